Context: an optimization exercise on an open-source flow, tuned for small area and a short achievable clock period. The choices shown serve that exercise and are no tape-out recipe. Where RTL was checked, it was by simulation tests only, not by an equivalence proof against the original. The runs stand in the order in which they began. Some may have run side by side, so a run need not build on the results above it, and the first need not be the original design. Not every run is shown, and edits may drop behaviour that the tests do not exercise. Function not checked in runs 2, 5 and 7 to 10: the RTL went through the layout flow alone.

File: flow/design.v
`timescale 1ns / 1ps
module Full_Adder(   
	input signed p,
    input signed q,
    input signed cin,
    output signed cout,
    output signed sum
    );
    wire signed w1, w2, w3, w4;
    xor(w1, p, q);
    xor(sum, w1, cin);
    and(w2, p, q);
    and(w3, p, cin);
    and(w4, q, cin);
    or(cout, w2, w3, w4);
endmodule
`timescale 1ns / 1ps
module Adder(
    input signed [15:0] p,
    input signed [15:0] q,
    input signed cin,
    output signed [15:0] sum,
    output signed cout
);
    wire [15:0] t;
    assign t={16{cin}} ^q ;
    wire signed [15:0] carry;
    Full_Adder FA0 (
        .p(p[0]),
        .q(t[0]),
        .cin(cin),
        .sum(sum[0]),
        .cout(carry[0])
    );
    genvar i;
    generate
        for (i = 1; i < 16; i = i + 1) begin : full_adder_chain
            Full_Adder FA (
                .p(p[i]),
                .q(t[i]),
                .cin(carry[i-1]),
                .sum(sum[i]),
                .cout(carry[i])
            );
        end
    endgenerate
    assign cout = carry[15];
endmodule
`timescale 1ns / 1ps
module Hadamard(
    input signed [15:0] a0, a1, a2, a3,
    output signed [15:0] g0, g1, g2, g3
    );
    wire signed [15:0] i0, i1, i2, i3, i4, i5, i6, i7;
    Adder A1 ( .p(a0), .q(a1), .cin(1'd0), .cout(), .sum(i0));
    Adder A2 ( .p(i0), .q(a2), .cin(1'd0), .cout(), .sum(i1));
    Adder A3 ( .p(i1), .q(a3), .cin(1'd0), .cout(), .sum(g0));
   Adder S1 ( .p(a0), .q(a1), .cin(1'd1), .cout(), .sum(i2));
    Adder A4 ( .p(i2), .q(a2), .cin(1'd0), .cout(), .sum(i3));
    Adder S2 ( .p(i3), .q(a3), .cin(1'd1), .cout(), .sum(g1));
    Adder A5 ( .p(a0), .q(a1), .cin(1'd0), .cout(), .sum(i4));
    Adder S3 ( .p(i4), .q(a2), .cin(1'd1), .cout(), .sum(i5));
    Adder S4 ( .p(i5), .q(a3), .cin(1'd1), .cout(), .sum(g2));
    Adder S5 ( .p(a0), .q(a1), .cin(1'd1), .cout(), .sum(i6));
    Adder S6 ( .p(i6), .q(a2), .cin(1'd1), .cout(), .sum(i7));
    Adder A6 ( .p(i7), .q(a3), .cin(1'd0), .cout(), .sum(g3));
endmodule 
`timescale 1ns / 1ps
module Multiplication(
    input signed [15:0] a,
    input signed [15:0] b,
    output reg signed [15:0] out    
);
    reg signed [15:0] accm;
    reg signed [15:0] tempb;
    reg signed [16:0] sum;
    reg signed carry;
    integer i;
    reg [31:0] temmmp;
    always @(*) begin
        accm = 0;
        tempb = b;
        carry = 0;
        for (i = 0; i < 16; i = i + 1) begin
            if (tempb[0] == 0) begin
                tempb = {accm[0], tempb[15:1]};
                accm = {carry, accm[15:1]};
            end
            else begin
                sum = accm + a;
                carry = sum[16];
                accm = sum[15:0];
                tempb = {accm[0], tempb[15:1]};
                accm = {carry, accm[15:1]};
            end
        end
         temmmp= {accm, tempb};
         out=temmmp[15:0];
    end
endmodule
module Algorithmic_Multiplier(
    input signed [15:0] b0, b1, b2, b3,
    input signed [15:0] x0, x1, x2, x3,
    input clk,
    output signed [15:0] y0, y1, y2, y3
);
    wire signed [15:0] s0, s1, s2, s3;
    wire signed [15:0] s4, s5, s6, s7;
    wire signed [15:0] w0, w1, w2, w3;
    wire signed [15:0] z0, z1, z2, z3;
    wire signed [15:0] m0, m1, m2, m3, m4, m5, m6, m7;
    wire signed [15:0] n0, n1, n2, n3;
    assign s4 = b1 <<< 1;
    assign s5 = b3 <<< 1;
    assign s6 = b2 <<< 1;
    assign s7 = b0 <<< 1;
    reg signed [15:0] s4_latch, s5_latch, s6_latch, s7_latch;
    reg signed [15:0] b0_latch, b1_latch, b2_latch, b3_latch;
    reg signed [15:0] x0_latch, x1_latch, x2_latch, x3_latch;
    always @(posedge clk) begin
        s4_latch <= s4;
        s5_latch <= s5;
        s6_latch <= s6;
        s7_latch <= s7;
        b0_latch <= b0;
        b1_latch <= b1;
        b2_latch <= b2;
        b3_latch <= b3;
        x0_latch <= x0;
        x1_latch <= x1;
        x2_latch <= x2;
        x3_latch <= x3;
    end
    Hadamard H1(
        .a0(x0_latch), .a1(x1_latch), .a2(x2_latch), .a3(x3_latch),
        .g0(w0), .g1(w1), .g2(w2), .g3(w3)
    );
    Hadamard H2(
        .a0(b0_latch), .a1(b1_latch), .a2(b2_latch), .a3(b3_latch),
        .g0(s0), .g1(s1), .g2(s2), .g3(s3)
    );
    reg signed [15:0] w0_latch, w1_latch, w2_latch, w3_latch;
    reg signed [15:0] s0_latch, s1_latch, s2_latch, s3_latch;
    reg signed [15:0] s4_latch1, s5_latch1, s6_latch1, s7_latch1;
    reg signed [15:0] x0_latch1, x1_latch1, x2_latch1, x3_latch1;
    always @(posedge clk) begin
        w0_latch <= w0;
        w1_latch <= w1;
        w2_latch <= w2;
        w3_latch <= w3;
        s0_latch <= s0;
        s1_latch <= s1;
        s2_latch <= s2;
        s3_latch <= s3;
        s4_latch1 <= s4_latch;
        s5_latch1 <= s5_latch;
        s6_latch1 <= s6_latch;
        s7_latch1 <= s7_latch;
        x0_latch1 <= x0_latch;
        x1_latch1 <= x1_latch;
        x2_latch1 <= x2_latch;
        x3_latch1 <= x3_latch;
    end
    Multiplication M0 (.a(s0_latch), .b(w0_latch), .out(m0));
    Multiplication M1 (.a(s1_latch), .b(w1_latch), .out(m1));
    Multiplication M2 (.a(s2_latch), .b(w2_latch), .out(m2));
    Multiplication M3 (.a(s3_latch), .b(w3_latch), .out(m3));
    Multiplication M4 (.a(s6_latch1), .b(x1_latch1), .out(m4));
    Multiplication M5 (.a(s4_latch1), .b(x3_latch1), .out(m5));
    Multiplication M6 (.a(s5_latch1), .b(x2_latch1), .out(m6));
    Multiplication M7 (.a(s7_latch1), .b(x0_latch1), .out(m7));
    reg signed [15:0] m0_latch,m1_latch,m2_latch,m3_latch;
    reg signed [15:0] m4_latch,m5_latch,m6_latch,m7_latch;                    
    always @(posedge clk) begin
        m0_latch <= m0;
        m1_latch <= m1;
        m2_latch <= m2;
        m3_latch <= m3;
        m4_latch <= m4;
        m5_latch <= m5;
        m6_latch <= m6;
        m7_latch <= m7;
    end
    Hadamard H3(
        .a0(m0_latch), .a1(m1_latch), .a2(m2_latch), .a3(m3_latch),
        .g0(z0), .g1(z1), .g2(z2), .g3(z3)
    );
    assign n0 = z0 >>> 2;
    assign n1 = z1 >>> 2;
    assign n2 = z2 >>> 2;
    assign n3 = z3 >>> 2;
    reg signed [15:0] n0_latch,n1_latch,n2_latch,n3_latch;
    reg signed [15:0] m4_latch1,m5_latch1,m6_latch1,m7_latch1; 
    always @(posedge clk) begin
        n0_latch<=n0;
        n1_latch<=n1;
        n2_latch<=n2;
        n3_latch<=n3;
        m4_latch1 <= m4_latch;
        m5_latch1 <= m5_latch;
        m6_latch1 <= m6_latch;
        m7_latch1 <= m7_latch;
    end
    Adder S0 (.p(m7_latch1), .q(n0_latch), .cin(1'd1), .sum(y0), .cout());
    Adder S1 (.p(n3_latch), .q(m4_latch1), .cin(1'd1), .sum(y3), .cout());
    Adder S2 (.p(n2_latch), .q(m5_latch1), .cin(1'd1), .sum(y2), .cout());
    Adder S3 (.p(n1_latch), .q(m6_latch1), .cin(1'd1), .sum(y1), .cout());
endmodule
File: flow/run.sh
#!/bin/bash
# synth_recipe.tcl (not shown) runs the flow's synth.tcl, then flattens the netlist and writes it again
# the make line also repeats each setting of config.mk as NAME=value (left out here)
make -C /OpenROAD-flow-scripts/flow DESIGN_CONFIG=/design/flow/config.mk WORK_HOME=/design/flow/orfs CLKGATE_MAP_FILE= SYNTH_SCRIPT=/design/flow/synth_recipe.tcl finish
File: flow/config.mk
export PLATFORM = sky130hd
export DESIGN_NAME = Algorithmic_Multiplier
export DESIGN_NICKNAME = Algorithmic_Multiplier
export VERILOG_FILES = /design/flow/design.v
export SDC_FILE = /design/flow/constraint.sdc
export NUM_CORES = 4
export LEC_CHECK = 0
export CAP_MARGIN = 20
export CORE_MARGIN = 2
export CORE_UTILIZATION = 40
export SLEW_MARGIN = 20
File: flow/constraint.sdc
create_clock -name core_clock -period 21.0 [get_ports {clk}]
set_input_delay 4.2000 -clock core_clock [delete_from_list [all_inputs] [get_ports {clk}]]
set_output_delay 4.2000 -clock core_clock [all_outputs]
set_load 0.01 [all_outputs]
==> results.py, run 1 <==
metrics = {
    "sta": {
        "drv_slew": 0,
        "worst_pin_slew_ps": 1042,
        "slew_headroom_pct": 30.46,
        "fin_crit_sh_pct": 88.84,
        "clock_skew_ps": 37.66,
        "finalSetupViolCount": 0,
        "tns_ps": 0,
        "whs_ps": 312.9,
        "finalHoldViolCount": 0,
        "min_period_ps": 18660,
        "rsz0062_at_grt": "no",
        "fmax_mhz": 53.60,
    },
    "drt": {
        "detail_route.vias_per_cell": 5.423,
        "drt-wirelength-per-cell_um": 20.79,
        "drt_first_pass_iters": 5,
        "route.antenna.remaining_nets": 0,
        "first_iter_violations": 3968,
        "drc": 0,
        "routed-via-count": 56890,
        "routed_wl_mm": 218.1,
    },
    "die": {
        "coreArea_mm2": 0.1736,
        "die_y_um": 421.6,
        "die_width_um": 421.6,
        "pin_count": 193,
        "initial_core_util_pct": 40.18,
        "dieArea_mm2": 0.1778,
        "rows": 153,
    },
    "clock_tree": {
        "cts_setup_buffers": 0,
        "cts_repair_resize_count": 0,
        "numCtsBuffers": 75,
        "h-tree-depth": 3,
        "clkSinkCount": 616,
        "cts_tree": "done",
        "clk_pin_slew_ps": 70,
        "hold_buffers": 0,
        "cts_root_buffer": "clkbuf_16",
        "cts.path.max_buffers": 3,
        "clk_latency_ps": 700,
    },
    "worst_setup_path": {
        "critical_path.startpoint": "s1_latch[1]$_DFF_P_",
        "critPathMaxFanout": 16,
        "critical-path-slowest-cell": "dfxtp_1",
        "path_class": "register to register",
        "rr_worst_depth": 76,
        "crit_required_ps": 21570,
        "end_kind": "register",
        "critPathTopFamily": "compound AO/OA/AOI/OAI gates",
        "crit_end": "m1_latch[15]$_DFF_P_",
        "r2r_setup_slack_ps": 2340,
        "reg2reg_from": "s1_latch[1]$_DFF_P_",
        "arrival_ps": 19220,
        "path_buf_inv": 4,
        "r2r-end": "m1_latch[15]$_DFF_P_",
        "cp.depth": 76,
        "critical-path-max-stage-delay_ps": 850,
        "cp-start-kind": "register",
        "worst_path_most_repeated_cell": "ha_1",
    },
    "yosys": {
        "synth-seq-area-share_pct": 17.68,
        "async_flop_share_pct": 0,
        "synth_cells": 8026,
        "ys_warn_count": 2,
        "yosys_most_used_dff": "dfxtp_1",
        "yosys_register_bits": 616,
        "netlist_area_mm2": 0.06977,
        "avgSynthCellArea_um2": 8.692,
        "synth-edff-count": 0,
        "ys_types": 105,
    },
    "placed_design": {
        "port_buffers": 192,
        "place_inst": 10350,
        "place.gp.congestion": 0.9479,
        "dp_hpwl_mm": 180.8,
    },
    "global_routing": {
        "grt_max_degree": 33,
        "grt_pass1_wl_mm": 335.2,
        "grt-ovfl-total": 0,
        "antenna_found_initial": 16,
        "grt_pass1_vias": 57240,
        "grt_use_total_pct": 24.24,
    },
    "layout": {
        "final_common_cell": "inv_1",
        "fin_cells": 10490,
        "fin_nets": 9617,
        "drive_above_1_share_pct": 5.329,
        "mostFrequentLayoutCells": "1020 x inv_1, 813 x ha_1, 616 x dfxtp_1",
        "area_delta_synth_final_pct": 9.548,
    },
    "min_path": {
        "holdCritPathClass": "register to register",
    },
    "status": {
        "status": "no timing/DRC/antenna violations",
    },
    "flow_run": {
        "cap_viol_max_count": 0,
    },
}
[cell usage after synthesis (all sizes together), types with 105 or more instances]
cell type / instances / area share, %
a21o: 249 / 2.7
a21oi: 550 / 4.0
and2: 105 / 0.94
clkbuf: 158 / 0.85
dfxtp: 616 / 18
fa: 569 / 16
ha: 813 / 15
inv: 1022 / 5.5
mux2: 182 / 2.9
nand2: 610 / 3.3
nor2: 433 / 2.3
nor2b: 119 / 1.1
o21a: 129 / 1.4
o21ai: 461 / 3.3
xnor2: 464 / 5.8
xor2: 204 / 2.6
[logic make-up (layout without fill, tap and decap cells)]
kind of cell | count (synthesis) | after routing | share of synthesized area [%]
multiplexers | 286 | 286 | 4.441
buffers and inverters | 1273 | 1410 | 7.211
other | 0 | 3 | 0
adder cells (fa/ha/maj) | 1385 | 1385 | 30.95
AND/OR/NAND/NOR | 1751 | 1751 | 11.86
flip-flops | 616 | 616 | 17.68
XOR/XNOR | 684 | 684 | 8.904
AO/OA/AOI/OAI | 2031 | 2031 | 18.95
[registers in the layout (all words and copies together), names as in the netlist, 16 cells and up]
name      flops
x2_latch     16
s0_latch     16
w3_latch     16
b2_latch     16
s3_latch     16
m0_latch     16
m2_latch     16
s2_latch     16
b0_latch     16
w0_latch     16
w1_latch     16
w2_latch     16
x3_latch     16
s1_latch     16
m1_latch     16
x1_latch     16
x0_latch     16
m3_latch     16
b1_latch     16
b3_latch     16
[through the flow]
step           utilization, %  worst slack, ps  instance area (µm²)
5_1_grt                 44.01            990.9                76420
2_1_floorplan               -             5310                69770
3_3_place_gp            42.51             2887                73820
4_1_cts                 44.01             2573                76420
6_report                44.02             2344                76430
3_5_place_dp            42.51             2711                73820
[how the worst min path moves through the flow]
stage	startpoint	end	slack [ps]	depth (start not counted)
global placement	m7_latch[11]$_DFF_P_	m7_latch1[11]$_DFF_P_	310	0
finish	m6_latch[3]$_DFF_P_	m6_latch1[3]$_DFF_P_	310	0
floorplan	m4_latch[10]$_DFF_P_	m4_latch1[10]$_DFF_P_	310	0
global route	m5_latch[3]$_DFF_P_	m5_latch1[3]$_DFF_P_	330	0
CTS	m6_latch[3]$_DFF_P_	m6_latch1[3]$_DFF_P_	310	0
detailed placement	m5_latch[4]$_DFF_P_	m5_latch1[4]$_DFF_P_	310	0
[final cells by class]
type                       instances  area [µm²]
fill                           16970       97200
multi-input combinational       6137       52400
sequential                       616       12330
inverter                        1035        3885
tap                             2325        2909
timing repair buffer             241        2290
clock buffer                      89        2051
clock inverter                    45       550.5
antenna                            3       7.507
[layer usage]
layer | wire (µm) | global-route usage (%)
met4 | 11130 | 11.43
met1 | 94690 | 31.05
met2 | 100500 | 40.06
met3 | 11660 | 3.571
met5 | 48 | 0
Power of run 1 is not shown: default switching activity piles up to over one toggle a cycle in this logic, so the estimate is an artifact.
==> inputs of run 2 (changes only) <==
==> flow/design.v (replaced) <==
module Algorithmic_Multiplier(
    input signed [15:0] b0, b1, b2, b3,
    input signed [15:0] x0, x1, x2, x3,
    input clk,
    output signed [15:0] y0, y1, y2, y3
);
    reg [15:0] xr0, xr1, xr2, xr3, br0, br1, br2, br3;
    always @(posedge clk) begin
        xr0 <= x0; xr1 <= x1; xr2 <= x2; xr3 <= x3;
        br0 <= b0; br1 <= b1; br2 <= b2; br3 <= b3;
    end
    wire [15:0] xp01 = xr0 + xr1, xm01 = xr0 - xr1, xp23 = xr2 + xr3, xm23 = xr2 - xr3;
    wire [15:0] bp01 = br0 + br1, bm01 = br0 - br1, bp23 = br2 + br3, bm23 = br2 - br3;
    reg [15:0] w0, w1, w2, w3, s0, s1, s2, s3;
    reg [14:0] p4, p5, p6, p7;
    always @(posedge clk) begin
        w0 <= xp01 + xp23; w1 <= xm01 + xm23; w2 <= xp01 - xp23; w3 <= xm01 - xm23;
        s0 <= bp01 + bp23; s1 <= bm01 + bm23; s2 <= bp01 - bp23; s3 <= bm01 - bm23;
        p4 <= br2[14:0] * xr1[14:0];
        p5 <= br1[14:0] * xr3[14:0];
        p6 <= br3[14:0] * xr2[14:0];
        p7 <= br0[14:0] * xr0[14:0];
    end
    reg [15:0] m0, m1, m2, m3;
    reg [14:0] q4, q5, q6, q7;
    always @(posedge clk) begin
        m0 <= s0 * w0; m1 <= s1 * w1; m2 <= s2 * w2; m3 <= s3 * w3;
        q4 <= p4; q5 <= p5; q6 <= p6; q7 <= p7;
    end
    wire [15:0] zp01 = m0 + m1, zm01 = m0 - m1, zp23 = m2 + m3, zm23 = m2 - m3;
    wire [15:0] z0 = zp01 + zp23, z1 = zm01 + zm23, z2 = zp01 - zp23, z3 = zm01 - zm23;
    wire [15:0] n0 = {{2{z0[15]}}, z0[15:2]};
    wire [15:0] n1 = {{2{z1[15]}}, z1[15:2]};
    wire [15:0] n2 = {{2{z2[15]}}, z2[15:2]};
    wire [15:0] n3 = {{2{z3[15]}}, z3[15:2]};
    reg [15:0] r0, r1, r2, r3;
    always @(posedge clk) begin
        r0 <= {q7, 1'b0} - n0;
        r1 <= n1 - {q6, 1'b0};
        r2 <= n2 - {q5, 1'b0};
        r3 <= n3 - {q4, 1'b0};
    end
    assign y0 = r0; assign y1 = r1; assign y2 = r2; assign y3 = r3;
endmodule
==> run 2 against run 1 <==
Against the previous run:
- routed wire length down 25%
- sequential share of layout area down 0.14 points
- final area down 18%
- fmax rose to 3.1 times the previous value
- global-route usage down 1.4 points
- die area down 19%
- critical path type is now register to primary output
==> results.py, run 2 <==
metrics = {
    "worst_setup_path": {
        "critPathTopFamily": "buffers and inverters",
        "cp.depth": 1,
        "path_buf_inv": 1,
        "rr_worst_depth": 25,
        "end_kind": "primary output",
        "crit_required_ps": 16800,
        "critical-path-slowest-cell": "clkdlybuf4s50_1",
        "critical-path-max-stage-delay_ps": 630,
        "critPathMaxFanout": 1,
        "cp-start-kind": "register",
        "cp_cell_sequence": "clkdlybuf4s50_1",
        "arrival_ps": 1870,
        "path_class": "register to primary output",
    },
    "yosys": {
        "yosys_register_bits": 498,
        "yosys_most_used_dff": "dfxtp_1",
        "synth_common_cells": "1225 x inv_1, 773 x ha_1, 616 x fa_1",
        "avgSynthCellArea_um2": 8.767,
        "async_flop_share_pct": 0,
        "synth-compound-area-share_pct": 8.934,
        "synth-edff-count": 0,
        "netlist_area_mm2": 0.05651,
        "synth_xor_area_share_pct": 10.47,
        "ys_types": 83,
        "synth_cells": 6446,
        "synth_area_leaders": "fa_1 22%, dfxtp_1 18%, ha_1 17%, inv_1 8.1%, xnor2_1 8.1%",
        "synth_top_family_by_area": "adder cells",
        "synthSimpleGateAreaFrac_pct": 14.52,
        "synth-seq-area-share_pct": 17.64,
        "yosysMostFrequentCell": "inv_1",
        "synthDominantCellAreaShare_pct": 21.82,
        "synth-adder-area-share_pct": 38.94,
        "yosysTopAreaCell": "fa_1",
        "muxShareOfSynthArea_pct": 0.1240,
        "ys_warn_count": 1,
    },
    "sta": {
        "worst_pin_slew_ps": 1057,
        "finalSetupViolCount": 0,
        "whs_ps": 324.1,
        "fin_crit_sh_pct": 28.88,
        "slew_headroom_pct": 29.43,
        "clock_skew_ps": 30.47,
        "rsz0062_at_grt": "no",
        "min_period_ps": 6065,
        "tns_ps": 0,
        "fmax_mhz": 164.9,
        "drv_slew": 0,
        "finalHoldViolCount": 0,
    },
    "drt": {
        "detail_route.vias_per_cell": 4.949,
        "drc": 0,
        "routed_wl_mm": 163.1,
        "route.antenna.remaining_nets": 0,
        "routed-via-count": 41930,
        "drt-wirelength-per-cell_um": 19.25,
        "first_iter_violations": 2702,
        "drt_first_pass_iters": 5,
    },
    "layout": {
        "fin_nets": 8063,
        "final-seq-area_mm2": 0.009971,
        "mostFrequentLayoutCells": "1225 x inv_1, 773 x ha_1, 616 x fa_1",
        "multi_input_area_mm2": 0.04124,
        "fill_cells": 13810,
        "drive_above_1_share_pct": 2.865,
        "area_delta_synth_final_pct": 10.34,
        "final_common_cell": "inv_1",
    },
    "global_routing": {
        "gr-usage-met1_pct": 30.76,
        "grt_pass1_wl_mm": 254.1,
        "grt-ovfl-total": 0,
        "busiest_layer": "met2",
        "grt_use_total_pct": 22.83,
        "grt_pass1_vias": 42980,
        "antenna_found_initial": 16,
        "grt_max_degree": 32,
        "met2_usage_pct": 37.32,
        "met3_usage_pct": 2.690,
    },
    "die": {
        "initial_core_util_pct": 40.40,
        "coreArea_mm2": 0.1399,
        "die_y_um": 379.9,
        "rows": 137,
        "dieArea_mm2": 0.1443,
        "die_width_um": 379.9,
        "pin_count": 193,
    },
    "clock_tree": {
        "numCtsBuffers": 60,
        "clk_latency_ps": 700,
        "cts.path.max_buffers": 3,
        "h-tree-depth": 2,
        "cts_root_buffer": "clkbuf_16",
        "cts_repair_resize_count": 0,
        "cts_setup_buffers": 0,
        "cts_tree": "done",
        "hold_buffers": 0,
        "clkSinkCount": 498,
        "clk_pin_slew_ps": 60,
    },
    "placed_design": {
        "port_buffers": 192,
        "dp_hpwl_mm": 136.4,
        "place.gp.congestion": 0.9467,
    },
    "min_path": {
        "min_path_cells": 0,
        "holdCritPathClass": "register to register",
    },
    "status": {
        "status": "no timing/DRC/antenna violations",
    },
    "flow_run": {
        "cap_viol_max_count": 0,
    },
}
run 2: final timing paths:
check / start / slack (ps) / endpoint
hold reg to reg: p7[11]$_DFF_P_ / 320 / q7[11]$_DFF_P_
setup reg to reg: m3[0]$_DFF_P_ / 14960 / r0[15]$_DFF_P_
hold / removal: p7[11]$_DFF_P_ / 320 / q7[11]$_DFF_P_
setup / recovery: r3[15]$_DFF_P_ / 14930 / y3[15]
run 2: cells by family (layout without fill, tap and decap cells):
logic type	Yosys count	count (layout)
AND/OR/NAND/NOR	1703	1703
AO/OA/AOI/OAI	768	768
adder cells (fa/ha/maj)	1389	1389
buffers and inverters	1408	1558
multiplexers	7	7
flip-flops	498	498
other	0	1
XOR/XNOR	673	673
run 2: area by class of cell:
cell class / count / share of cell area, %
clock buffer: 71 / 2.554
clock inverter: 42 / 0.7685
tap: 1876 / 3.764
multi-input combinational: 4540 / 66.14
inverter: 1228 / 7.392
timing repair buffer: 217 / 3.383
antenna: 1 / 0.004013
sequential: 498 / 15.99
run 2: worst register-to-register path, cell delays in order, from the launching register on:
cell and delay (ps):
dfxtp_1 360, ha_1 250, inv_1 70, fa_1 410, o21ba_2 210, o21bai_1 220
a21oi_1 120, o21bai_1 220, a21oi_1 130, o21ai_0 220, a2111oi_0 180, or3_1 410
xnor2_1 150, ha_1 370, nand3_1 110, o21ai_2 230, nor2_1 110, nor2b_1 120
nor2_1 60, xnor2_1 170, ha_1 220, or3_1 370, o21ai_0 700, nor3b_1 260
mux2i_1 110, xnor2_1 150
run 2: routing by layer:
metal / up-vias / share of wire, %
met5: - / 0
met4: 0 / 4.3
met3: 238 / 5.5
met2: 1124 / 45
met1: 20390 / 45
li1: 20180 / -
run 2: per-stage QoR:
step           worst slack [ps]  util, %  instances  area [µm²]
4_1_cts                   14890    44.58       8472       62350
6_report                  14930    44.58       8473       62350
5_1_grt                   14500    44.58       8472       62350
3_5_place_dp              14940    43.10       8359       60280
2_1_floorplan             15770        -       6446       56510
3_3_place_gp              14940    43.10       8359       60280
Power of run 2 is left out for the same reason.
==> run 3: too many edits to list; what changed since run 2 <==
flow/design.v: 44 -> 6021 lines; modules unchanged: 0
  Algorithmic_Multiplier: edited, 44 -> 6013 lines, shown in part
  Full_Adder: new, 4 lines
  Half_Adder: new, 4 lines
==> module Algorithmic_Multiplier, changes in run 3, first 79 of 6036 lines <==
@@ -9,36 +9,6005 @@
         xr0 <= x0; xr1 <= x1; xr2 <= x2; xr3 <= x3;
         br0 <= b0; br1 <= b1; br2 <= b2; br3 <= b3;
     end
-    wire [15:0] xp01 = xr0 + xr1, xm01 = xr0 - xr1, xp23 = xr2 + xr3, xm23 = xr2 - xr3;
-    wire [15:0] bp01 = br0 + br1, bm01 = br0 - br1, bp23 = br2 + br3, bm23 = br2 - br3;
-    reg [15:0] w0, w1, w2, w3, s0, s1, s2, s3;
-    reg [14:0] p4, p5, p6, p7;
+    reg xr0_12_r1;
+    reg xr0_13_r1;
+    reg xr0_14_r1;
+    reg xr1_12_r1;
+    reg xr1_13_r1;
+    reg xr1_14_r1;
+    reg xr2_12_r1;
+    reg xr2_13_r1;
+    reg xr2_14_r1;
+    reg xr3_12_r1;
+    reg xr3_13_r1;
+    reg xr3_14_r1;
+    reg br0_12_r1;
+    reg br0_13_r1;
+    reg br0_14_r1;
+    reg br1_12_r1;
+    reg br1_13_r1;
+    reg br1_14_r1;
+    reg br2_12_r1;
+    reg br2_13_r1;
+    reg br2_14_r1;
+    reg br3_12_r1;
+    reg br3_13_r1;
+    reg br3_14_r1;
+    reg hc317_r1;
+    reg fc347_r1;
+    reg fs349_r1;
+    reg fc350_r1;
+    reg fs385_r1;
+    reg x418_r1;
+    reg hc737_r1;
+    reg fc767_r1;
+    reg fs769_r1;
+    reg fc770_r1;
+    reg fs805_r1;
+    reg x838_r1;
+    reg hc1157_r1;
+    reg fc1187_r1;
+    reg fs1189_r1;
+    reg fc1190_r1;
+    reg fs1225_r1;
+    reg x1258_r1;
+    reg p1261_r1;
+    reg hs1381_r1;
+    reg hs1387_r1;
+    reg hs1396_r1;
+    reg hs1408_r1;
+    reg hs1423_r1;
+    reg hs1423_r2;
+    reg hs1441_r1;
+    reg hs1441_r2;
+    reg hs1462_r1;
+    reg hs1462_r2;
+    reg hs1486_r1;
+    reg hs1486_r2;
+    reg hs1513_r1;
+    reg hs1513_r2;
+    reg hs1543_r1;
+    reg hs1543_r2;
+    reg hs1576_r1;
+    reg hs1576_r2;
+    reg hc1577_r1;
+    reg fc1607_r1;
+    reg fs1609_r1;
+    reg fc1610_r1;
+    reg hs1612_r2;
+    reg fs1645_r1;
+    reg hs1651_r2;
+    reg x1678_r1;
+    reg x1680_r2;
+    reg fs1714_r1;
==> module Full_Adder as of run 3 <==
module Full_Adder(input p, q, cin, output sum, cout);
    assign sum = p ^ q ^ cin;
    assign cout = (p & q) | (p & cin) | (q & cin);
endmodule
==> module Half_Adder as of run 3 <==
module Half_Adder(input p, q, output sum, cout);
    assign sum = p ^ q;
    assign cout = p & q;
endmodule
--- a/flow/config.mk
+++ b/flow/config.mk
@@ -9,3 +9,5 @@
 export CORE_MARGIN = 2
 export CORE_UTILIZATION = 40
 export SLEW_MARGIN = 20
+export SYNTH_HIERARCHICAL = 1
+export SYNTH_MINIMUM_KEEP_SIZE = 0
==> run 3 against run 2 <==
Against the previous run:
- still clean
- non-clock buffer count shrank 12
- critical path depth grew 12
- fmax grew 0.71%
- cell count shrank 40%
- critical path type is now register to register
- critical endpoint is now fs2412_r1$_DFF_P_
- largest cell class unchanged
==> results.py, run 3 <==
metrics = {
    "yosys": {
        "synth_xor_area_share_pct": 5.463,
        "synth-edff-count": 0,
        "yosys_most_used_dff": "dfxtp_1",
        "ys_types": 20,
        "synth_top_family_by_area": "adder cells",
        "async_flop_share_pct": 0,
        "yosysTopAreaCell": "fa_1",
        "synthSimpleGateAreaFrac_pct": 13.29,
        "synth_common_cells": "1065 x fa_1, 790 x and2_1, 554 x dfxtp_1",
        "synth_area_leaders": "fa_1 48%, dfxtp_1 25%, and2_1 11%, ha_1 3.8%, xnor2_1 3.6%",
        "avgSynthCellArea_um2": 12.81,
        "synth-adder-area-share_pct": 51.95,
        "synth_cells": 3454,
        "ys_warn_count": 7,
        "netlist_area_mm2": 0.04425,
        "synthDominantCellAreaShare_pct": 48.18,
        "synth-seq-area-share_pct": 25.07,
        "yosysMostFrequentCell": "fa_1",
        "yosys_register_bits": 554,
        "muxShareOfSynthArea_pct": 0.1810,
        "synth-compound-area-share_pct": 0,
    },
    "clock_tree": {
        "cts_setup_buffers": 0,
        "clk_latency_ps": 670,
        "cts_root_buffer": "clkbuf_16",
        "cts_tree": "done",
        "numCtsBuffers": 69,
        "clk_pin_slew_ps": 60,
        "h-tree-depth": 3,
        "cts_repair_resize_count": 0,
        "hold_buffers": 0,
        "clkSinkCount": 554,
        "cts.path.max_buffers": 3,
    },
    "worst_setup_path": {
        "reg2reg_from": "br1[0]$_DFF_P_",
        "critical-path-max-stage-delay_ps": 790,
        "cp-start-kind": "register",
        "critical_path.startpoint": "br1[0]$_DFF_P_",
        "cp.depth": 13,
        "path_class": "register to register",
        "rr_worst_depth": 13,
        "crit_end": "fs2412_r1$_DFF_P_",
        "critPathTopFamily": "adder cells",
        "worst_path_most_repeated_cell": "fa_1",
        "r2r_setup_slack_ps": 14980,
        "crit_required_ps": 21510,
        "cp_cell_sequence": "ha_1 > inv_1 > fa_1 > fa_1 > fa_1 > fa_1 > fa_1 > fa_1 > fa_1 > fa_1 > fa_1 > fa_1 > fa_1",
        "critical-path-slowest-cell": "dfxtp_1",
        "path_buf_inv": 1,
        "critPathMaxFanout": 17,
        "end_kind": "register",
        "arrival_ps": 6540,
        "r2r-end": "fs2412_r1$_DFF_P_",
    },
    "sta": {
        "tns_ps": 0,
        "slew_headroom_pct": 24.52,
        "min_period_ps": 6023,
        "worst_pin_slew_ps": 1124,
        "finalHoldViolCount": 0,
        "fmax_mhz": 166.0,
        "finalSetupViolCount": 0,
        "drv_slew": 0,
        "fin_crit_sh_pct": 28.68,
        "rsz0062_at_grt": "no",
        "clock_skew_ps": 46.35,
    },
    "drt": {
        "routed-via-count": 24820,
        "drt_first_pass_iters": 5,
        "first_iter_violations": 1737,
        "routed_wl_mm": 124.3,
        "detail_route.vias_per_cell": 4.847,
        "drc": 0,
        "drt-wirelength-per-cell_um": 24.28,
        "route.antenna.remaining_nets": 0,
    },
    "layout": {
        "drive_above_1_share_pct": 3.582,
        "area_delta_synth_final_pct": 12.35,
        "fin_cells": 5121,
        "final_common_cell": "fa_1",
        "fin_area_mm2": 0.04971,
        "fin_nets": 4907,
        "mostFrequentLayoutCells": "1065 x fa_1, 790 x and2_1, 554 x dfxtp_1",
    },
    "global_routing": {
        "grt_pass1_vias": 28930,
        "antenna_found_initial": 5,
        "grt-ovfl-total": 0,
        "grt_use_total_pct": 23.02,
        "grt_max_degree": 18,
        "grt_pass1_wl_mm": 187.4,
    },
    "placed_design": {
        "dp_hpwl_mm": 103.8,
        "place_inst": 4997,
        "port_buffers": 192,
        "place_area_mm2": 0.04733,
        "place.gp.congestion": 0.9407,
    },
    "die": {
        "die_y_um": 336.6,
        "die_width_um": 336.6,
        "dieArea_mm2": 0.1133,
        "rows": 122,
        "initial_core_util_pct": 40.15,
        "pin_count": 193,
        "coreArea_mm2": 0.1102,
    },
    "min_path": {
        "min_path_cells": 0,
        "holdCritPathClass": "register to register",
    },
    "flow_run": {
        "cap_viol_max_count": 0,
    },
    "status": {
        "status": "no timing/DRC/antenna violations",
    },
}
run 3: cell types whose count changed after synthesis, sizes merged, moves of 90 or more:
cell,change
o21ai,-123
o21bai,-90
inv,-967
xor2,-102
ha,-640
nor2,-258
and2,+331
nand2,-448
a21oi,-276
fa,+449
xnor2,-342
run 3: cells by family (layout without fill, tap and decap cells):
family,count (synthesis),count (layout)
adder cells (fa/ha/maj),1198,1198
AND/OR/NAND/NOR,1034,1034
flip-flops,554,554
buffers and inverters,414,589
XOR/XNOR,246,246
multiplexers,8,8
other,0,4
run 3: metal layers:
| metal | track usage, % | wire length (µm) | vias up |
|---|---|---|---|
| met1 | 29.82 | 50360 | 13220 |
| met2 | 36.92 | 58490 | 907 |
| met5 | 0 | 0 | - |
| li1 | - | - | 10450 |
| met3 | 4.170 | 8270 | 245 |
| met4 | 12.17 | 7206 | 0 |
run 3: worst min-delay path by stage:
stage,slack (ps),endpoint,startpoint
floorplan,310,fs4744_r3$_DFF_P_,fs4744_r2$_DFF_P_
global placement,310,n5093_r2$_DFF_P_,n5093_r1$_DFF_P_
detailed placement,310,fs5106_r3$_DFF_P_,fs5106_r2$_DFF_P_
CTS,320,n5036_r2$_DFF_P_,n5036_r1$_DFF_P_
global route,330,fs4996_r3$_DFF_P_,fs4996_r2$_DFF_P_
finish,320,n5037_r2$_DFF_P_,n5037_r1$_DFF_P_
run 3: Yosys stat by module, one instance, submodules excluded:
module,flip-flops and latches,cells,copies in the design
Full_Adder,0,1,1065
Algorithmic_Multiplier,554,2269,1
Half_Adder,0,1,120
run 3: worst register-to-register path, stage by stage (launching register included):
cell and delay (ps):
dfxtp_1 790, ha_1 310, inv_1 60, fa_1 390
fa_1 470, fa_1 410, fa_1 390, fa_1 380
fa_1 380, fa_1 390, fa_1 390, fa_1 440
fa_1 650, fa_1 430
run 3: layout make-up:
class                           count  area, µm²
Clock inverter                     34      493.0
Timing Repair Buffer              205       2019
Fill cell                       10140      60500
Clock buffer                       86       1882
Antenna cell                        4      10.01
Tap cell                         1488       1862
Inverter                          264      991.0
Sequential cell                   554      11090
Multi-Input combinational cell   2486      31360
run 3: metrics by stage:
step	setup WS (ps)	hold slack, ps	utilization, %
floorplan	15500	309.6	-
global placement	15080	310.0	42.94
detailed placement	15040	312.1	42.94
CTS	15010	324.5	45.10
global route	14790	330.3	45.10
finish	14980	324.6	45.10
Power of run 3 is left out for the same reason.
==> inputs of run 4 (changes only) <==
==> flow/flow/run.sh (new file) <==
#!/bin/bash
# Standard ORFS layout, with the port buffers chosen here instead of by buffer_ports' default.
set -euo pipefail
W=$PWD
export DONT_BUFFER_PORTS=1
export PRE_GLOBAL_PLACE_TCL=$W/flow/ports.tcl
bash standard.sh > $W/standard_make.log 2>&1
==> flow/flow/ports.tcl (new file) <==
# Buffer every input and output port: small buffers on the inputs, a stronger one on the outputs.
buffer_ports -inputs -buffer_cell sky130_fd_sc_hd__buf_1
buffer_ports -outputs -buffer_cell sky130_fd_sc_hd__buf_4
==> flow/standard.sh (new file) <==
#!/bin/bash
# synth_recipe.tcl (not shown) runs the flow's synth.tcl, then flattens the netlist and writes it again
# the make line also repeats each setting of config.mk as NAME=value (left out here)
make -C /OpenROAD-flow-scripts/flow DESIGN_CONFIG=/design/flow/config.mk WORK_HOME=/design/flow/orfs CLKGATE_MAP_FILE= SYNTH_SCRIPT=/design/flow/synth_recipe.tcl "${@:-finish}"
removed: flow/run.sh
==> run 4 against run 3 <==
Against the previous run:
- sequential share of layout area grew 0.79 points
- synthesized cell count did not move
- critical path type unchanged
- register-to-register slack is essentially flat
- die area stayed put
- first-iteration DRC count down 4.5%
- core utilization shrank 1.5 points
- highest routed layer is now met5
- fmax shrank 0.11%
==> results.py, run 4 <==
metrics = {
    "die": {
        "coreArea_mm2": 0.1102,
        "rows": 122,
        "initial_core_util_pct": 40.15,
        "dieArea_mm2": 0.1133,
        "die_width_um": 336.6,
        "pin_count": 193,
        "die_y_um": 336.6,
    },
    "sta": {
        "finalSetupViolCount": 0,
        "fmax_mhz": 165.9,
        "drv_slew": 0,
        "worst_pin_slew_ps": 978.1,
        "fin_crit_sh_pct": 28.71,
        "slew_headroom_pct": 34.71,
        "rsz0062_at_grt": "no",
        "finalHoldViolCount": 0,
        "min_period_ps": 6029,
        "tns_ps": 0,
        "clock_skew_ps": 54.59,
    },
    "min_path": {
        "holdCritPathClass": "register to register",
    },
    "worst_setup_path": {
        "path_class": "register to register",
        "cp-start-kind": "register",
        "end_kind": "register",
        "crit_required_ps": 21550,
        "critPathMaxFanout": 14,
        "arrival_ps": 6580,
    },
    "global_routing": {
        "grt_pass1_wl_mm": 182.7,
        "antenna_found_initial": 6,
        "grt-ovfl-total": 0,
        "grt_use_total_pct": 22.47,
        "grt_pass1_vias": 27610,
        "grt_max_degree": 18,
    },
    "placed_design": {
        "place_inst": 4812,
        "dp_hpwl_mm": 100.8,
        "port_buffers": 192,
        "place.gp.congestion": 0.9292,
    },
    "drt": {
        "routed-via-count": 24080,
        "routed_wl_mm": 121.3,
        "drt-wirelength-per-cell_um": 24.57,
        "first_iter_violations": 1659,
        "met2_length_mm": 56.67,
        "top_layer": "met5",
        "wl_met1_mm": 50.25,
        "route.met3.wl_mm": 7.852,
        "drc": 0,
        "detail_route.vias_per_cell": 4.875,
        "drt_first_pass_iters": 5,
        "route.antenna.remaining_nets": 0,
    },
    "yosys": {
        "synth_area_leaders": "fa_1 48%, dfxtp_1 25%, and2_1 11%, ha_1 3.8%, xnor2_1 3.6%",
        "yosys_register_bits": 554,
        "async_flop_share_pct": 0,
        "yosysTopAreaCell": "fa_1",
        "netlist_area_mm2": 0.04425,
        "synth-seq-area-share_pct": 25.07,
        "ys_warn_count": 7,
        "avgSynthCellArea_um2": 12.81,
        "ys_types": 20,
        "synthDominantCellAreaShare_pct": 48.18,
        "synth_common_cells": "1065 x fa_1, 790 x and2_1, 554 x dfxtp_1",
        "yosys_most_used_dff": "dfxtp_1",
        "synth-edff-count": 0,
        "yosysMostFrequentCell": "fa_1",
        "synth_cells": 3454,
    },
    "clock_tree": {
        "cts_setup_buffers": 0,
        "cts_tree": "done",
        "cts.path.max_buffers": 3,
        "h-tree-depth": 3,
        "clkSinkCount": 554,
        "clk_latency_ps": 670,
        "cts_repair_resize_count": 0,
        "clk_pin_slew_ps": 70,
        "numCtsBuffers": 67,
        "cts_root_buffer": "clkbuf_16",
        "hold_buffers": 0,
    },
    "layout": {
        "drive_above_1_share_pct": 4.180,
        "fill_cells": 10180,
        "area_delta_synth_final_pct": 8.511,
        "fin_nets": 4720,
        "fin_cells": 4938,
        "mostFrequentLayoutCells": "1065 x fa_1, 790 x and2_1, 554 x dfxtp_1",
        "final_common_cell": "fa_1",
        "final-seq-area_mm2": 0.01109,
        "multi_input_area_mm2": 0.03136,
    },
    "flow_run": {
        "cap_viol_max_count": 0,
    },
    "status": {
        "status": "no timing/DRC/antenna violations",
    },
}
[run 4: cell count changes in the layout (fill, tap and decap cells not counted), sizes merged]
cell	before	now
buf	13	20
bufinv	8	14
diode	4	5
clkbuf	86	80
clkdlybuf4s50	192	0
inv	266	267
[run 4: metal layers]
layer | global-route usage, % | vias up
li1 | - | 10090
met1 | 29.65 | 12850
met2 | 35.85 | 883
met3 | 4.360 | 254
met4 | 10.49 | 2
met5 | 0 | -
[run 4: modules after synthesis, one instance, submodules excluded]
module | cell area (µm²) | copies in the design | flip-flops and latches
Algorithmic_Multiplier | 21430 | 1 | 554
Full_Adder | 20.02 | 1065 | 0
Half_Adder | 12.51 | 120 | 0
[run 4: critical path, stage by stage, from the launching register on]
cell	delay, ps
dfxtp_1	620
inv_1	410
ha_1	330
inv_1	70
fa_1	480
fa_1	410
fa_1	380
fa_1	410
fa_1	400
fa_1	390
fa_1	390
fa_1	400
fa_1	390
fa_1	400
fa_1	430
[run 4: path summary, 6_finish.rpt]
kind	start	endpoint	slack, ps	cells after the start
worst max-delay path	xr2[0]$_DFF_P_	fs1976_r1$_DFF_P_	14970	14
worst min-delay path	n4977_r1$_DFF_P_	n4977_r2$_DFF_P_	320	0
worst max register to register	xr2[0]$_DFF_P_	fs1976_r1$_DFF_P_	14970	14
worst min register to register	n4977_r1$_DFF_P_	n4977_r2$_DFF_P_	320	0
[run 4: cells by family (layout without fill, tap and decap cells)]
kind of cell | count (synthesis) | count (layout) | synth area share, %
buffers and inverters | 414 | 405 | 4.055
multiplexers | 8 | 8 | 0.1810
flip-flops | 554 | 554 | 25.07
AND/OR/NAND/NOR | 1034 | 1034 | 13.29
adder cells (fa/ha/maj) | 1198 | 1198 | 51.95
XOR/XNOR | 246 | 246 | 5.463
other | 0 | 5 | 0
[run 4: metrics by stage]
stage	util, %	area, µm²	setup slack [ps]	hold WS (ps)
global route	43.56	48010	14800	327.6
CTS	43.55	48000	14940	323.5
floorplan	-	44250	15500	309.6
detailed placement	41.24	45460	14960	312.1
finish	43.57	48010	14970	323.4
global placement	41.24	45460	15040	310.3
[run 4: final cells by class]
type,count,share of cell area (%)
Multi-Input combinational cell,2486,65.32
Tap cell,1488,3.878
Inverter,264,2.064
Clock inverter,41,1.475
Antenna cell,5,0.02606
Sequential cell,554,23.10
Clock buffer,80,3.826
Timing Repair Buffer,20,0.3127
Power of run 4 is left out for the same reason.
--- run 5: outline of the changes from run 4 ---
flow/design.v: 6021 -> 4807 lines; modules unchanged: 2
  Algorithmic_Multiplier: edited, 6013 -> 4799 lines, shown in part
==> module Algorithmic_Multiplier, changes in run 5, first 87 of 10727 lines <==
@@ -9,6005 +9,4791 @@
         xr0 <= x0; xr1 <= x1; xr2 <= x2; xr3 <= x3;
         br0 <= b0; br1 <= b1; br2 <= b2; br3 <= b3;
     end
+    reg xr0_10_r1;
+    reg xr0_11_r1;
     reg xr0_12_r1;
     reg xr0_13_r1;
     reg xr0_14_r1;
+    reg xr1_10_r1;
+    reg xr1_11_r1;
     reg xr1_12_r1;
     reg xr1_13_r1;
     reg xr1_14_r1;
+    reg xr2_10_r1;
+    reg xr2_11_r1;
     reg xr2_12_r1;
     reg xr2_13_r1;
     reg xr2_14_r1;
+    reg xr3_10_r1;
+    reg xr3_11_r1;
     reg xr3_12_r1;
     reg xr3_13_r1;
     reg xr3_14_r1;
+    reg br0_10_r1;
+    reg br0_11_r1;
     reg br0_12_r1;
     reg br0_13_r1;
     reg br0_14_r1;
+    reg br1_10_r1;
+    reg br1_11_r1;
     reg br1_12_r1;
     reg br1_13_r1;
     reg br1_14_r1;
+    reg br2_10_r1;
+    reg br2_11_r1;
     reg br2_12_r1;
     reg br2_13_r1;
     reg br2_14_r1;
+    reg br3_10_r1;
+    reg br3_11_r1;
     reg br3_12_r1;
     reg br3_13_r1;
     reg br3_14_r1;
-    reg hc317_r1;
-    reg fc347_r1;
-    reg fs349_r1;
-    reg fc350_r1;
-    reg fs385_r1;
-    reg x418_r1;
-    reg hc737_r1;
-    reg fc767_r1;
-    reg fs769_r1;
-    reg fc770_r1;
-    reg fs805_r1;
-    reg x838_r1;
-    reg hc1157_r1;
-    reg fc1187_r1;
-    reg fs1189_r1;
-    reg fc1190_r1;
-    reg fs1225_r1;
-    reg x1258_r1;
-    reg p1261_r1;
-    reg hs1381_r1;
-    reg hs1387_r1;
-    reg hs1396_r1;
-    reg hs1408_r1;
-    reg hs1423_r1;
-    reg hs1423_r2;
-    reg hs1441_r1;
-    reg hs1441_r2;
-    reg hs1462_r1;
-    reg hs1462_r2;
-    reg hs1486_r1;
-    reg hs1486_r2;
-    reg hs1513_r1;
-    reg hs1513_r2;
-    reg hs1543_r1;
-    reg hs1543_r2;
-    reg hs1576_r1;
-    reg hs1576_r2;
-    reg hc1577_r1;
-    reg fc1607_r1;
-    reg fs1609_r1;
-    reg fc1610_r1;
-    reg hs1612_r2;
-    reg fs1645_r1;
--- a/flow/flow/run.sh
+++ b/flow/flow/run.sh
@@ -4,4 +4,5 @@
 W=$PWD
 export DONT_BUFFER_PORTS=1
 export PRE_GLOBAL_PLACE_TCL=$W/flow/ports.tcl
+export SETUP_SLACK_MARGIN=15.7
 bash standard.sh > $W/standard_make.log 2>&1
==> run 5 against run 4 <==
Against the previous run:
- global-route usage decreased by 0.80 points
- critical path depth is 1 higher
- sequential share of layout area up 1.1 points
- critical endpoint is now x4338_r2$_DFF_P_
- count of clock-buffer cells in the layout grew 13
- routed wire length fell by 3.6%
==> results.py, run 5 <==
metrics = {
    "layout": {
        "fin_cells": 5082,
        "fin_nets": 4937,
        "mostFrequentLayoutCells": "1004 x nand2_1, 963 x fa_1, 543 x dfxtp_1",
        "multi_input_area_mm2": 0.02985,
        "final-seq-area_mm2": 0.01164,
        "drive_above_1_share_pct": 10.41,
        "fill_cells": 9722,
        "area_delta_synth_final_pct": 10.54,
        "final_common_cell": "nand2_1",
    },
    "clock_tree": {
        "numCtsBuffers": 73,
        "cts_root_buffer": "clkbuf_16",
        "h-tree-depth": 3,
        "clk_pin_slew_ps": 60,
        "clkSinkCount": 578,
        "clk_latency_ps": 650,
        "cts_tree": "done",
        "hold_buffers": 0,
        "cts.path.max_buffers": 3,
    },
    "yosys": {
        "yosysTopAreaCell": "fa_1",
        "synth-seq-area-share_pct": 26.62,
        "avgSynthCellArea_um2": 11.86,
        "synth-edff-count": 0,
        "synthDominantCellAreaShare_pct": 49.06,
        "yosys_most_used_dff": "dfxtp_1",
        "ys_warn_count": 7,
        "netlist_area_mm2": 0.04346,
        "synth_common_cells": "1065 x fa_1, 1007 x nand2_1, 578 x dfxtp_1",
        "synth_cells": 3665,
        "async_flop_share_pct": 0,
        "synth_area_leaders": "fa_1 49%, dfxtp_1 27%, nand2_1 8.7%, ha_1 3.8%, xnor2_1 3.5%",
        "ys_types": 16,
        "yosysMostFrequentCell": "fa_1",
        "yosys_register_bits": 578,
    },
    "sta": {
        "rsz0062_at_grt": "yes",
        "worst_pin_slew_ps": 982.4,
        "clock_skew_ps": 35.17,
        "fin_crit_sh_pct": 25.80,
        "min_period_ps": 5417,
        "tns_ps": 0,
        "finalHoldViolCount": 0,
        "drv_slew": 0,
        "fmax_mhz": 184.6,
        "slew_headroom_pct": 34.41,
        "finalSetupViolCount": 0,
    },
    "drt": {
        "routed_wl_mm": 116.9,
        "detail_route.vias_per_cell": 4.934,
        "drt-wirelength-per-cell_um": 23.01,
        "routed-via-count": 25080,
        "drt_first_pass_iters": 6,
        "first_iter_violations": 1807,
        "route.antenna.remaining_nets": 0,
        "drc": 0,
    },
    "worst_setup_path": {
        "end_kind": "register",
        "path_class": "register to register",
        "arrival_ps": 5950,
        "critPathMaxFanout": 3,
        "cp-start-kind": "register",
        "crit_required_ps": 21530,
        "rr_worst_depth": 15,
    },
    "global_routing": {
        "grt_use_total_pct": 21.67,
        "grt-ovfl-total": 0,
        "antenna_found_initial": 10,
        "grt_max_degree": 18,
        "grt_pass1_vias": 28600,
        "grt_pass1_wl_mm": 177.4,
    },
    "die": {
        "rows": 120,
        "coreArea_mm2": 0.1074,
        "die_y_um": 333.6,
        "initial_core_util_pct": 40.48,
        "dieArea_mm2": 0.1113,
        "pin_count": 193,
        "die_width_um": 333.6,
    },
    "status": {
        "status": "no timing/DRC/antenna violations",
    },
    "flow_run": {
        "cap_viol_max_count": 0,
    },
    "placed_design": {
        "place.gp.congestion": 0.9513,
        "dp_hpwl_mm": 94.91,
        "place_inst": 4903,
        "port_buffers": 192,
    },
    "min_path": {
        "min_path_cells": 0,
        "holdCritPathClass": "register to register",
    },
}
==> run 5: modules after synthesis (local to each module, per instance) <==
module,flip-flops and latches,times used,cell area [µm²]
Algorithmic_Multiplier,578,1,22030
Full_Adder,0,1065,20.02
Half_Adder,0,9,12.51
==> run 5: timing repair <==
item / in CTS / in global routing
resized for setup: 108 / 94
hold endpoints to repair: 0 / 0
buffers inserted: 28 / 8
setup endpoints to repair: 32 / 21
pin swaps: 77 / 49
==> run 5: worst max-delay path: stages, from the launching register on <==
cell and delay [ps]:
dfxtp_1 320, fa_2 610, inv_2 50, fa_2 640, nand2_2 80, fa_1 540
fa_1 450, fa_1 540, fa_1 450, fa_2 380, fa_2 350, xor2_1 160
xnor2_1 170, xnor2_1 160, xnor2_1 160, xnor3_1 230
==> run 5: logic make-up after synthesis <==
family / after synthesis / share of synthesized area [%]
flip-flops: 578 / 26.62
buffers and inverters: 604 / 5.769
AND/OR/NAND/NOR: 1034 / 9.068
multiplexers: 8 / 0.1843
XOR/XNOR: 244 / 5.499
adder cells (fa/ha/maj): 1197 / 52.86
==> run 5: per-layer routing <==
layer,vias up,global-route usage (%),share of wire (%)
li1,10530,-,-
met1,13230,27.69,40
met2,1070,34.29,47
met3,248,5.186,8.0
met4,4,11.38,5.5
met5,-,0,0.018
==> run 5: worst paths after layout <==
check / start / endpoint / slack [ps]
setup / recovery: n2244_r1$_DFF_P_ / x4338_r2$_DFF_P_ / 15580
hold / removal: x196_r1$_DFF_P_ / x196_r2$_DFF_P_ / 320
setup reg to reg: n2244_r1$_DFF_P_ / x4338_r2$_DFF_P_ / 15580
hold reg to reg: x196_r1$_DFF_P_ / x196_r2$_DFF_P_ / 320
==> run 5: layout make-up <==
| cell class | instances | share of cell area [%] |
|---|---|---|
| multi-input cells | 2483 | 62.13 |
| flip-flops and latches | 578 | 24.22 |
| clock buffers | 93 | 4.321 |
| well taps | 1403 | 3.654 |
| inverters | 396 | 3.094 |
| repair buffers | 79 | 1.419 |
| clock inverters | 41 | 1.115 |
| diodes | 9 | 0.04688 |
==> run 5: stage by stage <==
stage          util [%]  instance area [µm²]  setup WS (ps)  hold WS (ps)
4_1_cts           44.37                47630          15500         320.4
3_3_place_gp      41.47                44520          15030         311.2
3_5_place_dp      41.47                44520          14980         312.1
5_1_grt           44.75                48040          15380         327.9
2_1_floorplan         -                43470          15680         309.6
6_report          44.75                48040          15580         316.3
Power of run 5 is left out for the same reason.
==> inputs of run 6 (changes only) <==
==> flow/design.v: back to that of run 3 <==
--- a/flow/flow/run.sh
+++ b/flow/flow/run.sh
@@ -4,5 +4,5 @@
 W=$PWD
 export DONT_BUFFER_PORTS=1
 export PRE_GLOBAL_PLACE_TCL=$W/flow/ports.tcl
-export SETUP_SLACK_MARGIN=15.7
+export SETUP_SLACK_MARGIN=15.5
 bash standard.sh > $W/standard_make.log 2>&1
==> run 6 against run 5 <==
Against the previous run:
- worst hold slack improved by 7.6 ps
- fmax fell by 0.64%
- synthesized cell count fell by 5.8%
- critical path depth fell by 1
- non-clock buffer count fell by 7
- cell count fell by 1.8%
- die area rose by 1.8%
- core utilization fell by 0.071 points
- routed wire length rose by 6.1%
- clock skew rose by 20 ps
- register-to-register slack got worse by 30 ps
- area after synthesis rose by 1.8%
==> results.py, run 6 <==
metrics = {
    "status": {
        "status": "no timing/DRC/antenna violations",
    },
    "yosys": {
        "ys_types": 20,
        "synth-seq-area-share_pct": 25.07,
        "async_flop_share_pct": 0,
        "synth_area_leaders": "fa_1 48%, dfxtp_1 25%, and2_1 11%, ha_1 3.8%, xnor2_1 3.6%",
        "synthDominantCellAreaShare_pct": 48.18,
        "avgSynthCellArea_um2": 12.81,
        "synth-edff-count": 0,
        "yosysMostFrequentCell": "fa_1",
        "synth_common_cells": "1065 x fa_1, 790 x and2_1, 554 x dfxtp_1",
        "ys_warn_count": 7,
        "yosys_most_used_dff": "dfxtp_1",
        "yosys_register_bits": 554,
        "netlist_area_mm2": 0.04425,
        "synth_cells": 3454,
        "yosysTopAreaCell": "fa_1",
    },
    "drt": {
        "first_iter_violations": 1639,
        "drt-wirelength-per-cell_um": 24.88,
        "drc": 0,
        "route.antenna.remaining_nets": 0,
        "routed-via-count": 24450,
        "routed_wl_mm": 124.1,
        "detail_route.vias_per_cell": 4.900,
        "drt_first_pass_iters": 5,
    },
    "flow_run": {
        "cap_viol_max_count": 0,
    },
    "sta": {
        "finalSetupViolCount": 0,
        "slew_headroom_pct": 36.11,
        "fmax_mhz": 183.4,
        "setup_slack_ps": 15550,
        "min_period_ps": 5452,
        "worst_pin_slew_ps": 951.4,
        "clock_skew_ps": 55.46,
        "drv_slew": 0,
        "finalHoldViolCount": 0,
        "fin_crit_sh_pct": 25.96,
        "tns_ps": 0,
        "rsz0062_at_grt": "yes",
    },
    "worst_setup_path": {
        "worst_path_most_repeated_cell": "fa_1",
        "path_class": "register to register",
        "cp-start-kind": "register",
        "critical-path-max-stage-delay_ps": 480,
        "path_buf_inv": 2,
        "end_kind": "register",
        "arrival_ps": 6010,
        "crit_required_ps": 21550,
        "critical-path-slowest-cell": "fa_2",
        "cp_cell_sequence": "clkinvlp_4 > ha_1 > inv_1 > fa_2 > fa_1 > fa_1 > fa_1 > fa_1 > fa_1 > fa_1 > fa_1 > fa_1 > fa_1 > fa_1",
        "critPathMaxFanout": 4,
        "critPathTopFamily": "adder cells",
    },
    "layout": {
        "mostFrequentLayoutCells": "977 x fa_1, 789 x and2_1, 492 x dfxtp_1",
        "fin_area_mm2": 0.04924,
        "final_common_cell": "fa_1",
        "fin_nets": 4772,
        "area_delta_synth_final_pct": 11.29,
        "fill_cells": 10050,
        "drive_above_1_share_pct": 11.21,
    },
    "clock_tree": {
        "numCtsBuffers": 67,
        "h-tree-depth": 3,
        "cts.path.max_buffers": 3,
        "cts_tree": "done",
        "clk_pin_slew_ps": 70,
        "clk_latency_ps": 670,
        "cts_root_buffer": "clkbuf_16",
        "clkSinkCount": 554,
        "hold_buffers": 0,
    },
    "placed_design": {
        "place.gp.congestion": 0.9292,
        "place_area_mm2": 0.04546,
        "pre_cts_slack_ps": 14960,
        "port_buffers": 192,
        "dp_hpwl_mm": 100.8,
    },
    "die": {
        "coreArea_mm2": 0.1102,
        "rows": 122,
        "initial_core_util_pct": 40.15,
        "die_width_um": 336.6,
        "pin_count": 193,
        "die_y_um": 336.6,
        "dieArea_mm2": 0.1133,
    },
    "global_routing": {
        "grt-ovfl-total": 0,
        "grt_pass1_wl_mm": 184.6,
        "grt_max_degree": 18,
        "grt_pass1_vias": 27810,
        "grt_use_total_pct": 22.81,
        "antenna_found_initial": 10,
    },
    "min_path": {
        "holdCritPathClass": "register to register",
    },
}
[run 6: changes by cell type after synthesis, moves of 2 or more]
cell	delta
clkbuf_1	-60
and2_1	+774
clkinv_1	+4
inv_2	+2
inv_1	-138
dfxtp_1	-24
nor2_1	+102
xnor2_1	+9
nand2_1	-877
buf_1	+2
xor2_1	-7
[run 6: worst paths after layout]
| path | start | endpoint | slack (ps) | cells past startpoint |
|---|---|---|---|---|
| setup / recovery | xr2[0]$_DFF_P_ | fs1976_r1$_DFF_P_ | 15550 | 14 |
| hold / removal | x5043_r2$_DFF_P_ | x5043_r3$_DFF_P_ | 320 | 0 |
| setup reg to reg | xr2[0]$_DFF_P_ | fs1976_r1$_DFF_P_ | 15550 | 14 |
| hold reg to reg | x5043_r2$_DFF_P_ | x5043_r3$_DFF_P_ | 320 | 0 |
[run 6: cells by family (layout without fill, tap and decap cells)]
kind of cell	Yosys count	after routing	synth area share, %
fa+ha+maj	1198	1198	51.95
simple gates	1034	1034	13.29
flops	554	554	25.07
buf+inv	414	457	4.055
xor+xnor	246	246	5.463
mux	8	8	0.1810
other cells	0	4	0
[run 6: what timing repair did]
item                       CTS  global route
pin swaps                   14            29
gates resized for setup    137           115
gates cloned                 0             0
setup buffers               22            30
setup endpoints to repair   78            40
[run 6: modules after synthesis, one instance, submodules excluded]
module	area, µm²	flip-flops and latches
Algorithmic_Multiplier	21430	554
Full_Adder	20.02	0
Half_Adder	12.51	0
[run 6: routing by layer]
metal,part of all wire (%),wire length (µm),global-route usage (%)
met1,41,51420,30.20
met2,46,57290,35.98
met3,6.8,8460,4.653
met4,5.6,6914,10.86
met5,0.021,26,0
[run 6: cell type report]
cell class	count	area (µm²)	area share [%]
multi-input cells	2486	31960	64.90
flip-flops and latches	554	11250	22.85
well taps	1488	1862	3.781
clock buffers	80	1837	3.730
inverters	264	1028	2.089
clock inverters	41	708.2	1.438
repair buffers	72	586.8	1.192
diodes	4	10.01	0.02033
[run 6: worst register-to-register path, delay by kind of cell (launching register included)]
kind | cells | cell delay (ps)
adders and majority gates | 12 | 4680
DFF | 1 | 420
buffers and inverters | 2 | 230
[run 6: per-stage QoR]
stage	cells	hold slack, ps	utilization, %
final	4989	323.9	44.68
after global routing	4986	327.6	44.67
after CTS	4955	323.5	44.18
after detailed placement	4812	312.1	41.24
after global placement	4812	310.3	41.24
after floorplan	3454	309.6	-
Power of run 6 is left out for the same reason.
==> inputs of run 7 (changes only) <==
==> flow/design.v: back to that of run 5 <==
--- a/flow/flow/run.sh
+++ b/flow/flow/run.sh
@@ -4,5 +4,5 @@
 W=$PWD
 export DONT_BUFFER_PORTS=1
 export PRE_GLOBAL_PLACE_TCL=$W/flow/ports.tcl
-export SETUP_SLACK_MARGIN=15.5
+export SETUP_SLACK_MARGIN=15.7
 bash standard.sh > $W/standard_make.log 2>&1
--- a/flow/config.mk
+++ b/flow/config.mk
@@ -8,6 +8,8 @@
 export CAP_MARGIN = 20
 export CORE_MARGIN = 2
 export CORE_UTILIZATION = 40
+export CTS_CLUSTER_DIAMETER = 100
+export CTS_CLUSTER_SIZE = 30
 export SLEW_MARGIN = 20
 export SYNTH_HIERARCHICAL = 1
 export SYNTH_MINIMUM_KEEP_SIZE = 0
==> run 7 against run 6 <==
Against the previous run:
- sequential share of layout area rose by 2.1 points
- global-route usage fell by 1.4 points
- fmax rose by 0.27%
- register-to-register slack barely moved
- die area fell by 1.8%
- critical path type unchanged
==> results.py, run 7 <==
metrics = {
    "global_routing": {
        "grt_max_degree": 31,
        "grt_use_total_pct": 21.37,
        "antenna_found_initial": 10,
        "met2_usage_pct": 33.72,
        "grt_pass1_wl_mm": 174.5,
        "grt-ovfl-total": 0,
        "grt_pass1_vias": 28000,
        "met3_usage_pct": 5.256,
        "gr-usage-met1_pct": 27.39,
        "busiest_layer": "met2",
    },
    "worst_setup_path": {
        "crit_required_ps": 21510,
        "arrival_ps": 5950,
        "end_kind": "register",
        "r2r_setup_slack_ps": 15560,
        "cp-start-kind": "register",
        "reg2reg_from": "br2_10_r1$_DFF_P_",
        "critPathMaxFanout": 4,
        "path_class": "register to register",
        "r2r-end": "x2940_r2$_DFF_P_",
        "rr_worst_depth": 15,
    },
    "die": {
        "rows": 120,
        "die_y_um": 333.6,
        "initial_core_util_pct": 40.48,
        "dieArea_mm2": 0.1113,
        "coreArea_mm2": 0.1074,
        "die_width_um": 333.6,
        "pin_count": 193,
    },
    "sta": {
        "rsz0062_at_grt": "yes",
        "worst_pin_slew_ps": 920.2,
        "slew_headroom_pct": 38.57,
        "tns_ps": 0,
        "fin_crit_sh_pct": 25.89,
        "finalSetupViolCount": 0,
        "fmax_mhz": 183.9,
        "min_period_ps": 5438,
        "clock_skew_ps": 40.44,
        "drv_slew": 0,
        "finalHoldViolCount": 0,
    },
    "clock_tree": {
        "clkSinkCount": 578,
        "cts.path.max_buffers": 3,
        "clk_latency_ps": 640,
        "hold_buffers": 0,
        "cts_root_buffer": "clkbuf_16",
        "numCtsBuffers": 34,
        "clk_pin_slew_ps": 110,
        "cts_tree": "done",
        "h-tree-depth": 2,
    },
    "drt": {
        "routed_wl_mm": 115.8,
        "drt_first_pass_iters": 6,
        "route.antenna.remaining_nets": 0,
        "routed-via-count": 24710,
        "detail_route.vias_per_cell": 4.930,
        "first_iter_violations": 1869,
        "drt-wirelength-per-cell_um": 23.11,
        "drc": 0,
    },
    "layout": {
        "mostFrequentLayoutCells": "1003 x nand2_1, 965 x fa_1, 539 x dfxtp_1",
        "fin_nets": 4901,
        "fill_cells": 9832,
        "fin_area_mm2": 0.04673,
        "drive_above_1_share_pct": 8.725,
        "final_common_cell": "nand2_1",
        "area_delta_synth_final_pct": 7.531,
    },
    "yosys": {
        "netlist_area_mm2": 0.04346,
        "yosysTopAreaCell": "fa_1",
        "ys_types": 16,
        "avgSynthCellArea_um2": 11.86,
        "ys_warn_count": 7,
        "yosys_most_used_dff": "dfxtp_1",
        "synth-edff-count": 0,
        "synth_common_cells": "1065 x fa_1, 1007 x nand2_1, 578 x dfxtp_1",
        "synth_area_leaders": "fa_1 49%, dfxtp_1 27%, nand2_1 8.7%, ha_1 3.8%, xnor2_1 3.5%",
        "synth_cells": 3665,
        "synth-seq-area-share_pct": 26.62,
        "async_flop_share_pct": 0,
        "yosys_register_bits": 578,
        "synthDominantCellAreaShare_pct": 49.06,
        "yosysMostFrequentCell": "fa_1",
    },
    "flow_run": {
        "cap_viol_max_count": 0,
    },
    "placed_design": {
        "dp_hpwl_mm": 94.91,
        "place_area_mm2": 0.04452,
        "port_buffers": 192,
        "place.gp.congestion": 0.9513,
    },
    "status": {
        "status": "no timing/DRC/antenna violations",
    },
    "min_path": {
        "hold_end": "x196_r2$_DFF_P_",
        "min_path_cells": 0,
        "holdCritPathClass": "register to register",
        "hold_start": "x196_r1$_DFF_P_",
    },
}
[run 7: logic make-up after synthesis]
family	Yosys count	synth area share, %
DFF	578	26.62
muxes	8	0.1843
buffers and inverters	604	5.769
and+or+nand+nor	1034	9.068
xor gates and xnor gates	244	5.499
adders and majority gates	1197	52.86
[run 7: area by class of cell]
class                      count  area, µm²  share of cell area, %
multi-input combinational   2483      29800                  63.77
clock inverter                21      324.1                 0.6934
clock buffer                  39      953.4                  2.040
sequential                   578      11650                  24.92
tap                         1403       1755                  3.756
timing repair buffer          82      743.2                  1.590
inverter                     396       1486                  3.181
antenna                        9      22.52                0.04819
[run 7: per-module statistics from Yosys, one instance, submodules excluded]
module	times used	cell area (µm²)	cells inside
Full_Adder	1065	20.02	1
Half_Adder	9	12.51	1
Algorithmic_Multiplier	1	22030	2591
[run 7: layer usage]
metal | up-vias | routed length, µm
met3 | 229 | 9872
met4 | 6 | 6631
met1 | 12990 | 45660
li1 | 10420 | -
met2 | 1060 | 53590
met5 | - | 34
[run 7: critical path, stage by stage, from the launching register on]
cell	delay, ps
dfxtp_4	380
fa_1	490
buf_4	170
fa_2	620
nand2_2	80
fa_1	530
fa_1	440
fa_1	530
fa_1	440
fa_2	360
fa_2	360
xor2_2	190
xnor2_1	170
xnor2_1	150
xnor2_1	150
xnor3_1	230
[run 7: what timing repair did]
action | in CTS | in global routing
buffers inserted | 27 | 11
cloned | 0 | 1
pin swaps | 69 | 52
endpoints found under the setup margin | 32 | 23
gates resized for setup | 108 | 98
[run 7: how the worst max path moves through the flow]
stage                                 start               end  slack [ps]  cells after the start
after global routing       n1820_r1$_DFF_P_  x4338_r2$_DFF_P_       15400                     15
after detailed placement  fc2761_r2$_DFF_P_  x4909_r3$_DFF_P_       14980                     15
after global placement    fc2761_r2$_DFF_P_  x4909_r3$_DFF_P_       15030                     15
final                     br2_10_r1$_DFF_P_  x2940_r2$_DFF_P_       15560                     15
after floorplan           xr0_10_r1$_DFF_P_  x2940_r2$_DFF_P_       15680                     14
after CTS                 fc3230_r2$_DFF_P_  x4909_r3$_DFF_P_       15500                     15
[run 7: through the flow]
step | utilization (%) | worst slack, ps | hold WS [ps] | cells
2_1_floorplan | - | 15680 | 309.6 | 3665
3_3_place_gp | 41.47 | 15030 | 311.2 | 4903
3_5_place_dp | 41.47 | 14980 | 312.1 | 4903
4_1_cts | 43.11 | 15500 | 330.7 | 4990
5_1_grt | 43.53 | 15400 | 332.5 | 5009
6_report | 43.53 | 15560 | 330.5 | 5011
Power of run 7 is left out for the same reason.
==> inputs of run 8 (changes only) <==
--- a/flow/config.mk
+++ b/flow/config.mk
@@ -7,9 +7,7 @@
 export LEC_CHECK = 0
 export CAP_MARGIN = 20
 export CORE_MARGIN = 2
-export CORE_UTILIZATION = 40
-export CTS_CLUSTER_DIAMETER = 100
-export CTS_CLUSTER_SIZE = 30
+export CORE_UTILIZATION = 60
 export SLEW_MARGIN = 20
 export SYNTH_HIERARCHICAL = 1
 export SYNTH_MINIMUM_KEEP_SIZE = 0
==> run 8 against run 7 <==
Against the previous run:
- still clean on timing, DRC and antenna
- fmax grew 0.96%
- worst hold slack worse by 26 ps
- first-iteration DRC count is 9.1% higher
- clock skew down 11 ps
- routed wire length up 4.5%
- flip-flop and latch count stayed put
- setup slack better by 52 ps
- count of clock-buffer cells in the layout is 49 higher
- die area down 33%
- core utilization is 22 points higher
- critical path type unchanged
- critical endpoint is now x3872_r2$_DFF_P_
==> results.py, run 8 <==
metrics = {
    "global_routing": {
        "grt-ovfl-total": 0,
        "gr-usage-met1_pct": 44.70,
        "grt_max_degree": 18,
        "met3_usage_pct": 7.565,
        "antenna_found_initial": 3,
        "met2_usage_pct": 53.30,
        "busiest_layer": "met2",
        "grt_pass1_vias": 29130,
        "grt_use_total_pct": 33.89,
        "grt_pass1_wl_mm": 181.2,
    },
    "placed_design": {
        "dp_hpwl_mm": 99.18,
        "place.gp.congestion": 0.9736,
        "port_buffers": 192,
    },
    "layout": {
        "final_common_cell": "nand2_1",
        "antennaDiodeCount": 0,
        "drive_above_1_share_pct": 9.700,
        "fin_util_pct": 65.60,
        "mostFrequentLayoutCells": "1001 x nand2_1, 977 x fa_1, 524 x dfxtp_1",
        "fin_nets": 4916,
        "fill_cells": 5451,
        "area_delta_synth_final_pct": 8.081,
    },
    "yosys": {
        "synth-compound-area-share_pct": 0,
        "synth-seq-area-share_pct": 26.62,
        "synth_cells": 3665,
        "synth-adder-area-share_pct": 52.86,
        "synth_area_leaders": "fa_1 49%, dfxtp_1 27%, nand2_1 8.7%, ha_1 3.8%, xnor2_1 3.5%",
        "yosysMostFrequentCell": "fa_1",
        "async_flop_share_pct": 0,
        "yosysTopAreaCell": "fa_1",
        "synth_xor_area_share_pct": 5.499,
        "synthSimpleGateAreaFrac_pct": 9.068,
        "synthDominantCellAreaShare_pct": 49.06,
        "ys_types": 16,
        "avgSynthCellArea_um2": 11.86,
        "yosys_most_used_dff": "dfxtp_1",
        "synth-edff-count": 0,
        "muxShareOfSynthArea_pct": 0.1842,
        "synth_common_cells": "1065 x fa_1, 1007 x nand2_1, 578 x dfxtp_1",
        "yosys_register_bits": 578,
        "ys_warn_count": 7,
        "synth_top_family_by_area": "adder cells",
        "netlist_area_mm2": 0.04346,
    },
    "clock_tree": {
        "clk_latency_ps": 620,
        "cts_tree": "done",
        "numCtsBuffers": 66,
        "cts.path.max_buffers": 3,
        "clkSinkCount": 578,
        "cts_root_buffer": "clkbuf_16",
        "h-tree-depth": 3,
        "clk_pin_slew_ps": 60,
    },
    "sta": {
        "slew_headroom_pct": 30.01,
        "finalHoldViolCount": 0,
        "worst_pin_slew_ps": 1048,
        "rsz0062_at_grt": "yes",
        "fin_crit_sh_pct": 25.65,
        "clock_skew_ps": 29.07,
        "finalSetupViolCount": 0,
        "drv_slew": 0,
        "tns_ps": 0,
        "min_period_ps": 5386,
        "fmax_mhz": 185.7,
    },
    "die": {
        "coreArea_mm2": 0.07161,
        "pin_count": 193,
        "die_y_um": 273.1,
        "die_width_um": 273.1,
        "initial_core_util_pct": 60.69,
        "rows": 98,
        "dieArea_mm2": 0.07461,
    },
    "worst_setup_path": {
        "end_kind": "register",
        "critical-path-max-stage-delay_ps": 750,
        "crit_required_ps": 21480,
        "worst_path_most_repeated_cell": "fa_1",
        "critPathMaxFanout": 7,
        "path_class": "register to register",
        "arrival_ps": 5860,
        "critical-path-slowest-cell": "fa_1",
        "cp_cell_sequence": "fa_1 > nand2_1 > fa_1 > fa_1 > fa_1 > fa_1 > fa_1 > fa_2 > fa_2 > xor2_2 > xnor2_2 > xnor2_1 > xnor2_1 > xnor3_1",
        "cp-start-kind": "register",
    },
    "flow_run": {
        "cap_viol_max_count": 0,
    },
    "drt": {
        "first_iter_violations": 2040,
        "drt-wirelength-per-cell_um": 26.37,
        "routed_wl_mm": 121.0,
        "detail_route.vias_per_cell": 5.577,
        "drt_first_pass_iters": 5,
        "routed-via-count": 25600,
        "route.antenna.remaining_nets": 0,
        "drc": 0,
    },
    "status": {
        "status": "no timing/DRC/antenna violations",
    },
    "min_path": {
        "holdCritPathClass": "register to register",
    },
}
==> run 8: cell counts after synthesis <==
Identical to the previous run, type by type.
==> run 8: per-module statistics from Yosys (local to each module, per instance) <==
| module | copies in the design | flops+latches |
|---|---|---|
| Algorithmic_Multiplier | 1 | 578 |
| Full_Adder | 1065 | 0 |
| Half_Adder | 9 | 0 |
==> run 8: repair_timing <==
item	CTS	global route
gates resized for setup	110	103
hold buffers	0	0
cloned	0	1
setup buffers	22	8
setup endpoints to repair	33	29
pin swaps	62	62
==> run 8: cells by family (layout without fill, tap and decap cells) <==
kind of cell | count (synthesis) | in the layout
flops | 578 | 578
fa+ha+maj | 1197 | 1197
mux | 8 | 8
buf+inv | 604 | 578
xor+xnor | 244 | 244
simple gates | 1034 | 1034
==> run 8: worst max-delay path: cells and delay by family, from the launching register on <==
kind / cells / cell delay [ps]
fa+ha+maj: 8 / 3920
xor+xnor: 5 / 870
flops: 1 / 340
simple gates: 1 / 130
==> run 8: path summary, 6_finish.rpt <==
check	startpoint	endpoint	slack, ps	cells past startpoint
worst max-delay path	fs2080_r1$_DFF_P_	x3872_r2$_DFF_P_	15610	14
worst min-delay path	x990_r1$_DFF_P_	x990_r2$_DFF_P_	300	0
worst min register to register	x990_r1$_DFF_P_	x990_r2$_DFF_P_	300	0
worst max register to register	fs2080_r1$_DFF_P_	x3872_r2$_DFF_P_	15610	14
==> run 8: final cells by class <==
class | count | area [µm²] | area share (%)
clock buffer | 88 | 1837 | 3.910
clock inverter | 29 | 394.1 | 0.8390
inverter | 396 | 1486 | 3.164
multi-input combinational | 2483 | 29860 | 63.56
sequential | 578 | 11670 | 24.85
tap | 950 | 1189 | 2.530
timing repair buffer | 65 | 539.3 | 1.148
==> run 8: per-stage QoR <==
stage | instances | setup slack, ps | hold WS (ps) | area (µm²)
after detailed placement | 4441 | 14950 | 312.1 | 43890
after global routing | 4589 | 15470 | 316.8 | 46970
after global placement | 4441 | 15010 | 310.9 | 43890
after floorplan | 3665 | 15680 | 309.6 | 43470
after CTS | 4580 | 15450 | 315.7 | 46590
final | 4589 | 15610 | 304.0 | 46970
==> run 8: layer usage <==
| layer | wire (µm) | vias to the layer above |
|---|---|---|
| met1 | 46500 | 13470 |
| met3 | 10650 | 265 |
| met5 | 0 | - |
| met2 | 56840 | 1376 |
| li1 | - | 10480 |
| met4 | 7025 | 0 |
Power of run 8 is left out for the same reason.
==> run 9: too many edits to list; what changed since run 8 <==
flow/design.v: 4807 -> 4834 lines; modules unchanged: 2
  Algorithmic_Multiplier: edited, 4799 -> 4826 lines, shown in part
==> module Algorithmic_Multiplier, changes in run 9, first 95 of 2886 lines <==
@@ -53,6 +53,7 @@
     reg x121_r1;
     reg x126_r1;
     reg x134_r1;
+    reg x134_r2;
     reg x145_r1;
     reg x145_r2;
     reg x159_r1;
@@ -65,11 +66,11 @@
     reg x219_r2;
     reg x245_r1;
     reg x245_r2;
+    reg o246_r1;
     reg fc269_r1;
+    reg fs271_r1;
     reg fc272_r1;
-    reg x274_r1;
     reg x274_r2;
-    reg o275_r1;
     reg fs300_r1;
     reg fc301_r1;
     reg x306_r2;
@@ -84,6 +85,7 @@
     reg x528_r1;
     reg x533_r1;
     reg x541_r1;
+    reg x541_r2;
     reg x552_r1;
     reg x552_r2;
     reg x566_r1;
@@ -96,11 +98,11 @@
     reg x626_r2;
     reg x652_r1;
     reg x652_r2;
+    reg o653_r1;
     reg fc676_r1;
+    reg fs678_r1;
     reg fc679_r1;
-    reg x681_r1;
     reg x681_r2;
-    reg o682_r1;
     reg fs707_r1;
     reg fc708_r1;
     reg x713_r2;
@@ -115,6 +117,7 @@
     reg x935_r1;
     reg x940_r1;
     reg x948_r1;
+    reg x948_r2;
     reg x959_r1;
     reg x959_r2;
     reg x973_r1;
@@ -127,11 +130,11 @@
     reg x1033_r2;
     reg x1059_r1;
     reg x1059_r2;
+    reg o1060_r1;
     reg fc1083_r1;
+    reg fs1085_r1;
     reg fc1086_r1;
-    reg x1088_r1;
     reg x1088_r2;
-    reg o1089_r1;
     reg fs1114_r1;
     reg fc1115_r1;
     reg x1120_r2;
@@ -142,20 +145,24 @@
     reg x1193_r2;
     reg x1219_r1;
     reg x1221_r2;
+    reg o1467_r1;
     reg fc1490_r1;
+    reg fs1492_r1;
     reg fc1493_r1;
-    reg x1495_r1;
-    reg o1496_r1;
     reg fs1521_r1;
     reg fc1522_r1;
     reg fs1556_r1;
     reg fc1557_r1;
+    reg x1562_r2;
     reg fs1594_r1;
+    reg x1600_r2;
     reg x1626_r1;
     reg x1628_r2;
+    reg fs1653_r1;
     reg fs1656_r1;
     reg fc1657_r1;
     reg x1674_r1;
+    reg fs1707_r1;
     reg fs1711_r1;
     reg fc1712_r1;
     reg n1714_r1;
@@ -163,9 +170,11 @@
     reg n1722_r1;
==> flow/flow/run.sh (replaced) <==
#!/bin/bash
# Standard ORFS layout, with the port buffers chosen here (flow/ports.tcl) and timing repair
# aimed at a period well below the design's, so that it sizes the critical paths.
set -euo pipefail
W=$PWD
export DONT_BUFFER_PORTS=1
export PRE_GLOBAL_PLACE_TCL=$W/flow/ports.tcl
export SKIP_BUFFER_REMOVAL=1
export SETUP_SLACK_MARGIN=15.8
bash standard.sh > $W/standard_make.log 2>&1
==> flow/flow/ports.tcl (replaced) <==
# Buffer every input and output port (as the standard flow does), with small buffers on the
# inputs and a stronger one on the outputs, and keep those buffers through timing repair.
buffer_ports -inputs -buffer_cell sky130_fd_sc_hd__buf_1
buffer_ports -outputs -buffer_cell sky130_fd_sc_hd__buf_4
foreach port [get_ports -quiet *] {
  if {[get_name $port] eq "clk"} { continue }
  foreach pin [get_pins -quiet -of_objects [get_nets -quiet -of_objects $port]] {
    set_dont_touch [get_cells -of_objects $pin]
  }
}
--- a/flow/config.mk
+++ b/flow/config.mk
@@ -7,7 +7,9 @@
 export LEC_CHECK = 0
 export CAP_MARGIN = 20
 export CORE_MARGIN = 2
-export CORE_UTILIZATION = 60
+export CORE_UTILIZATION = 70
+export CTS_CLUSTER_DIAMETER = 80
+export CTS_CLUSTER_SIZE = 25
 export SLEW_MARGIN = 20
 export SYNTH_HIERARCHICAL = 1
 export SYNTH_MINIMUM_KEEP_SIZE = 0
==> run 9 against run 8 <==
Against the previous run:
- the run now fails in global placement
- area after synthesis rose by 0.52%
- synthesized cell count rose by 0.98%
==> results.py, run 9 <==
metrics = {
    "yosys": {
        "synth_area_leaders": "fa_1 48%, dfxtp_1 27%, nand2_1 8.6%, ha_1 4.0%, xnor2_1 3.8%",
        "synth-edff-count": 0,
        "synthDominantCellAreaShare_pct": 48.44,
        "synth_common_cells": "1057 x fa_1, 1005 x nand2_1, 588 x dfxtp_1",
        "yosys_register_bits": 588,
        "yosys_most_used_dff": "dfxtp_1",
        "yosysMostFrequentCell": "fa_1",
        "async_flop_share_pct": 0,
        "ys_warn_count": 7,
        "ys_types": 21,
        "synth_cells": 3701,
        "netlist_area_mm2": 0.04369,
        "yosysTopAreaCell": "fa_1",
        "synth-seq-area-share_pct": 26.94,
        "avgSynthCellArea_um2": 11.80,
    },
    "die": {
        "initial_core_util_pct": 70.79,
        "rows": 91,
        "die_width_um": 253.8,
        "pin_count": 193,
        "die_y_um": 253.8,
    },
    "status": {
        "status": "aborted with a tool error",
        "haltStage": "global placement",
        "error": "[ERROR STA-0100] unsupported object type Port.",
    },
    "placed_design": {
        "port_buffers": 192,
    },
}
==> run 9: cell count changes after synthesis, moves of 5 or more <==
cell and delta:
xnor3_1 -10, clkbuf_1 -5, nand2b_1 -8, ha_1 +8, dfxtp_1 +10, fa_1 -8, xnor2_1 +20, inv_1 +8
xor2_1 +11
==> run 9: logic make-up after synthesis <==
logic type,share of synthesized area [%]
flip-flops,26.94
multiplexers,0.1833
XOR/XNOR,5.631
adder cells (fa/ha/maj),52.45
buffers and inverters,5.774
AND/OR/NAND/NOR,9.022
==> run 9: modules after synthesis (local to each module, per instance) <==
module / cell area [µm²] / cells inside / flip-flops and latches
Full_Adder: 20.02 / 1 / 0
Algorithmic_Multiplier: 22410 / 2635 / 588
Half_Adder: 12.51 / 1 / 0
--- run 10: outline of the changes from run 9 ---
flow/design.v: 4834 -> 4800 lines; modules unchanged: 2
  Algorithmic_Multiplier: edited, 4826 -> 4792 lines, shown in part
==> module Algorithmic_Multiplier, changes in run 10, first 93 of 6714 lines <==
@@ -52,6 +52,7 @@
     reg p1_r1;
     reg x121_r1;
     reg x126_r1;
+    reg x126_r2;
     reg x134_r1;
     reg x134_r2;
     reg x145_r1;
@@ -84,6 +85,7 @@
     reg p408_r1;
     reg x528_r1;
     reg x533_r1;
+    reg x533_r2;
     reg x541_r1;
     reg x541_r2;
     reg x552_r1;
@@ -116,6 +118,7 @@
     reg p815_r1;
     reg x935_r1;
     reg x940_r1;
+    reg x940_r2;
     reg x948_r1;
     reg x948_r2;
     reg x959_r1;
@@ -162,313 +165,312 @@
     reg fs1656_r1;
     reg fc1657_r1;
     reg x1674_r1;
-    reg fs1707_r1;
-    reg fs1711_r1;
-    reg fc1712_r1;
-    reg n1714_r1;
-    reg n1718_r1;
-    reg n1722_r1;
-    reg n1726_r1;
-    reg n1730_r1;
-    reg fs1759_r1;
-    reg fs1762_r1;
-    reg fc1763_r1;
-    reg x1780_r1;
-    reg fs1813_r1;
-    reg fs1817_r1;
-    reg fc1818_r1;
-    reg n1820_r1;
-    reg n1824_r1;
-    reg n1828_r1;
-    reg n1832_r1;
-    reg n1836_r1;
-    reg hs1841_r1;
-    reg fs1844_r1;
-    reg fs1847_r1;
-    reg fs1850_r1;
-    reg fs1853_r1;
-    reg fs1856_r1;
-    reg fs1859_r1;
-    reg fs1862_r1;
-    reg fc1863_r1;
-    reg hs1888_r1;
-    reg fs1891_r1;
-    reg fs1894_r1;
-    reg fs1897_r1;
-    reg fs1900_r1;
-    reg fs1903_r1;
-    reg fs1906_r1;
-    reg fs1909_r1;
-    reg fc1910_r1;
-    reg x1935_r1;
-    reg fs1938_r1;
-    reg fs1942_r1;
-    reg fs1946_r1;
-    reg fs1950_r1;
-    reg fs1954_r1;
-    reg fs1958_r1;
-    reg fs1962_r1;
-    reg fc1963_r1;
-    reg n1965_r1;
-    reg n1969_r1;
-    reg x1994_r1;
+    reg fs1706_r1;
+    reg fs1710_r1;
+    reg fc1711_r1;
+    reg n1713_r1;
+    reg n1717_r1;
+    reg n1721_r1;
+    reg n1725_r1;
+    reg n1729_r1;
+    reg fs1758_r1;
+    reg fs1761_r1;
+    reg fc1762_r1;
+    reg x1779_r1;
+    reg fs1811_r1;
+    reg fs1815_r1;
+    reg fc1816_r1;
--- a/flow/flow/run.sh
+++ b/flow/flow/run.sh
@@ -7,4 +7,5 @@
 export PRE_GLOBAL_PLACE_TCL=$W/flow/ports.tcl
 export SKIP_BUFFER_REMOVAL=1
 export SETUP_SLACK_MARGIN=15.8
+export CTS_ARGS="-sink_clustering_enable -repair_clock_nets -sink_clustering_size 25 -sink_clustering_max_diameter 80 -dont_use_dummy_load"
 bash standard.sh > $W/standard_make.log 2>&1
==> flow/flow/ports.tcl (replaced) <==
# Buffer every input and output port (as the standard flow does), with small buffers on the
# inputs and a stronger one on the outputs, and keep those buffers through timing repair.
# Synthesis' pass-through buffers (flip-flop to output port) go first.
remove_buffers
buffer_ports -inputs -buffer_cell sky130_fd_sc_hd__buf_1
buffer_ports -outputs -buffer_cell sky130_fd_sc_hd__buf_4
set kept 0
foreach bt [[ord::get_db_block] getBTerms] {
  set net [$bt getNet]
  if {[$net getSigType] eq "CLOCK" || [$bt getName] eq "clk"} { continue }
  foreach it [$net getITerms] {
    set inst [$it getInst]
    if {[string match "sky130_fd_sc_hd__buf_*" [[$inst getMaster] getName]]} {
      $inst setDoNotTouch 1
      incr kept
    }
  }
}
puts "port buffers kept: $kept"
==> run 10 against run 9 <==
Against the previous run:
- the run now finishes clean
- area after synthesis fell by 0.68%
- synthesized cell count fell by 0.95%
==> results.py, run 10 <==
metrics = {
    "status": {
        "status": "no timing/DRC/antenna violations",
    },
    "worst_setup_path": {
        "crit_required_ps": 16800,
        "path_buf_inv": 1,
        "arrival_ps": 1050,
        "critPathTopFamily": "flip-flops",
        "critPathMaxFanout": 1,
        "critical-path-max-stage-delay_ps": 360,
        "path_class": "register to primary output",
        "cp-start-kind": "register",
        "critical-path-slowest-cell": "dfxtp_2",
        "cp_cell_sequence": "buf_4",
        "end_kind": "primary output",
    },
    "die": {
        "initial_core_util_pct": 70.57,
        "coreArea_mm2": 0.06148,
        "rows": 91,
        "die_width_um": 253.0,
        "pin_count": 193,
        "dieArea_mm2": 0.06399,
        "die_y_um": 253.0,
    },
    "clock_tree": {
        "cts_tree": "done",
        "cts_root_buffer": "clkbuf_16",
        "cts.path.max_buffers": 3,
        "hold_buffers": 0,
        "clk_latency_ps": 600,
        "numCtsBuffers": 39,
        "clk_pin_slew_ps": 90,
        "clkSinkCount": 590,
        "h-tree-depth": 2,
    },
    "yosys": {
        "avgSynthCellArea_um2": 11.84,
        "synth_common_cells": "1051 x fa_1, 1002 x nand2_1, 590 x dfxtp_1",
        "async_flop_share_pct": 0,
        "netlist_area_mm2": 0.04339,
        "ys_types": 22,
        "yosysMostFrequentCell": "fa_1",
        "synth_cells": 3666,
        "yosys_register_bits": 590,
        "synth_area_leaders": "fa_1 48%, dfxtp_1 27%, nand2_1 8.7%, xnor2_1 3.9%, ha_1 3.7%",
        "ys_warn_count": 7,
        "yosysTopAreaCell": "fa_1",
        "synth-seq-area-share_pct": 27.22,
        "synthDominantCellAreaShare_pct": 48.49,
        "synth-edff-count": 0,
        "yosys_most_used_dff": "dfxtp_1",
    },
    "global_routing": {
        "grt-ovfl-total": 0,
        "grt_use_total_pct": 37.37,
        "grt_pass1_vias": 29860,
        "antenna_found_initial": 2,
        "grt_pass1_wl_mm": 173.3,
        "grt_max_degree": 39,
    },
    "layout": {
        "fill_cells": 4114,
        "fin_nets": 5032,
        "area_delta_synth_final_pct": 6.673,
        "multi_input_area_mm2": 0.02966,
        "drive_above_1_share_pct": 10.29,
        "final-seq-area_mm2": 0.01199,
        "final_common_cell": "nand2_1",
        "mostFrequentLayoutCells": "998 x nand2_1, 928 x fa_1, 508 x dfxtp_1",
    },
    "drt": {
        "routed_wl_mm": 113.6,
        "detail_route.vias_per_cell": 5.811,
        "drc": 0,
        "drt_first_pass_iters": 6,
        "drt-wirelength-per-cell_um": 25.17,
        "route.antenna.remaining_nets": 0,
        "route.met3.wl_mm": 11.44,
        "routed-via-count": 26240,
        "first_iter_violations": 2363,
        "met2_length_mm": 52.78,
        "wl_met1_mm": 40.70,
        "top_layer": "met5",
    },
    "sta": {
        "min_period_ps": 5255,
        "drv_slew": 0,
        "finalSetupViolCount": 0,
        "fmax_mhz": 190.3,
        "slew_headroom_pct": 34.44,
        "fin_crit_sh_pct": 25.02,
        "worst_pin_slew_ps": 982.0,
        "rsz0062_at_grt": "yes",
        "tns_ps": 0,
        "finalHoldViolCount": 0,
        "clock_skew_ps": 59.75,
    },
    "min_path": {
        "holdCritPathClass": "register to register",
    },
    "placed_design": {
        "place.gp.congestion": 1.027,
        "dp_hpwl_mm": 91.58,
        "port_buffers": 192,
    },
    "flow_run": {
        "cap_viol_max_count": 0,
    },
}
-- run 10: changes by cell type after synthesis, sizes merged, moves of 2 or more --
cell and change:
inv -26, ha -13, clkbuf +7, fa -6
nand2b +6, nand2 -3, nor2 -3, dfxtp +2
-- run 10: cell type report --
type	instances	share of cell area (%)
Tap cell	790	2.136
Clock buffer	39	2.109
Sequential cell	590	25.90
Timing Repair Buffer	227	2.684
Inverter	378	3.076
Antenna cell	2	0.01081
Multi-Input combinational cell	2489	64.08
-- run 10: metrics by stage --
step | cell area, µm² | setup WS (ps) | hold slack, ps | instances | util, %
final | 46290 | 15750 | 317.2 | 4515 | 75.28
after global routing | 46280 | 15670 | 329.3 | 4513 | 75.27
after CTS | 45740 | 15710 | 318.5 | 4500 | 74.40
after detailed placement | 44450 | 15300 | 312.1 | 4457 | 72.30
after global placement | 44450 | 15380 | 310.2 | 4457 | 72.30
after floorplan | 43390 | 15960 | 309.6 | 3667 | -
-- run 10: path summary, 6_finish.rpt --
kind | start | end | slack [ps] | cells after the start
max reg2reg | fc4114_r2$_DFF_P_ | k4906_r3$_DFF_P_ | 15790 | 15
max | k4904_r3$_DFF_P_ | y3[13] | 15750 | 1
min reg2reg | x948_r1$_DFF_P_ | x948_r2$_DFF_P_ | 320 | 0
min | x948_r1$_DFF_P_ | x948_r2$_DFF_P_ | 320 | 0
-- run 10: logic make-up after synthesis --
kind of cell,count (synthesis),share of synthesized area [%]
adders and majority gates,1178,52.15
and+or+nand+nor,1035,9.132
DFF,590,27.22
buffers and inverters,588,5.640
xor gates and xnor gates,266,5.661
muxes,8,0.1846
other,1,0.008642
-- run 10: what timing repair did --
action,CTS,global route
buffers inserted,4,13
resized for setup,125,150
setup endpoints to repair,93,88
pin swaps,29,66
-- run 10: modules after synthesis, one instance, submodules excluded --
module                  copies in the design  cells  area, µm²  flops+latches
Full_Adder                              1051      1      20.02              0
Algorithmic_Multiplier                     1   2609      22280            590
Half_Adder                                 6      1      12.51              0
-- run 10: layer usage --
metal  track usage [%]  vias up
li1                  -    10700
met1             48.43    13480
met2             58.33     1652
met3             8.378      395
met4             22.76        2
met5                 0        -
Power of run 10 is left out for the same reason.
## Run 11: large edit since run 10, in outline
flow/design.v: 4800 -> 4936 lines; modules unchanged: 2
  Algorithmic_Multiplier: edited, 4792 -> 4922 lines, shown in part
  Or_Gate: new, 3 lines
  And_Gate: new, 3 lines
==> module Algorithmic_Multiplier, changes in run 11, first 98 of 9020 lines <==
@@ -51,426 +51,426 @@
     reg br3_14_r1;
     reg p1_r1;
     reg x121_r1;
-    reg x126_r1;
-    reg x126_r2;
-    reg x134_r1;
-    reg x134_r2;
-    reg x145_r1;
-    reg x145_r2;
-    reg x159_r1;
-    reg x159_r2;
-    reg x176_r1;
-    reg x176_r2;
-    reg x196_r1;
-    reg x196_r2;
-    reg x219_r1;
-    reg x219_r2;
-    reg x245_r1;
-    reg x245_r2;
-    reg o246_r1;
-    reg fc269_r1;
-    reg fs271_r1;
-    reg fc272_r1;
-    reg x274_r2;
-    reg fs300_r1;
-    reg fc301_r1;
-    reg x306_r2;
-    reg fs335_r1;
-    reg fc336_r1;
-    reg x341_r2;
-    reg fs373_r1;
-    reg x379_r2;
-    reg x405_r1;
-    reg x407_r2;
-    reg p408_r1;
-    reg x528_r1;
-    reg x533_r1;
-    reg x533_r2;
+    reg x127_r1;
+    reg x127_r2;
+    reg x136_r1;
+    reg x136_r2;
+    reg x148_r1;
+    reg x148_r2;
+    reg x163_r1;
+    reg x163_r2;
+    reg x181_r1;
+    reg x181_r2;
+    reg x202_r1;
+    reg x202_r2;
+    reg x226_r1;
+    reg x226_r2;
+    reg x253_r1;
+    reg x253_r2;
+    reg oc254_r1;
+    reg fc278_r1;
+    reg fs280_r1;
+    reg fc281_r1;
+    reg x283_r2;
+    reg fs310_r1;
+    reg fc311_r1;
+    reg x316_r2;
+    reg fs346_r1;
+    reg fc347_r1;
+    reg x352_r2;
+    reg fs385_r1;
+    reg x391_r2;
+    reg x418_r1;
+    reg x420_r2;
+    reg p421_r1;
     reg x541_r1;
-    reg x541_r2;
-    reg x552_r1;
-    reg x552_r2;
-    reg x566_r1;
-    reg x566_r2;
+    reg x547_r1;
+    reg x547_r2;
+    reg x556_r1;
+    reg x556_r2;
+    reg x568_r1;
+    reg x568_r2;
     reg x583_r1;
     reg x583_r2;
-    reg x603_r1;
-    reg x603_r2;
-    reg x626_r1;
-    reg x626_r2;
-    reg x652_r1;
-    reg x652_r2;
-    reg o653_r1;
-    reg fc676_r1;
-    reg fs678_r1;
-    reg fc679_r1;
-    reg x681_r2;
-    reg fs707_r1;
-    reg fc708_r1;
==> module Or_Gate as of run 11 <==
module Or_Gate(input p, q, output y);
    assign y = p | q;
endmodule
==> module And_Gate as of run 11 <==
module And_Gate(input p, q, output y);
    assign y = p & q;
endmodule
--- a/flow/flow/ports.tcl
+++ b/flow/flow/ports.tcl
@@ -4,6 +4,8 @@
 remove_buffers
 buffer_ports -inputs -buffer_cell sky130_fd_sc_hd__buf_1
 buffer_ports -outputs -buffer_cell sky130_fd_sc_hd__buf_4
+# connect the new buffers to the power grid before they are marked don't-touch
+global_connect
 set kept 0
 foreach bt [[ord::get_db_block] getBTerms] {
   set net [$bt getNet]
==> run 11 against run 10 <==
Against the previous run:
- still clean
- area after synthesis down 1.1%
- global-route usage is essentially flat
- flip-flop and latch count unchanged
- setup slack lost 29 ps
- register-to-register slack better by 70 ps
- routed wire length is 0.69% lower
- count of clock-buffer cells in the layout shrank 1
- via count is 0.82% lower
- core utilization is 0.67 points higher
- clock skew up 21 ps
==> results.py, run 11 <==
metrics = {
    "status": {
        "status": "no timing/DRC/antenna violations",
    },
    "global_routing": {
        "grt_use_total_pct": 37.37,
        "grt_pass1_vias": 29610,
        "grt-ovfl-total": 0,
        "grt_pass1_wl_mm": 171.4,
        "antenna_found_initial": 6,
        "grt_max_degree": 62,
    },
    "drt": {
        "drt-wirelength-per-cell_um": 25.43,
        "drc": 0,
        "detail_route.vias_per_cell": 5.864,
        "route.antenna.remaining_nets": 0,
        "drt_first_pass_iters": 8,
        "routed_wl_mm": 112.8,
        "routed-via-count": 26020,
        "first_iter_violations": 2536,
    },
    "yosys": {
        "yosysTopAreaCell": "fa_1",
        "muxShareOfSynthArea_pct": 0.1866,
        "synth_cells": 3586,
        "synthSimpleGateAreaFrac_pct": 10.82,
        "yosys_most_used_dff": "dfxtp_1",
        "synth_area_leaders": "fa_1 49%, dfxtp_1 28%, nand2_1 8.9%, xnor2_1 5.5%, xor2_1 2.0%",
        "synth-seq-area-share_pct": 27.52,
        "ys_types": 21,
        "netlist_area_mm2": 0.04292,
        "avgSynthCellArea_um2": 11.97,
        "synth-edff-count": 0,
        "yosysMostFrequentCell": "fa_1",
        "synth_top_family_by_area": "adder cells",
        "yosys_register_bits": 590,
        "ys_warn_count": 7,
        "synth_xor_area_share_pct": 8.038,
        "synth_common_cells": "1051 x fa_1, 1018 x nand2_1, 590 x dfxtp_1",
        "synth-adder-area-share_pct": 49.43,
        "synthDominantCellAreaShare_pct": 49.02,
        "synth-compound-area-share_pct": 0,
        "async_flop_share_pct": 0,
    },
    "layout": {
        "final_common_cell": "nand2_1",
        "fin_cells": 4437,
        "mostFrequentLayoutCells": "1018 x nand2_1, 934 x fa_1, 504 x dfxtp_1",
        "fin_area_mm2": 0.04593,
        "fin_nets": 4850,
        "area_delta_synth_final_pct": 7.014,
        "drive_above_1_share_pct": 10.73,
        "fin_util_pct": 75.95,
    },
    "die": {
        "pin_count": 193,
        "dieArea_mm2": 0.06331,
        "initial_core_util_pct": 70.97,
        "rows": 90,
        "coreArea_mm2": 0.06047,
        "die_width_um": 251.6,
        "die_y_um": 251.6,
    },
    "clock_tree": {
        "clk_latency_ps": 600,
        "cts_tree": "done",
        "cts_root_buffer": "clkbuf_16",
        "hold_buffers": 0,
        "clk_pin_slew_ps": 100,
        "cts.path.max_buffers": 3,
        "numCtsBuffers": 38,
        "h-tree-depth": 2,
        "clkSinkCount": 590,
    },
    "sta": {
        "tns_ps": 0,
        "clock_skew_ps": 80.76,
        "fin_crit_sh_pct": 25.16,
        "drv_slew": 0,
        "slew_headroom_pct": 35.25,
        "finalHoldViolCount": 0,
        "finalSetupViolCount": 0,
        "fmax_mhz": 189.3,
        "rsz0062_at_grt": "yes",
        "min_period_ps": 5283,
        "worst_pin_slew_ps": 970.0,
    },
    "min_path": {
        "hold_end": "x163_r2$_DFF_P_",
        "holdCritPathClass": "register to register",
        "min_path_cells": 0,
        "hold_start": "x163_r1$_DFF_P_",
    },
    "worst_setup_path": {
        "reg2reg_from": "fc2791_r2$_DFF_P_",
        "arrival_ps": 1080,
        "rr_worst_depth": 13,
        "r2r_setup_slack_ps": 15860,
        "path_class": "register to primary output",
        "cp-start-kind": "register",
        "r2r-end": "k4944_r3$_DFF_P_",
        "critical-path-slowest-cell": "dfxtp_4",
        "path_buf_inv": 1,
        "critical-path-max-stage-delay_ps": 390,
        "end_kind": "primary output",
        "critPathMaxFanout": 1,
        "crit_required_ps": 16800,
        "critPathTopFamily": "flip-flops",
        "cp_cell_sequence": "buf_4",
    },
    "placed_design": {
        "place_area_mm2": 0.04390,
        "dp_hpwl_mm": 92.36,
        "port_buffers": 192,
        "place.gp.congestion": 0.9593,
        "place_inst": 4358,
    },
    "flow_run": {
        "cap_viol_max_count": 0,
    },
}
==> run 11: worst max-delay path by stage <==
stage	start	endpoint	slack, ps	cells after the start
finish	fs5025_r3$_DFF_P_	y3[12]	15720	1
CTS	k5036_r3$_DFF_P_	y3[15]	15690	1
global placement	fs4514_r2$_DFF_P_	k4944_r3$_DFF_P_	15460	13
floorplan	fs4514_r2$_DFF_P_	k5036_r3$_DFF_P_	15960	13
detailed placement	fs4251_r2$_DFF_P_	k4944_r3$_DFF_P_	15430	12
global route	k5036_r3$_DFF_P_	y3[15]	15690	1
==> run 11: kinds of logic after synthesis <==
kind of cell / after synthesis
DFF: 590
and+or+nand+nor: 1150
xor gates and xnor gates: 379
buffers and inverters: 394
muxes: 8
adders and majority gates: 1065
==> run 11: Yosys stat by module (local to each module, per instance) <==
module | flip-flops and latches | cell area [µm²] | copies in the design
Algorithmic_Multiplier | 590 | 21050 | 1
Half_Adder | 0 | 12.51 | 6
Full_Adder | 0 | 20.02 | 1051
Or_Gate | 0 | 6.256 | 121
==> run 11: repair_timing <==
action / 4_1_cts / 5_1_grt
pin swaps: 26 / 66
resized for setup: 134 / 153
hold endpoints to repair: 0 / 0
buffers inserted: 6 / 34
setup endpoints to repair: 80 / 88
==> run 11: layer usage <==
metal  track usage [%]  vias up  wire length [µm]  part of all wire, %
li1                  -    10560                 -                    -
met1             46.44    13530             38630                   34
met2             60.47     1583             54760                   49
met3             9.048      350             11760                   10
met4             21.92        4              7672                  6.8
met5                 0        -                21                0.019
==> run 11: stage by stage <==
step / hold WS (ps) / worst slack [ps]
detailed placement: 312.1 / 15430
CTS: 289.3 / 15690
global route: 280.7 / 15690
finish: 290.0 / 15720
floorplan: 309.6 / 15960
global placement: 310.7 / 15460
==> run 11: area by class of cell <==
cell class,count,area (µm²)
antenna,1,2.502
clock buffer,38,950.9
fill,3887,14540
inverter,182,683.2
multi-input combinational,2602,29930
sequential,590,12040
tap,782,978.4
timing repair buffer,242,1348
Power of run 11 is left out for the same reason.
==> inputs of run 12 (changes only) <==
--- a/flow/config.mk
+++ b/flow/config.mk
@@ -7,7 +7,7 @@
 export LEC_CHECK = 0
 export CAP_MARGIN = 20
 export CORE_MARGIN = 2
-export CORE_UTILIZATION = 70
+export CORE_UTILIZATION = 80
 export CTS_CLUSTER_DIAMETER = 80
 export CTS_CLUSTER_SIZE = 25
 export SLEW_MARGIN = 20
==> run 12 against run 11 <==
Against the previous run:
- still clean on timing, DRC and antenna
- sequential share of layout area up 0.075 points
- via count up 9.0%
- synthesized cell count unchanged
==> results.py, run 12 <==
metrics = {
    "status": {
        "status": "no timing/DRC/antenna violations",
    },
    "layout": {
        "drive_above_1_share_pct": 10.84,
        "mostFrequentLayoutCells": "1017 x nand2_1, 937 x fa_1, 498 x dfxtp_1",
        "fin_nets": 4848,
        "final_common_cell": "nand2_1",
        "fin_area_mm2": 0.04581,
        "fin_cells": 4342,
        "area_delta_synth_final_pct": 6.732,
    },
    "yosys": {
        "async_flop_share_pct": 0,
        "synthDominantCellAreaShare_pct": 49.02,
        "yosysMostFrequentCell": "fa_1",
        "yosys_register_bits": 590,
        "synth-seq-area-share_pct": 27.52,
        "netlist_area_mm2": 0.04292,
        "ys_types": 21,
        "yosysTopAreaCell": "fa_1",
        "avgSynthCellArea_um2": 11.97,
        "yosys_most_used_dff": "dfxtp_1",
        "synth_common_cells": "1051 x fa_1, 1018 x nand2_1, 590 x dfxtp_1",
        "synth_area_leaders": "fa_1 49%, dfxtp_1 28%, nand2_1 8.9%, xnor2_1 5.5%, xor2_1 2.0%",
        "synth_cells": 3586,
        "synth-edff-count": 0,
        "ys_warn_count": 7,
    },
    "die": {
        "coreArea_mm2": 0.05276,
        "pin_count": 193,
        "initial_core_util_pct": 81.34,
        "die_width_um": 235.6,
        "dieArea_mm2": 0.05551,
        "rows": 84,
        "die_y_um": 235.6,
    },
    "flow_run": {
        "cap_viol_max_count": 0,
    },
    "sta": {
        "rsz0062_at_grt": "yes",
        "slew_headroom_pct": 3.727,
        "finalHoldViolCount": 0,
        "finalSetupViolCount": 0,
        "drv_slew": 0,
        "worst_pin_slew_ps": 1434,
        "clock_skew_ps": 58.74,
        "min_period_ps": 5825,
        "whs_ps": 321.9,
        "tns_ps": 0,
        "fmax_mhz": 171.7,
        "fin_crit_sh_pct": 27.74,
    },
    "worst_setup_path": {
        "cp.depth": 10,
        "worst_path_most_repeated_cell": "fa_1",
        "arrival_ps": 6320,
        "crit_required_ps": 21490,
        "path_class": "register to register",
        "critical-path-slowest-cell": "xnor2_1",
        "path_buf_inv": 1,
        "critical-path-max-stage-delay_ps": 1130,
        "critPathTopFamily": "adder cells",
        "rr_worst_depth": 10,
        "end_kind": "register",
        "critPathMaxFanout": 35,
        "cp-start-kind": "register",
        "cp_cell_sequence": "buf_6 > nand2_1 > fa_1 > fa_1 > fa_1 > fa_1 > xnor2_1 > fa_1 > fa_1 > fa_1",
    },
    "drt": {
        "drc": 0,
        "drt_first_pass_iters": 7,
        "detail_route.vias_per_cell": 6.532,
        "first_iter_violations": 3635,
        "routed-via-count": 28360,
        "route.antenna.remaining_nets": 0,
        "drt-wirelength-per-cell_um": 29.66,
        "routed_wl_mm": 128.8,
    },
    "global_routing": {
        "met2_usage_pct": 71.32,
        "grt_use_total_pct": 46.01,
        "antenna_found_initial": 15,
        "met3_usage_pct": 13.45,
        "grt_max_degree": 60,
        "grt_pass1_vias": 31520,
        "grt_pass1_wl_mm": 183.9,
        "grt-ovfl-total": 0,
        "busiest_layer": "met2",
        "gr-usage-met1_pct": 54.47,
    },
    "clock_tree": {
        "h-tree-depth": 2,
        "cts.path.max_buffers": 3,
        "cts_tree": "done",
        "cts_root_buffer": "clkbuf_16",
        "clk_latency_ps": 630,
        "numCtsBuffers": 37,
        "clkSinkCount": 590,
        "hold_buffers": 0,
        "clk_pin_slew_ps": 90,
    },
    "placed_design": {
        "dp_hpwl_mm": 94.15,
        "place.gp.congestion": 1.021,
        "place_area_mm2": 0.04378,
        "port_buffers": 192,
        "place_inst": 4264,
    },
    "min_path": {
        "min_path_cells": 0,
        "holdCritPathClass": "register to register",
    },
}
run 12: final cells by class:
type / instances / area, µm²
Antenna cell: 2 / 5.005
Clock buffer: 37 / 925.9
Fill cell: 2425 / 6954
Inverter: 182 / 683.2
Multi-Input combinational cell: 2602 / 29940
Sequential cell: 590 / 12040
Tap cell: 688 / 860.8
Timing Repair Buffer: 241 / 1355
run 12: final timing paths:
kind | startpoint | end | slack (ps)
max reg2reg | hs2317_r1$_DFF_P_ | fs4665_r2$_DFF_P_ | 15170
min | n4870_r1$_DFF_P_ | n4870_r2$_DFF_P_ | 320
max | hs2317_r1$_DFF_P_ | fs4665_r2$_DFF_P_ | 15170
min reg2reg | n4870_r1$_DFF_P_ | n4870_r2$_DFF_P_ | 320
run 12: metal layers:
layer  share of wire (%)  wire [µm]
met4                  11      13820
met2                  45      58430
met1                  30      38220
met5                0.10        129
met3                  14      18190
run 12: per-stage QoR:
stage          setup WS, ps  util, %
2_1_floorplan         15960        -
3_3_place_gp          15680    82.98
3_5_place_dp          15480    82.98
4_1_cts               15670    85.40
5_1_grt               15150    86.81
6_report              15170    86.82
run 12: cells by family (layout without fill, tap and decap cells):
group         Yosys count  in the layout  synth area share [%]
mux                     8              8                0.1866
flops                 590            590                 27.52
simple gates         1150           1150                 10.82
buf+inv               394            460                 4.006
other cells             0              2                     0
xor+xnor              379            379                 8.038
fa+ha+maj            1065           1065                 49.43
run 12: repair_timing:
item	4_1_cts	5_1_grt
pin swaps	12	70
gates resized for setup	121	171
hold endpoints to repair	0	0
endpoints found under the setup margin	83	89
buffers inserted	5	34
run 12: worst register-to-register path, cell delays in order (launching register included):
cell and delay [ps]:
dfxtp_4 610, buf_6 400, nand2_1 180, fa_1 480, fa_1 420, fa_1 400
fa_1 480, xnor2_1 1130, fa_1 660, fa_1 460, fa_1 510
run 12: modules after synthesis, one instance, submodules excluded:
module | flip-flops and latches | copies in the design | cells
Algorithmic_Multiplier | 590 | 1 | 2408
Or_Gate | 0 | 121 | 1
Half_Adder | 0 | 6 | 1
Full_Adder | 0 | 1051 | 1
Power of run 12 is left out for the same reason.
==> inputs of run 13 (changes only) <==
--- a/flow/flow/run.sh
+++ b/flow/flow/run.sh
@@ -6,6 +6,6 @@
 export DONT_BUFFER_PORTS=1
 export PRE_GLOBAL_PLACE_TCL=$W/flow/ports.tcl
 export SKIP_BUFFER_REMOVAL=1
-export SETUP_SLACK_MARGIN=15.8
+export SETUP_SLACK_MARGIN=15.75
 export CTS_ARGS="-sink_clustering_enable -repair_clock_nets -sink_clustering_size 25 -sink_clustering_max_diameter 80 -dont_use_dummy_load"
 bash standard.sh > $W/standard_make.log 2>&1
--- a/flow/config.mk
+++ b/flow/config.mk
@@ -7,7 +7,7 @@
 export LEC_CHECK = 0
 export CAP_MARGIN = 20
 export CORE_MARGIN = 2
-export CORE_UTILIZATION = 80
+export CORE_UTILIZATION = 70
 export CTS_CLUSTER_DIAMETER = 80
 export CTS_CLUSTER_SIZE = 25
 export SLEW_MARGIN = 20
==> run 13 against run 12 <==
Against the previous run:
- still clean
- area after synthesis stayed put
- worst hold slack worse by 31 ps
- setup slack improved by 540 ps
- clock skew grew 18 ps
- fmax rose by 10%
- final area fell by 0.15%
- cell count grew 1.9%
- routed wire length fell by 12%
- sequential share of layout area hardly changed
- global-route usage shrank 8.7 points
- die area increased by 14%
- critical path depth down 9
- critical endpoint is now y3[15]
==> results.py, run 13 <==
metrics = {
    "worst_setup_path": {
        "rr_worst_depth": 14,
        "path_buf_inv": 1,
        "critPathMaxFanout": 1,
        "critical-path-max-stage-delay_ps": 360,
        "arrival_ps": 1080,
        "cp-start-kind": "register",
        "path_class": "register to primary output",
        "r2r_setup_slack_ps": 15820,
        "end_kind": "primary output",
        "crit_required_ps": 16800,
        "cp_cell_sequence": "buf_4",
        "critical-path-slowest-cell": "dfxtp_4",
        "reg2reg_from": "fs2817_r2$_DFF_P_",
        "critPathTopFamily": "flip-flops",
        "r2r-end": "k4943_r3$_DFF_P_",
    },
    "min_path": {
        "min_path_cells": 0,
        "hold_end": "x163_r2$_DFF_P_",
        "holdCritPathClass": "register to register",
        "hold_start": "x163_r1$_DFF_P_",
    },
    "placed_design": {
        "port_buffers": 192,
        "place.gp.congestion": 0.9593,
        "dp_hpwl_mm": 92.36,
    },
    "global_routing": {
        "antenna_found_initial": 8,
        "grt-ovfl-total": 0,
        "grt_pass1_wl_mm": 171.3,
        "grt_pass1_vias": 29580,
        "grt_use_total_pct": 37.36,
        "grt_max_degree": 62,
    },
    "layout": {
        "final_common_cell": "nand2_1",
        "fill_cells": 3883,
        "fin_nets": 4838,
        "multi_input_area_mm2": 0.02985,
        "mostFrequentLayoutCells": "1018 x nand2_1, 952 x fa_1, 510 x dfxtp_1",
        "area_delta_synth_final_pct": 6.571,
        "final-seq-area_mm2": 0.01201,
        "drive_above_1_share_pct": 9.692,
    },
    "sta": {
        "finalSetupViolCount": 0,
        "slew_headroom_pct": 31.49,
        "fmax_mhz": 189.3,
        "worst_pin_slew_ps": 1026,
        "rsz0062_at_grt": "yes",
        "drv_slew": 0,
        "finalHoldViolCount": 0,
        "min_period_ps": 5283,
        "tns_ps": 0,
        "clock_skew_ps": 76.40,
        "fin_crit_sh_pct": 25.16,
    },
    "status": {
        "status": "no timing/DRC/antenna violations",
    },
    "die": {
        "die_y_um": 251.6,
        "dieArea_mm2": 0.06331,
        "coreArea_mm2": 0.06047,
        "die_width_um": 251.6,
        "pin_count": 193,
        "rows": 90,
        "initial_core_util_pct": 70.97,
    },
    "yosys": {
        "yosysMostFrequentCell": "fa_1",
        "netlist_area_mm2": 0.04292,
        "synthDominantCellAreaShare_pct": 49.02,
        "synth_area_leaders": "fa_1 49%, dfxtp_1 28%, nand2_1 8.9%, xnor2_1 5.5%, xor2_1 2.0%",
        "ys_types": 21,
        "yosysTopAreaCell": "fa_1",
        "synth-edff-count": 0,
        "synth_common_cells": "1051 x fa_1, 1018 x nand2_1, 590 x dfxtp_1",
        "yosys_most_used_dff": "dfxtp_1",
        "yosys_register_bits": 590,
        "synth_cells": 3586,
        "avgSynthCellArea_um2": 11.97,
        "synth-seq-area-share_pct": 27.52,
        "async_flop_share_pct": 0,
        "ys_warn_count": 7,
    },
    "clock_tree": {
        "clk_latency_ps": 590,
        "cts.path.max_buffers": 3,
        "numCtsBuffers": 38,
        "hold_buffers": 0,
        "clkSinkCount": 590,
        "cts_tree": "done",
        "clk_pin_slew_ps": 100,
        "cts_root_buffer": "clkbuf_16",
        "h-tree-depth": 2,
    },
    "drt": {
        "route.antenna.remaining_nets": 0,
        "route.met3.wl_mm": 12.19,
        "drt_first_pass_iters": 6,
        "drc": 0,
        "met2_length_mm": 54.26,
        "detail_route.vias_per_cell": 5.880,
        "routed-via-count": 26020,
        "first_iter_violations": 2200,
        "routed_wl_mm": 112.8,
        "wl_met1_mm": 38.21,
        "top_layer": "met5",
        "drt-wirelength-per-cell_um": 25.49,
    },
    "flow_run": {
        "cap_viol_max_count": 0,
    },
}
-- run 13: cell types whose count changed in the layout (fill, tap and decap cells not counted), moves of 2 or more --
cell / delta
fa_1: +15
fa_2: -15
dfxtp_1: +12
buf_4: -9
dfxtp_2: -8
dfxtp_4: -4
xnor2_2: +3
xnor2_4: -2
xor2_1: +2
xor2_2: -2
-- run 13: kinds of logic after synthesis --
family / Yosys count / synth area share (%)
buffers and inverters: 394 / 4.006
XOR/XNOR: 379 / 8.038
multiplexers: 8 / 0.1866
adder cells (fa/ha/maj): 1065 / 49.43
flip-flops: 590 / 27.52
AND/OR/NAND/NOR: 1150 / 10.82
-- run 13: layout make-up --
class                      instances  share of cell area (%)
timing repair buffer             230                   2.741
inverter                         182                   1.494
sequential                       590                   26.27
multi-input combinational       2602                   65.27
clock buffer                      38                   2.079
antenna                            1                0.005471
tap                              782                   2.139
-- run 13: per-stage QoR --
step / utilization [%] / cells / hold slack [ps] / setup slack (ps) / cell area [µm²]
finish: 75.64 / 4425 / 290.6 / 15720 / 45740
global route: 75.63 / 4424 / 281.8 / 15660 / 45740
CTS: 74.65 / 4401 / 289.3 / 15690 / 45140
detailed placement: 72.59 / 4358 / 312.1 / 15430 / 43900
global placement: 72.59 / 4358 / 310.7 / 15460 / 43900
floorplan: - / 3586 / 309.6 / 15960 / 42920
-- run 13: what timing repair did --
action | in CTS | in global routing
endpoints found under the hold margin | 0 | 0
gates cloned | 0 | 0
pin swaps | 19 | 54
setup buffers | 5 | 23
resized for setup | 107 | 144
endpoints found under the setup margin | 56 | 56
-- run 13: Yosys stat by module, one instance, submodules excluded --
module / times used / flip-flops and latches / area (µm²) / cells inside
Algorithmic_Multiplier: 1 / 590 / 21050 / 2408
Full_Adder: 1051 / 0 / 20.02 / 1
Half_Adder: 6 / 0 / 12.51 / 1
Or_Gate: 121 / 0 / 6.256 / 1
-- run 13: worst max path at each step --
stage	start	end	slack, ps	depth (start not counted)
floorplan	fs4514_r2$_DFF_P_	k5036_r3$_DFF_P_	15960	13
global placement	fs4514_r2$_DFF_P_	k4944_r3$_DFF_P_	15460	13
detailed placement	fs4251_r2$_DFF_P_	k4944_r3$_DFF_P_	15430	12
CTS	k5036_r3$_DFF_P_	y3[15]	15690	1
global route	fs2335_r1$_DFF_P_	x3001_r2$_DFF_P_	15660	15
finish	k5036_r3$_DFF_P_	y3[15]	15720	1
-- run 13: metal layers --
| metal | global-route usage [%] | up-vias |
|---|---|---|
| li1 | - | 10540 |
| met3 | 8.986 | 374 |
| met1 | 46.45 | 13450 |
| met2 | 60.36 | 1651 |
| met5 | 0 | - |
| met4 | 22.11 | 6 |
Power of run 13 is left out for the same reason.
==> inputs of run 14 (changes only) <==
--- a/flow/flow/run.sh
+++ b/flow/flow/run.sh
@@ -7,5 +7,5 @@
 export PRE_GLOBAL_PLACE_TCL=$W/flow/ports.tcl
 export SKIP_BUFFER_REMOVAL=1
 export SETUP_SLACK_MARGIN=15.75
-export CTS_ARGS="-sink_clustering_enable -repair_clock_nets -sink_clustering_size 25 -sink_clustering_max_diameter 80 -dont_use_dummy_load"
+export CTS_ARGS="-sink_clustering_enable -repair_clock_nets -sink_clustering_size 30 -sink_clustering_max_diameter 100 -dont_use_dummy_load"
 bash standard.sh > $W/standard_make.log 2>&1
==> run 14 against run 13 <==
Against the previous run:
- worst hold slack improved by 0.94 ps
- cell count fell by 0.14%
- die area did not move
- critical path depth did not move
- sequential share of layout area rose by 0.060 points
- routed wire length fell by 0.53%
- final area fell by 0.43%
- setup slack got worse by 110 ps
- count of clock-buffer cells in the layout fell by 8
- register-to-register slack got worse by 60 ps
- first-iteration DRC count rose by 12%
==> results.py, run 14 <==
metrics = {
    "drt": {
        "detail_route.vias_per_cell": 5.869,
        "drt_first_pass_iters": 5,
        "route.antenna.remaining_nets": 0,
        "drt-wirelength-per-cell_um": 25.39,
        "routed_wl_mm": 112.2,
        "first_iter_violations": 2465,
        "drc": 0,
        "routed-via-count": 25930,
    },
    "yosys": {
        "synth_xor_area_share_pct": 8.038,
        "synth_top_family_by_area": "adder cells",
        "muxShareOfSynthArea_pct": 0.1866,
        "avgSynthCellArea_um2": 11.97,
        "synthDominantCellAreaShare_pct": 49.02,
        "synth-compound-area-share_pct": 0,
        "yosysTopAreaCell": "fa_1",
        "synth-edff-count": 0,
        "yosys_most_used_dff": "dfxtp_1",
        "ys_types": 21,
        "synth_common_cells": "1051 x fa_1, 1018 x nand2_1, 590 x dfxtp_1",
        "synth-seq-area-share_pct": 27.52,
        "async_flop_share_pct": 0,
        "synth-adder-area-share_pct": 49.43,
        "ys_warn_count": 7,
        "synthSimpleGateAreaFrac_pct": 10.82,
        "yosysMostFrequentCell": "fa_1",
        "synth_area_leaders": "fa_1 49%, dfxtp_1 28%, nand2_1 8.9%, xnor2_1 5.5%, xor2_1 2.0%",
        "synth_cells": 3586,
        "netlist_area_mm2": 0.04292,
        "yosys_register_bits": 590,
    },
    "min_path": {
        "holdCritPathClass": "register to register",
        "min_path_cells": 0,
        "hold_end": "x1042_r2$_DFF_P_",
        "hold_start": "x1042_r1$_DFF_P_",
    },
    "layout": {
        "mostFrequentLayoutCells": "1018 x nand2_1, 954 x fa_1, 515 x dfxtp_1",
        "final_common_cell": "nand2_1",
        "antennaDiodeCount": 0,
        "drive_above_1_share_pct": 9.348,
        "fin_nets": 4833,
        "area_delta_synth_final_pct": 6.116,
    },
    "clock_tree": {
        "clk_pin_slew_ps": 110,
        "cts.path.max_buffers": 3,
        "cts_root_buffer": "clkbuf_16",
        "clk_latency_ps": 670,
        "hold_buffers": 0,
        "cts_tree": "done",
        "numCtsBuffers": 30,
        "clkSinkCount": 590,
        "h-tree-depth": 1,
    },
    "worst_setup_path": {
        "rr_worst_depth": 13,
        "r2r_setup_slack_ps": 15760,
        "critical-path-slowest-cell": "dfxtp_4",
        "critPathTopFamily": "flip-flops",
        "path_class": "register to primary output",
        "reg2reg_from": "fs4251_r2$_DFF_P_",
        "path_buf_inv": 1,
        "cp-start-kind": "register",
        "r2r-end": "k4944_r3$_DFF_P_",
        "arrival_ps": 1190,
        "critical-path-max-stage-delay_ps": 390,
        "end_kind": "primary output",
        "cp_cell_sequence": "buf_4",
        "crit_required_ps": 16800,
        "critPathMaxFanout": 1,
    },
    "placed_design": {
        "port_buffers": 192,
        "place.gp.congestion": 0.9593,
        "dp_hpwl_mm": 92.36,
    },
    "global_routing": {
        "grt-ovfl-total": 0,
        "grt_use_total_pct": 37.19,
        "grt_pass1_vias": 29300,
        "grt_pass1_wl_mm": 171.2,
        "antenna_found_initial": 5,
        "grt_max_degree": 62,
    },
    "die": {
        "dieArea_mm2": 0.06331,
        "coreArea_mm2": 0.06047,
        "die_width_um": 251.6,
        "die_y_um": 251.6,
        "pin_count": 193,
        "rows": 90,
        "initial_core_util_pct": 70.97,
    },
    "sta": {
        "finalSetupViolCount": 0,
        "tns_ps": 0,
        "fmax_mhz": 185.5,
        "clock_skew_ps": 84.18,
        "finalHoldViolCount": 0,
        "fin_crit_sh_pct": 25.67,
        "rsz0062_at_grt": "yes",
        "min_period_ps": 5391,
        "drv_slew": 0,
        "slew_headroom_pct": 32.36,
        "worst_pin_slew_ps": 1013,
    },
    "status": {
        "status": "no timing/DRC/antenna violations",
    },
    "flow_run": {
        "cap_viol_max_count": 0,
    },
}
## run 14: per-stage QoR
stage	utilization [%]	hold WS [ps]	cells	worst slack (ps)	area, µm²
after CTS	74.31	298.6	4393	15590	44930
final	75.31	291.5	4419	15610	45540
after floorplan	-	309.6	3586	15960	42920
after detailed placement	72.59	312.1	4358	15430	43900
after global placement	72.59	310.7	4358	15460	43900
after global routing	75.31	293.2	4419	15580	45540
## run 14: layer usage
metal	GRT usage, %	vias up	share of wire, %
met3	7.572	310	9.9
met1	47.58	13540	35
met5	0	-	0.012
met2	60.71	1552	48
met4	19.95	2	6.6
li1	-	10530	-
## run 14: how the worst max path moves through the flow
| stage | start | end | slack [ps] | cells past startpoint |
|---|---|---|---|---|
| floorplan | fs4514_r2$_DFF_P_ | k5036_r3$_DFF_P_ | 15960 | 13 |
| global placement | fs4514_r2$_DFF_P_ | k4944_r3$_DFF_P_ | 15460 | 13 |
| detailed placement | fs4251_r2$_DFF_P_ | k4944_r3$_DFF_P_ | 15430 | 12 |
| CTS | fs5025_r3$_DFF_P_ | y3[12] | 15590 | 1 |
| global route | fs5025_r3$_DFF_P_ | y3[12] | 15580 | 1 |
| finish | fs5025_r3$_DFF_P_ | y3[12] | 15610 | 1 |
## run 14: timing repair
item / CTS / global route
gates resized for setup: 103 / 135
setup endpoints to repair: 78 / 85
buffers inserted: 5 / 26
pin swaps: 21 / 48
## run 14: area by class of cell
class / count / area (µm²)
tap: 782 / 978.4
timing repair buffer: 233 / 1280
clock buffer: 30 / 750.7
fill: 3962 / 14930
multi-input combinational: 2602 / 29860
inverter: 182 / 683.2
sequential: 590 / 11990
## run 14: cells by family after synthesis
kind of cell,after synthesis
mux,8
buf+inv,394
flops,590
simple gates,1150
xor+xnor,379
fa+ha+maj,1065
## run 14: Yosys stat by module, one instance, submodules excluded
module,cells,area [µm²],times used,flops+latches
Algorithmic_Multiplier,2408,21050,1,590
Full_Adder,1,20.02,1051,0
Half_Adder,1,12.51,6,0
Or_Gate,1,6.256,121,0
Power of run 14 is left out for the same reason.
==> inputs of run 15 (changes only) <==
--- a/flow/flow/run.sh
+++ b/flow/flow/run.sh
@@ -7,5 +7,5 @@
 export PRE_GLOBAL_PLACE_TCL=$W/flow/ports.tcl
 export SKIP_BUFFER_REMOVAL=1
 export SETUP_SLACK_MARGIN=15.75
-export CTS_ARGS="-sink_clustering_enable -repair_clock_nets -sink_clustering_size 30 -sink_clustering_max_diameter 100 -dont_use_dummy_load"
+export CTS_ARGS="-sink_clustering_enable -repair_clock_nets -sink_clustering_size 25 -sink_clustering_max_diameter 80 -dont_use_dummy_load"
 bash standard.sh > $W/standard_make.log 2>&1
--- a/flow/config.mk
+++ b/flow/config.mk
@@ -7,7 +7,7 @@
 export LEC_CHECK = 0
 export CAP_MARGIN = 20
 export CORE_MARGIN = 2
-export CORE_UTILIZATION = 70
+export CORE_UTILIZATION = 65
 export CTS_CLUSTER_DIAMETER = 80
 export CTS_CLUSTER_SIZE = 25
 export SLEW_MARGIN = 20
==> run 15 against run 14 <==
Against the previous run:
- still clean on timing, DRC and antenna
- critical path depth stayed put
- cell count grew 1.6%
- die area up 7.6%
- clock skew down 23 ps
- fmax up 1.8%
- non-clock buffer count down 21
- count of clock-buffer cells in the layout rose by 10
- worst hold slack better by 24 ps
- synthesized cell count stayed put
- critical path type unchanged
- highest routed layer unchanged
==> results.py, run 15 <==
metrics = {
    "global_routing": {
        "grt_pass1_wl_mm": 169.2,
        "antenna_found_initial": 5,
        "grt_pass1_vias": 28750,
        "grt_max_degree": 58,
        "grt_use_total_pct": 34.43,
        "grt-ovfl-total": 0,
    },
    "worst_setup_path": {
        "cp-start-kind": "register",
        "critPathMaxFanout": 1,
        "critical-path-slowest-cell": "dfxtp_4",
        "cp_cell_sequence": "buf_4",
        "end_kind": "primary output",
        "critPathTopFamily": "flip-flops",
        "crit_required_ps": 16800,
        "reg2reg_from": "fs3269_r2$_DFF_P_",
        "path_buf_inv": 1,
        "path_class": "register to primary output",
        "critical-path-max-stage-delay_ps": 370,
        "r2r_setup_slack_ps": 15780,
        "rr_worst_depth": 12,
        "arrival_ps": 1100,
        "r2r-end": "k4944_r3$_DFF_P_",
    },
    "sta": {
        "finalHoldViolCount": 0,
        "min_period_ps": 5296,
        "tns_ps": 0,
        "fin_crit_sh_pct": 25.22,
        "fmax_mhz": 188.8,
        "setup_slack_ps": 15700,
        "finalSetupViolCount": 0,
        "clock_skew_ps": 61.18,
        "worst_pin_slew_ps": 928.2,
        "drv_slew": 0,
        "rsz0062_at_grt": "yes",
        "slew_headroom_pct": 38.03,
    },
    "drt": {
        "route.antenna.remaining_nets": 0,
        "first_iter_violations": 2086,
        "detail_route.vias_per_cell": 5.662,
        "drt_first_pass_iters": 6,
        "drt-wirelength-per-cell_um": 24.90,
        "routed_wl_mm": 111.8,
        "routed-via-count": 25430,
        "drc": 0,
    },
    "placed_design": {
        "dp_hpwl_mm": 92.47,
        "place_area_mm2": 0.04399,
        "place.gp.congestion": 0.9616,
        "pre_cts_slack_ps": 15310,
        "port_buffers": 192,
    },
    "yosys": {
        "synth_cells": 3586,
        "yosysTopAreaCell": "fa_1",
        "synth-seq-area-share_pct": 27.52,
        "netlist_area_mm2": 0.04292,
        "synth_area_leaders": "fa_1 49%, dfxtp_1 28%, nand2_1 8.9%, xnor2_1 5.5%, xor2_1 2.0%",
        "async_flop_share_pct": 0,
        "ys_types": 21,
        "synth-edff-count": 0,
        "ys_warn_count": 7,
        "avgSynthCellArea_um2": 11.97,
        "yosys_register_bits": 590,
        "synth_common_cells": "1051 x fa_1, 1018 x nand2_1, 590 x dfxtp_1",
        "synthDominantCellAreaShare_pct": 49.02,
        "yosys_most_used_dff": "dfxtp_1",
        "yosysMostFrequentCell": "fa_1",
    },
    "layout": {
        "fin_area_mm2": 0.04587,
        "final_common_cell": "nand2_1",
        "fin_nets": 4822,
        "area_delta_synth_final_pct": 6.889,
        "drive_above_1_share_pct": 10.01,
        "fin_util_pct": 70.03,
        "mostFrequentLayoutCells": "1015 x nand2_1, 935 x fa_1, 506 x dfxtp_1",
    },
    "clock_tree": {
        "clkSinkCount": 590,
        "numCtsBuffers": 40,
        "h-tree-depth": 2,
        "cts_tree": "done",
        "clk_latency_ps": 600,
        "cts_root_buffer": "clkbuf_16",
        "hold_buffers": 0,
        "cts.path.max_buffers": 3,
        "clk_pin_slew_ps": 90,
    },
    "die": {
        "dieArea_mm2": 0.06810,
        "rows": 94,
        "initial_core_util_pct": 65.51,
        "die_y_um": 261.0,
        "die_width_um": 261.0,
        "pin_count": 193,
        "coreArea_mm2": 0.06551,
    },
    "status": {
        "status": "no timing/DRC/antenna violations",
    },
    "min_path": {
        "hold_start": "x646_r1$_DFF_P_",
        "min_path_cells": 0,
        "holdCritPathClass": "register to register",
        "hold_end": "x646_r2$_DFF_P_",
    },
    "flow_run": {
        "cap_viol_max_count": 0,
    },
}
[run 15: repair_timing]
| item | 4_1_cts | 5_1_grt |
|---|---|---|
| endpoints found under the setup margin | 49 | 52 |
| buffers inserted | 1 | 10 |
| pin swaps | 8 | 78 |
| resized for setup | 104 | 177 |
[run 15: metal layers]
| layer | wire (µm) | share of wire (%) | track usage (%) | vias to the layer above |
|---|---|---|---|---|
| met5 | 13 | 0.012 | 0 | - |
| met2 | 52990 | 47 | 55.62 | 1326 |
| li1 | - | - | - | 10520 |
| met1 | 41090 | 37 | 44.19 | 13280 |
| met4 | 7763 | 6.9 | 19.35 | 2 |
| met3 | 9983 | 8.9 | 6.843 | 300 |
[run 15: worst max-delay path by stage]
stage / depth (start not counted) / from / slack (ps) / endpoint
2_1_floorplan: 13 / fs4514_r2$_DFF_P_ / 15960 / k5036_r3$_DFF_P_
3_3_place_gp: 12 / fs3293_r2$_DFF_P_ / 15340 / k4944_r3$_DFF_P_
3_5_place_dp: 12 / fs3293_r2$_DFF_P_ / 15310 / k4944_r3$_DFF_P_
4_1_cts: 1 / fs5025_r3$_DFF_P_ / 15660 / y3[12]
5_1_grt: 12 / fs3269_r2$_DFF_P_ / 15640 / k4944_r3$_DFF_P_
6_report: 1 / fs5025_r3$_DFF_P_ / 15700 / y3[12]
[run 15: final cells by class]
| type | instances | area (µm²) |
|---|---|---|
| sequential | 590 | 12020 |
| timing repair buffer | 212 | 1119 |
| antenna | 1 | 2.502 |
| tap | 864 | 1081 |
| clock buffer | 40 | 1001 |
| inverter | 182 | 683.2 |
| fill | 4607 | 19640 |
| multi-input combinational | 2602 | 29970 |
[run 15: per-stage QoR]
step | hold slack (ps) | std cells
2_1_floorplan | 309.6 | 3586
3_3_place_gp | 309.7 | 4439
3_5_place_dp | 312.1 | 4439
4_1_cts | 317.1 | 4480
5_1_grt | 326.6 | 4490
6_report | 316.0 | 4491
[run 15: kinds of logic (layout without fill, tap and decap cells)]
family,Yosys count,in the layout,synth area share [%]
other cells,0,1,0
mux,8,8,0.1866
fa+ha+maj,1065,1065,49.43
simple gates,1150,1150,10.82
buf+inv,394,434,4.006
xor+xnor,379,379,8.038
flops,590,590,27.52
[run 15: modules after synthesis (local to each module, per instance)]
module | area (µm²) | copies in the design | cells | flops+latches
Half_Adder | 12.51 | 6 | 1 | 0
Full_Adder | 20.02 | 1051 | 1 | 0
Algorithmic_Multiplier | 21050 | 1 | 2408 | 590
Or_Gate | 6.256 | 121 | 1 | 0
Power of run 15 is left out for the same reason.
==> inputs of run 16 (changes only) <==
--- a/flow/flow/ports.tcl
+++ b/flow/flow/ports.tcl
@@ -1,9 +1,9 @@
 # Buffer every input and output port (as the standard flow does), with small buffers on the
-# inputs and a stronger one on the outputs, and keep those buffers through timing repair.
+# inputs and buf_2 on the outputs, and keep those buffers through timing repair.
 # Synthesis' pass-through buffers (flip-flop to output port) go first.
 remove_buffers
 buffer_ports -inputs -buffer_cell sky130_fd_sc_hd__buf_1
-buffer_ports -outputs -buffer_cell sky130_fd_sc_hd__buf_4
+buffer_ports -outputs -buffer_cell sky130_fd_sc_hd__buf_2
 # connect the new buffers to the power grid before they are marked don't-touch
 global_connect
 set kept 0
--- a/flow/config.mk
+++ b/flow/config.mk
@@ -7,7 +7,7 @@
 export LEC_CHECK = 0
 export CAP_MARGIN = 20
 export CORE_MARGIN = 2
-export CORE_UTILIZATION = 65
+export CORE_UTILIZATION = 70
 export CTS_CLUSTER_DIAMETER = 80
 export CTS_CLUSTER_SIZE = 25
 export SLEW_MARGIN = 20
==> run 16 against run 15 <==
Against the previous run:
- flip-flop and latch count unchanged
- cell count decreased by 1.2%
- core utilization increased by 5.8 points
- fmax increased by 0.48%
- final area about the same
- count of clock-buffer cells in the layout decreased by 2
- global-route usage increased by 3.1 points
- setup slack improved by 25 ps
- non-clock buffer count increased by 32
- register-to-register slack improved by 70 ps
- clock skew decreased by 7.7 ps
- synthesized cell count unchanged
- critical path type unchanged
- critical endpoint is now y3[14]
==> results.py, run 16 <==
metrics = {
    "sta": {
        "tns_ps": 0,
        "finalHoldViolCount": 0,
        "min_period_ps": 5271,
        "setup_slack_ps": 15730,
        "slew_headroom_pct": 35.95,
        "finalSetupViolCount": 0,
        "fin_crit_sh_pct": 25.10,
        "clock_skew_ps": 53.44,
        "fmax_mhz": 189.7,
        "rsz0062_at_grt": "yes",
        "worst_pin_slew_ps": 959.5,
        "drv_slew": 0,
    },
    "layout": {
        "fill_cells": 3876,
        "area_delta_synth_final_pct": 6.857,
        "drive_above_1_share_pct": 11.35,
        "mostFrequentLayoutCells": "1017 x nand2_1, 932 x fa_1, 491 x dfxtp_1",
        "final_common_cell": "nand2_1",
        "fin_nets": 4852,
        "antennaDiodeCount": 0,
    },
    "yosys": {
        "synth-compound-area-share_pct": 0,
        "yosys_most_used_dff": "dfxtp_1",
        "avgSynthCellArea_um2": 11.97,
        "muxShareOfSynthArea_pct": 0.1866,
        "yosysMostFrequentCell": "fa_1",
        "synth-edff-count": 0,
        "ys_warn_count": 7,
        "synth_top_family_by_area": "adder cells",
        "synth_cells": 3586,
        "synthDominantCellAreaShare_pct": 49.02,
        "ys_types": 21,
        "synth-adder-area-share_pct": 49.43,
        "netlist_area_mm2": 0.04292,
        "yosys_register_bits": 590,
        "synth_xor_area_share_pct": 8.038,
        "synth_area_leaders": "fa_1 49%, dfxtp_1 28%, nand2_1 8.9%, xnor2_1 5.5%, xor2_1 2.0%",
        "synthSimpleGateAreaFrac_pct": 10.82,
        "yosysTopAreaCell": "fa_1",
        "synth_common_cells": "1051 x fa_1, 1018 x nand2_1, 590 x dfxtp_1",
        "async_flop_share_pct": 0,
        "synth-seq-area-share_pct": 27.52,
    },
    "clock_tree": {
        "clkSinkCount": 590,
        "clk_pin_slew_ps": 80,
        "hold_buffers": 0,
        "cts_root_buffer": "clkbuf_16",
        "cts_tree": "done",
        "h-tree-depth": 2,
        "clk_latency_ps": 590,
        "numCtsBuffers": 38,
        "cts.path.max_buffers": 3,
    },
    "worst_setup_path": {
        "cp-start-kind": "register",
        "arrival_ps": 1070,
        "path_class": "register to primary output",
        "crit_required_ps": 16800,
        "critPathTopFamily": "flip-flops",
        "rr_worst_depth": 13,
        "crit_end": "y3[14]",
        "critical-path-slowest-cell": "dfxtp_4",
        "r2r_setup_slack_ps": 15850,
        "cp_cell_sequence": "buf_2",
        "critical-path-max-stage-delay_ps": 380,
        "critPathMaxFanout": 1,
        "reg2reg_from": "fc4464_r2$_DFF_P_",
        "r2r-end": "k4897_r3$_DFF_P_",
        "cp.depth": 1,
        "path_buf_inv": 1,
        "critical_path.startpoint": "k5035_r3$_DFF_P_",
        "end_kind": "primary output",
    },
    "die": {
        "die_y_um": 251.6,
        "initial_core_util_pct": 70.97,
        "dieArea_mm2": 0.06331,
        "die_width_um": 251.6,
        "rows": 90,
        "coreArea_mm2": 0.06047,
        "pin_count": 193,
    },
    "global_routing": {
        "grt_pass1_wl_mm": 172.2,
        "grt_pass1_vias": 29510,
        "grt_use_total_pct": 37.54,
        "grt-ovfl-total": 0,
        "antenna_found_initial": 3,
        "grt_max_degree": 60,
    },
    "drt": {
        "wl_met1_mm": 39.25,
        "top_layer": "met5",
        "drc": 0,
        "detail_route.vias_per_cell": 5.869,
        "met2_length_mm": 55.11,
        "route.met3.wl_mm": 11.49,
        "routed_wl_mm": 113.2,
        "routed-via-count": 26050,
        "first_iter_violations": 2330,
        "route.antenna.remaining_nets": 0,
        "drt_first_pass_iters": 5,
        "drt-wirelength-per-cell_um": 25.51,
    },
    "min_path": {
        "holdCritPathClass": "register to register",
    },
    "flow_run": {
        "cap_viol_max_count": 0,
    },
    "placed_design": {
        "dp_hpwl_mm": 92.87,
        "pre_cts_slack_ps": 15400,
        "place.gp.congestion": 0.9976,
        "port_buffers": 192,
    },
    "status": {
        "status": "no timing/DRC/antenna violations",
    },
}
-- run 16: cell counts after synthesis --
Identical to the previous run, type by type.
-- run 16: cell families after synthesis --
kind of cell | count (synthesis)
xor+xnor | 379
mux | 8
flops | 590
fa+ha+maj | 1065
simple gates | 1150
buf+inv | 394
-- run 16: per-stage QoR --
| stage | instance area [µm²] | cells | util [%] | hold slack, ps |
|---|---|---|---|---|
| global placement | 43720 | 4356 | 72.30 | 310.4 |
| global route | 45860 | 4438 | 75.84 | 324.3 |
| finish | 45860 | 4438 | 75.84 | 314.3 |
| detailed placement | 43720 | 4356 | 72.30 | 312.1 |
| floorplan | 42920 | 3586 | - | 309.6 |
| CTS | 44960 | 4397 | 74.35 | 317.5 |
-- run 16: modules after synthesis (local to each module, per instance) --
| module | times used | area, µm² |
|---|---|---|
| Full_Adder | 1051 | 20.02 |
| Or_Gate | 121 | 6.256 |
| Algorithmic_Multiplier | 1 | 21050 |
| Half_Adder | 6 | 12.51 |
-- run 16: final cells by class --
class / instances / area (µm²) / area share [%]
inverters: 182 / 683.2 / 1.490
well taps: 782 / 978.4 / 2.134
repair buffers: 244 / 1195 / 2.606
clock buffers: 38 / 950.9 / 2.074
flip-flops and latches: 590 / 12080 / 26.33
multi-input cells: 2602 / 29980 / 65.37
-- run 16: repair_timing --
action,CTS,global route
pin swaps,15,71
endpoints found under the setup margin,45,64
buffers inserted,3,41
gates resized for setup,115,200
-- run 16: how the worst min path moves through the flow --
stage / start / endpoint / slack [ps] / depth (start not counted)
2_1_floorplan: fs4695_r2$_DFF_P_ / fs4695_r3$_DFF_P_ / 310 / 0
5_1_grt: x1093_r1$_DFF_P_ / x1093_r2$_DFF_P_ / 320 / 0
3_5_place_dp: x1021_r1$_DFF_P_ / x1021_r2$_DFF_P_ / 310 / 0
3_3_place_gp: x646_r1$_DFF_P_ / x646_r2$_DFF_P_ / 310 / 0
6_report: n4878_r1$_DFF_P_ / n4878_r2$_DFF_P_ / 310 / 0
4_1_cts: n4878_r1$_DFF_P_ / n4878_r2$_DFF_P_ / 320 / 0
-- run 16: routing by layer --
layer  vias up  track usage [%]
met4         2            20.80
met1     13600            47.45
met2      1556            60.62
met3       316            8.872
li1      10570                -
met5         -                0
Power of run 16 is left out for the same reason.
==> inputs of run 17 (changes only) <==
--- a/flow/design.v
+++ b/flow/design.v
@@ -148,12 +148,32 @@
     reg x1231_r2;
     reg x1258_r1;
     reg x1260_r2;
+    reg p1261_r1;
+    reg x1381_r1;
+    reg x1387_r1;
+    reg x1387_r2;
+    reg x1396_r1;
+    reg x1396_r2;
+    reg x1408_r1;
+    reg x1408_r2;
+    reg x1423_r1;
+    reg x1423_r2;
+    reg x1441_r1;
+    reg x1441_r2;
+    reg x1462_r1;
+    reg x1462_r2;
+    reg x1486_r1;
+    reg x1486_r2;
+    reg x1513_r1;
+    reg x1513_r2;
     reg oc1514_r1;
     reg fc1538_r1;
     reg fs1540_r1;
     reg fc1541_r1;
+    reg x1543_r2;
     reg fs1570_r1;
     reg fc1571_r1;
+    reg x1576_r2;
     reg fs1606_r1;
     reg fc1607_r1;
     reg x1612_r2;
@@ -168,11 +188,6 @@
     reg fs1760_r1;
     reg fs1764_r1;
     reg fc1765_r1;
-    reg n1767_r1;
-    reg n1771_r1;
-    reg n1775_r1;
-    reg n1779_r1;
-    reg n1783_r1;
     reg fs1812_r1;
     reg fs1815_r1;
     reg fc1816_r1;
@@ -180,11 +195,6 @@
     reg fs1867_r1;
     reg fs1871_r1;
     reg fc1872_r1;
-    reg n1874_r1;
-    reg n1878_r1;
-    reg n1882_r1;
-    reg n1886_r1;
-    reg n1890_r1;
     reg hs1895_r1;
     reg fs1898_r1;
     reg fs1901_r1;
@@ -211,7 +221,6 @@
     reg fs2014_r1;
     reg fc2015_r1;
     reg n2017_r1;
-    reg n2021_r1;
     reg fs2047_r1;
     reg fs2051_r1;
     reg fs2055_r1;
@@ -220,8 +229,6 @@
     reg fs2067_r1;
     reg fs2071_r1;
     reg fc2072_r1;
-    reg n2074_r1;
-    reg n2078_r1;
     reg fs2127_r1;
     reg fs2130_r1;
     reg fc2131_r1;
@@ -229,11 +236,6 @@
     reg fs2182_r1;
     reg fs2186_r1;
     reg fc2187_r1;
-    reg n2189_r1;
-    reg n2193_r1;
-    reg n2197_r1;
-    reg n2201_r1;
-    reg n2205_r1;
     reg fs2234_r1;
     reg fs2237_r1;
     reg fc2238_r1;
@@ -241,11 +243,6 @@
     reg fs2289_r1;
     reg fs2293_r1;
     reg fc2294_r1;
-    reg n2296_r1;
-    reg n2300_r1;
-    reg n2304_r1;
-    reg n2308_r1;
-    reg n2312_r1;
     reg hs2317_r1;
     reg fs2320_r1;
     reg fs2323_r1;
@@ -272,7 +269,6 @@
     reg fs2436_r1;
     reg fc2437_r1;
     reg n2439_r1;
-    reg n2443_r1;
     reg fs2469_r1;
     reg fs2473_r1;
     reg fs2477_r1;
@@ -281,8 +277,6 @@
     reg fs2489_r1;
     reg fs2493_r1;
     reg fc2494_r1;
-    reg n2496_r1;
-    reg n2500_r1;
     reg x2766_r2;
     reg fc2791_r2;
     reg x2793_r2;
@@ -343,22 +337,23 @@
     reg fs4323_r2;
     reg fs4359_r2;
     reg fs4362_r2;
+    reg fc4363_r2;
+    reg fs4395_r2;
+    reg fs4398_r2;
     reg fs4401_r2;
-    reg fs4404_r2;
-    reg fc4405_r2;
     reg x4438_r2;
+    reg fs4460_r2;
     reg fs4463_r2;
     reg fc4464_r2;
     reg fs4514_r2;
     reg fs4518_r2;
     reg fc4519_r2;
-    reg n4521_r2;
+    reg fs4565_r2;
     reg fs4568_r2;
     reg fc4569_r2;
     reg fs4615_r2;
     reg fs4619_r2;
     reg fc4620_r2;
-    reg n4622_r2;
     reg fs4662_r2;
     reg fs4665_r2;
     reg fc4666_r2;
@@ -369,48 +364,25 @@
     reg x4736_r2;
     reg x4736_r3;
     reg fs4749_r2;
-    reg fs4753_r2;
-    reg fc4754_r2;
-    reg n4756_r2;
+    reg fc4750_r2;
     reg x4789_r2;
     reg x4789_r3;
     reg fs4802_r2;
     reg fc4803_r2;
-    reg n4805_r2;
-    reg n4842_r1;
     reg fs4843_r2;
     reg fs4843_r3;
-    reg n4846_r1;
     reg fs4847_r2;
     reg fs4847_r3;
     reg fc4848_r2;
-    reg n4850_r1;
-    reg n4850_r2;
     reg fs4851_r3;
-    reg n4854_r1;
-    reg n4854_r2;
     reg fs4855_r3;
-    reg n4858_r1;
-    reg n4858_r2;
     reg fs4859_r3;
-    reg n4862_r1;
-    reg n4862_r2;
     reg fs4863_r3;
-    reg n4866_r1;
-    reg n4866_r2;
     reg fs4867_r3;
-    reg n4870_r1;
-    reg n4870_r2;
     reg fs4871_r3;
-    reg n4874_r1;
-    reg n4874_r2;
     reg fs4875_r3;
-    reg n4878_r1;
-    reg n4878_r2;
     reg fs4879_r3;
-    reg n4882_r2;
     reg fs4883_r3;
-    reg n4886_r2;
     reg fs4887_r3;
     reg k4896_r3;
     reg k4897_r3;
@@ -1901,21 +1873,21 @@
     wire n1763 = ~xr1[9];
     wire fs1764, fc1765;
     Full_Adder u1766 (.p(xr0[9]), .q(n1763), .cin(fc1761), .sum(fs1764), .cout(fc1765));
-    wire n1767 = ~xr1[10];
+    wire n1767 = ~xr1_10_r1;
     wire fs1768, fc1769;
-    Full_Adder u1770 (.p(xr0_10_r1), .q(n1767_r1), .cin(fc1765_r1), .sum(fs1768), .cout(fc1769));
-    wire n1771 = ~xr1[11];
+    Full_Adder u1770 (.p(xr0_10_r1), .q(n1767), .cin(fc1765_r1), .sum(fs1768), .cout(fc1769));
+    wire n1771 = ~xr1_11_r1;
     wire fs1772, fc1773;
-    Full_Adder u1774 (.p(xr0_11_r1), .q(n1771_r1), .cin(fc1769), .sum(fs1772), .cout(fc1773));
-    wire n1775 = ~xr1[12];
+    Full_Adder u1774 (.p(xr0_11_r1), .q(n1771), .cin(fc1769), .sum(fs1772), .cout(fc1773));
+    wire n1775 = ~xr1_12_r1;
     wire fs1776, fc1777;
-    Full_Adder u1778 (.p(xr0_12_r1), .q(n1775_r1), .cin(fc1773), .sum(fs1776), .cout(fc1777));
-    wire n1779 = ~xr1[13];
+    Full_Adder u1778 (.p(xr0_12_r1), .q(n1775), .cin(fc1773), .sum(fs1776), .cout(fc1777));
+    wire n1779 = ~xr1_13_r1;
     wire fs1780, fc1781;
-    Full_Adder u1782 (.p(xr0_13_r1), .q(n1779_r1), .cin(fc1777), .sum(fs1780), .cout(fc1781));
-    wire n1783 = ~xr1[14];
+    Full_Adder u1782 (.p(xr0_13_r1), .q(n1779), .cin(fc1777), .sum(fs1780), .cout(fc1781));
+    wire n1783 = ~xr1_14_r1;
     wire fs1784, fc1785;
-    Full_Adder u1786 (.p(xr0_14_r1), .q(n1783_r1), .cin(fc1781), .sum(fs1784), .cout(fc1785));
+    Full_Adder u1786 (.p(xr0_14_r1), .q(n1783), .cin(fc1781), .sum(fs1784), .cout(fc1785));
     wire x1787 = x1726_r1 ^ fc1785;
     wire hs1788, hc1789;
     Half_Adder u1790 (.p(xr2[0]), .q(xr3[0]), .sum(hs1788), .cout(hc1789));
@@ -1979,21 +1951,21 @@
     wire n1870 = ~xr3[9];
     wire fs1871, fc1872;
     Full_Adder u1873 (.p(xr2[9]), .q(n1870), .cin(fc1868), .sum(fs1871), .cout(fc1872));
-    wire n1874 = ~xr3[10];
+    wire n1874 = ~xr3_10_r1;
     wire fs1875, fc1876;
-    Full_Adder u1877 (.p(xr2_10_r1), .q(n1874_r1), .cin(fc1872_r1), .sum(fs1875), .cout(fc1876));
-    wire n1878 = ~xr3[11];
+    Full_Adder u1877 (.p(xr2_10_r1), .q(n1874), .cin(fc1872_r1), .sum(fs1875), .cout(fc1876));
+    wire n1878 = ~xr3_11_r1;
     wire fs1879, fc1880;
-    Full_Adder u1881 (.p(xr2_11_r1), .q(n1878_r1), .cin(fc1876), .sum(fs1879), .cout(fc1880));
-    wire n1882 = ~xr3[12];
+    Full_Adder u1881 (.p(xr2_11_r1), .q(n1878), .cin(fc1876), .sum(fs1879), .cout(fc1880));
+    wire n1882 = ~xr3_12_r1;
     wire fs1883, fc1884;
-    Full_Adder u1885 (.p(xr2_12_r1), .q(n1882_r1), .cin(fc1880), .sum(fs1883), .cout(fc1884));
-    wire n1886 = ~xr3[13];
+    Full_Adder u1885 (.p(xr2_12_r1), .q(n1882), .cin(fc1880), .sum(fs1883), .cout(fc1884));
+    wire n1886 = ~xr3_13_r1;
     wire fs1887, fc1888;
-    Full_Adder u1889 (.p(xr2_13_r1), .q(n1886_r1), .cin(fc1884), .sum(fs1887), .cout(fc1888));
-    wire n1890 = ~xr3[14];
+    Full_Adder u1889 (.p(xr2_13_r1), .q(n1886), .cin(fc1884), .sum(fs1887), .cout(fc1888));
+    wire n1890 = ~xr3_14_r1;
     wire fs1891, fc1892;
-    Full_Adder u1893 (.p(xr2_14_r1), .q(n1890_r1), .cin(fc1888), .sum(fs1891), .cout(fc1892));
+    Full_Adder u1893 (.p(xr2_14_r1), .q(n1890), .cin(fc1888), .sum(fs1891), .cout(fc1892));
     wire x1894 = x1833_r1 ^ fc1892;
     wire hs1895, hc1896;
     Half_Adder u1897 (.p(hs1681), .q(hs1788), .sum(hs1895), .cout(hc1896));
@@ -2084,9 +2056,9 @@
     wire n2017 = ~fs1812;
     wire fs2018, fc2019;
     Full_Adder u2020 (.p(fs1705_r1), .q(n2017_r1), .cin(fc2015_r1), .sum(fs2018), .cout(fc2019));
-    wire n2021 = ~fs1815;
+    wire n2021 = ~fs1815_r1;
     wire fs2022, fc2023;
-    Full_Adder u2024 (.p(fs1708_r1), .q(n2021_r1), .cin(fc2019), .sum(fs2022), .cout(fc2023));
+    Full_Adder u2024 (.p(fs1708_r1), .q(n2021), .cin(fc2019), .sum(fs2022), .cout(fc2023));
     wire n2025 = ~fs1818;
     wire fs2026, fc2027;
     Full_Adder u2028 (.p(fs1711), .q(n2025), .cin(fc2023), .sum(fs2026), .cout(fc2027));
@@ -2124,12 +2096,12 @@
     wire n2070 = ~fs1863;
     wire fs2071, fc2072;
     Full_Adder u2073 (.p(fs1756), .q(n2070), .cin(fc2068), .sum(fs2071), .cout(fc2072));
-    wire n2074 = ~fs1867;
+    wire n2074 = ~fs1867_r1;
     wire fs2075, fc2076;
-    Full_Adder u2077 (.p(fs1760_r1), .q(n2074_r1), .cin(fc2072_r1), .sum(fs2075), .cout(fc2076));
-    wire n2078 = ~fs1871;
+    Full_Adder u2077 (.p(fs1760_r1), .q(n2074), .cin(fc2072_r1), .sum(fs2075), .cout(fc2076));
+    wire n2078 = ~fs1871_r1;
     wire fs2079, fc2080;
-    Full_Adder u2081 (.p(fs1764_r1), .q(n2078_r1), .cin(fc2076), .sum(fs2079), .cout(fc2080));
+    Full_Adder u2081 (.p(fs1764_r1), .q(n2078), .cin(fc2076), .sum(fs2079), .cout(fc2080));
     wire n2082 = ~fs1875;
     wire fs2083, fc2084;
     Full_Adder u2085 (.p(fs1768), .q(n2082), .cin(fc2080), .sum(fs2083), .cout(fc2084));
@@ -2208,21 +2180,21 @@
     wire n2185 = ~br1[9];
     wire fs2186, fc2187;
     Full_Adder u2188 (.p(br0[9]), .q(n2185), .cin(fc2183), .sum(fs2186), .cout(fc2187));
-    wire n2189 = ~br1[10];
+    wire n2189 = ~br1_10_r1;
     wire fs2190, fc2191;
-    Full_Adder u2192 (.p(br0_10_r1), .q(n2189_r1), .cin(fc2187_r1), .sum(fs2190), .cout(fc2191));
-    wire n2193 = ~br1[11];
+    Full_Adder u2192 (.p(br0_10_r1), .q(n2189), .cin(fc2187_r1), .sum(fs2190), .cout(fc2191));
+    wire n2193 = ~br1_11_r1;
     wire fs2194, fc2195;
-    Full_Adder u2196 (.p(br0_11_r1), .q(n2193_r1), .cin(fc2191), .sum(fs2194), .cout(fc2195));
-    wire n2197 = ~br1[12];
+    Full_Adder u2196 (.p(br0_11_r1), .q(n2193), .cin(fc2191), .sum(fs2194), .cout(fc2195));
+    wire n2197 = ~br1_12_r1;
     wire fs2198, fc2199;
-    Full_Adder u2200 (.p(br0_12_r1), .q(n2197_r1), .cin(fc2195), .sum(fs2198), .cout(fc2199));
-    wire n2201 = ~br1[13];
+    Full_Adder u2200 (.p(br0_12_r1), .q(n2197), .cin(fc2195), .sum(fs2198), .cout(fc2199));
+    wire n2201 = ~br1_13_r1;
     wire fs2202, fc2203;
-    Full_Adder u2204 (.p(br0_13_r1), .q(n2201_r1), .cin(fc2199), .sum(fs2202), .cout(fc2203));
-    wire n2205 = ~br1[14];
+    Full_Adder u2204 (.p(br0_13_r1), .q(n2201), .cin(fc2199), .sum(fs2202), .cout(fc2203));
+    wire n2205 = ~br1_14_r1;
     wire fs2206, fc2207;
-    Full_Adder u2208 (.p(br0_14_r1), .q(n2205_r1), .cin(fc2203), .sum(fs2206), .cout(fc2207));
+    Full_Adder u2208 (.p(br0_14_r1), .q(n2205), .cin(fc2203), .sum(fs2206), .cout(fc2207));
     wire x2209 = x2148_r1 ^ fc2207;
     wire hs2210, hc2211;
     Half_Adder u2212 (.p(br2[0]), .q(br3[0]), .sum(hs2210), .cout(hc2211));
@@ -2286,21 +2258,21 @@
     wire n2292 = ~br3[9];
     wire fs2293, fc2294;
     Full_Adder u2295 (.p(br2[9]), .q(n2292), .cin(fc2290), .sum(fs2293), .cout(fc2294));
-    wire n2296 = ~br3[10];
+    wire n2296 = ~br3_10_r1;
     wire fs2297, fc2298;
-    Full_Adder u2299 (.p(br2_10_r1), .q(n2296_r1), .cin(fc2294_r1), .sum(fs2297), .cout(fc2298));
-    wire n2300 = ~br3[11];
+    Full_Adder u2299 (.p(br2_10_r1), .q(n2296), .cin(fc2294_r1), .sum(fs2297), .cout(fc2298));
+    wire n2300 = ~br3_11_r1;
     wire fs2301, fc2302;
-    Full_Adder u2303 (.p(br2_11_r1), .q(n2300_r1), .cin(fc2298), .sum(fs2301), .cout(fc2302));
-    wire n2304 = ~br3[12];
+    Full_Adder u2303 (.p(br2_11_r1), .q(n2300), .cin(fc2298), .sum(fs2301), .cout(fc2302));
+    wire n2304 = ~br3_12_r1;
     wire fs2305, fc2306;
-    Full_Adder u2307 (.p(br2_12_r1), .q(n2304_r1), .cin(fc2302), .sum(fs2305), .cout(fc2306));
-    wire n2308 = ~br3[13];
+    Full_Adder u2307 (.p(br2_12_r1), .q(n2304), .cin(fc2302), .sum(fs2305), .cout(fc2306));
+    wire n2308 = ~br3_13_r1;
     wire fs2309, fc2310;
-    Full_Adder u2311 (.p(br2_13_r1), .q(n2308_r1), .cin(fc2306), .sum(fs2309), .cout(fc2310));
-    wire n2312 = ~br3[14];
+    Full_Adder u2311 (.p(br2_13_r1), .q(n2308), .cin(fc2306), .sum(fs2309), .cout(fc2310));
+    wire n2312 = ~br3_14_r1;
     wire fs2313, fc2314;
-    Full_Adder u2315 (.p(br2_14_r1), .q(n2312_r1), .cin(fc2310), .sum(fs2313), .cout(fc2314));
+    Full_Adder u2315 (.p(br2_14_r1), .q(n2312), .cin(fc2310), .sum(fs2313), .cout(fc2314));
     wire x2316 = x2255_r1 ^ fc2314;
     wire hs2317, hc2318;
     Half_Adder u2319 (.p(hs2103), .q(hs2210), .sum(hs2317), .cout(hc2318));
@@ -2391,9 +2363,9 @@
     wire n2439 = ~fs2234;
     wire fs2440, fc2441;
     Full_Adder u2442 (.p(fs2127_r1), .q(n2439_r1), .cin(fc2437_r1), .sum(fs2440), .cout(fc2441));
-    wire n2443 = ~fs2237;
+    wire n2443 = ~fs2237_r1;
     wire fs2444, fc2445;
-    Full_Adder u2446 (.p(fs2130_r1), .q(n2443_r1), .cin(fc2441), .sum(fs2444), .cout(fc2445));
+    Full_Adder u2446 (.p(fs2130_r1), .q(n2443), .cin(fc2441), .sum(fs2444), .cout(fc2445));
     wire n2447 = ~fs2240;
     wire fs2448, fc2449;
     Full_Adder u2450 (.p(fs2133), .q(n2447), .cin(fc2445), .sum(fs2448), .cout(fc2449));
@@ -2431,12 +2403,12 @@
     wire n2492 = ~fs2285;
     wire fs2493, fc2494;
     Full_Adder u2495 (.p(fs2178), .q(n2492), .cin(fc2490), .sum(fs2493), .cout(fc2494));
-    wire n2496 = ~fs2289;
+    wire n2496 = ~fs2289_r1;
     wire fs2497, fc2498;
-    Full_Adder u2499 (.p(fs2182_r1), .q(n2496_r1), .cin(fc2494_r1), .sum(fs2497), .cout(fc2498));
-    wire n2500 = ~fs2293;
+    Full_Adder u2499 (.p(fs2182_r1), .q(n2496), .cin(fc2494_r1), .sum(fs2497), .cout(fc2498));
+    wire n2500 = ~fs2293_r1;
     wire fs2501, fc2502;
-    Full_Adder u2503 (.p(fs2186_r1), .q(n2500_r1), .cin(fc2498), .sum(fs2501), .cout(fc2502));
+    Full_Adder u2503 (.p(fs2186_r1), .q(n2500), .cin(fc2498), .sum(fs2501), .cout(fc2502));
     wire n2504 = ~fs2297;
     wire fs2505, fc2506;
     Full_Adder u2507 (.p(fs2190), .q(n2504), .cin(fc2502), .sum(fs2505), .cout(fc2506));
@@ -3842,9 +3814,9 @@
     wire fs4215, fc4216;
     Full_Adder u4217 (.p(fs4209), .q(p3986), .cin(p4063), .sum(fs4215), .cout(fc4216));
     wire fs4218, fc4219;
-    Full_Adder u4220 (.p(fc4189), .q(p3971), .cin(p4070), .sum(fs4218), .cout(fc4219));
+    Full_Adder u4220 (.p(fc4189), .q(fs4212), .cin(p3971), .sum(fs4218), .cout(fc4219));
     wire fs4221, fc4222;
-    Full_Adder u4223 (.p(fc4192), .q(fs4212), .cin(fs4215), .sum(fs4221), .cout(fc4222));
+    Full_Adder u4223 (.p(p4070), .q(fc4192), .cin(fs4215), .sum(fs4221), .cout(fc4222));
     wire fs4224, fc4225;
     Full_Adder u4226 (.p(fc4195), .q(fs4218), .cin(fs4221), .sum(fs4224), .cout(fc4225));
     wire fs4227, fc4228;
@@ -3865,7 +3837,7 @@
     wire fs4248, fc4249;
     Full_Adder u4250 (.p(fs4239), .q(p3972), .cin(p4077), .sum(fs4248), .cout(fc4249));
     wire fs4251, fc4252;
-    Full_Adder u4253 (.p(fc4219), .q(fs4242), .cin(fc4222), .sum(fs4251), .cout(fc4252));
+    Full_Adder u4253 (.p(fs4242), .q(fc4219), .cin(fc4222), .sum(fs4251), .cout(fc4252));
     wire fs4254, fc4255;
     Full_Adder u4256 (.p(fs4245), .q(fs4248), .cin(fc4225), .sum(fs4254), .cout(fc4255));
     wire fs4257, fc4258;
@@ -3880,11 +3852,11 @@
     wire fs4269, fc4270;
     Full_Adder u4271 (.p(p4015), .q(p4065), .cin(fc4237), .sum(fs4269), .cout(fc4270));
     wire fs4272, fc4273;
-    Full_Adder u4274 (.p(p4002), .q(p4072), .cin(fc4240), .sum(fs4272), .cout(fc4273));
+    Full_Adder u4274 (.p(fs4266), .q(p4002), .cin(p4072), .sum(fs4272), .cout(fc4273));
     wire fs4275, fc4276;
-    Full_Adder u4277 (.p(fs4266), .q(p3988), .cin(p4078), .sum(fs4275), .cout(fc4276));
+    Full_Adder u4277 (.p(fc4240), .q(fc4243), .cin(fs4269), .sum(fs4275), .cout(fc4276));
     wire fs4278, fc4279;
-    Full_Adder u4280 (.p(fc4243), .q(fs4269), .cin(fc4246), .sum(fs4278), .cout(fc4279));
+    Full_Adder u4280 (.p(p3988), .q(p4078), .cin(fc4246), .sum(fs4278), .cout(fc4279));
     wire fs4281, fc4282;
     Full_Adder u4283 (.p(fs4272), .q(p3973), .cin(p4083), .sum(fs4281), .cout(fc4282));
     wire fs4284, fc4285;
@@ -3907,9 +3879,9 @@
     wire fs4308, fc4309;
     Full_Adder u4310 (.p(p4003), .q(p4079), .cin(fc4273), .sum(fs4308), .cout(fc4309));
     wire fs4311, fc4312;
-    Full_Adder u4313 (.p(fs4302), .q(p3989), .cin(p4084), .sum(fs4311), .cout(fc4312));
+    Full_Adder u4313 (.p(fs4302), .q(fc4276), .cin(fs4305), .sum(fs4311), .cout(fc4312));
     wire fs4314, fc4315;
-    Full_Adder u4316 (.p(fc4276), .q(fs4305), .cin(fc4279), .sum(fs4314), .cout(fc4315));
+    Full_Adder u4316 (.p(p3989), .q(p4084), .cin(fc4279), .sum(fs4314), .cout(fc4315));
     wire fs4317, fc4318;
     Full_Adder u4319 (.p(fs4308), .q(p3974), .cin(p4088), .sum(fs4317), .cout(fc4318));
     wire fs4320, fc4321;
@@ -3928,11 +3900,11 @@
     wire fs4338, fc4339;
     Full_Adder u4340 (.p(p4029), .q(p4074), .cin(fc4300), .sum(fs4338), .cout(fc4339));
     wire fs4341, fc4342;
-    Full_Adder u4343 (.p(p4017), .q(p4080), .cin(fc4303), .sum(fs4341), .cout(fc4342));
+    Full_Adder u4343 (.p(fs4335), .q(p4017), .cin(p4080), .sum(fs4341), .cout(fc4342));
     wire fs4344, fc4345;
-    Full_Adder u4346 (.p(fs4335), .q(fs4338), .cin(p4004), .sum(fs4344), .cout(fc4345));
+    Full_Adder u4346 (.p(fc4303), .q(fs4338), .cin(fc4306), .sum(fs4344), .cout(fc4345));
     wire fs4347, fc4348;
-    Full_Adder u4349 (.p(p4085), .q(fc4306), .cin(fc4309), .sum(fs4347), .cout(fc4348));
+    Full_Adder u4349 (.p(p4004), .q(p4085), .cin(fc4309), .sum(fs4347), .cout(fc4348));
     wire fs4350, fc4351;
     Full_Adder u4352 (.p(fs4341), .q(p3990), .cin(p4089), .sum(fs4350), .cout(fc4351));
     wire fs4353, fc4354;
@@ -3959,9 +3931,9 @@
     wire fs4383, fc4384;
     Full_Adder u4385 (.p(p4018), .q(p4086), .cin(fc4342), .sum(fs4383), .cout(fc4384));
     wire fs4386, fc4387;
-    Full_Adder u4388 (.p(fs4377), .q(fs4380), .cin(p4005), .sum(fs4386), .cout(fc4387));
+    Full_Adder u4388 (.p(fs4377), .q(fs4380), .cin(fc4345), .sum(fs4386), .cout(fc4387));
     wire fs4389, fc4390;
-    Full_Adder u4391 (.p(p4090), .q(fc4345), .cin(fc4348), .sum(fs4389), .cout(fc4390));
+    Full_Adder u4391 (.p(p4005), .q(p4090), .cin(fc4348), .sum(fs4389), .cout(fc4390));
     wire fs4392, fc4393;
     Full_Adder u4394 (.p(fs4383), .q(p3991), .cin(p4093), .sum(fs4392), .cout(fc4393));
     wire fs4395, fc4396;
@@ -3971,9 +3943,9 @@
     wire fs4401, fc4402;
     Full_Adder u4403 (.p(fc4357), .q(fs4392), .cin(fc4360), .sum(fs4401), .cout(fc4402));
     wire fs4404, fc4405;
-    Full_Adder u4406 (.p(fs4395), .q(fs4398), .cin(fc4363), .sum(fs4404), .cout(fc4405));
+    Full_Adder u4406 (.p(fs4395_r2), .q(fs4398_r2), .cin(fc4363_r2), .sum(fs4404), .cout(fc4405));
     wire fs4407, fc4408;
-    Full_Adder u4409 (.p(fs4401_r2), .q(fs4404_r2), .cin(fc4366), .sum(fs4407), .cout(fc4408));
+    Full_Adder u4409 (.p(fs4401_r2), .q(fs4404), .cin(fc4366), .sum(fs4407), .cout(fc4408));
     wire x4410 = ~(oc4369 ^ fs4407);
     wire oc4411;
     Or_Gate u4412 (.p(oc4369), .q(fs4407), .y(oc4411));
@@ -3990,8 +3962,8 @@
     wire x4423 = p4019 ^ p4091;
     wire x4424 = x4421 ^ fc4384;
     wire x4425 = x4422 ^ x4423;
-    wire x4426 = p4006 ^ p4094;
-    wire x4427 = x4424 ^ fc4387;
+    wire x4426 = x4424 ^ p4006;
+    wire x4427 = p4094 ^ fc4387;
     wire x4428 = x4425 ^ fc4390;
     wire x4429 = x4426 ^ x4427;
     wire x4430 = p3992 ^ p4096;
@@ -4003,7 +3975,7 @@
     wire x4436 = x4433 ^ x4434;
     wire x4437 = x4435 ^ fc4402;
     wire x4438 = x4436 ^ x4437;
-    wire x4439 = fc4405_r2 ^ x4438_r2;
+    wire x4439 = x4438_r2 ^ fc4405;
     wire x4440 = x4439 ^ fc4408;
     wire x4441 = x4440 ^ oc4411;
     wire x4442 = ~(p2525 ^ p2525);
@@ -4064,9 +4036,9 @@
     wire n4517 = ~x2742;
     wire fs4518, fc4519;
     Full_Adder u4520 (.p(n4517), .q(x3221), .cin(fc4515), .sum(fs4518), .cout(fc4519));
-    wire n4521 = ~x2766;
+    wire n4521 = ~x2766_r2;
     wire fs4522, fc4523;
-    Full_Adder u4524 (.p(n4521_r2), .q(x3245_r2), .cin(fc4519_r2), .sum(fs4522), .cout(fc4523));
+    Full_Adder u4524 (.p(n4521), .q(x3245_r2), .cin(fc4519_r2), .sum(fs4522), .cout(fc4523));
     wire n4525 = ~x2793_r2;
     wire fs4526, fc4527;
     Full_Adder u4528 (.p(n4525), .q(x3272), .cin(fc4523), .sum(fs4526), .cout(fc4527));
@@ -4137,9 +4109,9 @@
     wire n4618 = ~x3700;
     wire fs4619, fc4620;
     Full_Adder u4621 (.p(n4618), .q(x4179), .cin(fc4616), .sum(fs4619), .cout(fc4620));
-    wire n4622 = ~x3724;
+    wire n4622 = ~x3724_r2;
     wire fs4623, fc4624;
-    Full_Adder u4625 (.p(n4622_r2), .q(x4203_r2), .cin(fc4620_r2), .sum(fs4623), .cout(fc4624));
+    Full_Adder u4625 (.p(n4622), .q(x4203_r2), .cin(fc4620_r2), .sum(fs4623), .cout(fc4624));
     wire n4626 = ~x3751_r2;
     wire fs4627, fc4628;
     Full_Adder u4629 (.p(n4626), .q(x4230), .cin(fc4624), .sum(fs4627), .cout(fc4628));
@@ -4231,15 +4203,15 @@
     wire n4748 = ~fs4457;
     wire fs4749, fc4750;
     Full_Adder u4751 (.p(n4748), .q(fs4562), .cin(fc4746), .sum(fs4749), .cout(fc4750));
-    wire n4752 = ~fs4460;
+    wire n4752 = ~fs4460_r2;
     wire fs4753, fc4754;
-    Full_Adder u4755 (.p(n4752), .q(fs4565), .cin(fc4750), .sum(fs4753), .cout(fc4754));
-    wire n4756 = ~fs4463;
+    Full_Adder u4755 (.p(n4752), .q(fs4565_r2), .cin(fc4750_r2), .sum(fs4753), .cout(fc4754));
+    wire n4756 = ~fs4463_r2;
     wire fs4757, fc4758;
-    Full_Adder u4759 (.p(n4756_r2), .q(fs4568_r2), .cin(fc4754_r2), .sum(fs4757), .cout(fc4758));
+    Full_Adder u4759 (.p(n4756), .q(fs4568_r2), .cin(fc4754), .sum(fs4757), .cout(fc4758));
     wire n4760 = ~fs4466;
     wire fs4761, fc4762;
-    Full_Adder u4763 (.p(fc4758), .q(fs4571), .cin(n4760), .sum(fs4761), .cout(fc4762));
+    Full_Adder u4763 (.p(fs4571), .q(n4760), .cin(fc4758), .sum(fs4761), .cout(fc4762));
     wire n4764 = ~fs4469;
     wire fs4765, fc4766;
     Full_Adder u4767 (.p(n4764), .q(fs4574), .cin(fc4762), .sum(fs4765), .cout(fc4766));
@@ -4272,9 +4244,9 @@
     wire n4801 = ~fs4611;
     wire fs4802, fc4803;
     Full_Adder u4804 (.p(fs4510), .q(n4801), .cin(fc4799), .sum(fs4802), .cout(fc4803));
-    wire n4805 = ~fs4615;
+    wire n4805 = ~fs4615_r2;
     wire fs4806, fc4807;
-    Full_Adder u4808 (.p(fs4514_r2), .q(n4805_r2), .cin(fc4803_r2), .sum(fs4806), .cout(fc4807));
+    Full_Adder u4808 (.p(fs4514_r2), .q(n4805), .cin(fc4803_r2), .sum(fs4806), .cout(fc4807));
     wire n4809 = ~fs4619_r2;
     wire fs4810, fc4811;
     Full_Adder u4812 (.p(fs4518_r2), .q(n4809), .cin(fc4807), .sum(fs4810), .cout(fc4811));
@@ -4300,42 +4272,42 @@
     wire fs4838, fc4839;
     Full_Adder u4840 (.p(fs4546), .q(n4837), .cin(fc4835), .sum(fs4838), .cout(fc4839));
     wire x4841 = x4734 ^ fc4839;
-    wire n4842 = ~p1261;
+    wire n4842 = ~p1261_r1;
     wire fs4843, fc4844;
-    Full_Adder u4845 (.p(n4842_r1), .q(fs4653), .cin(fs4656), .sum(fs4843), .cout(fc4844));
-    wire n4846 = ~x1381;
+    Full_Adder u4845 (.p(n4842), .q(fs4653), .cin(fs4656), .sum(fs4843), .cout(fc4844));
+    wire n4846 = ~x1381_r1;
     wire fs4847, fc4848;
-    Full_Adder u4849 (.p(n4846_r1), .q(fs4659), .cin(fc4844), .sum(fs4847), .cout(fc4848));
-    wire n4850 = ~x1387;
+    Full_Adder u4849 (.p(n4846), .q(fs4659), .cin(fc4844), .sum(fs4847), .cout(fc4848));
+    wire n4850 = ~x1387_r2;
     wire fs4851, fc4852;
-    Full_Adder u4853 (.p(n4850_r2), .q(fs4662_r2), .cin(fc4848_r2), .sum(fs4851), .cout(fc4852));
-    wire n4854 = ~x1396;
+    Full_Adder u4853 (.p(n4850), .q(fs4662_r2), .cin(fc4848_r2), .sum(fs4851), .cout(fc4852));
+    wire n4854 = ~x1396_r2;
     wire fs4855, fc4856;
-    Full_Adder u4857 (.p(n4854_r2), .q(fs4665_r2), .cin(fc4852), .sum(fs4855), .cout(fc4856));
-    wire n4858 = ~x1408;
+    Full_Adder u4857 (.p(n4854), .q(fs4665_r2), .cin(fc4852), .sum(fs4855), .cout(fc4856));
+    wire n4858 = ~x1408_r2;
     wire fs4859, fc4860;
-    Full_Adder u4861 (.p(n4858_r2), .q(fs4668), .cin(fc4856), .sum(fs4859), .cout(fc4860));
-    wire n4862 = ~x1423;
+    Full_Adder u4861 (.p(n4858), .q(fs4668), .cin(fc4856), .sum(fs4859), .cout(fc4860));
+    wire n4862 = ~x1423_r2;
     wire fs4863, fc4864;
-    Full_Adder u4865 (.p(n4862_r2), .q(fs4671), .cin(fc4860), .sum(fs4863), .cout(fc4864));
-    wire n4866 = ~x1441;
+    Full_Adder u4865 (.p(n4862), .q(fs4671), .cin(fc4860), .sum(fs4863), .cout(fc4864));
+    wire n4866 = ~x1441_r2;
     wire fs4867, fc4868;
-    Full_Adder u4869 (.p(n4866_r2), .q(fs4674), .cin(fc4864), .sum(fs4867), .cout(fc4868));
-    wire n4870 = ~x1462;
+    Full_Adder u4869 (.p(n4866), .q(fs4674), .cin(fc4864), .sum(fs4867), .cout(fc4868));
+    wire n4870 = ~x1462_r2;
     wire fs4871, fc4872;
-    Full_Adder u4873 (.p(n4870_r2), .q(fs4677), .cin(fc4868), .sum(fs4871), .cout(fc4872));
-    wire n4874 = ~x1486;
+    Full_Adder u4873 (.p(n4870), .q(fs4677), .cin(fc4868), .sum(fs4871), .cout(fc4872));
+    wire n4874 = ~x1486_r2;
     wire fs4875, fc4876;
-    Full_Adder u4877 (.p(n4874_r2), .q(fs4680), .cin(fc4872), .sum(fs4875), .cout(fc4876));
-    wire n4878 = ~x1513;
+    Full_Adder u4877 (.p(n4874), .q(fs4680), .cin(fc4872), .sum(fs4875), .cout(fc4876));
+    wire n4878 = ~x1513_r2;
     wire fs4879, fc4880;
-    Full_Adder u4881 (.p(n4878_r2), .q(fs4683), .cin(fc4876), .sum(fs4879), .cout(fc4880));
-    wire n4882 = ~x1543;
+    Full_Adder u4881 (.p(n4878), .q(fs4683), .cin(fc4876), .sum(fs4879), .cout(fc4880));
+    wire n4882 = ~x1543_r2;
     wire fs4883, fc4884;
-    Full_Adder u4885 (.p(n4882_r2), .q(fs4686), .cin(fc4880), .sum(fs4883), .cout(fc4884));
-    wire n4886 = ~x1576;
+    Full_Adder u4885 (.p(n4882), .q(fs4686), .cin(fc4880), .sum(fs4883), .cout(fc4884));
+    wire n4886 = ~x1576_r2;
     wire fs4887, fc4888;
-    Full_Adder u4889 (.p(n4886_r2), .q(fs4689), .cin(fc4884), .sum(fs4887), .cout(fc4888));
+    Full_Adder u4889 (.p(n4886), .q(fs4689), .cin(fc4884), .sum(fs4887), .cout(fc4888));
     wire k4890 = (~x1612_r2) ^ fc4888;
     wire k4891 = (~x1651_r2) ^ ((~x1612_r2) & fc4888);
     wire k4892 = x1680_r2 ^ ((~x1651_r2) & (~x1612_r2) & fc4888);
@@ -4389,7 +4361,7 @@
     wire fs4952, fc4953;
     Full_Adder u4954 (.p(x547_r2), .q(fs4749_r2), .cin(fc4950_r2), .sum(fs4952), .cout(fc4953));
     wire fs4955, fc4956;
-    Full_Adder u4957 (.p(x556_r2), .q(fs4753_r2), .cin(fc4953), .sum(fs4955), .cout(fc4956));
+    Full_Adder u4957 (.p(x556_r2), .q(fc4953), .cin(fs4753), .sum(fs4955), .cout(fc4956));
     wire fs4958, fc4959;
     Full_Adder u4960 (.p(x568_r2), .q(fs4757), .cin(fc4956), .sum(fs4958), .cout(fc4959));
     wire fs4961, fc4962;
@@ -4426,7 +4398,7 @@
     wire fs5001, fc5002;
     Full_Adder u5003 (.p(x136_r2), .q(fc4999), .cin(fs4806), .sum(fs5001), .cout(fc5002));
     wire fs5004, fc5005;
-    Full_Adder u5006 (.p(x148_r2), .q(fs4810), .cin(fc5002), .sum(fs5004), .cout(fc5005));
+    Full_Adder u5006 (.p(x148_r2), .q(fc5002), .cin(fs4810), .sum(fs5004), .cout(fc5005));
     wire fs5007, fc5008;
     Full_Adder u5009 (.p(x163_r2), .q(fs4814), .cin(fc5005), .sum(fs5007), .cout(fc5008));
     wire fs5010, fc5011;
@@ -4591,12 +4563,32 @@
         x1231_r2 <= x1231;
         x1258_r1 <= x1258;
         x1260_r2 <= x1260;
+        p1261_r1 <= p1261;
+        x1381_r1 <= x1381;
+        x1387_r1 <= x1387;
+        x1387_r2 <= x1387_r1;
+        x1396_r1 <= x1396;
+        x1396_r2 <= x1396_r1;
+        x1408_r1 <= x1408;
+        x1408_r2 <= x1408_r1;
+        x1423_r1 <= x1423;
+        x1423_r2 <= x1423_r1;
+        x1441_r1 <= x1441;
+        x1441_r2 <= x1441_r1;
+        x1462_r1 <= x1462;
+        x1462_r2 <= x1462_r1;
+        x1486_r1 <= x1486;
+        x1486_r2 <= x1486_r1;
+        x1513_r1 <= x1513;
+        x1513_r2 <= x1513_r1;
         oc1514_r1 <= oc1514;
         fc1538_r1 <= fc1538;
         fs1540_r1 <= fs1540;
         fc1541_r1 <= fc1541;
+        x1543_r2 <= x1543;
         fs1570_r1 <= fs1570;
         fc1571_r1 <= fc1571;
+        x1576_r2 <= x1576;
         fs1606_r1 <= fs1606;
         fc1607_r1 <= fc1607;
         x1612_r2 <= x1612;
@@ -4611,11 +4603,6 @@
         fs1760_r1 <= fs1760;
         fs1764_r1 <= fs1764;
         fc1765_r1 <= fc1765;
-        n1767_r1 <= n1767;
-        n1771_r1 <= n1771;
-        n1775_r1 <= n1775;
-        n1779_r1 <= n1779;
-        n1783_r1 <= n1783;
         fs1812_r1 <= fs1812;
         fs1815_r1 <= fs1815;
         fc1816_r1 <= fc1816;
@@ -4623,11 +4610,6 @@
         fs1867_r1 <= fs1867;
         fs1871_r1 <= fs1871;
         fc1872_r1 <= fc1872;
-        n1874_r1 <= n1874;
-        n1878_r1 <= n1878;
-        n1882_r1 <= n1882;
-        n1886_r1 <= n1886;
-        n1890_r1 <= n1890;
         hs1895_r1 <= hs1895;
         fs1898_r1 <= fs1898;
         fs1901_r1 <= fs1901;
@@ -4654,7 +4636,6 @@
         fs2014_r1 <= fs2014;
         fc2015_r1 <= fc2015;
         n2017_r1 <= n2017;
-        n2021_r1 <= n2021;
         fs2047_r1 <= fs2047;
         fs2051_r1 <= fs2051;
         fs2055_r1 <= fs2055;
@@ -4663,8 +4644,6 @@
         fs2067_r1 <= fs2067;
         fs2071_r1 <= fs2071;
         fc2072_r1 <= fc2072;
-        n2074_r1 <= n2074;
-        n2078_r1 <= n2078;
         fs2127_r1 <= fs2127;
         fs2130_r1 <= fs2130;
         fc2131_r1 <= fc2131;
@@ -4672,11 +4651,6 @@
         fs2182_r1 <= fs2182;
         fs2186_r1 <= fs2186;
         fc2187_r1 <= fc2187;
-        n2189_r1 <= n2189;
-        n2193_r1 <= n2193;
-        n2197_r1 <= n2197;
-        n2201_r1 <= n2201;
-        n2205_r1 <= n2205;
         fs2234_r1 <= fs2234;
         fs2237_r1 <= fs2237;
         fc2238_r1 <= fc2238;
@@ -4684,11 +4658,6 @@
         fs2289_r1 <= fs2289;
         fs2293_r1 <= fs2293;
         fc2294_r1 <= fc2294;
-        n2296_r1 <= n2296;
-        n2300_r1 <= n2300;
-        n2304_r1 <= n2304;
-        n2308_r1 <= n2308;
-        n2312_r1 <= n2312;
         hs2317_r1 <= hs2317;
         fs2320_r1 <= fs2320;
         fs2323_r1 <= fs2323;
@@ -4715,7 +4684,6 @@
         fs2436_r1 <= fs2436;
         fc2437_r1 <= fc2437;
         n2439_r1 <= n2439;
-        n2443_r1 <= n2443;
         fs2469_r1 <= fs2469;
         fs2473_r1 <= fs2473;
         fs2477_r1 <= fs2477;
@@ -4724,8 +4692,6 @@
         fs2489_r1 <= fs2489;
         fs2493_r1 <= fs2493;
         fc2494_r1 <= fc2494;
-        n2496_r1 <= n2496;
-        n2500_r1 <= n2500;
         x2766_r2 <= x2766;
         fc2791_r2 <= fc2791;
         x2793_r2 <= x2793;
@@ -4786,22 +4752,23 @@
         fs4323_r2 <= fs4323;
         fs4359_r2 <= fs4359;
         fs4362_r2 <= fs4362;
+        fc4363_r2 <= fc4363;
+        fs4395_r2 <= fs4395;
+        fs4398_r2 <= fs4398;
         fs4401_r2 <= fs4401;
-        fs4404_r2 <= fs4404;
-        fc4405_r2 <= fc4405;
         x4438_r2 <= x4438;
+        fs4460_r2 <= fs4460;
         fs4463_r2 <= fs4463;
         fc4464_r2 <= fc4464;
         fs4514_r2 <= fs4514;
         fs4518_r2 <= fs4518;
         fc4519_r2 <= fc4519;
-        n4521_r2 <= n4521;
+        fs4565_r2 <= fs4565;
         fs4568_r2 <= fs4568;
         fc4569_r2 <= fc4569;
         fs4615_r2 <= fs4615;
         fs4619_r2 <= fs4619;
         fc4620_r2 <= fc4620;
-        n4622_r2 <= n4622;
         fs4662_r2 <= fs4662;
         fs4665_r2 <= fs4665;
         fc4666_r2 <= fc4666;
@@ -4812,48 +4779,25 @@
         x4736_r2 <= x4736;
         x4736_r3 <= x4736_r2;
         fs4749_r2 <= fs4749;
-        fs4753_r2 <= fs4753;
-        fc4754_r2 <= fc4754;
-        n4756_r2 <= n4756;
+        fc4750_r2 <= fc4750;
         x4789_r2 <= x4789;
         x4789_r3 <= x4789_r2;
         fs4802_r2 <= fs4802;
         fc4803_r2 <= fc4803;
-        n4805_r2 <= n4805;
-        n4842_r1 <= n4842;
         fs4843_r2 <= fs4843;
         fs4843_r3 <= fs4843_r2;
-        n4846_r1 <= n4846;
         fs4847_r2 <= fs4847;
         fs4847_r3 <= fs4847_r2;
         fc4848_r2 <= fc4848;
-        n4850_r1 <= n4850;
-        n4850_r2 <= n4850_r1;
         fs4851_r3 <= fs4851;
-        n4854_r1 <= n4854;
-        n4854_r2 <= n4854_r1;
         fs4855_r3 <= fs4855;
-        n4858_r1 <= n4858;
-        n4858_r2 <= n4858_r1;
         fs4859_r3 <= fs4859;
-        n4862_r1 <= n4862;
-        n4862_r2 <= n4862_r1;
         fs4863_r3 <= fs4863;
-        n4866_r1 <= n4866;
-        n4866_r2 <= n4866_r1;
         fs4867_r3 <= fs4867;
-        n4870_r1 <= n4870;
-        n4870_r2 <= n4870_r1;
         fs4871_r3 <= fs4871;
-        n4874_r1 <= n4874;
-        n4874_r2 <= n4874_r1;
         fs4875_r3 <= fs4875;
-        n4878_r1 <= n4878;
-        n4878_r2 <= n4878_r1;
         fs4879_r3 <= fs4879;
-        n4882_r2 <= n4882;
         fs4883_r3 <= fs4883;
-        n4886_r2 <= n4886;
         fs4887_r3 <= fs4887;
         k4896_r3 <= k4896;
         k4897_r3 <= k4897;
--- a/flow/flow/ports.tcl
+++ b/flow/flow/ports.tcl
@@ -1,9 +1,9 @@
 # Buffer every input and output port (as the standard flow does), with small buffers on the
-# inputs and buf_2 on the outputs, and keep those buffers through timing repair.
+# inputs and a stronger one on the outputs, and keep those buffers through timing repair.
 # Synthesis' pass-through buffers (flip-flop to output port) go first.
 remove_buffers
 buffer_ports -inputs -buffer_cell sky130_fd_sc_hd__buf_1
-buffer_ports -outputs -buffer_cell sky130_fd_sc_hd__buf_2
+buffer_ports -outputs -buffer_cell sky130_fd_sc_hd__buf_4
 # connect the new buffers to the power grid before they are marked don't-touch
 global_connect
 set kept 0
==> run 17 against run 16 <==
Against the previous run:
- non-clock buffer count down 4
- core utilization shrank 0.51 points
- routed wire length decreased by 0.76%
- still clean on timing, DRC and antenna
- area after synthesis decreased by 1.2%
- via count down 0.40%
- final area fell by 1.2%
- largest cell class unchanged
==> results.py, run 17 <==
metrics = {
    "layout": {
        "area_delta_synth_final_pct": 6.831,
        "mostFrequentLayoutCells": "1017 x nand2_1, 954 x fa_1, 483 x dfxtp_1",
        "fin_util_pct": 75.33,
        "final_common_cell": "nand2_1",
        "drive_above_1_share_pct": 10.01,
        "fin_nets": 4831,
        "fin_cells": 4419,
        "fill_cells": 3991,
        "multi_input_area_mm2": 0.02986,
        "final-seq-area_mm2": 0.01145,
    },
    "yosys": {
        "synth-edff-count": 0,
        "synth_cells": 3570,
        "ys_types": 20,
        "synth-seq-area-share_pct": 26.54,
        "synth-adder-area-share_pct": 50.04,
        "synthSimpleGateAreaFrac_pct": 10.94,
        "synth_common_cells": "1051 x fa_1, 1019 x nand2_1, 562 x dfxtp_1",
        "muxShareOfSynthArea_pct": 0.1889,
        "avgSynthCellArea_um2": 11.88,
        "yosys_most_used_dff": "dfxtp_1",
        "ys_warn_count": 7,
        "netlist_area_mm2": 0.04240,
        "async_flop_share_pct": 0,
        "synth_top_family_by_area": "adder cells",
        "yosys_register_bits": 562,
        "yosysTopAreaCell": "fa_1",
        "synthDominantCellAreaShare_pct": 49.62,
        "synth_xor_area_share_pct": 8.136,
        "synth_area_leaders": "fa_1 50%, dfxtp_1 27%, nand2_1 9.0%, xnor2_1 5.8%, or2_1 1.8%",
        "synth-compound-area-share_pct": 0,
        "yosysMostFrequentCell": "fa_1",
    },
    "clock_tree": {
        "cts_tree": "done",
        "clk_latency_ps": 600,
        "clk_pin_slew_ps": 90,
        "clkSinkCount": 562,
        "cts.path.max_buffers": 3,
        "numCtsBuffers": 37,
        "h-tree-depth": 2,
        "cts_root_buffer": "clkbuf_16",
    },
    "global_routing": {
        "grt_pass1_vias": 29300,
        "gr-usage-met1_pct": 46.71,
        "met3_usage_pct": 7.752,
        "antenna_found_initial": 7,
        "met2_usage_pct": 59.98,
        "grt_pass1_wl_mm": 170.0,
        "grt_max_degree": 58,
        "busiest_layer": "met2",
        "grt_use_total_pct": 37.46,
        "grt-ovfl-total": 0,
    },
    "placed_design": {
        "place.gp.congestion": 0.9528,
        "dp_hpwl_mm": 91.71,
        "place_inst": 4342,
        "port_buffers": 192,
    },
    "die": {
        "die_width_um": 250.1,
        "initial_core_util_pct": 70.51,
        "dieArea_mm2": 0.06256,
        "coreArea_mm2": 0.06013,
        "die_y_um": 250.1,
        "rows": 90,
        "pin_count": 193,
    },
    "sta": {
        "tns_ps": 0,
        "drv_slew": 0,
        "fin_crit_sh_pct": 25.34,
        "fmax_mhz": 187.9,
        "slew_headroom_pct": 38.73,
        "finalSetupViolCount": 0,
        "clock_skew_ps": 62.94,
        "rsz0062_at_grt": "yes",
        "min_period_ps": 5322,
        "finalHoldViolCount": 0,
        "whs_ps": 313.3,
        "worst_pin_slew_ps": 917.8,
    },
    "drt": {
        "detail_route.vias_per_cell": 5.870,
        "routed-via-count": 25940,
        "drt_first_pass_iters": 6,
        "route.antenna.remaining_nets": 0,
        "first_iter_violations": 2432,
        "drc": 0,
        "drt-wirelength-per-cell_um": 25.43,
        "routed_wl_mm": 112.4,
    },
    "worst_setup_path": {
        "critPathMaxFanout": 1,
        "critical-path-max-stage-delay_ps": 400,
        "path_buf_inv": 1,
        "path_class": "register to primary output",
        "end_kind": "primary output",
        "critPathTopFamily": "flip-flops",
        "critical-path-slowest-cell": "dfxtp_4",
        "cp_cell_sequence": "buf_4",
        "cp-start-kind": "register",
        "arrival_ps": 1120,
        "crit_required_ps": 16800,
    },
    "status": {
        "status": "no timing/DRC/antenna violations",
    },
    "min_path": {
        "holdCritPathClass": "register to register",
    },
    "flow_run": {
        "cap_viol_max_count": 0,
    },
}
run 17: cell families after synthesis:
family | count (synthesis)
simple gates | 1150
flops | 562
xor+xnor | 379
mux | 8
fa+ha+maj | 1065
buf+inv | 406
run 17: Yosys stat by module (local to each module, per instance):
module	flip-flops and latches	copies in the design	area (µm²)
Full_Adder	0	1051	20.02
Half_Adder	0	6	12.51
Or_Gate	0	121	6.256
Algorithmic_Multiplier	562	1	20530
run 17: worst paths after layout:
path                                        start                 to  slack (ps)  depth (start not counted)
worst max-delay path             k5034_r3$_DFF_P_             y3[13]       15680                          1
worst min-delay path            fs4995_r2$_DFF_P_  fs4995_r3$_DFF_P_         310                          0
worst min register to register  fs4995_r2$_DFF_P_  fs4995_r3$_DFF_P_         310                          0
worst max register to register  fs3293_r2$_DFF_P_   k4990_r3$_DFF_P_       15750                         14
run 17: per-stage QoR:
| stage | setup WS, ps | area [µm²] |
|---|---|---|
| after floorplan | 15920 | 42400 |
| after global placement | 15550 | 43380 |
| after detailed placement | 15470 | 43380 |
| after CTS | 15640 | 44590 |
| after global routing | 15620 | 45290 |
| final | 15680 | 45300 |
run 17: area by class of cell:
cell class,count,area share [%]
multi-input cells,2602,65.92
repair buffers,240,2.989
diodes,2,0.01105
inverters,194,1.608
well taps,782,2.160
flip-flops and latches,562,25.27
clock buffers,37,2.044
run 17: what timing repair did:
| item | 4_1_cts | 5_1_grt |
|---|---|---|
| gates cloned | 0 | 0 |
| hold endpoints to repair | 0 | 0 |
| pin swaps | 10 | 45 |
| buffers inserted | 5 | 33 |
| resized for setup | 93 | 156 |
| hold buffers | 0 | 0 |
| endpoints found under the setup margin | 44 | 45 |
run 17: per-layer routing:
metal	vias to the layer above	part of all wire (%)
met3	390	9.4
met1	13460	35
met5	-	0.0098
met2	1593	48
li1	10500	-
met4	2	8.1
Power of run 17 is left out for the same reason.
==> inputs of run 18 (changes only) <==
--- a/flow/flow/run.sh
+++ b/flow/flow/run.sh
@@ -7,5 +7,5 @@
 export PRE_GLOBAL_PLACE_TCL=$W/flow/ports.tcl
 export SKIP_BUFFER_REMOVAL=1
 export SETUP_SLACK_MARGIN=15.75
-export CTS_ARGS="-sink_clustering_enable -repair_clock_nets -sink_clustering_size 25 -sink_clustering_max_diameter 80 -dont_use_dummy_load"
+export CTS_ARGS="-sink_clustering_enable -repair_clock_nets -sink_clustering_size 20 -sink_clustering_max_diameter 60 -dont_use_dummy_load -sink_clustering_buffer sky130_fd_sc_hd__clkbuf_8"
 bash standard.sh > $W/standard_make.log 2>&1
==> run 18 against run 17 <==
Against the previous run:
- still clean on timing, DRC and antenna
- register-to-register slack about the same
- final area down 0.41%
- count of clock-buffer cells in the layout up 10
- cell count up 0.32%
- clock skew up 20 ps
- largest cell class unchanged
==> results.py, run 18 <==
metrics = {
    "sta": {
        "slew_headroom_pct": 36.64,
        "rsz0062_at_grt": "yes",
        "drv_slew": 0,
        "min_period_ps": 5319,
        "fin_crit_sh_pct": 25.33,
        "worst_pin_slew_ps": 949.1,
        "fmax_mhz": 188.0,
        "tns_ps": 0,
        "finalSetupViolCount": 0,
        "clock_skew_ps": 83.36,
        "setup_slack_ps": 15680,
        "finalHoldViolCount": 0,
    },
    "yosys": {
        "synth-edff-count": 0,
        "synth_cells": 3570,
        "netlist_area_mm2": 0.04240,
        "yosys_register_bits": 562,
        "avgSynthCellArea_um2": 11.88,
        "synthDominantCellAreaShare_pct": 49.62,
        "ys_types": 20,
        "synth_common_cells": "1051 x fa_1, 1019 x nand2_1, 562 x dfxtp_1",
        "async_flop_share_pct": 0,
        "yosysTopAreaCell": "fa_1",
        "yosys_most_used_dff": "dfxtp_1",
        "synth-seq-area-share_pct": 26.54,
        "ys_warn_count": 7,
        "synth_area_leaders": "fa_1 50%, dfxtp_1 27%, nand2_1 9.0%, xnor2_1 5.8%, or2_1 1.8%",
        "yosysMostFrequentCell": "fa_1",
    },
    "worst_setup_path": {
        "r2r-end": "x3959_r2$_DFF_P_",
        "critical-path-slowest-cell": "dfxtp_4",
        "path_buf_inv": 1,
        "critical-path-max-stage-delay_ps": 410,
        "arrival_ps": 1120,
        "crit_required_ps": 16800,
        "end_kind": "primary output",
        "critical_path.startpoint": "k5036_r3$_DFF_P_",
        "path_class": "register to primary output",
        "cp-start-kind": "register",
        "rr_worst_depth": 15,
        "reg2reg_from": "fs2420_r1$_DFF_P_",
        "critPathTopFamily": "flip-flops",
        "r2r_setup_slack_ps": 15760,
        "cp_cell_sequence": "buf_4",
        "crit_end": "y3[15]",
        "cp.depth": 1,
        "critPathMaxFanout": 1,
    },
    "clock_tree": {
        "clkSinkCount": 562,
        "h-tree-depth": 2,
        "hold_buffers": 0,
        "cts_root_buffer": "clkbuf_16",
        "cts.path.max_buffers": 3,
        "clk_pin_slew_ps": 110,
        "cts_tree": "done",
        "numCtsBuffers": 47,
        "clk_latency_ps": 600,
    },
    "global_routing": {
        "grt_pass1_vias": 29320,
        "grt-ovfl-total": 0,
        "grt_use_total_pct": 37.38,
        "grt_max_degree": 58,
        "antenna_found_initial": 13,
        "grt_pass1_wl_mm": 169.7,
    },
    "drt": {
        "drt_first_pass_iters": 8,
        "detail_route.vias_per_cell": 5.862,
        "drt-wirelength-per-cell_um": 25.31,
        "route.antenna.remaining_nets": 0,
        "routed-via-count": 25990,
        "first_iter_violations": 2249,
        "routed_wl_mm": 112.2,
        "drc": 0,
    },
    "layout": {
        "final_common_cell": "nand2_1",
        "fin_area_mm2": 0.04511,
        "mostFrequentLayoutCells": "1017 x nand2_1, 948 x fa_1, 474 x dfxtp_1",
        "fin_nets": 4843,
        "drive_above_1_share_pct": 10.64,
        "area_delta_synth_final_pct": 6.395,
        "fin_cells": 4433,
    },
    "die": {
        "coreArea_mm2": 0.06013,
        "die_width_um": 250.1,
        "initial_core_util_pct": 70.51,
        "pin_count": 193,
        "dieArea_mm2": 0.06256,
        "die_y_um": 250.1,
        "rows": 90,
    },
    "placed_design": {
        "place.gp.congestion": 0.9528,
        "pre_cts_slack_ps": 15470,
        "place_inst": 4342,
        "port_buffers": 192,
        "place_area_mm2": 0.04338,
        "dp_hpwl_mm": 91.71,
    },
    "flow_run": {
        "cap_viol_max_count": 0,
    },
    "min_path": {
        "holdCritPathClass": "register to register",
    },
    "status": {
        "status": "no timing/DRC/antenna violations",
    },
}
## run 18: cell families (layout without fill, tap and decap cells)
logic type / count (synthesis) / after routing / synth area share [%]
AND/OR/NAND/NOR: 1150 / 1150 / 10.94
adder cells (fa/ha/maj): 1065 / 1065 / 50.04
flip-flops: 562 / 562 / 26.54
buffers and inverters: 406 / 483 / 4.161
XOR/XNOR: 379 / 379 / 8.136
multiplexers: 8 / 8 / 0.1889
other: 0 / 4 / 0
## run 18: how the worst min path moves through the flow
stage,startpoint,end,slack (ps),depth (start not counted)
after detailed placement,x1486_r1$_DFF_P_,x1486_r2$_DFF_P_,310,0
after CTS,x673_r1$_DFF_P_,x673_r2$_DFF_P_,320,0
after global placement,x1513_r1$_DFF_P_,x1513_r2$_DFF_P_,310,0
after floorplan,fs4695_r2$_DFF_P_,fs4695_r3$_DFF_P_,310,0
after global routing,x646_r1$_DFF_P_,x646_r2$_DFF_P_,320,0
final,x673_r1$_DFF_P_,x673_r2$_DFF_P_,320,0
## run 18: layer usage
metal / vias up / GRT usage [%] / wire length, µm
li1: 10530 / - / -
met1: 13410 / 46.02 / 38310
met2: 1630 / 59.24 / 52810
met3: 406 / 8.895 / 11360
met4: 10 / 25.82 / 9656
met5: - / 0 / 59
## run 18: per-module statistics from Yosys, one instance, submodules excluded
module | cell area, µm² | flops+latches | copies in the design
Full_Adder | 20.02 | 0 | 1051
Or_Gate | 6.256 | 0 | 121
Algorithmic_Multiplier | 20530 | 562 | 1
Half_Adder | 12.51 | 0 | 6
## run 18: repair_timing
| action | 4_1_cts | 5_1_grt |
|---|---|---|
| buffers inserted | 1 | 39 |
| endpoints found under the setup margin | 67 | 72 |
| pin swaps | 10 | 50 |
| resized for setup | 117 | 141 |
## run 18: final cells by class
class,instances,area [µm²]
clock buffers,47,703.2
repair buffers,242,1366
flip-flops and latches,562,11450
inverters,194,728.2
multi-input cells,2602,29880
well taps,782,978.4
diodes,4,10.01
fillers,4037,15020
## run 18: metrics by stage
stage / hold slack (ps) / utilization (%)
after floorplan: 309.6 / -
after global placement: 312.0 / 72.14
after detailed placement: 312.1 / 72.14
after CTS: 318.9 / 73.83
after global routing: 324.6 / 75.00
final: 318.5 / 75.02
Power of run 18 is left out for the same reason.
==> inputs of run 19 (changes only) <==
==> flow/flow/run.sh (replaced) <==
#!/bin/bash
# Standard ORFS layout, with the port buffers chosen here (flow/ports.tcl) and timing repair
# aimed at a period well below the design's, so that it sizes the critical paths.
set -euo pipefail
W=$PWD
export DONT_BUFFER_PORTS=1
export PRE_GLOBAL_PLACE_TCL=$W/flow/ports.tcl
export SKIP_BUFFER_REMOVAL=1
export SETUP_SLACK_MARGIN=15.7
export CTS_ARGS="-sink_clustering_enable -repair_clock_nets -sink_clustering_size 25 -sink_clustering_max_diameter 80 -dont_use_dummy_load"
bash standard.sh > $W/standard_make.log 2>&1
==> run 19 against run 18 <==
Against the previous run:
- highest routed layer unchanged
- fmax down 0.12%
- cell count shrank 0.52%
- count of clock-buffer cells in the layout fell by 10
- sequential share of layout area about the same
- via count decreased by 0.96%
- clock skew decreased by 18 ps
- core utilization about the same
- synthesized cell count did not move
==> results.py, run 19 <==
metrics = {
    "sta": {
        "fin_crit_sh_pct": 25.36,
        "clock_skew_ps": 64.97,
        "drv_slew": 0,
        "finalSetupViolCount": 0,
        "rsz0062_at_grt": "yes",
        "finalHoldViolCount": 0,
        "worst_pin_slew_ps": 899.7,
        "tns_ps": 0,
        "fmax_mhz": 187.8,
        "min_period_ps": 5326,
        "slew_headroom_pct": 39.94,
    },
    "clock_tree": {
        "clk_latency_ps": 600,
        "clkSinkCount": 562,
        "numCtsBuffers": 37,
        "clk_pin_slew_ps": 90,
        "cts_root_buffer": "clkbuf_16",
        "h-tree-depth": 2,
        "cts_tree": "done",
        "cts.path.max_buffers": 3,
    },
    "worst_setup_path": {
        "cp_cell_sequence": "buf_4",
        "path_class": "register to primary output",
        "crit_required_ps": 16800,
        "cp-start-kind": "register",
        "critPathTopFamily": "flip-flops",
        "end_kind": "primary output",
        "path_buf_inv": 1,
        "critical-path-max-stage-delay_ps": 410,
        "critPathMaxFanout": 1,
        "arrival_ps": 1130,
        "critical-path-slowest-cell": "dfxtp_4",
    },
    "layout": {
        "fin_cells": 4410,
        "area_delta_synth_final_pct": 6.389,
        "fill_cells": 4014,
        "drive_above_1_share_pct": 8.720,
        "mostFrequentLayoutCells": "1018 x nand2_1, 977 x fa_1, 491 x dfxtp_1",
        "fin_util_pct": 75.01,
        "final_common_cell": "nand2_1",
        "fin_nets": 4820,
    },
    "global_routing": {
        "grt_use_total_pct": 37.46,
        "grt_pass1_wl_mm": 170.1,
        "antenna_found_initial": 11,
        "grt_max_degree": 58,
        "grt-ovfl-total": 0,
        "grt_pass1_vias": 29240,
    },
    "drt": {
        "routed-via-count": 25740,
        "routed_wl_mm": 111.7,
        "detail_route.vias_per_cell": 5.836,
        "first_iter_violations": 2314,
        "route.antenna.remaining_nets": 0,
        "drt_first_pass_iters": 7,
        "drc": 0,
        "drt-wirelength-per-cell_um": 25.33,
    },
    "yosys": {
        "synth-seq-area-share_pct": 26.54,
        "synth-edff-count": 0,
        "yosys_register_bits": 562,
        "synth_cells": 3570,
        "async_flop_share_pct": 0,
        "synthDominantCellAreaShare_pct": 49.62,
        "synth_common_cells": "1051 x fa_1, 1019 x nand2_1, 562 x dfxtp_1",
        "yosys_most_used_dff": "dfxtp_1",
        "ys_types": 20,
        "yosysMostFrequentCell": "fa_1",
        "netlist_area_mm2": 0.04240,
        "yosysTopAreaCell": "fa_1",
        "ys_warn_count": 7,
        "synth_area_leaders": "fa_1 50%, dfxtp_1 27%, nand2_1 9.0%, xnor2_1 5.8%, or2_1 1.8%",
        "avgSynthCellArea_um2": 11.88,
    },
    "placed_design": {
        "dp_hpwl_mm": 91.71,
        "place.gp.congestion": 0.9528,
        "place_inst": 4342,
        "port_buffers": 192,
    },
    "die": {
        "die_width_um": 250.1,
        "coreArea_mm2": 0.06013,
        "dieArea_mm2": 0.06256,
        "rows": 90,
        "die_y_um": 250.1,
        "pin_count": 193,
        "initial_core_util_pct": 70.51,
    },
    "status": {
        "status": "no timing/DRC/antenna violations",
    },
    "flow_run": {
        "cap_viol_max_count": 0,
    },
    "min_path": {
        "holdCritPathClass": "register to register",
    },
}
-- run 19: cell count changes in the layout (fill, tap and decap cells not counted), sizes merged --
cell,delta
buf,-12
clkbuf,-11
-- run 19: cells by family after synthesis --
logic type,share of synthesized area (%)
multiplexers,0.1889
AND/OR/NAND/NOR,10.94
XOR/XNOR,8.136
flip-flops,26.54
adder cells (fa/ha/maj),50.04
buffers and inverters,4.161
-- run 19: timing repair --
action | CTS | global route
hold buffers | 0 | 0
setup endpoints to repair | 13 | 19
buffers inserted | 2 | 25
resized for setup | 66 | 143
pin swaps | 3 | 29
-- run 19: final timing paths --
check,from,endpoint,slack [ps],cells after the start
setup / recovery,k5036_r3$_DFF_P_,y3[15],15670,1
hold / removal,fs4995_r2$_DFF_P_,fs4995_r3$_DFF_P_,310,0
setup reg to reg,fc2437_r1$_DFF_P_,x3959_r2$_DFF_P_,15760,15
hold reg to reg,fs4995_r2$_DFF_P_,fs4995_r3$_DFF_P_,310,0
-- run 19: per-stage QoR --
step / hold WS, ps / instance area (µm²) / setup WS (ps)
floorplan: 309.6 / 42400 / 15920
global placement: 312.0 / 43380 / 15550
detailed placement: 312.1 / 43380 / 15470
CTS: 318.1 / 44490 / 15620
global route: 320.8 / 45100 / 15620
finish: 313.5 / 45110 / 15670
-- run 19: Yosys stat by module (local to each module, per instance) --
module                  flip-flops and latches  copies in the design
Half_Adder                                   0                     6
Algorithmic_Multiplier                     562                     1
Or_Gate                                      0                   121
Full_Adder                                   0                  1051
-- run 19: per-layer routing --
layer	up-vias	part of all wire, %	global-route usage, %
met4	6	8.4	25.65
li1	10490	-	-
met3	384	9.4	8.189
met2	1552	47	59.60
met1	13300	35	46.53
met5	-	0.036	0
-- run 19: worst reg2reg max path, stage by stage (launching register included) --
cell,delay (ps)
dfxtp_1,330
fa_2,770
nand2_1,140
fa_1,490
fa_1,410
fa_1,410
fa_1,390
fa_1,400
fa_1,400
fa_1,390
xnor2_1,200
xnor2_1,160
xnor2_1,110
xnor2_1,260
xnor2_2,160
xnor2_1,80
-- run 19: cell type report --
class	count	area [µm²]	share of cell area, %
Multi-Input combinational cell	2602	29760	65.98
Sequential cell	562	11430	25.35
Timing Repair Buffer	229	1267	2.810
Tap cell	782	978.4	2.169
Clock buffer	37	925.9	2.053
Inverter	194	728.2	1.614
Antenna cell	4	10.01	0.02219
Power of run 19 is left out for the same reason.
==> inputs of run 20 (changes only) <==
--- a/flow/flow/run.sh
+++ b/flow/flow/run.sh
@@ -7,5 +7,5 @@
 export PRE_GLOBAL_PLACE_TCL=$W/flow/ports.tcl
 export SKIP_BUFFER_REMOVAL=1
 export SETUP_SLACK_MARGIN=15.7
-export CTS_ARGS="-sink_clustering_enable -repair_clock_nets -sink_clustering_size 25 -sink_clustering_max_diameter 80 -dont_use_dummy_load"
+export CTS_ARGS="-sink_clustering_enable -repair_clock_nets -sink_clustering_size 20 -sink_clustering_max_diameter 60 -dont_use_dummy_load -sink_clustering_buffer sky130_fd_sc_hd__clkbuf_8"
 bash standard.sh > $W/standard_make.log 2>&1
==> run 20 against run 19 <==
Against the previous run:
- via count increased by 0.48%
- setup slack improved by 3.3 ps
- worst hold slack improved by 2.6 ps
- area after synthesis unchanged
- sequential share of layout area increased by 0.075 points
- critical endpoint unchanged
==> results.py, run 20 <==
metrics = {
    "status": {
        "status": "no timing/DRC/antenna violations",
    },
    "worst_setup_path": {
        "end_kind": "primary output",
        "r2r_setup_slack_ps": 15740,
        "crit_required_ps": 16800,
        "cp_cell_sequence": "buf_4",
        "critical-path-max-stage-delay_ps": 410,
        "critical-path-slowest-cell": "dfxtp_4",
        "path_buf_inv": 1,
        "rr_worst_depth": 15,
        "critPathMaxFanout": 1,
        "r2r-end": "x3959_r2$_DFF_P_",
        "arrival_ps": 1120,
        "path_class": "register to primary output",
        "reg2reg_from": "fc2437_r1$_DFF_P_",
        "cp-start-kind": "register",
        "critPathTopFamily": "flip-flops",
    },
    "global_routing": {
        "grt_pass1_wl_mm": 169.6,
        "grt-ovfl-total": 0,
        "grt_max_degree": 58,
        "antenna_found_initial": 8,
        "grt_use_total_pct": 37.32,
        "grt_pass1_vias": 29250,
    },
    "layout": {
        "fill_cells": 4068,
        "fin_nets": 4834,
        "mostFrequentLayoutCells": "1018 x nand2_1, 969 x fa_1, 488 x dfxtp_1",
        "area_delta_synth_final_pct": 5.949,
        "drive_above_1_share_pct": 9.401,
        "final_common_cell": "nand2_1",
    },
    "die": {
        "die_y_um": 250.1,
        "rows": 90,
        "initial_core_util_pct": 70.51,
        "die_width_um": 250.1,
        "coreArea_mm2": 0.06013,
        "pin_count": 193,
        "dieArea_mm2": 0.06256,
    },
    "clock_tree": {
        "clk_pin_slew_ps": 110,
        "numCtsBuffers": 47,
        "clk_latency_ps": 600,
        "cts.path.max_buffers": 3,
        "cts_tree": "done",
        "clkSinkCount": 562,
        "h-tree-depth": 2,
        "cts_root_buffer": "clkbuf_16",
    },
    "yosys": {
        "synth-seq-area-share_pct": 26.54,
        "yosys_most_used_dff": "dfxtp_1",
        "synth_common_cells": "1051 x fa_1, 1019 x nand2_1, 562 x dfxtp_1",
        "async_flop_share_pct": 0,
        "synthDominantCellAreaShare_pct": 49.62,
        "yosys_register_bits": 562,
        "ys_warn_count": 7,
        "synth_area_leaders": "fa_1 50%, dfxtp_1 27%, nand2_1 9.0%, xnor2_1 5.8%, or2_1 1.8%",
        "yosysTopAreaCell": "fa_1",
        "ys_types": 20,
        "avgSynthCellArea_um2": 11.88,
        "synth-edff-count": 0,
        "netlist_area_mm2": 0.04240,
        "yosysMostFrequentCell": "fa_1",
        "synth_cells": 3570,
    },
    "min_path": {
        "hold_start": "x673_r1$_DFF_P_",
        "holdCritPathClass": "register to register",
        "min_path_cells": 0,
        "hold_end": "x673_r2$_DFF_P_",
    },
    "placed_design": {
        "port_buffers": 192,
        "dp_hpwl_mm": 91.71,
        "place.gp.congestion": 0.9528,
    },
    "flow_run": {
        "cap_viol_max_count": 0,
    },
    "drt": {
        "first_iter_violations": 2341,
        "detail_route.vias_per_cell": 5.849,
        "route.antenna.remaining_nets": 0,
        "routed_wl_mm": 111.6,
        "drt-wirelength-per-cell_um": 25.23,
        "drc": 0,
        "drt_first_pass_iters": 6,
        "routed-via-count": 25860,
    },
    "sta": {
        "clock_skew_ps": 82.79,
        "rsz0062_at_grt": "yes",
        "drv_slew": 0,
        "min_period_ps": 5323,
        "slew_headroom_pct": 38.50,
        "tns_ps": 0,
        "fin_crit_sh_pct": 25.35,
        "fmax_mhz": 187.9,
        "finalSetupViolCount": 0,
        "finalHoldViolCount": 0,
        "worst_pin_slew_ps": 921.2,
    },
}
## run 20: cell counts after synthesis
Identical to the previous run, type by type.
## run 20: cells by family (layout without fill, tap and decap cells)
family	Yosys count	in the layout	synth area share, %
other	0	1	0
xor gates and xnor gates	379	379	8.136
and+or+nand+nor	1150	1150	10.94
buffers and inverters	406	474	4.161
adders and majority gates	1065	1065	50.04
muxes	8	8	0.1889
DFF	562	562	26.54
## run 20: how the worst max path moves through the flow
stage | endpoint | slack (ps) | startpoint | cells past startpoint
global route | y3[15] | 15620 | k5036_r3$_DFF_P_ | 1
detailed placement | x3959_r2$_DFF_P_ | 15470 | fs2412_r1$_DFF_P_ | 15
finish | y3[15] | 15680 | k5036_r3$_DFF_P_ | 1
CTS | x3959_r2$_DFF_P_ | 15630 | fs2002_r1$_DFF_P_ | 15
floorplan | x4438_r2$_DFF_P_ | 15920 | fs2473_r1$_DFF_P_ | 16
global placement | x3959_r2$_DFF_P_ | 15550 | fs2412_r1$_DFF_P_ | 15
## run 20: cell type report
class                      instances  area [µm²]  area share, %
antenna                            1       2.502       0.005571
clock buffer                      47       703.2          1.565
inverter                         194       728.2          1.621
multi-input combinational       2602       29790          66.32
sequential                       562       11420          25.42
tap                              782       978.4          2.178
timing repair buffer             233        1297          2.888
## run 20: per-stage QoR
stage / hold WS (ps) / std cells / utilization [%] / setup WS, ps / area, µm²
after floorplan: 309.6 / 3570 / - / 15920 / 42400
after global placement: 312.0 / 4342 / 72.14 / 15550 / 43380
after detailed placement: 312.1 / 4342 / 72.14 / 15470 / 43380
after CTS: 318.9 / 4390 / 73.66 / 15630 / 44290
after global routing: 326.9 / 4420 / 74.70 / 15620 / 44920
final: 316.1 / 4421 / 74.70 / 15680 / 44920
## run 20: what timing repair did
item                       CTS  global route
buffers inserted             1            30
setup endpoints to repair   16            17
pin swaps                    3            49
gates resized for setup     77           137
hold buffers                 0             0
## run 20: metal layers
| metal | share of wire, % | global-route usage, % | up-vias |
|---|---|---|---|
| met5 | 0.052 | 0 | - |
| met1 | 35 | 46.51 | 13400 |
| met3 | 9.7 | 8.272 | 390 |
| met2 | 47 | 59.13 | 1549 |
| li1 | - | - | 10510 |
| met4 | 8.4 | 25.59 | 10 |
## run 20: modules after synthesis, one instance, submodules excluded
module | flops+latches | times used | cells
Or_Gate | 0 | 121 | 1
Half_Adder | 0 | 6 | 1
Full_Adder | 0 | 1051 | 1
Algorithmic_Multiplier | 562 | 1 | 2392
Power of run 20 is left out for the same reason.
==> inputs of run 21 (changes only) <==
==> flow/flow/run.sh (replaced) <==
#!/bin/bash
# Standard ORFS layout, with the port buffers chosen here (flow/ports.tcl) and timing repair
# aimed at a period well below the design's, so that it sizes the critical paths.
set -euo pipefail
W=$PWD
export DONT_BUFFER_PORTS=1
export PRE_GLOBAL_PLACE_TCL=$W/flow/ports.tcl
export SKIP_BUFFER_REMOVAL=1
export SETUP_SLACK_MARGIN=15.7
export CTS_ARGS="-sink_clustering_enable -repair_clock_nets -sink_clustering_size 18 -sink_clustering_max_diameter 55 -dont_use_dummy_load -sink_clustering_buffer sky130_fd_sc_hd__clkbuf_8"
bash standard.sh > $W/standard_make.log 2>&1
==> run 21 against run 20 <==
Against the previous run:
- area after synthesis stayed put
- worst hold slack worse by 6.4 ps
- flip-flop and latch count stayed put
- clock skew is 12 ps lower
- via count is 0.51% higher
- synthesized cell count stayed put
- core utilization is 0.51 points higher
- first-iteration DRC count is 6.3% higher
- critical path depth stayed put
- critical endpoint is now y3[14]
==> results.py, run 21 <==
metrics = {
    "status": {
        "status": "no timing/DRC/antenna violations",
    },
    "layout": {
        "fill_cells": 4034,
        "final_common_cell": "nand2_1",
        "mostFrequentLayoutCells": "1016 x nand2_1, 974 x fa_1, 489 x dfxtp_1",
        "drive_above_1_share_pct": 10.04,
        "final-seq-area_mm2": 0.01144,
        "fin_nets": 4861,
        "antennaDiodeCount": 0,
        "multi_input_area_mm2": 0.02981,
        "area_delta_synth_final_pct": 6.669,
    },
    "sta": {
        "whs_ps": 309.7,
        "drv_slew": 0,
        "setup_slack_ps": 15720,
        "finalSetupViolCount": 0,
        "min_period_ps": 5281,
        "worst_pin_slew_ps": 888.6,
        "finalHoldViolCount": 0,
        "rsz0062_at_grt": "yes",
        "fin_crit_sh_pct": 25.15,
        "slew_headroom_pct": 40.68,
        "clock_skew_ps": 70.45,
        "fmax_mhz": 189.4,
        "tns_ps": 0,
    },
    "yosys": {
        "ys_warn_count": 7,
        "synth-seq-area-share_pct": 26.54,
        "ys_types": 20,
        "yosys_register_bits": 562,
        "yosysTopAreaCell": "fa_1",
        "synthDominantCellAreaShare_pct": 49.62,
        "netlist_area_mm2": 0.04240,
        "synth-adder-area-share_pct": 50.04,
        "synthSimpleGateAreaFrac_pct": 10.94,
        "avgSynthCellArea_um2": 11.88,
        "synth_top_family_by_area": "adder cells",
        "synth_xor_area_share_pct": 8.136,
        "synth_common_cells": "1051 x fa_1, 1019 x nand2_1, 562 x dfxtp_1",
        "synth_area_leaders": "fa_1 50%, dfxtp_1 27%, nand2_1 9.0%, xnor2_1 5.8%, or2_1 1.8%",
        "synth-edff-count": 0,
        "muxShareOfSynthArea_pct": 0.1889,
        "async_flop_share_pct": 0,
        "yosys_most_used_dff": "dfxtp_1",
        "synth_cells": 3570,
        "yosysMostFrequentCell": "fa_1",
        "synth-compound-area-share_pct": 0,
    },
    "die": {
        "die_y_um": 250.1,
        "pin_count": 193,
        "coreArea_mm2": 0.06013,
        "rows": 90,
        "dieArea_mm2": 0.06256,
        "initial_core_util_pct": 70.51,
        "die_width_um": 250.1,
    },
    "placed_design": {
        "place.gp.congestion": 0.9528,
        "dp_hpwl_mm": 91.71,
        "port_buffers": 192,
        "pre_cts_slack_ps": 15470,
    },
    "worst_setup_path": {
        "critPathMaxFanout": 1,
        "reg2reg_from": "fs3293_r2$_DFF_P_",
        "critical-path-max-stage-delay_ps": 370,
        "end_kind": "primary output",
        "path_class": "register to primary output",
        "arrival_ps": 1080,
        "path_buf_inv": 1,
        "critPathTopFamily": "flip-flops",
        "cp-start-kind": "register",
        "r2r_setup_slack_ps": 15800,
        "rr_worst_depth": 12,
        "crit_required_ps": 16800,
        "cp_cell_sequence": "buf_4",
        "critical-path-slowest-cell": "dfxtp_4",
        "r2r-end": "k4944_r3$_DFF_P_",
    },
    "min_path": {
        "min_path_cells": 0,
        "holdCritPathClass": "register to register",
        "hold_end": "x673_r2$_DFF_P_",
        "hold_start": "x673_r1$_DFF_P_",
    },
    "global_routing": {
        "antenna_found_initial": 10,
        "grt-ovfl-total": 0,
        "grt_pass1_wl_mm": 169.8,
        "grt_max_degree": 58,
        "grt_pass1_vias": 29380,
        "grt_use_total_pct": 37.37,
    },
    "clock_tree": {
        "hold_buffers": 0,
        "numCtsBuffers": 56,
        "h-tree-depth": 2,
        "clkSinkCount": 562,
        "cts.path.max_buffers": 3,
        "cts_tree": "done",
        "cts_root_buffer": "clkbuf_16",
        "clk_pin_slew_ps": 100,
        "clk_latency_ps": 600,
    },
    "drt": {
        "drt_first_pass_iters": 6,
        "detail_route.vias_per_cell": 5.845,
        "routed-via-count": 25990,
        "drc": 0,
        "first_iter_violations": 2488,
        "routed_wl_mm": 111.9,
        "route.antenna.remaining_nets": 0,
        "drt-wirelength-per-cell_um": 25.17,
    },
    "flow_run": {
        "cap_viol_max_count": 0,
    },
}
[run 21: per-layer routing]
| layer | global-route usage [%] | share of wire [%] | wire [µm] |
|---|---|---|---|
| met1 | 46.28 | 34 | 38460 |
| met2 | 60.00 | 48 | 53600 |
| met3 | 8.189 | 9.8 | 11000 |
| met4 | 24.70 | 7.9 | 8804 |
| met5 | 0 | 0.051 | 57 |
[run 21: area by class of cell]
type / count / area share, %
sequential: 562 / 25.30
multi-input combinational: 2602 / 65.90
clock buffer: 56 / 1.829
timing repair buffer: 251 / 3.190
inverter: 194 / 1.610
tap: 782 / 2.163
[run 21: timing repair]
action,CTS,global route
endpoints found under the hold margin,0,0
pin swaps,3,38
setup buffers,2,47
endpoints found under the setup margin,16,18
gates resized for setup,72,151
[run 21: per-module statistics from Yosys (local to each module, per instance)]
module                  cell area [µm²]  copies in the design
Full_Adder                        20.02                  1051
Or_Gate                           6.256                   121
Algorithmic_Multiplier            20530                     1
Half_Adder                        12.51                     6
[run 21: worst max path at each step]
stage | startpoint | cells after the start | end
after floorplan | fs2473_r1$_DFF_P_ | 16 | x4438_r2$_DFF_P_
after global placement | fs2412_r1$_DFF_P_ | 15 | x3959_r2$_DFF_P_
after detailed placement | fs2412_r1$_DFF_P_ | 15 | x3959_r2$_DFF_P_
after CTS | fs1705_r1$_DFF_P_ | 15 | x3959_r2$_DFF_P_
after global routing | fs1867_r1$_DFF_P_ | 16 | x4438_r2$_DFF_P_
final | k5035_r3$_DFF_P_ | 1 | y3[14]
[run 21: kinds of logic after synthesis]
logic type / Yosys count
AND/OR/NAND/NOR: 1150
adder cells (fa/ha/maj): 1065
flip-flops: 562
buffers and inverters: 406
XOR/XNOR: 379
multiplexers: 8
[run 21: through the flow]
step | utilization [%] | instances | cell area, µm²
global route | 75.21 | 4447 | 45230
floorplan | - | 3570 | 42400
CTS | 73.89 | 4400 | 44430
global placement | 72.14 | 4342 | 43380
finish | 75.21 | 4447 | 45230
detailed placement | 72.14 | 4342 | 43380
Power of run 21 is left out for the same reason.
==> inputs of run 22 (changes only) <==
--- a/flow/config.mk
+++ b/flow/config.mk
@@ -10,6 +10,7 @@
 export CORE_UTILIZATION = 70
 export CTS_CLUSTER_DIAMETER = 80
 export CTS_CLUSTER_SIZE = 25
+export PLACE_DENSITY = 0.75
 export SLEW_MARGIN = 20
 export SYNTH_HIERARCHICAL = 1
 export SYNTH_MINIMUM_KEEP_SIZE = 0
==> run 22 against run 21 <==
Against the previous run:
- sequential share of layout area up 0.097 points
- clock skew down 13 ps
- synthesized cell count is the same
- die area stayed put
- register-to-register slack gained 30 ps
- final area fell by 0.92%
- non-clock buffer count fell by 34
- cell count down 0.61%
- via count fell by 0.19%
- still clean on timing, DRC and antenna
==> results.py, run 22 <==
metrics = {
    "yosys": {
        "yosysTopAreaCell": "fa_1",
        "synth_area_leaders": "fa_1 50%, dfxtp_1 27%, nand2_1 9.0%, xnor2_1 5.8%, or2_1 1.8%",
        "yosys_most_used_dff": "dfxtp_1",
        "async_flop_share_pct": 0,
        "ys_types": 20,
        "synth-edff-count": 0,
        "synth-seq-area-share_pct": 26.54,
        "avgSynthCellArea_um2": 11.88,
        "netlist_area_mm2": 0.04240,
        "yosysMostFrequentCell": "fa_1",
        "synth_cells": 3570,
        "synthDominantCellAreaShare_pct": 49.62,
        "yosys_register_bits": 562,
        "synth_common_cells": "1051 x fa_1, 1019 x nand2_1, 562 x dfxtp_1",
        "ys_warn_count": 7,
    },
    "drt": {
        "drt_first_pass_iters": 8,
        "drt-wirelength-per-cell_um": 24.93,
        "first_iter_violations": 2144,
        "detail_route.vias_per_cell": 5.869,
        "routed-via-count": 25940,
        "routed_wl_mm": 110.2,
        "route.antenna.remaining_nets": 0,
        "drc": 0,
    },
    "sta": {
        "tns_ps": 0,
        "worst_pin_slew_ps": 997.7,
        "fmax_mhz": 187.6,
        "setup_slack_ps": 15670,
        "rsz0062_at_grt": "yes",
        "finalSetupViolCount": 0,
        "min_period_ps": 5330,
        "drv_slew": 0,
        "clock_skew_ps": 57.35,
        "slew_headroom_pct": 33.40,
        "fin_crit_sh_pct": 25.38,
        "finalHoldViolCount": 0,
    },
    "worst_setup_path": {
        "r2r-end": "k4990_r3$_DFF_P_",
        "rr_worst_depth": 14,
        "critPathMaxFanout": 1,
        "critical-path-slowest-cell": "dfxtp_4",
        "critPathTopFamily": "flip-flops",
        "arrival_ps": 1130,
        "reg2reg_from": "fs2814_r2$_DFF_P_",
        "cp-start-kind": "register",
        "crit_required_ps": 16800,
        "cp.depth": 1,
        "critical-path-max-stage-delay_ps": 380,
        "path_class": "register to primary output",
        "r2r_setup_slack_ps": 15830,
        "path_buf_inv": 1,
        "cp_cell_sequence": "buf_4",
        "end_kind": "primary output",
    },
    "flow_run": {
        "cap_viol_max_count": 0,
    },
    "min_path": {
        "holdCritPathClass": "register to register",
        "hold_end": "x673_r2$_DFF_P_",
        "min_path_cells": 0,
        "hold_start": "x673_r1$_DFF_P_",
    },
    "die": {
        "pin_count": 193,
        "rows": 90,
        "initial_core_util_pct": 70.51,
        "die_width_um": 250.1,
        "die_y_um": 250.1,
        "coreArea_mm2": 0.06013,
        "dieArea_mm2": 0.06256,
    },
    "clock_tree": {
        "h-tree-depth": 2,
        "clkSinkCount": 562,
        "clk_latency_ps": 610,
        "cts_tree": "done",
        "clk_pin_slew_ps": 110,
        "numCtsBuffers": 56,
        "hold_buffers": 0,
        "cts.path.max_buffers": 3,
        "cts_root_buffer": "clkbuf_16",
    },
    "placed_design": {
        "place.gp.congestion": 0.9599,
        "port_buffers": 192,
        "dp_hpwl_mm": 90.18,
        "pre_cts_slack_ps": 15540,
    },
    "global_routing": {
        "grt-ovfl-total": 0,
        "grt_pass1_vias": 29660,
        "antenna_found_initial": 12,
        "grt_use_total_pct": 37.28,
        "grt_pass1_wl_mm": 170.4,
        "grt_max_degree": 57,
    },
    "layout": {
        "final_common_cell": "nand2_1",
        "multi_input_area_mm2": 0.02972,
        "final-seq-area_mm2": 0.01138,
        "area_delta_synth_final_pct": 5.684,
        "mostFrequentLayoutCells": "1018 x nand2_1, 987 x fa_1, 499 x dfxtp_1",
        "fin_nets": 4827,
        "drive_above_1_share_pct": 8.317,
        "fill_cells": 4047,
    },
    "status": {
        "status": "no timing/DRC/antenna violations",
    },
}
[run 22: cell counts after synthesis]
No cell type changed its count.
[run 22: timing repair]
item                                    4_1_cts  5_1_grt
buffers inserted                              3        5
endpoints found under the hold margin         0        0
endpoints found under the setup margin       13       22
gates resized for setup                      54      118
pin swaps                                     7       30
[run 22: area by class of cell]
class / count / area share [%]
clock buffer: 56 / 1.846
sequential: 562 / 25.40
antenna: 7 / 0.03909
multi-input combinational: 2602 / 66.33
tap: 782 / 2.184
timing repair buffer: 217 / 2.580
inverter: 194 / 1.625
[run 22: worst max-delay path by stage]
stage	startpoint	endpoint	slack (ps)
floorplan	fs2473_r1$_DFF_P_	x4438_r2$_DFF_P_	15920
global placement	fs2814_r2$_DFF_P_	k4990_r3$_DFF_P_	15620
detailed placement	fs4615_r2$_DFF_P_	k5036_r3$_DFF_P_	15540
CTS	k5036_r3$_DFF_P_	y3[15]	15640
global route	k5036_r3$_DFF_P_	y3[15]	15650
finish	k5034_r3$_DFF_P_	y3[13]	15670
[run 22: routing by layer]
metal / routed length [µm] / part of all wire, % / global-route usage [%]
met3: 11150 / 10 / 8.677
met5: 13 / 0.012 / 0
met4: 9163 / 8.3 / 25.39
met2: 51910 / 47 / 58.83
met1: 37970 / 34 / 46.45
[run 22: kinds of logic after synthesis]
kind of cell	Yosys count	share of synthesized area [%]
DFF	562	26.54
buffers and inverters	406	4.161
adders and majority gates	1065	50.04
xor gates and xnor gates	379	8.136
muxes	8	0.1889
and+or+nand+nor	1150	10.94
[run 22: per-module statistics from Yosys (local to each module, per instance)]
module,flip-flops and latches,cell area [µm²],cells inside
Full_Adder,0,20.02,1
Or_Gate,0,6.256,1
Half_Adder,0,12.51,1
Algorithmic_Multiplier,562,20530,2392
[run 22: per-stage QoR]
step | hold WS (ps) | area (µm²) | utilization, % | std cells
after global routing | 296.5 | 44790 | 74.49 | 4413
after CTS | 296.2 | 44400 | 73.84 | 4408
after floorplan | 309.6 | 42400 | - | 3570
final | 294.5 | 44810 | 74.52 | 4420
after detailed placement | 312.1 | 43430 | 72.23 | 4349
after global placement | 310.9 | 43430 | 72.23 | 4349
Power of run 22 is left out for the same reason.
==> inputs of run 23 (changes only) <==
--- a/flow/flow/run.sh
+++ b/flow/flow/run.sh
@@ -5,6 +5,7 @@
 W=$PWD
 export DONT_BUFFER_PORTS=1
 export PRE_GLOBAL_PLACE_TCL=$W/flow/ports.tcl
+export POST_GLOBAL_PLACE_TCL=$W/flow/outflops.tcl
 export SKIP_BUFFER_REMOVAL=1
 export SETUP_SLACK_MARGIN=15.7
 export CTS_ARGS="-sink_clustering_enable -repair_clock_nets -sink_clustering_size 18 -sink_clustering_max_diameter 55 -dont_use_dummy_load -sink_clustering_buffer sky130_fd_sc_hd__clkbuf_8"
==> flow/flow/outflops.tcl (new file) <==
# Move each output flip-flop next to its output port buffer, so that the flip-flop drives a short
# wire; detailed placement legalizes the moved cells afterwards.
set block [ord::get_db_block]
set moved 0
foreach bt [$block getBTerms] {
  if {[$bt getIoType] ne "OUTPUT"} { continue }
  set pnet [$bt getNet]
  set buf ""
  foreach it [$pnet getITerms] { if {[$it isOutputSignal]} { set buf [$it getInst] } }
  if {$buf eq ""} { continue }
  set inet [[$buf findITerm A] getNet]
  foreach it [$inet getITerms] {
    if {[$it isOutputSignal]} {
      set ff [$it getInst]
      if {[string match "*dfxtp*" [[$ff getMaster] getName]]} {
        set loc [$buf getLocation]
        $ff setLocation [lindex $loc 0] [lindex $loc 1]
        incr moved
      }
    }
  }
}
puts "output flip-flops moved: $moved"
--- a/flow/config.mk
+++ b/flow/config.mk
@@ -10,7 +10,6 @@
 export CORE_UTILIZATION = 70
 export CTS_CLUSTER_DIAMETER = 80
 export CTS_CLUSTER_SIZE = 25
-export PLACE_DENSITY = 0.75
 export SLEW_MARGIN = 20
 export SYNTH_HIERARCHICAL = 1
 export SYNTH_MINIMUM_KEEP_SIZE = 0
==> run 23 against run 22 <==
Against the previous run:
- global-route usage grew 0.38 points
- die area stayed put
- area after synthesis did not move
- via count is 0.33% lower
- register-to-register slack got worse by 40 ps
- core utilization is 0.55 points higher
- final area is 0.73% higher
- count of clock-buffer cells in the layout unchanged
- setup slack better by 64 ps
- cell count about the same
==> results.py, run 23 <==
metrics = {
    "status": {
        "status": "no timing/DRC/antenna violations",
    },
    "clock_tree": {
        "hold_buffers": 0,
        "cts_root_buffer": "clkbuf_16",
        "clk_pin_slew_ps": 100,
        "clkSinkCount": 562,
        "numCtsBuffers": 56,
        "h-tree-depth": 2,
        "cts_tree": "done",
        "clk_latency_ps": 600,
        "cts.path.max_buffers": 3,
    },
    "die": {
        "initial_core_util_pct": 70.51,
        "coreArea_mm2": 0.06013,
        "pin_count": 193,
        "dieArea_mm2": 0.06256,
        "die_y_um": 250.1,
        "die_width_um": 250.1,
        "rows": 90,
    },
    "drt": {
        "drc": 0,
        "routed_wl_mm": 111.6,
        "routed-via-count": 25860,
        "detail_route.vias_per_cell": 5.847,
        "top_layer": "met5",
        "route.met3.wl_mm": 11.14,
        "met2_length_mm": 53.71,
        "wl_met1_mm": 38.26,
        "first_iter_violations": 2267,
        "drt-wirelength-per-cell_um": 25.23,
        "drt_first_pass_iters": 9,
        "route.antenna.remaining_nets": 0,
    },
    "sta": {
        "clock_skew_ps": 70.01,
        "tns_ps": 0,
        "finalHoldViolCount": 0,
        "whs_ps": 291.9,
        "fin_crit_sh_pct": 25.08,
        "worst_pin_slew_ps": 936.1,
        "fmax_mhz": 189.9,
        "setup_slack_ps": 15730,
        "slew_headroom_pct": 37.51,
        "min_period_ps": 5267,
        "drv_slew": 0,
        "finalSetupViolCount": 0,
        "rsz0062_at_grt": "yes",
    },
    "yosys": {
        "synth-seq-area-share_pct": 26.54,
        "synth_common_cells": "1051 x fa_1, 1019 x nand2_1, 562 x dfxtp_1",
        "synth_cells": 3570,
        "async_flop_share_pct": 0,
        "avgSynthCellArea_um2": 11.88,
        "yosysTopAreaCell": "fa_1",
        "yosys_register_bits": 562,
        "synth_area_leaders": "fa_1 50%, dfxtp_1 27%, nand2_1 9.0%, xnor2_1 5.8%, or2_1 1.8%",
        "synthDominantCellAreaShare_pct": 49.62,
        "yosysMostFrequentCell": "fa_1",
        "ys_types": 20,
        "yosys_most_used_dff": "dfxtp_1",
        "netlist_area_mm2": 0.04240,
        "ys_warn_count": 7,
        "synth-edff-count": 0,
    },
    "global_routing": {
        "grt_use_total_pct": 37.66,
        "grt_pass1_vias": 29860,
        "antenna_found_initial": 8,
        "grt-ovfl-total": 0,
        "grt_max_degree": 58,
        "grt_pass1_wl_mm": 171.7,
    },
    "layout": {
        "final_common_cell": "nand2_1",
        "fin_nets": 4834,
        "area_delta_synth_final_pct": 6.457,
        "fill_cells": 3979,
        "drive_above_1_share_pct": 10.01,
        "mostFrequentLayoutCells": "1019 x nand2_1, 944 x fa_1, 495 x dfxtp_1",
        "fin_cells": 4422,
    },
    "placed_design": {
        "port_buffers": 192,
        "dp_hpwl_mm": 91.90,
        "pre_cts_slack_ps": 15270,
        "place_inst": 4342,
    },
    "flow_run": {
        "cap_viol_max_count": 0,
    },
    "worst_setup_path": {
        "path_buf_inv": 1,
        "critical-path-slowest-cell": "dfxtp_2",
        "cp.depth": 1,
        "reg2reg_from": "fs4514_r2$_DFF_P_",
        "end_kind": "primary output",
        "critPathMaxFanout": 1,
        "r2r-end": "k4944_r3$_DFF_P_",
        "r2r_setup_slack_ps": 15790,
        "critical-path-max-stage-delay_ps": 330,
        "crit_end": "y0[4]",
        "arrival_ps": 1070,
        "crit_required_ps": 16800,
        "path_class": "register to primary output",
        "cp_cell_sequence": "buf_4",
        "critical_path.startpoint": "fs4855_r3$_DFF_P_",
        "cp-start-kind": "register",
        "critPathTopFamily": "flip-flops",
        "rr_worst_depth": 13,
    },
    "min_path": {
        "holdCritPathClass": "register to register",
    },
}
## run 23: logic make-up (layout without fill, tap and decap cells)
| kind of cell | after synthesis | in the layout | synth area share [%] |
|---|---|---|---|
| simple gates | 1150 | 1150 | 10.94 |
| xor+xnor | 379 | 379 | 8.136 |
| buf+inv | 406 | 474 | 4.161 |
| other cells | 0 | 2 | 0 |
| mux | 8 | 8 | 0.1889 |
| fa+ha+maj | 1065 | 1065 | 50.04 |
| flops | 562 | 562 | 26.54 |
## run 23: layer usage
layer	GRT usage [%]	up-vias
li1	-	10500
met1	46.45	13420
met2	60.72	1583
met3	8.760	357
met4	23.99	2
met5	0	-
## run 23: through the flow
step	util, %	cell area (µm²)
after floorplan	-	42400
after global placement	72.14	43380
after detailed placement	72.14	43380
after CTS	74.11	44560
after global routing	75.06	45130
final	75.06	45140
## run 23: Yosys stat by module, one instance, submodules excluded
| module | copies in the design | cells inside |
|---|---|---|
| Half_Adder | 6 | 1 |
| Or_Gate | 121 | 1 |
| Full_Adder | 1051 | 1 |
| Algorithmic_Multiplier | 1 | 2392 |
## run 23: repair_timing
item,in CTS,in global routing
pin swaps,20,49
endpoints found under the setup margin,14,16
resized for setup,99,143
buffers inserted,5,17
## run 23: cell type report
cell class / instances / area (µm²) / area share (%)
diodes: 2 / 5.005 / 0.01109
clock buffers: 56 / 827.0 / 1.832
inverters: 194 / 728.2 / 1.613
multi-input cells: 2602 / 29970 / 66.41
flip-flops and latches: 562 / 11410 / 25.27
well taps: 782 / 978.4 / 2.168
repair buffers: 224 / 1217 / 2.697
## run 23: worst min path at each step
stage	cells after the start	to	start	slack (ps)
final	0	x1513_r2$_DFF_P_	x1513_r1$_DFF_P_	290
after floorplan	0	fs4695_r3$_DFF_P_	fs4695_r2$_DFF_P_	310
after global routing	0	x1513_r2$_DFF_P_	x1513_r1$_DFF_P_	290
after CTS	0	x1513_r2$_DFF_P_	x1513_r1$_DFF_P_	290
after detailed placement	0	n4991_r3$_DFF_P_	n4991_r2$_DFF_P_	310
after global placement	0	x1513_r2$_DFF_P_	x1513_r1$_DFF_P_	310
Power of run 23 is left out for the same reason.
==> inputs of run 24 (changes only) <==
--- a/flow/flow/run.sh
+++ b/flow/flow/run.sh
@@ -1,6 +1,7 @@
 #!/bin/bash
 # Standard ORFS layout, with the port buffers chosen here (flow/ports.tcl) and timing repair
-# aimed at a period well below the design's, so that it sizes the critical paths.
+# aimed at a period well below the design's, so that it sizes the critical paths; the output
+# flip-flops are moved next to their port buffers after global placement (flow/outflops.tcl).
 set -euo pipefail
 W=$PWD
 export DONT_BUFFER_PORTS=1
==> run 24 against run 23 <==
Against the previous run:
- via count unchanged
- worst hold slack unchanged
- fmax unchanged
- synthesized cell count unchanged
- count of clock-buffer cells in the layout unchanged
- first-iteration DRC count unchanged
- register-to-register slack about the same
- critical path depth unchanged
- critical path type unchanged
==> results.py, run 24 <==
metrics = {
    "yosys": {
        "yosys_most_used_dff": "dfxtp_1",
        "synthDominantCellAreaShare_pct": 49.62,
        "synth-seq-area-share_pct": 26.54,
        "synth-compound-area-share_pct": 0,
        "synth_cells": 3570,
        "yosysTopAreaCell": "fa_1",
        "yosysMostFrequentCell": "fa_1",
        "synth_common_cells": "1051 x fa_1, 1019 x nand2_1, 562 x dfxtp_1",
        "synth-edff-count": 0,
        "synth-adder-area-share_pct": 50.04,
        "synth_top_family_by_area": "adder cells",
        "async_flop_share_pct": 0,
        "ys_types": 20,
        "yosys_register_bits": 562,
        "avgSynthCellArea_um2": 11.88,
        "netlist_area_mm2": 0.04240,
        "ys_warn_count": 7,
        "synth_area_leaders": "fa_1 50%, dfxtp_1 27%, nand2_1 9.0%, xnor2_1 5.8%, or2_1 1.8%",
        "synth_xor_area_share_pct": 8.136,
        "synthSimpleGateAreaFrac_pct": 10.94,
        "muxShareOfSynthArea_pct": 0.1889,
    },
    "drt": {
        "first_iter_violations": 2267,
        "drc": 0,
        "drt-wirelength-per-cell_um": 25.23,
        "drt_first_pass_iters": 9,
        "routed_wl_mm": 111.6,
        "routed-via-count": 25860,
        "route.antenna.remaining_nets": 0,
        "detail_route.vias_per_cell": 5.847,
    },
    "sta": {
        "tns_ps": 0,
        "worst_pin_slew_ps": 936.1,
        "drv_slew": 0,
        "min_period_ps": 5267,
        "fin_crit_sh_pct": 25.08,
        "rsz0062_at_grt": "yes",
        "finalHoldViolCount": 0,
        "clock_skew_ps": 70.01,
        "finalSetupViolCount": 0,
        "fmax_mhz": 189.9,
        "slew_headroom_pct": 37.51,
    },
    "clock_tree": {
        "clkSinkCount": 562,
        "cts_root_buffer": "clkbuf_16",
        "h-tree-depth": 2,
        "clk_pin_slew_ps": 100,
        "numCtsBuffers": 56,
        "cts_tree": "done",
        "cts.path.max_buffers": 3,
        "clk_latency_ps": 600,
    },
    "worst_setup_path": {
        "critical-path-slowest-cell": "dfxtp_2",
        "end_kind": "primary output",
        "critPathMaxFanout": 1,
        "cp-start-kind": "register",
        "critPathTopFamily": "flip-flops",
        "critical-path-max-stage-delay_ps": 330,
        "path_class": "register to primary output",
        "arrival_ps": 1070,
        "cp_cell_sequence": "buf_4",
        "crit_required_ps": 16800,
        "path_buf_inv": 1,
    },
    "die": {
        "initial_core_util_pct": 70.51,
        "dieArea_mm2": 0.06256,
        "die_y_um": 250.1,
        "rows": 90,
        "pin_count": 193,
        "die_width_um": 250.1,
        "coreArea_mm2": 0.06013,
    },
    "global_routing": {
        "grt_pass1_vias": 29860,
        "grt_use_total_pct": 37.66,
        "grt-ovfl-total": 0,
        "met3_usage_pct": 8.760,
        "grt_pass1_wl_mm": 171.7,
        "met2_usage_pct": 60.72,
        "busiest_layer": "met2",
        "grt_max_degree": 58,
        "gr-usage-met1_pct": 46.45,
        "antenna_found_initial": 8,
    },
    "layout": {
        "final_common_cell": "nand2_1",
        "drive_above_1_share_pct": 10.01,
        "mostFrequentLayoutCells": "1019 x nand2_1, 944 x fa_1, 495 x dfxtp_1",
        "area_delta_synth_final_pct": 6.457,
        "fill_cells": 3979,
        "fin_area_mm2": 0.04514,
        "fin_nets": 4834,
    },
    "placed_design": {
        "dp_hpwl_mm": 91.90,
        "place_area_mm2": 0.04338,
        "port_buffers": 192,
    },
    "flow_run": {
        "cap_viol_max_count": 0,
    },
    "min_path": {
        "holdCritPathClass": "register to register",
    },
    "status": {
        "status": "no timing/DRC/antenna violations",
    },
}
## run 24: cell counts in the layout (fill, tap and decap cells not counted)
Identical to the previous run, type by type.
## run 24: cell families after synthesis
| family | Yosys count |
|---|---|
| adder cells (fa/ha/maj) | 1065 |
| XOR/XNOR | 379 |
| flip-flops | 562 |
| buffers and inverters | 406 |
| AND/OR/NAND/NOR | 1150 |
| multiplexers | 8 |
## run 24: repair_timing
item,in CTS,in global routing
gates resized for setup,99,143
buffers inserted,5,17
hold buffers,0,0
pin swaps,20,49
setup endpoints to repair,14,16
## run 24: through the flow
step	setup slack [ps]	utilization, %	std cells	hold slack (ps)
floorplan	15920	-	3570	309.6
global placement	15550	72.14	4342	312.0
detailed placement	15270	72.14	4342	312.1
CTS	15660	74.11	4403	292.4
global route	15650	75.06	4421	290.3
finish	15730	75.06	4422	291.9
## run 24: modules after synthesis (local to each module, per instance)
module                  copies in the design  flops+latches  cells
Full_Adder                              1051              0      1
Or_Gate                                  121              0      1
Half_Adder                                 6              0      1
Algorithmic_Multiplier                     1            562   2392
## run 24: path summary, 6_finish.rpt
check | startpoint | to | slack (ps) | depth (start not counted)
worst max register to register | fs4514_r2$_DFF_P_ | k4944_r3$_DFF_P_ | 15790 | 13
worst min-delay path | x1513_r1$_DFF_P_ | x1513_r2$_DFF_P_ | 290 | 0
worst max-delay path | fs4855_r3$_DFF_P_ | y0[4] | 15730 | 1
worst min register to register | x1513_r1$_DFF_P_ | x1513_r2$_DFF_P_ | 290 | 0
## run 24: per-layer routing
metal / up-vias / wire length [µm] / part of all wire, %
li1: 10500 / - / -
met1: 13420 / 38260 / 34
met2: 1583 / 53710 / 48
met3: 357 / 11140 / 10
met4: 2 / 8447 / 7.6
met5: - / 12 / 0.011
## run 24: layout make-up
class	instances	area [µm²]	share of cell area, %
timing repair buffer	224	1217	2.697
antenna	2	5.005	0.01109
sequential	562	11410	25.27
clock buffer	56	827.0	1.832
inverter	194	728.2	1.613
tap	782	978.4	2.168
multi-input combinational	2602	29970	66.41
Power of run 24 is left out for the same reason.

## port drivers added, routing unchanged
The flow's constraints put no driver on any port. The routed layouts listed below were extracted and timed again, unchanged, in two steps.
Step 1: set_driving_cell puts a clkbuf_16 on clk and a buf_2 on each other input, an assumption about the parent block.
Step 2 moves the port delays by t, midway between the first and last clock arrival at a register: inputs arrive t later, outputs are due t later. That takes back most of the time a late clock gives input paths.
Three values: ideal, step 1, step 2; two values: the first two.
| run | t (ns) | setup slack, ns | worst hold slack (ns) |
|---|---|---|---|
| run 1 | 0.754 | 2.344 / 2.344 / 2.344 | 0.313 / 0.313 / 0.313 |
| run 2 | 0.766 | 14.935 / 14.853 / 14.959 | 0.324 / 0.324 / 0.324 |
| run 3 | 0.716 | 14.977 / 14.977 / 14.977 | 0.325 / 0.325 / 0.325 |
| run 4 | 0.709 | 14.971 / 14.971 / 14.971 | 0.323 / 0.323 / 0.323 |
| run 5 | 0.707 | 15.583 / 15.583 / 15.583 | 0.316 / 0.316 / 0.316 |
| run 6 | 0.713 | 15.548 / 15.548 / 15.548 | 0.324 / 0.324 / 0.324 |
| run 7 | 0.695 | 15.562 / 15.562 / 15.562 | 0.330 / 0.330 / 0.330 |
| run 8 | 0.679 | 15.614 / 15.614 / 15.614 | 0.304 / 0.304 / 0.304 |
| run 10 | 0.634 | 15.745 / 15.682 / 15.791 | 0.317 / 0.317 / 0.317 |
| run 11 | 0.622 | 15.717 / 15.652 / 15.860 | 0.290 / 0.290 / 0.290 |
| run 12 | 0.660 | 15.175 / 15.175 / 15.175 | 0.322 / 0.322 / 0.322 |
| run 13 | 0.624 | 15.717 / 15.649 / 15.815 | 0.291 / 0.291 / 0.291 |
| run 14 | 0.693 | 15.609 / 15.543 / 15.759 | 0.292 / 0.292 / 0.292 |
| run 15 | 0.639 | 15.704 / 15.635 / 15.778 | 0.316 / 0.316 / 0.316 |
| run 16 | 0.631 | 15.729 / 15.663 / 15.855 | 0.314 / 0.314 / 0.314 |
| run 17 | 0.635 | 15.678 / 15.610 / 15.752 | 0.313 / 0.313 / 0.313 |
| run 18 | 0.629 | 15.681 / 15.613 / 15.763 | 0.318 / 0.318 / 0.318 |
| run 19 | 0.635 | 15.674 / 15.606 / 15.756 | 0.314 / 0.314 / 0.314 |
| run 20 | 0.631 | 15.677 / 15.609 / 15.737 | 0.316 / 0.316 / 0.316 |
| run 21 | 0.635 | 15.719 / 15.654 / 15.798 | 0.310 / 0.310 / 0.310 |
| run 22 | 0.643 | 15.670 / 15.604 / 15.826 | 0.295 / 0.295 / 0.295 |
| run 23 | 0.632 | 15.734 / 15.668 / 15.785 | 0.292 / 0.292 / 0.292 |
| run 24 | 0.632 | 15.734 / 15.668 / 15.785 | 0.292 / 0.292 / 0.292 |
After both steps every run listed still meets setup and hold.
